Source: an optimization exercise on an open RTL-to-GDS flow (aim: a short achievable clock period and few clock cycles). Production flows keep margins and buffers that such runs may drop. In this exercise RTL edits were held to simulation tests only and were not proved equivalent to the original. Runs are listed by start time; runs that overlapped did not see each other's results, and the first one shown may already differ from the original design. Some runs may be left out. An edit can pass the tests and still lose a function that they never use. Power and IR drop assume default switching activity.

==> design/flow/design.v <==
module ALU(
    input [31:0] A,
    input [31:0] B,
    input [1:0] ALUOp,
    output [31:0] res
);
assign res = (ALUOp == 2'b00) ? (A + B) :
             (ALUOp == 2'b01) ? (A - B) :
             (ALUOp == 2'b10) ? (A | B) :
             32'b000000;
endmodule
module CMP(
    input [31:0] inputA,
    input [31:0] inputB,
    input [5:0] op,
    output signal,
    output zero
);
assign zero = (inputA == inputB) ? 1'b1 : 1'b0;
assign signal = 1'b0;
endmodule
module DEreg(
    input clk,
    input reset,
    input DE_en,
    input DE_clr,
    input [31:0] D_instr,
    input [31:0] D_PCplus8,
    input [31:0] D_PC,
    input [31:0] D_RD1,
    input [31:0] D_RD2,
    input [4:0] D_A3,
    input [31:0] D_ext32,
    output reg [31:0] E_instr,
    output reg [31:0] E_PCplus8,
    output reg [31:0] E_PC,
    output reg [31:0] E_RD1,
    output reg [31:0] E_RD2,
    output reg [4:0] E_A3,
    output reg [31:0] E_ext32
);
always @(posedge clk) begin
    if(reset | DE_clr) begin
        E_instr <= 32'h00000000;
        E_PCplus8 <= 32'h00000000;
        E_PC <= 32'h00000000;
        E_RD1 <= 32'h00000000;
        E_RD2 <= 32'h00000000;
        E_A3 <= 5'b00000;
        E_ext32 <= 32'h00000000;
    end
    else if(DE_en) begin
        E_instr <= D_instr;
        E_PCplus8 <= D_PCplus8;
        E_PC <= D_PC;
        E_RD1 <= D_RD1;
        E_RD2 <= D_RD2;
        E_A3 <= D_A3;
        E_ext32 <= D_ext32;
    end
end
endmodule
module EMreg(
    input clk,
    input reset,
    input EM_en,
    input EM_clr,
    input [31:0] E_instr,
    input [31:0] E_PCplus8,
    input [31:0] E_PC,
    input [31:0] E_ALUres,
    input [31:0] E_RD2,
    input [4:0] E_A3,
    output reg [31:0] M_instr,
    output reg [31:0] M_PCplus8,
    output reg [31:0] M_PC,
    output reg [31:0] M_ALUres,
    output reg [31:0] M_RD2,
    output reg [4:0] M_A3
);
always @(posedge clk) begin
    if (reset | EM_clr) begin
        M_instr <= 32'h00000000;
        M_PCplus8 <= 32'h00000000;
        M_PC <= 32'h00000000;
        M_ALUres <= 32'h00000000;
        M_A3 <= 5'b00000;
    end
    else if(EM_en) begin
        M_instr <= E_instr;
        M_PCplus8 <= E_PCplus8;
        M_PC <= E_PC;
        M_ALUres <=E_ALUres;
        M_RD2 <= E_RD2;
        M_A3 <= E_A3;
    end
end
endmodule
module EXT(
    input [15:0] imm,
    input [1:0] Exstyle,
    output [31:0] B
);
reg [31:0] resultB;
assign B = (Exstyle == 2'b00) ? {{16{imm[15]}},imm} :
           (Exstyle == 2'b01) ? {16'b0,imm} :
           (Exstyle == 2'b10) ? {imm,16'b0} :
           32'b000000;
endmodule
module FDreg(
    input clk,
    input reset,
    input FD_en,
    input FD_clr,
    input [31:0] F_instr,
    input [31:0] F_PCplus8,
    input [31:0] F_PC,
    output reg [31:0] D_instr,
    output reg [31:0] D_PCplus8,
    output reg [31:0] D_PC
);
always @(posedge clk) begin
    if(reset | FD_clr) begin
        D_instr <= 32'h00000000;
        D_PCplus8 <= 32'h00000000;
        D_PC <= 32'h00000000;
    end
    else begin
        if(FD_en) begin
            D_instr <= F_instr;
            D_PCplus8 <= F_PCplus8;
            D_PC <=F_PC;
        end
    end
end
endmodule
module GRF(
    input clk,
    input reset,
    input WE,
    input [4:0] A1,
    input [4:0] A2,
    input [4:0] A3,
    input [31:0] WD,
    input [31:0] WPC,
    output [31:0] RD1,
    output [31:0] RD2
);
integer i;
reg [31:0] grf_regs [0:31];
reg [31:0] resultRD1;
reg [31:0] resultRD2;
always @(posedge clk) begin
    if(reset == 1'b1) begin
        for(i = 0;i < 32;i = i + 1) begin
            grf_regs[i] <= 32'h00000000;
        end
    end
    else begin
        if(WE == 1'b1) begin
            if(A3 != 5'b0) begin
                grf_regs[A3] <= WD;
            end
        end
    end
end
assign RD1 = grf_regs[A1];
assign RD2 = grf_regs[A2];
endmodule
module MWreg(
    input clk,
    input reset,
    input MW_en,
    input MW_clr,
    input [31:0] M_instr,
    input [31:0] M_PCplus8,
    input [31:0] M_PC,
    input [4:0] M_A3,
    input [31:0] M_ALUres,
    input [31:0] M_data,
    output reg [31:0] W_instr,
    output reg [31:0] W_PCplus8,
    output reg [31:0] W_PC,
    output reg [4:0] W_A3,
    output reg [31:0] W_ALUres,
    output reg [31:0] W_data 
);
always @(posedge clk) begin
    if(reset | MW_clr) begin
        W_instr <= 32'h00000000;
        W_PCplus8 <= 32'h00000000;
        W_PC <= 32'h00000000;
        W_A3 <= 5'b00000;
        W_ALUres <= 32'h00000000;
        W_data <= 32'h00000000;
    end
    else if (MW_en) begin
        W_instr <= M_instr;
        W_PCplus8 <= M_PCplus8;
        W_PC <= M_PC;
        W_A3 <= M_A3;
        W_ALUres <= M_ALUres;;
        W_data <= M_data;
    end
end
endmodule
module NPC(
    input [31:0] F_PC,
    input [25:0] imm26,
    input [31:0] GRF,
    input [15:0] imm16,
    input zero,
    input [2:0] NPCsle,
    input signal,
    output [31:0] NPC
);
wire [31:0] NPC_PCplus4;
wire [31:0] extimm26;
wire [31:0] extimm16;
wire [31:0] signimm16;
assign signimm16 = {{{14{imm16[15]}},imm16,2'b0}};
assign NPC_PCplus4 = F_PC + 4;
assign extimm26 = {F_PC[31:28],imm26,2'b0};
assign extimm16 = signimm16 + F_PC;
assign NPC = (NPCsle == 3'b000) ? NPC_PCplus4 :
             (NPCsle == 3'b001) ? extimm26 :
             (NPCsle == 3'b010) ? GRF :
             (NPCsle == 3'b011 && zero) ? extimm16 :
             NPC_PCplus4;
endmodule
module PC(
    input clk,
    input reset,
    input [31:0] npc,
    input PC_en,
    output [31:0] pc
);
reg [31:0] regPC;
always @(posedge clk) begin
    if (reset == 1'b1) begin
        regPC <= 32'h00003000;
    end
    else if(PC_en) begin
        regPC <= npc;
    end
end
assign pc = regPC;
endmodule
module control(
    input [5:0] fuc,
    input [5:0] op,
    output [2:0]NPCsle,
    output RegWrite,
    output [1:0] ALUOp,
    output Extsle,
    output [1:0] exstyle,
    output [1:0]RegDst,
    output [1:0]MemData,
    output MemWrite,
    output [3:0] t_rs,
    output [3:0] t_rt,
    output [3:0] t
);
assign add = (op == 6'b000000 && fuc == 6'b100000) ? 1'b1 : 1'b0;
assign sub = (op == 6'b000000 && fuc == 6'b100010) ? 1'b1 : 1'b0;
assign ori = (op == 6'b001101) ? 1'b1 : 1'b0;
assign lui = (op == 6'b001111) ? 1'b1 : 1'b0;
assign lw = (op == 6'b100011) ? 1'b1 : 1'b0;
assign sw = (op == 6'b101011) ? 1'b1 : 1'b0;
assign beq = (op == 6'b000100) ? 1'b1 : 1'b0;
assign j = (op == 6'b000010) ? 1'b1 : 1'b0;
assign jr = (op == 6'b000000 && fuc == 6'b001000) ? 1'b1 : 1'b0;
assign jal = (op == 6'b000011) ? 1'b1 : 1'b0;
assign nop = (op == 6'b000000 && fuc == 6'b000000) ? 1'b1 : 1'b0;
assign RegWrite = (add | sub | ori | lui | lw | jal) ? 1'b1 : 1'b0;
assign ALUOp = (sub) ? 2'b01 :
               (ori) ? 2'b10 : 2'b00;
assign RegDst = (add | sub) ? 2'b01 :
                (jal) ? 2'b10 : 2'b0;
assign NPCsle = (j | jal) ? 3'b001 :
                (jr) ? 3'b010 :
                (beq) ? 3'b011 : 3'b000;
assign Extsle = (ori | lui | lw | sw) ? 1'b1 : 1'b0;
assign exstyle = (ori) ? 2'b01 :
                 (lui) ? 2'b10 : 2'b00;
assign MemData = (lw) ? 2'b01 :
                 (jal) ? 2'b10 :
                 2'b00;
assign MemWrite = (sw) ? 1'b1 : 1'b0;
assign t_rs = (add) ? 4'd1 :
              (sub) ? 4'd1 :
              (ori) ? 4'd1 :
              (lui) ? 4'd15 :
              (lw) ? 4'd1 :
              (sw) ? 4'd1 :
              (beq) ? 4'd0 :
              (j) ? 4'd15 :
              (jal) ? 4'd0 :
              (jr) ? 4'd0 : 4'd15;
assign t_rt = (add) ? 4'd1 :
              (sub) ? 4'd1 :
              (ori) ? 4'd15 :
              (lui) ? 4'd15 :
              (lw) ? 4'd15 :
              (sw) ? 4'd2 :
              (beq) ? 4'd0 :
              (j) ? 4'd15 :
              (jal) ? 4'd15 :
              (jr) ? 4'd15 : 4'd15;
assign t = (add) ? 4'd2 :
           (sub) ? 4'd2 :
           (ori) ? 4'd2 :
           (lui) ? 4'd2 :
           (lw) ? 4'd3 :
           (sw) ? 4'd15 :
           (beq) ? 4'd15 :
           (j) ? 4'd15 :
           (jr) ? 4'd15 :
           (jal) ? 4'd0 : 4'd15;
endmodule
module mips(
    input clk,
    input reset,
    input [31:0] i_inst_rdata,
    input [31:0] m_data_rdata,
    output [31:0] i_inst_addr,
    output [31:0] m_data_addr,
    output [31:0] m_data_wdata,
    output m_data_we,
    output [31:0] m_inst_addr,
    output w_grf_we,
    output [4:0] w_grf_addr,
    output [31:0] w_grf_wdata,
    output [31:0] w_inst_addr
);
wire [31:0] F_PC;
wire [31:0] F_NPC;
wire [31:0] F_PCplus8;
wire [31:0] F_instr;
wire [2:0] D_NPCsle;
wire [1:0] D_exstyle;
wire [1:0] D_RegDst;
wire [3:0] D_t_rs;
wire [3:0] D_t_rt;
wire [3:0] D_t;
wire [31:0] D_instr;
wire [5:0] D_op;
wire [5:0] D_fuc;
wire [15:0] D_imm16;
wire [25:0] D_imm26;
wire [4:0] D_rs;
wire [4:0] D_rt;
wire [4:0] D_rd;
wire [4:0] D_shamt;
wire [4:0] D_grf_a1;
wire [4:0] D_grf_a2;
wire [31:0] D_grf_rd1;
wire [31:0] D_grf_rd2;
wire [4:0] D_grf_a3;
wire [31:0] D_ext32;
wire D_zero;
wire D_signal;
wire [31:0] D_PCplus8;
wire [31:0] D_PC;
wire [3:0] E_t_rs;
wire [3:0] E_t_rt;
wire [3:0] E_t;
wire [1:0] E_ALUOp;
wire E_Extsle;
wire [31:0] E_instr;
wire [5:0] E_op;
wire [5:0] E_fuc;
wire [15:0] E_imm16;
wire [25:0] E_imm26;
wire [4:0] E_rs;
wire [4:0] E_rt;
wire [4:0] E_rd;
wire [4:0] E_shamt;
wire [31:0] E_alu_a;
wire [31:0] E_alu_b;
wire [31:0] E_alu_res;
wire [31:0] E_PCplus8;
wire [31:0] E_PC;
wire [31:0] E_RD1;
wire [31:0] E_RD2;
wire [4:0] E_A3;
wire [31:0] E_ext32;
wire M_MemWrite;
wire [3:0] M_t_rs;
wire [3:0] M_t_rt;
wire [3:0] M_t;
wire [31:0] M_instr;
wire [5:0] M_op;
wire [5:0] M_fuc;
wire [15:0] M_imm16;
wire [25:0] M_imm26;
wire [4:0] M_rs;
wire [4:0] M_rt;
wire [4:0] M_rd;
wire [4:0] M_shamt;
wire [31:0] M_dm_addr;
wire [31:0] M_dm_data;
wire [31:0] M_dm_wd;
wire [31:0] M_PCplus8;
wire [31:0] M_PC;
wire [31:0] M_ALUres;
wire [31:0] M_RD2;
wire [4:0] M_A3;
wire W_RegWrite;
wire [1:0] W_MemData;
wire [1:0] W_RegDst;
wire [3:0] W_t_rs;
wire [3:0] W_t_rt;
wire [3:0] W_t;
wire [31:0] W_instr;
wire [5:0] W_op;
wire [5:0] W_fuc;
wire [15:0] W_imm16;
wire [25:0] W_imm26;
wire [4:0] W_rs;
wire [4:0] W_rt;
wire [4:0] W_rd;
wire [4:0] W_shamt;
wire [4:0] W_A3;
wire [31:0] W_grf_wd; 
wire [31:0] W_PCplus8;
wire [31:0] W_PC;
wire [31:0] W_ALUres;
wire [31:0] W_data; 
wire [31:0] D_fixedRD1;
wire [31:0] D_fixedRD2;
wire [31:0] E_fixedRD1;
wire [31:0] E_fixedRD2;
wire [31:0] M_fixedRD2;
wire [3:0] D_t_rsuse;
wire [3:0] D_t_rtuse;
wire [3:0] D_t_new;
wire [3:0] E_t_rsuse;
wire [3:0] E_t_rtuse;
wire [3:0] E_t_new;
wire [3:0] M_t_rsuse;
wire [3:0] M_t_rtuse;
wire [3:0] M_t_new;
wire [3:0] W_t_rsuse;
wire [3:0] W_t_rtuse;
wire [3:0] W_t_new;
wire E_isPCplus8;
wire M_isPCplus8;
wire D_RD1_from_E_PCplus8;
wire D_RD2_from_E_PCplus8;
wire D_RD1_from_M_PCplus8;
wire D_RD2_from_M_PCplus8;
wire E_RD1_from_M_PCplus8;
wire E_RD2_from_M_PCplus8;
wire D_RD1_from_M;
wire D_RD2_from_M;
wire E_RD1_from_M;
wire E_RD2_from_M;
wire D_RD1_from_W;
wire D_RD2_from_W;
wire E_RD1_from_W;
wire E_RD2_from_W;
wire M_RD2_from_W;
wire PC_en;
wire FD_en;
wire DE_en;
wire EM_en;
wire MW_en;
wire FD_clr;
wire DE_clr;
wire EM_clr;
wire MW_clr;
wire D_stall;
PC PC(.clk(clk),.reset(reset),.PC_en(PC_en),.npc(F_NPC),.pc(F_PC));
NPC NPC(.F_PC(F_PC),.imm26(D_imm26),.GRF(D_fixedRD1),.imm16(D_imm16),
        .zero(D_zero),.NPCsle(D_NPCsle),.NPC(F_NPC),.signal(D_signal));
assign i_inst_addr = F_PC;
assign F_instr = i_inst_rdata;
FDreg FDreg(.clk(clk),.reset(reset),.FD_en(FD_en),.FD_clr(FD_clr),
            .F_instr(F_instr),.F_PCplus8(F_PCplus8),.F_PC(F_PC),
            .D_instr(D_instr),.D_PCplus8(D_PCplus8),.D_PC(D_PC));
control D_control(.op(D_op),.fuc(D_fuc),.exstyle(D_exstyle),.NPCsle(D_NPCsle),
                .RegDst(D_RegDst),.t_rs(D_t_rs),.t_rt(D_t_rt),.t(D_t));
GRF GRF(.clk(clk),.reset(reset),.WE(W_RegWrite),.A1(D_grf_a1),.A2(D_grf_a2),
        .A3(W_A3),.WD(W_grf_wd),.RD1(D_grf_rd1),.RD2(D_grf_rd2),.WPC(W_PC));
EXT EXT(.imm(D_imm16),.Exstyle(D_exstyle),.B(D_ext32));
CMP CMP(.inputA(D_fixedRD1),.inputB(D_fixedRD2),
        .zero(D_zero),.op(D_op),.signal(D_signal));
DEreg DEreg(.clk(clk),.reset(reset),.DE_en(DE_en),.DE_clr(DE_clr),.D_instr(D_instr),
            .D_PCplus8(D_PCplus8),.D_PC(D_PC),.D_RD1(D_fixedRD1),.D_RD2(D_fixedRD2),
            .D_A3(D_grf_a3),.D_ext32(D_ext32),.E_instr(E_instr),.E_PCplus8(E_PCplus8),
            .E_PC(E_PC),.E_RD1(E_RD1),.E_RD2(E_RD2),.E_A3(E_A3),.E_ext32(E_ext32));
control E_control(.op(E_op),.fuc(E_fuc),.ALUOp(E_ALUOp),.t_rs(E_t_rs),.t_rt(E_t_rt),.t(E_t),.Extsle(E_Extsle));
ALU ALU(.A(E_alu_a),.B(E_alu_b),.ALUOp(E_ALUOp),.res(E_alu_res));
EMreg EMreg(.clk(clk),.reset(reset),.EM_en(EM_en),.EM_clr(EM_clr),.E_instr(E_instr),.E_PCplus8(E_PCplus8),.E_PC(E_PC),
            .E_ALUres(E_alu_res),.E_RD2(E_fixedRD2),.E_A3(E_A3),.M_instr(M_instr),.M_PCplus8(M_PCplus8),
            .M_ALUres(M_ALUres),.M_PC(M_PC),.M_RD2(M_RD2),.M_A3(M_A3));
control M_control(.op(M_op),.fuc(M_fuc),.MemWrite(M_MemWrite),.t_rs(M_t_rs),.t_rt(M_t_rt),.t(M_t));
assign m_data_addr = M_dm_addr;
assign m_data_wdata = M_dm_wd;
assign m_data_we = M_MemWrite;
assign m_inst_addr = M_PC;
assign M_dm_data = m_data_rdata;
MWreg MWreg(.clk(clk),.reset(reset),.MW_en(MW_en),.MW_clr(MW_clr),.M_instr(M_instr),.M_PCplus8(M_PCplus8),.M_PC(M_PC),
            .M_A3(M_A3),.M_ALUres(M_ALUres),.M_data(M_dm_data),.W_instr(W_instr),.W_PCplus8(W_PCplus8),.W_PC(W_PC),
            .W_A3(W_A3),.W_ALUres(W_ALUres),.W_data(W_data));
control W_control(.op(W_op),.fuc(W_fuc),.MemData(W_MemData),.RegWrite(W_RegWrite),.t_rs(W_t_rs),
                  .t_rt(W_t_rt),.t(W_t));
assign F_PCplus8 = F_PC + 32'h00000008;
assign D_op = D_instr[31:26];
assign D_fuc = D_instr[5:0];
assign D_rs = D_instr[25:21];
assign D_rt = D_instr[20:16];
assign D_rd = D_instr[15:11];
assign D_shamt = D_instr[10:6];
assign D_imm16 = D_instr[15:0];
assign D_imm26 = D_instr[25:0];
assign D_grf_a1 = D_rs;
assign D_grf_a2 = D_rt;
assign D_grf_a3 = (D_RegDst == 2'b01) ? D_rd :
                  (D_RegDst == 2'b10) ? 5'b11111 : D_rt;
assign E_op = E_instr[31:26];
assign E_fuc = E_instr[5:0];
assign E_rs = E_instr[25:21];
assign E_rt = E_instr[20:16];
assign E_rd = E_instr[15:11];
assign E_shamt = E_instr[10:6];
assign E_imm16 = E_instr[15:0];
assign E_imm26 = E_instr[25:0];
assign E_alu_a = E_fixedRD1;
assign E_alu_b = (E_Extsle) ? E_ext32 : E_fixedRD2;
assign M_op = M_instr[31:26];
assign M_fuc = M_instr[5:0];
assign M_rs = M_instr[25:21];
assign M_rt = M_instr[20:16];
assign M_rd = M_instr[15:11];
assign M_shamt = M_instr[10:6];
assign M_imm16 = M_instr[15:0];
assign M_imm26 = M_instr[25:0];
assign M_dm_addr = M_ALUres;
assign M_dm_wd = M_fixedRD2;
assign W_op = W_instr[31:26];
assign W_fuc = W_instr[5:0];
assign W_rs = W_instr[25:21];
assign W_rt = W_instr[20:16];
assign W_rd = W_instr[15:11];
assign W_shamt = W_instr[10:6];
assign W_imm16 = W_instr[15:0];
assign W_imm26 = W_instr[25:0];
assign W_grf_wd = (W_MemData == 2'b01) ? W_data :
                  (W_MemData == 2'b10) ? W_PCplus8 : W_ALUres;
assign D_fixedRD1 = (D_RD1_from_E_PCplus8) ? E_PCplus8 :
                    (D_RD1_from_M_PCplus8) ? M_PCplus8 :
                    (D_RD1_from_M) ? M_ALUres :
                    (D_RD1_from_W) ? W_grf_wd : D_grf_rd1;
assign D_fixedRD2 = (D_RD2_from_E_PCplus8) ? E_PCplus8 :
                    (D_RD2_from_M_PCplus8) ? M_PCplus8 :
                    (D_RD2_from_M) ? M_ALUres :
                    (D_RD2_from_W) ? W_grf_wd : D_grf_rd2;
assign E_fixedRD1 = (E_RD1_from_M_PCplus8) ? M_PCplus8 :
                    (E_RD1_from_M) ? M_ALUres :
                    (E_RD1_from_W) ? W_grf_wd : E_RD1;
assign E_fixedRD2 = (E_RD2_from_M_PCplus8) ? M_PCplus8 :
                    (E_RD2_from_M) ? M_ALUres :
                    (E_RD2_from_W) ? W_grf_wd : E_RD2;
assign M_fixedRD2 = (M_RD2_from_W) ? W_grf_wd : M_RD2;                 
assign D_t_rsuse = D_t_rs;
assign D_t_rtuse = D_t_rt;
assign D_t_new =D_t;
assign E_t_rsuse = (E_t_rs == 4'd15) ? 4'd15 :
                   (E_t_rs >= 4'd1) ? (E_t_rs - 4'd1) :
                   4'd0;
assign E_t_rtuse = (E_t_rt == 4'd15) ? 4'd15 :
                   (E_t_rt >= 4'd1) ? (E_t_rt - 4'd1) :
                   4'd0;
assign E_t_new = (E_t == 4'd15) ? 4'd15 :
                 (E_t >= 4'd1) ? (E_t - 4'd1) :
                 4'd0;
assign M_t_rsuse = (M_t_rs == 4'd15) ? 4'd15 :
                   (M_t_rs >= 4'd2) ? (M_t_rs - 4'd2) :
                   4'd0;
assign M_t_rtuse = (M_t_rt == 4'd15) ? 4'd15 :
                   (M_t_rt >= 4'd2) ? (M_t_rt - 4'd2) :
                   4'd0;
assign M_t_new = (M_t == 4'd15) ? 4'd15 :
                 (M_t >= 4'd2) ? (M_t - 4'd2) :
                 4'd0;
assign W_t_rsuse = (W_t_rs == 4'd15) ? 4'd15 :
                   (W_t_rs >= 4'd3) ? (W_t_rs - 4'd3) :
                   4'd0;
assign W_t_rtuse = (W_t_rt == 4'd15) ? 4'd15 :
                   (W_t_rt >= 4'd3) ? (W_t_rt - 4'd3) :
                   4'd0;
assign W_t_new = (W_t == 4'd15) ? 4'd15 :
                 (W_t >= 4'd3) ? (W_t - 4'd3) :
                 4'd0;                 
assign E_isPCplus8 = (E_op == 6'b000011) ? 1'b1 : 1'b0;
assign M_isPCplus8 = (M_op == 6'b000011) ? 1'b1 : 1'b0;
assign D_RD1_from_E_PCplus8 = (E_isPCplus8 && E_A3 != 5'b00000 
                              && D_rs == E_A3 && D_t_rsuse != 4'd15 && E_t_new != 4'd15 
                              && D_t_rsuse >= E_t_new) ? 1'b1 : 1'b0;
assign D_RD2_from_E_PCplus8 = (E_isPCplus8 && E_A3 != 5'b00000 
                              && D_rt == E_A3 && D_t_rtuse != 4'd15 && E_t_new != 4'd15 
                              && D_t_rtuse >= E_t_new) ? 1'b1 : 1'b0;
assign D_RD1_from_M_PCplus8 = (M_isPCplus8 && M_A3 != 5'b00000 
                              && D_rs == M_A3 && D_t_rsuse != 4'd15 && M_t_new != 4'd15 
                              && D_t_rsuse >= M_t_new) ? 1'b1 : 1'b0;
assign D_RD2_from_M_PCplus8 = (M_isPCplus8 && M_A3 != 5'b00000 
                              && D_rt == M_A3 && D_t_rtuse != 4'd15 && M_t_new != 4'd15 
                              && D_t_rtuse >= M_t_new) ? 1'b1 : 1'b0;
assign E_RD1_from_M_PCplus8 = (M_isPCplus8 && M_A3 != 5'b00000 
                              && E_rs == M_A3 && E_t_rsuse != 4'd15 && M_t_new != 4'd15 
                              && E_t_rsuse >= M_t_new) ? 1'b1 : 1'b0;
assign E_RD2_from_M_PCplus8 = (M_isPCplus8 && M_A3 != 5'b00000 
                              && E_rt == M_A3 && E_t_rtuse != 4'd15 && M_t_new != 4'd15 
                              && E_t_rtuse >= M_t_new) ? 1'b1 : 1'b0;
assign D_RD1_from_M = (~M_isPCplus8 && M_A3 != 5'b00000 
                      && D_rs == M_A3 && D_t_rsuse != 4'd15 && M_t_new != 4'd15 
                      && D_t_rsuse >= M_t_new) ? 1'b1 : 1'b0;
assign D_RD2_from_M = (~M_isPCplus8 && M_A3 != 5'b00000 
                      && D_rt == M_A3 && D_t_rtuse != 4'd15 && M_t_new != 4'd15 
                      && D_t_rtuse >= M_t_new) ? 1'b1 : 1'b0;
assign E_RD1_from_M = (~M_isPCplus8 && M_A3 != 5'b00000 
                      && E_rs == M_A3 && E_t_rsuse != 4'd15 && M_t_new != 4'd15 
                      && E_t_rsuse >= M_t_new) ? 1'b1 : 1'b0;
assign E_RD2_from_M = (~M_isPCplus8 && M_A3 != 5'b00000 
                      && E_rt == M_A3 && E_t_rtuse != 4'd15 && M_t_new != 4'd15 
                      && E_t_rtuse >= M_t_new) ? 1'b1 : 1'b0;
assign D_RD1_from_W = (W_A3 != 5'b00000 && D_rs == W_A3 && D_t_rsuse != 4'd15 && W_t_new != 4'd15 && D_t_rsuse >= W_t_new) ? 1'b1 : 1'b0;
assign D_RD2_from_W = (W_A3 != 5'b00000 && D_rt == W_A3 && D_t_rtuse != 4'd15 && W_t_new != 4'd15 && D_t_rtuse >= W_t_new) ? 1'b1 : 1'b0;
assign E_RD1_from_W = (W_A3 != 5'b00000 && E_rs == W_A3 && E_t_rsuse != 4'd15 && W_t_new != 4'd15 && E_t_rsuse >= W_t_new) ? 1'b1 : 1'b0;
assign E_RD2_from_W = (W_A3 != 5'b00000 && E_rt == W_A3 && E_t_rtuse != 4'd15 && W_t_new != 4'd15 && E_t_rtuse >= W_t_new) ? 1'b1 : 1'b0;
assign M_RD2_from_W = (W_A3 != 5'b00000 && M_rt == W_A3 && M_t_rtuse != 4'd15 && W_t_new != 4'd15 && M_t_rtuse >= W_t_new) ? 1'b1 : 1'b0;
assign PC_en = (D_stall) ? 1'b0 : 1'b1;
assign FD_en = (D_stall) ? 1'b0 : 1'b1;
assign DE_en = 1'b1;
assign EM_en = 1'b1;
assign MW_en = 1'b1;
assign FD_clr = 1'b0;
assign DE_clr = (D_stall) ? 1'b1 : 1'b0;
assign EM_clr = 1'b0;
assign MW_clr = 1'b0;
assign D_stall = (E_A3 != 5'b00000 && D_rs == E_A3 && D_t_rsuse != 4'd15 && E_t_new != 4'd15 && D_t_rsuse < E_t_new) ? 1'b1 :
                 (E_A3 != 5'b00000 && D_rt == E_A3 && D_t_rtuse != 4'd15 && E_t_new != 4'd15 && D_t_rtuse < E_t_new) ? 1'b1 :
                 (M_A3 != 5'b00000 && D_rs == M_A3 && D_t_rsuse != 4'd15 && M_t_new != 4'd15 && D_t_rsuse < M_t_new) ? 1'b1 :
                 (M_A3 != 5'b00000 && D_rt == M_A3 && D_t_rtuse != 4'd15 && M_t_new != 4'd15 && D_t_rtuse < M_t_new) ? 1'b1 :
                 (W_A3 != 5'b00000 && D_rs == W_A3 && D_t_rsuse != 4'd15 && W_t_new != 4'd15 && D_t_rsuse < W_t_new) ? 1'b1 :
                 (W_A3 != 5'b00000 && D_rt == W_A3 && D_t_rtuse != 4'd15 && W_t_new != 4'd15 && D_t_rtuse < W_t_new) ? 1'b1 : 1'b0;
assign w_grf_we = W_RegWrite;
assign w_grf_addr = W_A3;
assign w_grf_wdata = W_grf_wd;
assign w_inst_addr = W_PC;
endmodule
==> design/flow/run.sh <==
#!/bin/bash
# synth_recipe.tcl (not shown) runs the flow's synth.tcl, then flattens the netlist and writes it again
# the make line also repeats each setting of config.mk as NAME=value (left out here)
make -C /OpenROAD-flow-scripts/flow DESIGN_CONFIG=/design/flow/config.mk WORK_HOME=/design/flow/orfs CLKGATE_MAP_FILE= SYNTH_SCRIPT=/design/flow/synth_recipe.tcl finish
==> design/flow/config.mk <==
export PLATFORM = sky130hd
export DESIGN_NAME = mips
export DESIGN_NICKNAME = mips
export VERILOG_FILES = /design/flow/design.v
export SDC_FILE = /design/flow/constraint.sdc
export NUM_CORES = 4
export LEC_CHECK = 0
export CAP_MARGIN = 20
export CORE_MARGIN = 2
export CORE_UTILIZATION = 40
export SLEW_MARGIN = 20
==> design/flow/constraint.sdc <==
create_clock -name core_clock -period 7.5 [get_ports {clk}]
set_input_delay 1.5000 -clock core_clock [delete_from_list [all_inputs] [get_ports {clk}]]
set_output_delay 1.5000 -clock core_clock [all_outputs]
set_load 0.01 [all_outputs]
==> results of run 1 <==
metal layers:
metal / GRT usage, % / up-vias / wire, um / part of all wire, %
met1: 45.05 / 35220 / 142200 / 37
met5: 0.06588 / - / 296 / 0.076
met3: 12.53 / 1310 / 56440 / 15
met4: 20.13 / 24 / 26780 / 6.9
met2: 50.16 / 5689 / 163100 / 42
li1: - / 28630 / - / -
area by class of cell:
cell class                      instances  share of cell area [%]
Multi-Input combinational cell       5293                   39.90
Inverter                              185                  0.7062
Clock buffer                          216                   4.809
Timing Repair Buffer                  693                   6.269
Antenna cell                           22                 0.05549
Tap cell                             2821                   3.558
Clock inverter                        108                   1.124
Sequential cell                      1630                   43.58
report_power, final:
group | leakage, nW | total, mW | switching (mW) | internal [mW]
Combinational | 18.5 | 3.81 | 2.41 | 1.39
Clock | 2.85 | 9.02 | 3.98 | 5.04
Sequential | 15.6 | 10.3 | 0.421 | 9.92
kinds of logic after synthesis:
logic type      Yosys count  synth area share [%]
buf+inv                 869                 4.192
mux                     865                 16.87
other cells               1              0.004381
simple gates           2798                 14.53
xor+xnor                168                 1.719
compound gates         1241                 9.434
fa+ha+maj               189                 2.786
flops                  1630                 50.47
cell usage after synthesis (all sizes together), types with 11 or more instances:
cell type | n | share of area, %
inv | 183 | 0.80
mux2 | 28 | 0.37
o21bai | 21 | 0.18
xnor2 | 96 | 0.98
o21a | 18 | 0.16
dfxtp | 574 | 13
a211o | 13 | 0.13
nor2b | 254 | 1.9
xor2 | 72 | 0.74
or3 | 19 | 0.14
o221ai | 14 | 0.14
and2 | 21 | 0.15
nand2b | 47 | 0.34
a32oi | 14 | 0.14
o31ai | 11 | 0.096
nor2 | 1387 | 6.1
nand4 | 38 | 0.28
a31oi | 35 | 0.26
mux2i | 378 | 4.4
a21oi | 298 | 1.7
a22oi | 86 | 0.75
nand2 | 607 | 2.7
o21ai | 283 | 1.7
a221oi | 28 | 0.29
mux4 | 459 | 12
clkbuf | 489 | 2.1
buf | 195 | 1.2
or4 | 15 | 0.14
a31o | 21 | 0.21
a2111oi | 11 | 0.12
a21o | 87 | 0.76
and3 | 130 | 0.95
or2 | 21 | 0.15
o211ai | 32 | 0.28
a211oi | 98 | 0.87
o22ai | 72 | 0.53
edfxtp | 1056 | 37
nand3 | 78 | 0.46
ha | 185 | 2.7
nor4 | 28 | 0.23
nor3 | 110 | 0.66
final timing paths:
check	endpoint	slack (ns)	depth (start not counted)
min	EMreg.M_PC[16]	0.44	1
max	PC.regPC[21]	0.22	24
min reg2reg	EMreg.M_PC[16]	0.44	1
max reg2reg	PC.regPC[21]	0.22	24
repair_timing:
action | in CTS | in global routing
pin swaps | 0 | 6
hold buffers | 0 | 0
endpoints found under the setup margin | 2 | 27
buffers inserted | 0 | 5
gates resized for setup | 4 | 47
hold endpoints to repair | 0 | 0
per-stage QoR:
stage	setup WS (ns)	power, mW	cell area, sq um	TNS (ns)
floorplan	0.07410	12.33	85710	0
global placement	-0.09903	14.10	92970	-0.3474
detailed placement	-0.1316	14.12	92990	-0.2534
CTS	0.08247	22.96	98880	0
global route	-0.01017	23.64	99160	-0.01796
finish	0.2195	23.18	99210	0
==> impl_results.md, run 1 <==
- CTS buffer count: between 150 and 200
- Vias/cell: approximately 6.5
- # DRC: 0
- Syn-to-layout area delta: 15.91%
- Crit path from: MWreg.W_instr[29]
- Register bank with the most flops: GRF.grf_regs
- Synth cell types: 97
- First-pass GRT wire length: ~530000 um
- Die W: 466.6 um
- Routed length per instance: between 30 and 40 um
- Final period util: 97.07%
- Max_slew headroom: between 8 and 9%
- CP max stage delay: around 0.76 ns
- Layout cells sized above 1: between 10% and 20%
- Final setup viols: 0
- WS Path Type: reg2reg
- Worst slack on hold paths: 0.4362 ns
- Post-layout min period: roughly 7.3 ns
- Number of enable flip-flop cells after synthesis: about 1100
- Hold Fails Final Rpt: 0
- Crit path max fanout: 12
- Vias in the first global route: approximately 67000
- Hold Crit Start: DEreg.E_PC[16]
- Multi-input logic area: 0.03959 sq mm
- Root buf cell: clkbuf_16
- Seq. cell area: around 0.043 sq mm
- Leakage: approximately 37 nW
- Placed Instances: about 11000
- Max Slew Vio Count: 0
- Yosys reg bits: 1630
- Vias: just over 70000
- Layout Utilization: a little under half
- Post-synthesis sequential area ratio: about half
- Max-cap viol count: 0
- Status: finished clean
- GRT overflow: 0
- Clock Path Buffers: 3
- Synth warnings: 17
- Final wirelength: approximately 390000 um
- Core area: between 0.2 and 0.25 sq mm
- CP top delay family: simple AND/OR/NAND/NOR gates
- CP startpoint kind: flip-flop
- Crit end category: flip-flop
- Average size of a mapped cell: approximately 11 sq um
- Final non-filler cell total: between 10000 and 15000
- Async set or reset register ratio after synthesis: 0%
- Routed Antenna Nets: 0
- Starting density of the core: approximately 40%
- I/O Pins: about 270
- Post-DP HPWL: between 200000 and 300000 um
- Hold Path Class: reg2reg
- Die Ht: 466.6 um
- Cell area after synthesis: approximately 0.086 sq mm
- H-tree lvl count: 4
- Drt initial violations: approximately 12000
- Routability Congestion: ~1.0
- Most frequent cells in the layout: 1382 x nor2_1, 1056 x edfxtp_1, 563 x dfxtp_1
- Post-Syn Instances: a little under 8000
- Max frequency: around 140 MHz
- Critical path cell sequence: or3b_2 -> a211oi_2 -> nor2_1 -> ha_1 -> maj3_1 -> inv_1 -> buf_4 -> ha_1 -> a211o_1 -> a21oi_1 -> buf_4 -> or3_1 -> and3_1 -> a211oi_1 -> a211oi_1 -> xnor2_1 -> nand2_1 -> or4_1 -> or4_2 -> buf_12 -> buf_12 -> mux2i_1 -> o211ai_1 -> a31o_1
- Skew-Pair Late Insertion Delay: around 0.89 ns
- Final net count: between 8000 and 9000
- CTS tree: built
- Crit path buf inv count: 5
- Max FFs per register: between 1000 and 1500
- Ys flop type: edfxtp_1
- Die Area: 0.2177 sq mm
- Crit path DAT: 8.03 ns
- Power Dens Cells: between 200 and 250 mW/mm^2
- Row count: roughly 170
- Num Clock Sinks: around 1600
- Total GRT Usage: around a third
- Worst flop-to-flop path startpoint: MWreg.W_instr[29]
- Initial antenna violation count: 33
- Fin Clk Skew: approximately 0.046 ns
- Fillcell total: 19330
- TritonRoute pass-1 iters: 8
- WP data required: between 8 and 9 ns
- Clk slew on worst S/H paths: about 0.060 ns
- Crit-path slowest cell: or4_2
- Worst Tran Pin Value: ~1.4 ns
- Port Buffers: approximately 260
- Pin count of the biggest net entering global routing: roughly 150
- Peak supply drop: around 280 uV
- Commonest non-fill, non-tap cell in the layout: nor2_1
Testbench counts, summed over its fixed seeds: cycles 59,257.
==> run 2, diff against run 1 <==
==> design/flow/design.v (replaced) <==
module mips(
    input clk,
    input reset,
    input [31:0] i_inst_rdata,
    input [31:0] m_data_rdata,
    output [31:0] i_inst_addr,
    output [31:0] m_data_addr,
    output [31:0] m_data_wdata,
    output m_data_we,
    output [31:0] m_inst_addr,
    output w_grf_we,
    output [4:0] w_grf_addr,
    output [31:0] w_grf_wdata,
    output [31:0] w_inst_addr
);
reg [31:0] pc;
reg [31:0] d_ir;
reg [31:0] d_pc;
reg [31:0] d_pcp4;
reg [31:0] d_pcp8;
reg [31:0] e_a;
reg [31:0] e_b;
reg [31:0] e_sd;
reg        e_bypa;
reg        e_bypb;
reg        e_bypsd;
reg        e_sub;
reg        e_or;
reg        e_beq;       
reg        e_load;
reg        e_store;
reg        e_we;
reg [4:0]  e_dest;
reg [31:0] e_pc;
reg [31:0] e_target;
reg [31:0] m_res;
reg [31:0] m_sd;
reg        m_load;
reg        m_store;
reg        m_we;
reg [4:0]  m_dest;
reg [31:0] m_pc;
reg [31:0] w_value;
reg        w_we;
reg [4:0]  w_dest;
reg [31:0] w_pc;
reg [31:0] grf_regs [1:31];
wire [31:0] m_value = m_load ? m_data_rdata : m_res;
wire [5:0] d_op = d_ir[31:26];
wire [5:0] d_fn = d_ir[5:0];
wire [4:0] d_rs = d_ir[25:21];
wire [4:0] d_rt = d_ir[20:16];
wire [4:0] d_rd = d_ir[15:11];
wire [15:0] d_imm = d_ir[15:0];
wire d_rtype = (d_op == 6'h00);
wire d_add = d_rtype && (d_fn == 6'h20);
wire d_sub = d_rtype && (d_fn == 6'h22);
wire d_jr  = d_rtype && (d_fn == 6'h08);
wire d_ori = (d_op == 6'h0d);
wire d_lui = (d_op == 6'h0f);
wire d_lw  = (d_op == 6'h23);
wire d_sw  = (d_op == 6'h2b);
wire d_beq = (d_op == 6'h04);
wire d_j   = (d_op == 6'h02);
wire d_jal = (d_op == 6'h03);
wire d_we = d_add | d_sub | d_ori | d_lui | d_lw | d_jal;
wire [4:0] d_dest = (d_add | d_sub) ? d_rd :
                    (d_ori | d_lui | d_lw) ? d_rt :
                    d_jal ? 5'd31 : 5'd0;
wire d_rs_nz = (d_rs != 5'd0);
wire d_rt_nz = (d_rt != 5'd0);
wire rs_e = d_rs_nz && (d_rs == e_dest);
wire rs_m = d_rs_nz && (d_rs == m_dest);
wire rs_w = d_rs_nz && (d_rs == w_dest);
wire rt_e = d_rt_nz && (d_rt == e_dest);
wire rt_m = d_rt_nz && (d_rt == m_dest);
wire rt_w = d_rt_nz && (d_rt == w_dest);
wire [31:0] rf_rs = d_rs_nz ? grf_regs[d_rs] : 32'd0;
wire [31:0] rf_rt = d_rt_nz ? grf_regs[d_rt] : 32'd0;
wire [31:0] rs_val = rs_m ? m_value : rs_w ? w_value : rf_rs;
wire [31:0] rt_val = rt_m ? m_value : rt_w ? w_value : rf_rt;
wire [31:0] d_sext = {{16{d_imm[15]}}, d_imm};
wire [31:0] d_btarget = d_pcp4 + {d_sext[29:0], 2'b00};
wire [31:0] d_jtarget = {d_pcp4[31:28], d_ir[25:0], 2'b00};
wire d_beq_always = d_beq && (d_rs == d_rt);
wire stall = d_jr && rs_e;
wire d_redirect = d_j | d_jal | d_jr | d_beq_always;
wire [31:0] d_target = d_jr ? rs_val : d_beq_always ? d_btarget : d_jtarget;
wire [31:0] ea = e_bypa ? m_value : e_a;
wire [31:0] eb = e_bypb ? m_value : e_b;
wire [31:0] esd = e_bypsd ? m_value : e_sd;
wire [31:0] e_sum = ea + (eb ^ {32{e_sub}}) + {31'd0, e_sub};
wire [31:0] e_res = e_or ? (ea | eb) : e_sum;
wire e_redirect = e_beq && (ea == eb);
wire [31:0] pc_p4 = pc + 32'd4;
wire [31:0] pc_p8 = pc + 32'd8;
assign i_inst_addr = pc;
always @(posedge clk) begin
    if (reset) begin
        pc <= 32'h00003000;
        d_ir <= 32'd0;
    end else begin
        if (e_redirect)
            pc <= e_target;
        else if (!stall)
            pc <= d_redirect ? d_target : pc_p4;
        if (!stall) begin
            d_ir <= e_redirect ? 32'd0 : i_inst_rdata;
            d_pc <= pc;
            d_pcp4 <= pc_p4;
            d_pcp8 <= pc_p8;
        end
    end
end
always @(posedge clk) begin
    if (reset || stall) begin
        e_bypa <= 1'b0;
        e_bypb <= 1'b0;
        e_bypsd <= 1'b0;
        e_sub <= 1'b0;
        e_or <= 1'b0;
        e_beq <= 1'b0;
        e_load <= 1'b0;
        e_store <= 1'b0;
        e_we <= 1'b0;
        e_dest <= 5'd0;
    end else begin
        e_bypa <= rs_e && !(d_lui | d_jal);
        e_bypb <= rt_e && (d_add | d_sub | d_beq);
        e_bypsd <= rt_e && d_sw;
        e_sub <= d_sub;
        e_or <= d_ori | d_lui;
        e_beq <= d_beq && !d_beq_always;
        e_load <= d_lw;
        e_store <= d_sw;
        e_we <= d_we;
        e_dest <= d_dest;
    end
    e_a <= d_jal ? d_pcp8 : d_lui ? 32'd0 : rs_val;
    e_b <= (d_add | d_sub | d_beq) ? rt_val :
           d_ori ? {16'd0, d_imm} :
           d_lui ? {d_imm, 16'd0} :
           d_jal ? 32'd0 : d_sext;
    e_sd <= rt_val;
    e_pc <= d_pc;
    e_target <= d_btarget;
end
always @(posedge clk) begin
    if (reset) begin
        m_load <= 1'b0;
        m_store <= 1'b0;
        m_we <= 1'b0;
        m_dest <= 5'd0;
    end else begin
        m_load <= e_load;
        m_store <= e_store;
        m_we <= e_we;
        m_dest <= e_dest;
    end
    m_res <= e_res;
    m_sd <= esd;
    m_pc <= e_pc;
end
always @(posedge clk) begin
    if (reset) begin
        w_we <= 1'b0;
        w_dest <= 5'd0;
    end else begin
        w_we <= m_we;
        w_dest <= m_dest;
    end
    w_value <= m_value;
    w_pc <= m_pc;
end
integer i;
always @(posedge clk) begin
    if (reset) begin
        for (i = 1; i < 32; i = i + 1)
            grf_regs[i] <= 32'd0;
    end else if (w_dest != 5'd0) begin
        grf_regs[w_dest] <= w_value;
    end
end
assign m_data_addr = m_res;
assign m_data_wdata = m_sd;
assign m_data_we = m_store;
assign m_inst_addr = m_pc;
assign w_grf_we = w_we;
assign w_grf_addr = w_dest;
assign w_grf_wdata = w_value;
assign w_inst_addr = w_pc;
endmodule
--- a/design/flow/config.mk
+++ b/design/flow/config.mk
@@ -6,6 +6,9 @@
 export NUM_CORES = 4
 export LEC_CHECK = 0
+export ABC_CLOCK_PERIOD_IN_PS = 2800
 export CAP_MARGIN = 20
 export CORE_MARGIN = 2
 export CORE_UTILIZATION = 40
+export GPL_TIMING_DRIVEN = 1
+export SETUP_SLACK_MARGIN = 4.6
 export SLEW_MARGIN = 20
==> impl_results.md, run 2 <==
- Final wirelength: about 320000 um
- List of most frequent post-synthesis cells: 1115 x edfxtp_1, 1011 x and2_1, 639 x mux4_2, 420 x dfxtp_1, 360 x clkbuf_1
- # DRC: 0
- Post-layout min period: between 4 and 5 ns
- Clock Path Buffers: 3
- Cell area after synthesis: roughly 0.077 sq mm
- Ys flop type: edfxtp_1
- Most frequent cells in the layout: 1115 x edfxtp_1, 1010 x and2_1, 639 x mux4_2
- Yosys reg bits: 1535
- Routed length per instance: around 35 um
- Hold-fix buffers, CTS: 0
- Post-DP HPWL: between 150000 and 200000 um
- Final WS setup: 3.448 ns
- Syn-to-layout area delta: 31.37%
- Drt initial violations: about 7600
- Hold Path Class: reg2reg
- First-pass GRT wire length: 432600 um
- Yosys top cell by area: edfxtp_1
- Starting density of the core: ~40%
- Max Slew Vio Count: 0
- Worst Tran Pin Value: ~1.2 ns
- Async set or reset register ratio after synthesis: 0%
- Final net count: approximately 6500
- CP max stage delay: ~0.41 ns
- Peak supply drop: ~270 uV
- Max-cap viol count: 0
- Final setup viols: 0
- Max FFs per register: approximately 1000
- Power Dens Cells: 274.9 mW/mm^2
- Commonest non-fill, non-tap cell in the layout: edfxtp_1
- Register bank with the most flops: grf_regs
- Total GRT Usage: 31.53%
- Root buf cell: clkbuf_16
- Number of enable flip-flop cells after synthesis: 1115
- WP data required: 8.18 ns
- Top-area cell type share of the netlist area: a little over two fifths
- Leakage: ~38 nW
- Worst slack on hold paths: roughly 0.33 ns
- Final period util: a little over half
- Routability Congestion: 0.9510
- Crit end category: flip-flop
- Max frequency: roughly 250 MHz
- I/O Pins: around 270
- Layout cells sized above 1: between 40% and 50%
- Post-Syn Instances: about 5500
- Crit path max fanout: 3
- Vias: 55980
- GRT overflow: 0
- Placed cell area: just over 0.08 sq mm
- Row count: 160
- Skew-Pair Late Insertion Delay: around 0.84 ns
- Die W: about 440 um
- Initial antenna violation count: 27
- Post-layout instance area: roughly 0.10 sq mm
- Crit-path slowest cell: a2111oi_4
- Largest cells by area after synthesis: edfxtp_1 44%, mux4_2 19%, dfxtp_1 11%, and2_1 8.2%, clkbuf_1 1.8%
- Die Ht: roughly 440 um
- Average size of a mapped cell: approximately 14 sq um
- Most numerous cell in the Yosys netlist: edfxtp_1
- Die Area: between 0.15 and 0.2 sq mm
- CP startpoint kind: input port
- Vias in the first global route: between 50000 and 60000
- Crit path buf inv count: 3
- Pin count of the biggest net entering global routing: a little under 70
- CTS tree: built
- Status: finished clean
- WS Path Type: in2reg
- TritonRoute pass-1 iters: 6
- Post-synthesis sequential area ratio: about 55%
- Max_slew headroom: between 10% and 20%
- Port Buffers: 264
- Unrepaired setup endpoints after global routing: yes
- Crit path DAT: 4.73 ns
- Synth warnings: 1
- Clk slew on worst S/H paths: 0.06 ns
- Routed Antenna Nets: 0
- Layout Utilization: between 50% and 60%
- Hold Fails Final Rpt: 0
- Critical path cell sequence: buf_6 -> mux2i_4 -> nor2_2 -> a21oi_2 -> xnor2_2 -> inv_2 -> fa_2 -> nand2b_4 -> a2111oi_4 -> o22ai_2 -> a221oi_2 -> o211ai_1 -> buf_4 -> o21ai_4 -> a31oi_4 -> o21bai_1 -> xnor2_1 -> mux2i_1
- Setup_tns: 0 ns
- Core area: roughly 0.19 sq mm
- Synth cell types: 81
- CTS buffer count: 167
- Fin Clk Skew: approximately 0.040 ns
- Vias/cell: between 6 and 7
- H-tree lvl count: 4
- Num Clock Sinks: 1535
- Place WS: between 1.5 and 2 ns
- CP top delay family: compound AO/OA/AOI/OAI gates
==> run 2: cell types whose count changed after synthesis, sizes merged, moves of 124 or more <==
cell    previous run  this run
mux2i            378        55
nor2            1387       295
nor2b            254        45
nand2            607       131
o21ai            283       159
and2              21      1011
dfxtp            574       420
mux4             459       639
clkbuf           489       360
==> run 2: cells by family after synthesis <==
logic type	Yosys count	share of synthesized area, %
fa+ha+maj	94	1.547
buf+inv	590	3.197
other cells	1	0.004881
flops	1535	54.52
xor+xnor	174	1.993
compound gates	681	5.775
mux	756	20.38
simple gates	1715	12.58
==> run 2: path summary, 6_finish.rpt <==
check | startpoint | to | slack, ns | depth (start not counted)
worst min register to register | e_pc[6] | m_pc[6] | 0.33 | 0
worst min-delay path | e_pc[6] | m_pc[6] | 0.33 | 0
worst max-delay path | m_data_rdata[1] | m_res[24] | 3.45 | 18
worst max register to register | m_load | m_res[24] | 3.56 | 18
==> run 2: per-stage QoR <==
stage          std cells  power (mW)
2_1_floorplan       5577       13.34
3_3_place_gp        7991       15.95
3_5_place_dp        7991       15.99
4_1_cts             8895       27.21
5_1_grt             8998       28.39
6_report            9005       27.75
==> run 2: area by class of cell <==
type	count	area (sq um)
Antenna cell	8	20.02
Clock buffer	212	4524
Clock inverter	86	849.6
Fill cell	15310	89660
Inverter	89	354.1
Multi-Input combinational cell	3479	36220
Sequential cell	1535	42280
Tap cell	2511	3142
Timing Repair Buffer	1085	13540
==> run 2: where the power goes <==
group | total [mW] | switching, mW | internal [mW]
Combinational | 8.98 | 5.05 | 3.92
Sequential | 10.4 | 0.527 | 9.92
Clock | 8.33 | 3.59 | 4.74
Total | 27.7 | 9.17 | 18.6
==> run 2: timing repair <==
| item | 4_1_cts | 5_1_grt |
|---|---|---|
| pin swaps | 158 | 81 |
| buffers inserted | 507 | 95 |
| gates cloned | 99 | 7 |
| resized for setup | 1853 | 168 |
| setup endpoints to repair | 1531 | 923 |
==> run 2: layer usage <==
layer	track usage (%)	vias up	wire length (um)
met2	47.60	3892	139800
met1	39.92	28560	113100
met4	17.82	14	21370
met3	10.32	944	40700
li1	-	22570	-
met5	0.1954	-	123
Testbench counts for the RTL of run 2, summed over its fixed seeds: cycles 56,752.
==> run 3, diff against run 2 <==
--- a/design/flow/design.v
+++ b/design/flow/design.v
@@ -1,2 +1,56 @@
+module ALU(
+    input [31:0] a,
+    input [31:0] b,
+    input cin,
+    input or_mode,
+    output [31:0] s
+);
+wire [31:0] ab = a & b;
+wire [31:0] g0 = ab & {32{~or_mode}};
+wire [31:0] p0 = (a | b) & ~g0;
+wire [31:0] g1, p1, g2, p2, g3, p3, g4, p4, g5, p5;
+wire [31:0] gi = {g0[31:1], g0[0] | (p0[0] & cin)};
+genvar k;
+generate
+for (k = 0; k < 32; k = k + 1) begin : lvl
+    if (k >= 1) begin : l1
+        assign g1[k] = gi[k] | (p0[k] & gi[k-1]);
+        assign p1[k] = p0[k] & p0[k-1];
+    end else begin : l1z
+        assign g1[k] = gi[k];
+        assign p1[k] = p0[k];
+    end
+    if (k >= 2) begin : l2
+        assign g2[k] = g1[k] | (p1[k] & g1[k-2]);
+        assign p2[k] = p1[k] & p1[k-2];
+    end else begin : l2z
+        assign g2[k] = g1[k];
+        assign p2[k] = p1[k];
+    end
+    if (k >= 4) begin : l3
+        assign g3[k] = g2[k] | (p2[k] & g2[k-4]);
+        assign p3[k] = p2[k] & p2[k-4];
+    end else begin : l3z
+        assign g3[k] = g2[k];
+        assign p3[k] = p2[k];
+    end
+    if (k >= 8) begin : l4
+        assign g4[k] = g3[k] | (p3[k] & g3[k-8]);
+        assign p4[k] = p3[k] & p3[k-8];
+    end else begin : l4z
+        assign g4[k] = g3[k];
+        assign p4[k] = p3[k];
+    end
+    if (k >= 16) begin : l5
+        assign g5[k] = g4[k] | (p4[k] & g4[k-16]);
+        assign p5[k] = p4[k] & p4[k-16];
+    end else begin : l5z
+        assign g5[k] = g4[k];
+        assign p5[k] = p4[k];
+    end
+end
+endgenerate
+assign s = p0 ^ {g5[30:0], cin & ~or_mode};
+endmodule
 module mips(
     input clk,
@@ -22,7 +76,7 @@
 reg [31:0] e_b;
 reg [31:0] e_sd;
-reg        e_bypa;
-reg        e_bypb;
-reg        e_bypsd;
+reg        e_a_ld, e_a_alu, e_a_reg;
+reg        e_b_ldp, e_b_ldn, e_b_alup, e_b_alun, e_b_reg;
+reg        e_sd_ld, e_sd_alu, e_sd_reg;
 reg        e_sub;
 reg        e_or;
@@ -85,12 +139,20 @@
 wire d_beq_always = d_beq && (d_rs == d_rt);
 wire stall = d_jr && rs_e;
+wire byp_a = rs_e && !(d_lui | d_jal);
+wire byp_b = rt_e && (d_add | d_sub | d_beq);
+wire byp_sd = rt_e && d_sw;
 wire d_redirect = d_j | d_jal | d_jr | d_beq_always;
 wire [31:0] d_target = d_jr ? rs_val : d_beq_always ? d_btarget : d_jtarget;
-wire [31:0] ea = e_bypa ? m_value : e_a;
-wire [31:0] eb = e_bypb ? m_value : e_b;
-wire [31:0] esd = e_bypsd ? m_value : e_sd;
-wire [31:0] e_sum = ea + (eb ^ {32{e_sub}}) + {31'd0, e_sub};
-wire [31:0] e_res = e_or ? (ea | eb) : e_sum;
-wire e_redirect = e_beq && (ea == eb);
+wire [31:0] ea = ({32{e_a_ld}} & m_data_rdata) | ({32{e_a_alu}} & m_res) |
+                 ({32{e_a_reg}} & e_a);
+wire [31:0] eb = ({32{e_b_ldp}} & m_data_rdata) | ({32{e_b_ldn}} & ~m_data_rdata) |
+                 ({32{e_b_alup}} & m_res) | ({32{e_b_alun}} & ~m_res) |
+                 ({32{e_b_reg}} & e_b);
+wire [31:0] esd = ({32{e_sd_ld}} & m_data_rdata) | ({32{e_sd_alu}} & m_res) |
+                  ({32{e_sd_reg}} & e_sd);
+wire [31:0] e_res;
+ALU ALU(.a(ea), .b(eb), .cin(e_sub), .or_mode(e_or), .s(e_res));
+wire e_eq = &(~(ea | eb) | (ea & eb));
+wire e_redirect = e_beq && e_eq;
 wire [31:0] pc_p4 = pc + 32'd4;
 wire [31:0] pc_p8 = pc + 32'd8;
@@ -115,7 +177,15 @@
 always @(posedge clk) begin
     if (reset || stall) begin
-        e_bypa <= 1'b0;
-        e_bypb <= 1'b0;
-        e_bypsd <= 1'b0;
+        e_a_ld <= 1'b0;
+        e_a_alu <= 1'b0;
+        e_a_reg <= 1'b0;
+        e_b_ldp <= 1'b0;
+        e_b_ldn <= 1'b0;
+        e_b_alup <= 1'b0;
+        e_b_alun <= 1'b0;
+        e_b_reg <= 1'b0;
+        e_sd_ld <= 1'b0;
+        e_sd_alu <= 1'b0;
+        e_sd_reg <= 1'b0;
         e_sub <= 1'b0;
         e_or <= 1'b0;
@@ -126,7 +196,15 @@
         e_dest <= 5'd0;
     end else begin
-        e_bypa <= rs_e && !(d_lui | d_jal);
-        e_bypb <= rt_e && (d_add | d_sub | d_beq);
-        e_bypsd <= rt_e && d_sw;
+        e_a_ld <= byp_a && e_load;
+        e_a_alu <= byp_a && !e_load;
+        e_a_reg <= !byp_a;
+        e_b_ldp <= byp_b && e_load && !d_sub;
+        e_b_ldn <= byp_b && e_load && d_sub;
+        e_b_alup <= byp_b && !e_load && !d_sub;
+        e_b_alun <= byp_b && !e_load && d_sub;
+        e_b_reg <= !byp_b;
+        e_sd_ld <= byp_sd && e_load;
+        e_sd_alu <= byp_sd && !e_load;
+        e_sd_reg <= !byp_sd;
         e_sub <= d_sub;
         e_or <= d_ori | d_lui;
@@ -138,5 +216,6 @@
     end
     e_a <= d_jal ? d_pcp8 : d_lui ? 32'd0 : rs_val;
-    e_b <= (d_add | d_sub | d_beq) ? rt_val :
+    e_b <= (d_add | d_beq) ? rt_val :
+           d_sub ? ~rt_val :
            d_ori ? {16'd0, d_imm} :
            d_lui ? {d_imm, 16'd0} :
==> impl_results.md, run 3 <==
- Die W: 447.6 um
- Clk slew on worst S/H paths: 0.07 ns
- Vias/cell: 6.291
- Crit end category: flip-flop
- Average size of a mapped cell: between 10 and 15 sq um
- CTS tree: built
- Max_slew headroom: 16.91%
- Top-area cell type share of the netlist area: approximately 43%
- Final setup viols: 0
- Starting density of the core: 40.32%
- Clock Path Buffers: 3
- Root buf cell: clkbuf_16
- Layout cells sized above 1: 38.52%
- Power Dens Cells: around 240 mW/mm^2
- I/O Pins: around 270
- WS Path Type: in2reg
- Setup_tns: 0 ns
- Unrepaired setup endpoints after global routing: yes
- Synth cell types: just under 100
- Commonest non-fill, non-tap cell in the layout: edfxtp_1
- Skew-Pair Late Insertion Delay: between 0.8 and 0.9 ns
- WP data required: 8.25 ns
- GRT overflow: 0
- Status: finished clean
- First-pass GRT wire length: roughly 460000 um
- Crit path max fanout: 5
- Hold Path Class: reg2reg
- Die Area: ~0.2 sq mm
- Total GRT Usage: approximately a third
- Synth warnings: 1
- Most frequent cells in the layout: 1115 x edfxtp_1, 1002 x and2_1, 573 x mux4_2
- Final period util: a little over 50%
- Routed Antenna Nets: 0
- TritonRoute pass-1 iters: 12
- Final non-filler cell total: 9538
- List of most frequent post-synthesis cells: 1115 x edfxtp_1, 1006 x and2_1, 573 x mux4_2, 428 x dfxtp_1, 385 x clkbuf_1
- Async set or reset register ratio after synthesis: 0%
- Port Buffers: 264
- Post-Syn Instances: about 6000
- Max frequency: 263.2 MHz
- Drt initial violations: between 9000 and 10000
- Max FFs per register: around 1000
- Syn-to-layout area delta: 30.25%
- Initial antenna violation count: 27
- Worst slack on hold paths: between 0.3 and 0.4 ns
- Pin count of the biggest net entering global routing: 78
- Vias in the first global route: slightly below 60000
- Largest cells by area after synthesis: edfxtp_1 43%, mux4_2 16%, dfxtp_1 11%, and2_1 8.0%, mux2i_1 1.9%
- Place WS: around 1.9 ns
- Most numerous cell in the Yosys netlist: edfxtp_1
- Final WS setup: ~3.7 ns
- Max-cap viol count: 0
- Num Clock Sinks: between 1500 and 2000
- Die Ht: between 400 and 500 um
- Routability Congestion: 0.9889
- Ys flop type: edfxtp_1
- Post-DP HPWL: around 190000 um
- # DRC: 0
- Yosys top cell by area: edfxtp_1
- Final net count: slightly below 7000
- Cell area after synthesis: 0.07871 sq mm
- Crit path DAT: between 4 and 5 ns
- Layout Utilization: ~53%
- CTS buffer count: 170
- Fin Clk Skew: 0.05232 ns
- Placed Instances: about 8500
- Yosys reg bits: roughly 1500
- Routed length per instance: roughly 35 um
- Peak supply drop: between 200 and 300 uV
- Post-synthesis sequential area ratio: between 50% and 60%
- Worst Tran Pin Value: 1.242 ns
- Number of enable flip-flop cells after synthesis: 1115
- Row count: around 160
- Register bank with the most flops: grf_regs
- Final wirelength: 337600 um
- CP startpoint kind: input port
- Core area: 0.1952 sq mm
- H-tree lvl count: 4
- Hold Fails Final Rpt: 0
- Vias: 60010
- Post-layout min period: 3.799 ns
- Leakage: 38.63 nW
- Max Slew Vio Count: 0
==> run 3: power breakdown <==
group | internal [mW] | total [mW] | switching (mW)
Sequential | 9.71 | 10.1 | 0.401
Clock | 5.08 | 8.84 | 3.76
Combinational | 2.39 | 5.48 | 3.09
==> run 3: logic make-up (layout without fill, tap and decap cells) <==
group                      Yosys count  in the layout  share of synthesized area, %
and+or+nand+nor                   1883           1888                         13.49
DFF                               1543           1543                         53.43
AOI/OAI and AO/OA                  804            806                         7.233
muxes                              780            780                         19.11
buffers and inverters              711           1628                         3.717
xor gates and xnor gates           132            132                         1.469
adders and majority gates           97             97                         1.552
other                                1             40                      0.004764
==> run 3: repair_timing <==
action / CTS / global route
setup buffers: 457 / 137
gates resized for setup: 1896 / 310
gates cloned: 76 / 15
endpoints found under the hold margin: 0 / 0
hold buffers: 0 / 0
pin swaps: 195 / 174
setup endpoints to repair: 1572 / 951
==> run 3: final timing paths <==
| check | start | endpoint | slack (ns) | depth (start not counted) |
|---|---|---|---|---|
| setup / recovery | m_data_rdata[3] | d_ir[0] | 3.70 | 15 |
| hold / removal | e_pc[20] | m_pc[20] | 0.32 | 0 |
| setup reg to reg | d_ir[27] | pc[13] | 3.86 | 8 |
| hold reg to reg | e_pc[20] | m_pc[20] | 0.32 | 0 |
==> run 3: metal layers <==
metal	wire length, um	vias to the layer above	part of all wire (%)	global-route usage (%)
li1	-	24110	-	-
met5	92	-	0.027	0
met2	152500	4379	45	50.84
met3	45670	978	14	10.90
met1	117500	30520	35	40.82
met4	21820	16	6.5	18.13
==> run 3: critical path: stages <==
cell             delay (ns)
clkdlybuf4s15_2        0.22
a222oi_1               0.42
inv_1                  0.14
ha_4                   0.25
nor4_4                 0.30
nand4_1                0.15
buf_6                  0.16
buf_6                  0.11
nor4_4                 0.30
clkbuf_16              0.23
nor2_4                 0.07
buf_4                  0.22
buf_4                  0.16
buf_16                 0.13
and3_1                 0.18
==> run 3: final cells by class <==
type	instances	area, sq um
fill	16040	92680
inverter	171	676.9
multi-input combinational	3735	37470
tap	2624	3283
timing repair buffer	1141	12760
clock buffer	232	4843
timing repair inverter	1	7.507
sequential	1543	42500
clock inverter	83	957.2
antenna	8	20.02
==> run 3: metrics by stage <==
step | total power, mW | instance area [sq um]
after floorplan | 11.98 | 79700
after global placement | 13.70 | 85050
after detailed placement | 13.73 | 85070
after CTS | 24.03 | 99820
after global routing | 24.92 | 102500
final | 24.42 | 102500
Testbench counts for the RTL of run 3, summed over its fixed seeds: cycles 56,752.
==> run 4, diff against run 3 <==
--- a/design/flow/design.v
+++ b/design/flow/design.v
@@ -70,7 +70,13 @@
 reg [31:0] pc;
 reg [31:0] d_ir;
+reg        d_kill;      
 reg [31:0] d_pc;
 reg [31:0] d_pcp4;
 reg [31:0] d_pcp8;
+reg [31:0] d_btarget;   
+reg [31:0] d_rsv;       
+reg [31:0] d_rtv;
+reg        d_rs_e, d_rs_m, d_rs_w, d_rs_x;    
+reg        d_rt_e, d_rt_m, d_rt_w, d_rt_x;    
 reg [31:0] e_a;
 reg [31:0] e_b;
@@ -81,5 +87,7 @@
 reg        e_sub;
 reg        e_or;
-reg        e_beq;       
+reg        e_beq_ld, e_beq_alu, e_beq_reg;   
+reg [31:0] e_cmp;
+reg        e_eq_pre;
 reg        e_load;
 reg        e_store;
@@ -99,4 +107,5 @@
 reg [4:0]  w_dest;
 reg [31:0] w_pc;
+reg [31:0] x_value;     
 reg [31:0] grf_regs [1:31];
 wire [31:0] m_value = m_load ? m_data_rdata : m_res;
@@ -107,35 +116,34 @@
 wire [4:0] d_rd = d_ir[15:11];
 wire [15:0] d_imm = d_ir[15:0];
-wire d_rtype = (d_op == 6'h00);
+wire d_ok = !d_kill;
+wire d_rtype = d_ok && (d_op == 6'h00);
 wire d_add = d_rtype && (d_fn == 6'h20);
 wire d_sub = d_rtype && (d_fn == 6'h22);
 wire d_jr  = d_rtype && (d_fn == 6'h08);
-wire d_ori = (d_op == 6'h0d);
-wire d_lui = (d_op == 6'h0f);
-wire d_lw  = (d_op == 6'h23);
-wire d_sw  = (d_op == 6'h2b);
-wire d_beq = (d_op == 6'h04);
-wire d_j   = (d_op == 6'h02);
-wire d_jal = (d_op == 6'h03);
+wire d_ori = d_ok && (d_op == 6'h0d);
+wire d_lui = d_ok && (d_op == 6'h0f);
+wire d_lw  = d_ok && (d_op == 6'h23);
+wire d_sw  = d_ok && (d_op == 6'h2b);
+wire d_beq = d_ok && (d_op == 6'h04);
+wire d_j   = d_ok && (d_op == 6'h02);
+wire d_jal = d_ok && (d_op == 6'h03);
 wire d_we = d_add | d_sub | d_ori | d_lui | d_lw | d_jal;
 wire [4:0] d_dest = (d_add | d_sub) ? d_rd :
                     (d_ori | d_lui | d_lw) ? d_rt :
                     d_jal ? 5'd31 : 5'd0;
-wire d_rs_nz = (d_rs != 5'd0);
-wire d_rt_nz = (d_rt != 5'd0);
-wire rs_e = d_rs_nz && (d_rs == e_dest);
-wire rs_m = d_rs_nz && (d_rs == m_dest);
-wire rs_w = d_rs_nz && (d_rs == w_dest);
-wire rt_e = d_rt_nz && (d_rt == e_dest);
-wire rt_m = d_rt_nz && (d_rt == m_dest);
-wire rt_w = d_rt_nz && (d_rt == w_dest);
-wire [31:0] rf_rs = d_rs_nz ? grf_regs[d_rs] : 32'd0;
-wire [31:0] rf_rt = d_rt_nz ? grf_regs[d_rt] : 32'd0;
-wire [31:0] rs_val = rs_m ? m_value : rs_w ? w_value : rf_rs;
-wire [31:0] rt_val = rt_m ? m_value : rt_w ? w_value : rf_rt;
+wire rs_e = d_rs_e;
+wire rs_m = d_rs_m;
+wire rs_w = d_rs_w;
+wire rt_e = d_rt_e;
+wire rt_m = d_rt_m;
+wire rt_w = d_rt_w;
+wire rs_x = d_rs_x;
+wire rt_x = d_rt_x;
+wire [31:0] rs_val = rs_m ? m_value : rs_w ? w_value : rs_x ? x_value : d_rsv;
+wire [31:0] rt_val = rt_m ? m_value : rt_w ? w_value : rt_x ? x_value : d_rtv;
 wire [31:0] d_sext = {{16{d_imm[15]}}, d_imm};
-wire [31:0] d_btarget = d_pcp4 + {d_sext[29:0], 2'b00};
 wire [31:0] d_jtarget = {d_pcp4[31:28], d_ir[25:0], 2'b00};
 wire d_beq_always = d_beq && (d_rs == d_rt);
+wire d_beq_cond = d_beq && (d_rs != d_rt);
 wire stall = d_jr && rs_e;
 wire byp_a = rs_e && !(d_lui | d_jal);
@@ -153,13 +161,31 @@
 wire [31:0] e_res;
 ALU ALU(.a(ea), .b(eb), .cin(e_sub), .or_mode(e_or), .s(e_res));
-wire e_eq = &(~(ea | eb) | (ea & eb));
-wire e_redirect = e_beq && e_eq;
+wire e_eq_ld = (m_data_rdata == e_cmp);
+wire e_eq_alu = (m_res == e_cmp);
+wire e_redirect = (e_beq_ld && e_eq_ld) || (e_beq_alu && e_eq_alu) ||
+                  (e_beq_reg && e_eq_pre);
 wire [31:0] pc_p4 = pc + 32'd4;
 wire [31:0] pc_p8 = pc + 32'd8;
+wire [31:0] f_btarget = pc_p4 + {{14{i_inst_rdata[15]}}, i_inst_rdata[15:0], 2'b00};
 assign i_inst_addr = pc;
+wire [4:0] f_rs = i_inst_rdata[25:21];
+wire [4:0] f_rt = i_inst_rdata[20:16];
+wire f_rs_nz = (f_rs != 5'd0);
+wire f_rt_nz = (f_rt != 5'd0);
+wire [31:0] f_rsv = f_rs_nz ? grf_regs[f_rs] : 32'd0;
+wire [31:0] f_rtv = f_rt_nz ? grf_regs[f_rt] : 32'd0;
 always @(posedge clk) begin
     if (reset) begin
         pc <= 32'h00003000;
         d_ir <= 32'd0;
+        d_kill <= 1'b0;
+        d_rs_e <= 1'b0;
+        d_rs_m <= 1'b0;
+        d_rs_w <= 1'b0;
+        d_rs_x <= 1'b0;
+        d_rt_e <= 1'b0;
+        d_rt_m <= 1'b0;
+        d_rt_w <= 1'b0;
+        d_rt_x <= 1'b0;
     end else begin
         if (e_redirect)
@@ -168,8 +194,31 @@
             pc <= d_redirect ? d_target : pc_p4;
         if (!stall) begin
-            d_ir <= e_redirect ? 32'd0 : i_inst_rdata;
+            d_ir <= i_inst_rdata;
+            d_kill <= e_redirect;
             d_pc <= pc;
             d_pcp4 <= pc_p4;
             d_pcp8 <= pc_p8;
+            d_btarget <= f_btarget;
+            d_rsv <= f_rsv;
+            d_rtv <= f_rtv;
+            d_rs_e <= f_rs_nz && (f_rs == d_dest);
+            d_rs_m <= f_rs_nz && (f_rs == e_dest);
+            d_rs_w <= f_rs_nz && (f_rs == m_dest);
+            d_rs_x <= f_rs_nz && (f_rs == w_dest);
+            d_rt_e <= f_rt_nz && (f_rt == d_dest);
+            d_rt_m <= f_rt_nz && (f_rt == e_dest);
+            d_rt_w <= f_rt_nz && (f_rt == m_dest);
+            d_rt_x <= f_rt_nz && (f_rt == w_dest);
+        end else begin
+            d_rsv <= rs_val;
+            d_rtv <= rt_val;
+            d_rs_e <= 1'b0;
+            d_rs_m <= d_rs_e;
+            d_rs_w <= d_rs_m;
+            d_rs_x <= d_rs_w;
+            d_rt_e <= 1'b0;
+            d_rt_m <= d_rt_e;
+            d_rt_w <= d_rt_m;
+            d_rt_x <= d_rt_w;
         end
     end
@@ -190,5 +239,7 @@
         e_sub <= 1'b0;
         e_or <= 1'b0;
-        e_beq <= 1'b0;
+        e_beq_ld <= 1'b0;
+        e_beq_alu <= 1'b0;
+        e_beq_reg <= 1'b0;
         e_load <= 1'b0;
         e_store <= 1'b0;
@@ -209,5 +260,7 @@
         e_sub <= d_sub;
         e_or <= d_ori | d_lui;
-        e_beq <= d_beq && !d_beq_always;
+        e_beq_ld <= d_beq_cond && (rs_e || rt_e) && e_load;
+        e_beq_alu <= d_beq_cond && (rs_e || rt_e) && !e_load;
+        e_beq_reg <= d_beq_cond && !(rs_e || rt_e);
         e_load <= d_lw;
         e_store <= d_sw;
@@ -222,4 +275,6 @@
            d_jal ? 32'd0 : d_sext;
     e_sd <= rt_val;
+    e_cmp <= rs_e ? rt_val : rs_val;
+    e_eq_pre <= (rs_val == rt_val);
     e_pc <= d_pc;
     e_target <= d_btarget;
@@ -250,4 +305,5 @@
     end
     w_value <= m_value;
+    x_value <= w_value;
     w_pc <= m_pc;
 end
--- a/design/flow/config.mk
+++ b/design/flow/config.mk
@@ -9,6 +9,7 @@
 export CAP_MARGIN = 20
 export CORE_MARGIN = 2
-export CORE_UTILIZATION = 40
+export CORE_UTILIZATION = 55
 export GPL_TIMING_DRIVEN = 1
+export PLACE_DENSITY = 0.65
 export SETUP_SLACK_MARGIN = 4.6
 export SLEW_MARGIN = 20
==> impl_results.md, run 4 <==
- Final wirelength: about 350000 um
- Layout Utilization: between 60% and 70%
- Die W: approximately 390 um
- Initial antenna violation count: 33
- Fin Clk Skew: 0.03612 ns
- CTS tree: built
- Num Clock Sinks: around 1700
- Yosys reg bits: 1677
- Starting density of the core: between 50% and 60%
- WS Path Type: in2reg
- Max-cap viol count: 0
- Crit-path slowest cell: a311o_1
- First-pass GRT wire length: about 470000 um
- Crit path max fanout: 4
- Crit end category: flip-flop
- TritonRoute pass-1 iters: 9
- Synth Area in Adders: 0.6278%
- Post-Syn Instances: between 6000 and 7000
- Max FFs per register: 1024
- Worst Tran Pin Value: between 1 and 1.5 ns
- Core area: approximately 0.15 sq mm
- Async set or reset register ratio after synthesis: 0%
- Power Dens Cells: ~230 mW/mm^2
- I/O Pins: 265
- Final non-filler cell total: about 9100
- Final net count: 7004
- # DRC: 0
- Routed Antenna Nets: 0
- XOR/XNOR Fraction of Synth Area: roughly 2.6%
- Die Area: 0.1539 sq mm
- Max Slew Vio Count: 0
- Drt initial violations: 10360
- Clock Path Buffers: 3
- Final setup viols: 0
- Register bank with the most flops: grf_regs
- Post-synthesis compound-gate area fraction: 6.906%
- Largest cells by area after synthesis: edfxtp_1 43%, mux4_2 15%, dfxtp_1 12%, and2_1 7.6%, mux2i_1 2.9%
- Hold-fix buffers, CTS: 0
- Peak supply drop: between 200 and 300 uV
- Seq. cell area: 0.04581 sq mm
- Number of enable flip-flop cells after synthesis: ~1200
- Fillcell total: ~10000
- Post-synthesis simple-gate area fraction: 12.87%
- Clk slew on worst S/H paths: about 0.060 ns
- Row count: about 140
- Final period util: around half
- WP data required: between 8 and 9 ns
- Hold Fails Final Rpt: 0
- Power Total: about 24 mW
- H-tree lvl count: 4
- Skew-Pair Late Insertion Delay: approximately 0.85 ns
- CP startpoint kind: input port
- Pin count of the biggest net entering global routing: 76
- Routability Congestion: between 1 and 1.5
- Max frequency: about 280 MHz
- Average size of a mapped cell: around 13 sq um
- Total GRT Usage: roughly 45%
- Crit path DAT: between 4 and 5 ns
- CTS buffer count: 176
- Post-DP HPWL: about 180000 um
- Combinational family with the most area after synthesis: multiplexers
- Vias: 62810
- Most numerous cell in the Yosys netlist: edfxtp_1
- Ys flop type: edfxtp_1
- Synth warnings: 1
- List of most frequent post-synthesis cells: 1183 x edfxtp_1, 1006 x and2_1, 568 x mux4_2, 494 x dfxtp_1, 415 x clkbuf_1
- Die Ht: around 390 um
- GRT overflow: 0
- Port Buffers: 264
- Hold Path Class: reg2reg
- Unrepaired setup endpoints after global routing: yes
- Cell area after synthesis: between 0.08 and 0.09 sq mm
- Mux cell area share after synthesis: 19.16%
- Multi-input logic area: 0.03821 sq mm
- Vias in the first global route: between 60000 and 70000
- Leakage: a little under 40 nW
- Commonest non-fill, non-tap cell in the layout: edfxtp_1
- Root buf cell: clkbuf_16
- Routed length per instance: around 38 um
- Placed Instances: about 8300
- Layout cells sized above 1: about 32%
- Synth cell types: between 80 and 90
- Syn-to-layout area delta: 24.65%
- Top-area cell type share of the netlist area: 42.85%
- Vias/cell: approximately 6.9
- Critical path cell sequence: buf_12 -> buf_4 -> buf_6 -> mux2i_4 -> a311o_1 -> nand2_2 -> ha_4 -> a21oi_2 -> nand2_2 -> o221ai_4 -> o211ai_1 -> a2bb2oi_2 -> o221ai_2 -> buf_4 -> a21o_1 -> a21oi_2 -> o31ai_2 -> xor2_1
- Most frequent cells in the layout: 1183 x edfxtp_1, 1003 x and2_1, 568 x mux4_2
- Max_slew headroom: 16.88%
- Post-synthesis sequential area ratio: roughly 55%
- Post-layout min period: roughly 3.6 ns
- Setup_tns: 0 ns
- Yosys top cell by area: edfxtp_1
- CP max stage delay: ~0.33 ns
- Status: finished clean
-- run 4: final cells by class --
cell class,count,area share [%]
Multi-Input combinational cell,4025,36.97
Clock buffer,237,4.867
Timing Repair Buffer,933,10.44
Sequential cell,1677,44.33
Clock inverter,78,0.5521
Inverter,91,0.3596
Timing Repair inverter,1,0.007264
Antenna cell,13,0.03148
Tap cell,2016,2.441
-- run 4: critical path: cells and delay by family --
family                   cells  cell delay (ns)
multiplexers                 1             0.18
adder cells (fa/ha/maj)      1             0.16
AO/OA/AOI/OAI                9             1.62
buffers and inverters        4             0.50
AND/OR/NAND/NOR              2             0.20
XOR/XNOR                     1             0.16
-- run 4: logic make-up (layout without fill, tap and decap cells) --
logic type	after synthesis	count (layout)
mux	869	869
buf+inv	645	1340
other cells	1	45
fa+ha+maj	43	43
simple gates	1963	1965
xor+xnor	250	250
flops	1677	1677
compound gates	866	866
-- run 4: metal layers --
layer	vias up	track usage, %	share of wire (%)
met5	-	0	0.027
met4	12	32.60	9.1
met3	1266	16.47	15
met2	5414	65.74	43
met1	31220	54.77	33
li1	24900	-	-
-- run 4: worst paths after layout --
| kind | startpoint | to | slack [ns] | cells after the start |
|---|---|---|---|---|
| hold reg to reg | e_pc[22] | m_pc[22] | 0.32 | 0 |
| setup reg to reg | pc[7] | d_btarget[30] | 3.92 | 16 |
| setup / recovery | m_data_rdata[0] | m_res[20] | 3.90 | 18 |
| hold / removal | e_pc[22] | m_pc[22] | 0.32 | 0 |
-- run 4: power by group --
part           total [mW]  internal (mW)  leakage, nW  switching, mW
clock                8.68           4.92         2.75           3.76
combinational        4.61           1.85         19.8           2.75
sequential           10.9           10.5         16.3          0.396
total                24.2           17.3         38.9           6.91
-- run 4: what timing repair did --
action / 4_1_cts / 5_1_grt
pin swaps: 128 / 118
buffers inserted: 314 / 81
cloned: 70 / 12
resized for setup: 1454 / 290
endpoints found under the setup margin: 2064 / 469
-- run 4: per-stage QoR --
step,hold slack (ns),worst slack [ns],instance area [sq um]
floorplan,0.3096,3.512,84850
finish,0.3220,3.898,103300
CTS,0.3236,3.800,101500
global placement,0.3108,2.287,88590
global route,0.3300,3.744,103300
detailed placement,0.3121,2.357,88600
Testbench counts for the RTL of run 4, summed over its fixed seeds: cycles 56,752.
==> run 5, diff against run 4 <==
--- a/design/flow/design.v
+++ b/design/flow/design.v
@@ -74,5 +74,4 @@
 reg [31:0] d_pcp4;
 reg [31:0] d_pcp8;
-reg [31:0] d_btarget;   
 reg [31:0] d_rsv;       
 reg [31:0] d_rtv;
@@ -80,14 +79,10 @@
 reg        d_rt_e, d_rt_m, d_rt_w, d_rt_x;    
 reg [31:0] e_a;
-reg [31:0] e_b;
+reg [31:0] e_b;         
 reg [31:0] e_sd;
-reg        e_a_ld, e_a_alu, e_a_reg;
-reg        e_b_ldp, e_b_ldn, e_b_alup, e_b_alun, e_b_reg;
-reg        e_sd_ld, e_sd_alu, e_sd_reg;
+reg        e_sd_ld;     
 reg        e_sub;
 reg        e_or;
-reg        e_beq_ld, e_beq_alu, e_beq_reg;   
-reg [31:0] e_cmp;
-reg        e_eq_pre;
+reg        e_beq;       
 reg        e_load;
 reg        e_store;
@@ -110,4 +105,8 @@
 reg [31:0] grf_regs [1:31];
 wire [31:0] m_value = m_load ? m_data_rdata : m_res;
+wire [31:0] e_res;
+ALU ALU(.a(e_a), .b(e_b), .cin(e_sub), .or_mode(e_or), .s(e_res));
+wire e_redirect = e_beq && (e_a == e_b);
+wire [31:0] esd = e_sd_ld ? m_data_rdata : e_sd;
 wire [5:0] d_op = d_ir[31:26];
 wire [5:0] d_fn = d_ir[5:0];
@@ -132,40 +131,29 @@
                     (d_ori | d_lui | d_lw) ? d_rt :
                     d_jal ? 5'd31 : 5'd0;
-wire rs_e = d_rs_e;
-wire rs_m = d_rs_m;
-wire rs_w = d_rs_w;
-wire rt_e = d_rt_e;
-wire rt_m = d_rt_m;
-wire rt_w = d_rt_w;
-wire rs_x = d_rs_x;
-wire rt_x = d_rt_x;
-wire [31:0] rs_val = rs_m ? m_value : rs_w ? w_value : rs_x ? x_value : d_rsv;
-wire [31:0] rt_val = rt_m ? m_value : rt_w ? w_value : rt_x ? x_value : d_rtv;
-wire [31:0] d_sext = {{16{d_imm[15]}}, d_imm};
-wire [31:0] d_jtarget = {d_pcp4[31:28], d_ir[25:0], 2'b00};
+wire [31:0] rs_val = d_rs_m ? m_value : d_rs_w ? w_value : d_rs_x ? x_value : d_rsv;
+wire [31:0] rt_val = d_rt_m ? m_value : d_rt_w ? w_value : d_rt_x ? x_value : d_rtv;
+wire d_use_rs = d_add | d_sub | d_ori | d_lw | d_sw | d_beq;    
+wire d_use_rt = d_add | d_sub | d_beq;                          
 wire d_beq_always = d_beq && (d_rs == d_rt);
 wire d_beq_cond = d_beq && (d_rs != d_rt);
-wire stall = d_jr && rs_e;
-wire byp_a = rs_e && !(d_lui | d_jal);
-wire byp_b = rt_e && (d_add | d_sub | d_beq);
-wire byp_sd = rt_e && d_sw;
+wire stall = (d_jr && d_rs_e) ||
+             (e_load && ((d_rs_e && d_use_rs) || (d_rt_e && d_use_rt)));
+wire [31:0] d_sext = {{16{d_imm[15]}}, d_imm};
+wire [31:0] d_btarget = d_pcp4 + {d_sext[29:0], 2'b00};
+wire [31:0] d_jtarget = {d_pcp4[31:28], d_ir[25:0], 2'b00};
 wire d_redirect = d_j | d_jal | d_jr | d_beq_always;
 wire [31:0] d_target = d_jr ? rs_val : d_beq_always ? d_btarget : d_jtarget;
-wire [31:0] ea = ({32{e_a_ld}} & m_data_rdata) | ({32{e_a_alu}} & m_res) |
-                 ({32{e_a_reg}} & e_a);
-wire [31:0] eb = ({32{e_b_ldp}} & m_data_rdata) | ({32{e_b_ldn}} & ~m_data_rdata) |
-                 ({32{e_b_alup}} & m_res) | ({32{e_b_alun}} & ~m_res) |
-                 ({32{e_b_reg}} & e_b);
-wire [31:0] esd = ({32{e_sd_ld}} & m_data_rdata) | ({32{e_sd_alu}} & m_res) |
-                  ({32{e_sd_reg}} & e_sd);
-wire [31:0] e_res;
-ALU ALU(.a(ea), .b(eb), .cin(e_sub), .or_mode(e_or), .s(e_res));
-wire e_eq_ld = (m_data_rdata == e_cmp);
-wire e_eq_alu = (m_res == e_cmp);
-wire e_redirect = (e_beq_ld && e_eq_ld) || (e_beq_alu && e_eq_alu) ||
-                  (e_beq_reg && e_eq_pre);
+wire [31:0] a_early = d_jal ? d_pcp8 : d_lui ? 32'd0 : rs_val;
+wire [31:0] b_early = d_add | d_beq ? rt_val :
+                      d_sub ? ~rt_val :
+                      d_ori ? {16'd0, d_imm} :
+                      d_lui ? {d_imm, 16'd0} :
+                      d_jal ? 32'd0 : d_sext;
+wire a_from_e = d_rs_e && !(d_lui | d_jal);
+wire b_from_e = d_rt_e && (d_add | d_sub | d_beq);
+wire sd_from_e = d_rt_e;
+wire [31:0] e_res_b = d_sub ? ~e_res : e_res;
 wire [31:0] pc_p4 = pc + 32'd4;
 wire [31:0] pc_p8 = pc + 32'd8;
-wire [31:0] f_btarget = pc_p4 + {{14{i_inst_rdata[15]}}, i_inst_rdata[15:0], 2'b00};
 assign i_inst_addr = pc;
 wire [4:0] f_rs = i_inst_rdata[25:21];
@@ -199,5 +187,4 @@
             d_pcp4 <= pc_p4;
             d_pcp8 <= pc_p8;
-            d_btarget <= f_btarget;
             d_rsv <= f_rsv;
             d_rtv <= f_rtv;
@@ -226,20 +213,8 @@
 always @(posedge clk) begin
     if (reset || stall) begin
-        e_a_ld <= 1'b0;
-        e_a_alu <= 1'b0;
-        e_a_reg <= 1'b0;
-        e_b_ldp <= 1'b0;
-        e_b_ldn <= 1'b0;
-        e_b_alup <= 1'b0;
-        e_b_alun <= 1'b0;
-        e_b_reg <= 1'b0;
         e_sd_ld <= 1'b0;
-        e_sd_alu <= 1'b0;
-        e_sd_reg <= 1'b0;
         e_sub <= 1'b0;
         e_or <= 1'b0;
-        e_beq_ld <= 1'b0;
-        e_beq_alu <= 1'b0;
-        e_beq_reg <= 1'b0;
+        e_beq <= 1'b0;
         e_load <= 1'b0;
         e_store <= 1'b0;
@@ -247,20 +222,8 @@
         e_dest <= 5'd0;
     end else begin
-        e_a_ld <= byp_a && e_load;
-        e_a_alu <= byp_a && !e_load;
-        e_a_reg <= !byp_a;
-        e_b_ldp <= byp_b && e_load && !d_sub;
-        e_b_ldn <= byp_b && e_load && d_sub;
-        e_b_alup <= byp_b && !e_load && !d_sub;
-        e_b_alun <= byp_b && !e_load && d_sub;
-        e_b_reg <= !byp_b;
-        e_sd_ld <= byp_sd && e_load;
-        e_sd_alu <= byp_sd && !e_load;
-        e_sd_reg <= !byp_sd;
+        e_sd_ld <= sd_from_e && e_load;
         e_sub <= d_sub;
         e_or <= d_ori | d_lui;
-        e_beq_ld <= d_beq_cond && (rs_e || rt_e) && e_load;
-        e_beq_alu <= d_beq_cond && (rs_e || rt_e) && !e_load;
-        e_beq_reg <= d_beq_cond && !(rs_e || rt_e);
+        e_beq <= d_beq_cond;
         e_load <= d_lw;
         e_store <= d_sw;
@@ -268,13 +231,7 @@
         e_dest <= d_dest;
     end
-    e_a <= d_jal ? d_pcp8 : d_lui ? 32'd0 : rs_val;
-    e_b <= (d_add | d_beq) ? rt_val :
-           d_sub ? ~rt_val :
-           d_ori ? {16'd0, d_imm} :
-           d_lui ? {d_imm, 16'd0} :
-           d_jal ? 32'd0 : d_sext;
-    e_sd <= rt_val;
-    e_cmp <= rs_e ? rt_val : rs_val;
-    e_eq_pre <= (rs_val == rt_val);
+    e_a <= a_from_e ? e_res : a_early;
+    e_b <= b_from_e ? e_res_b : b_early;
+    e_sd <= sd_from_e ? e_res : rt_val;
     e_pc <= d_pc;
     e_target <= d_btarget;
@@ -305,6 +262,6 @@
     end
     w_value <= m_value;
-    x_value <= w_value;
     w_pc <= m_pc;
+    x_value <= w_value;
 end
 integer i;
--- a/design/flow/config.mk
+++ b/design/flow/config.mk
@@ -9,7 +9,6 @@
 export CAP_MARGIN = 20
 export CORE_MARGIN = 2
-export CORE_UTILIZATION = 55
+export CORE_UTILIZATION = 40
 export GPL_TIMING_DRIVEN = 1
-export PLACE_DENSITY = 0.65
 export SETUP_SLACK_MARGIN = 4.6
 export SLEW_MARGIN = 20
==> impl_results.md, run 5 <==
- Status: finished clean
- TritonRoute pass-1 iters: 8
- Pin count of the biggest net entering global routing: 73
- CP startpoint kind: flip-flop
- Die Ht: between 400 and 500 um
- Max_slew headroom: 24.71%
- Routed length per instance: approximately 36 um
- Most numerous cell in the Yosys netlist: edfxtp_1
- Layout cells sized above 1: 32.10%
- Crit path max fanout: 5
- Top Layer Used: met5
- Largest cells by area after synthesis: edfxtp_1 43%, mux4_2 16%, dfxtp_1 11%, and2_1 7.7%, mux2i_1 2.7%
- Place WS: 2.676 ns
- Clk slew on worst S/H paths: approximately 0.070 ns
- Top-area cell type share of the netlist area: around 43%
- WS Path Type: reg2reg
- # DRC: 0
- First-pass GRT wire length: roughly 470000 um
- Final setup viols: 0
- Root buf cell: clkbuf_16
- Met2 wire length: roughly 150000 um
- Worst flop-to-flop path startpoint: e_a[0]
- Die Area: approximately 0.21 sq mm
- Most frequent cells in the layout: 1179 x edfxtp_1, 1004 x and2_1, 572 x mux4_2
- I/O Pins: roughly 270
- Max-cap viol count: 0
- Synth warnings: 1
- WP data required: 8.19 ns
- Peak supply drop: 239.3 uV
- Combinational family with the most area after synthesis: multiplexers
- R2R cell count: 14
- List of most frequent post-synthesis cells: 1179 x edfxtp_1, 1006 x and2_1, 572 x mux4_2, 449 x dfxtp_1, 407 x clkbuf_1
- Hold Fails Final Rpt: 0
- Met1 WL: 122700 um
- Final period util: a little over two fifths
- Ys flop type: edfxtp_1
- Hold Crit Start: e_pc[13]
- Fillcell total: approximately 17000
- Post-synthesis simple-gate area fraction: between 10 and 15%
- Post-synthesis sequential area ratio: a little over half
- Final wirelength: ~350000 um
- Post-DP HPWL: 191200 um
- Vias in the first global route: between 50000 and 60000
- Register bank with the most flops: grf_regs
- Hold Path Class: reg2reg
- Syn-to-layout area delta: 24.28%
- Power Dens Cells: 253.9 mW/mm^2
- Worst Tran Pin Value: around 1.1 ns
- Layout Utilization: between 40 and 50%
- Routed Antenna Nets: 0
- GRT overflow: 0
- Number of enable flip-flop cells after synthesis: between 1000 and 1500
- Starting density of the core: 40.16%
- Yosys top cell by area: edfxtp_1
- Synth Area in Adders: under 10%
- Row count: roughly 170
- Async set or reset register ratio after synthesis: 0%
- Final WS setup: about 4.3 ns
- Hold-fix buffers, CTS: 0
- Mux cell area share after synthesis: around a fifth
- Leakage: around 38 nW
- Max frequency: 308.4 MHz
- Crit end category: flip-flop
- Final net count: between 6000 and 7000
- Fin Clk Skew: between 0.02 and 0.03 ns
- Initial antenna violation count: 40
- Yosys reg bits: between 1500 and 2000
- CTS buffer count: ~180
- Routability Congestion: 0.9677
- CTS tree: built
- Max FFs per register: slightly above 1000
- Max Slew Vio Count: 0
- Reg2Reg Setup Slack: approximately 4.3 ns
- Vias/cell: between 6 and 7
- Total GRT Usage: approximately a third
- Hold Path Depth: 0
- Skew-Pair Late Insertion Delay: between 0.8 and 0.9 ns
- Post-synthesis compound-gate area fraction: 7.333%
- Post-layout min period: approximately 3.2 ns
- Crit path DAT: just under 4 ns
- Die W: roughly 460 um
- Vias: slightly above 60000
- Commonest non-fill, non-tap cell in the layout: edfxtp_1
- Post-Syn Instances: roughly 6300
- XOR/XNOR Fraction of Synth Area: under 10%
- Cell area after synthesis: 0.08208 sq mm
- Crit Reg-Reg Endpoint: e_b[30]
- Synth cell types: 99
- Hold Path End: m_pc[13]
- H-tree lvl count: 4
- WL met3: around 54000 um
- Unrepaired setup endpoints after global routing: yes
- Setup_tns: 0 ns
- Num Clock Sinks: between 1500 and 2000
- Drt initial violations: 10040
- Clock Path Buffers: 3
- Average size of a mapped cell: approximately 13 sq um
- Port Buffers: between 200 and 300
- Core area: between 0.2 and 0.25 sq mm
==> run 5: critical path: stages (launching register included) <==
cell and delay (ns):
dfxtp_4 0.36, ha_4 0.16, nor2b_4 0.12, or2_4 0.24
ha_4 0.17, or2_4 0.23, a221oi_4 0.33, o41ai_4 0.14
a31oi_4 0.25, buf_12 0.14, a21o_4 0.18, o21ai_4 0.08
o32a_1 0.43, xnor2_1 0.17, o21ai_1 0.08
==> run 5: stage by stage <==
| step | hold slack [ns] | instance area [sq um] | instances | power [mW] |
|---|---|---|---|---|
| after floorplan | 0.3096 | 83520 | 6293 | 13.02 |
| after detailed placement | 0.3121 | 88340 | 8863 | 14.96 |
| after global routing | 0.3146 | 102000 | 9615 | 26.41 |
| after global placement | 0.3100 | 88170 | 8858 | 14.90 |
| after CTS | 0.3027 | 99420 | 9477 | 25.40 |
| final | 0.3113 | 102000 | 9622 | 25.89 |
==> run 5: area by class of cell <==
type / count / area (sq um) / area share [%]
diodes: 11 / 27.53 / 0.02699
clock buffers: 233 / 4888 / 4.792
clock inverters: 100 / 1016 / 0.9960
inverters: 119 / 483.0 / 0.4735
multi-input cells: 4002 / 37670 / 36.93
flip-flops and latches: 1628 / 44750 / 43.87
well taps: 2688 / 3363 / 3.297
repair buffers: 840 / 9798 / 9.606
repair inverters: 1 / 7.507 / 0.007360
==> run 5: timing repair <==
item / in CTS / in global routing
gates resized for setup: 1475 / 216
endpoints found under the setup margin: 1548 / 501
hold endpoints to repair: 0 / 0
pin swaps: 106 / 82
setup buffers: 211 / 105
gates cloned: 70 / 29
==> run 5: cells by family (layout without fill, tap and decap cells) <==
group / count (synthesis) / count (layout)
AND/OR/NAND/NOR: 1840 / 1848
flip-flops: 1628 / 1628
XOR/XNOR: 175 / 175
AO/OA/AOI/OAI: 956 / 961
buffers and inverters: 676 / 1293
adder cells (fa/ha/maj): 97 / 97
other: 1 / 43
multiplexers: 889 / 889
==> run 5: how the worst max path moves through the flow <==
stage	start	to
5_1_grt	e_a[0]	e_b[30]
4_1_cts	e_a[0]	e_sd[28]
3_5_place_dp	i_inst_rdata[24]	d_rsv[8]
6_report	e_a[0]	e_b[30]
3_3_place_gp	i_inst_rdata[24]	d_rs_w
2_1_floorplan	d_ir[31]	e_sd_ld
==> run 5: metal layers <==
metal	track usage [%]	vias to the layer above
met4	15.63	18
met3	12.70	892
met1	40.77	30890
met2	46.91	4887
met5	0	-
li1	-	24520
==> run 5: report_power, final <==
group | internal, mW | total (mW) | switching, mW
combinational | 2.45 | 6.12 | 3.66
clock | 5.09 | 9.01 | 3.92
sequential | 10.3 | 10.8 | 0.428
Testbench counts for the RTL of run 5, summed over its fixed seeds: cycles 57,432.
==> run 6, diff against run 5 <==
--- a/design/flow/design.v
+++ b/design/flow/design.v
@@ -4,5 +4,6 @@
     input cin,
     input or_mode,
-    output [31:0] s
+    output [31:0] s,
+    output eq            
 );
 wire [31:0] ab = a & b;
@@ -51,4 +52,5 @@
 end
 endgenerate
+assign eq = ~|p0;
 assign s = p0 ^ {g5[30:0], cin & ~or_mode};
 endmodule
@@ -106,6 +108,7 @@
 wire [31:0] m_value = m_load ? m_data_rdata : m_res;
 wire [31:0] e_res;
-ALU ALU(.a(e_a), .b(e_b), .cin(e_sub), .or_mode(e_or), .s(e_res));
-wire e_redirect = e_beq && (e_a == e_b);
+wire e_eq;
+ALU ALU(.a(e_a), .b(e_b), .cin(e_sub), .or_mode(e_or), .s(e_res), .eq(e_eq));
+wire e_redirect = e_beq && e_eq;
 wire [31:0] esd = e_sd_ld ? m_data_rdata : e_sd;
 wire [5:0] d_op = d_ir[31:26];
==> impl_results.md, run 6 <==
- Hold Crit Start: e_pc[6]
- Leakage: around 37 nW
- Worst Tran Pin Value: 1.375 ns
- Power Dens Cells: ~250 mW/mm^2
- Layout cells sized above 1: roughly 32%
- Crit-path slowest cell: dfxtp_4
- CP startpoint kind: flip-flop
- Syn-to-layout area delta: 23.54%
- Final non-filler cell total: about 9500
- Unrepaired setup endpoints after global routing: yes
- Post-Syn Instances: ~6200
- Top-area cell type share of the netlist area: 43.23%
- # DRC: 0
- Final wirelength: approximately 340000 um
- Final period util: 44.03%
- Max Slew Vio Count: 0
- Largest cells by area after synthesis: edfxtp_1 43%, mux4_2 18%, dfxtp_1 11%, and2_1 7.7%, clkbuf_1 2.1%
- Peak supply drop: 276.5 uV
- Crit Reg-Reg Endpoint: e_sd[12]
- Cell area after synthesis: between 0.08 and 0.09 sq mm
- Async set or reset register ratio after synthesis: 0%
- Crit end category: flip-flop
- Number of enable flip-flop cells after synthesis: between 1000 and 1500
- GRT overflow: 0
- Ys flop type: edfxtp_1
- Yosys top cell by area: edfxtp_1
- CTS buffer count: about 180
- Post-DP HPWL: about 190000 um
- Drt initial violations: approximately 9000
- Die W: 456.5 um
- Layout Utilization: 49.60%
- Die Area: around 0.21 sq mm
- First-pass GRT wire length: between 400000 and 500000 um
- Cell mode on critical path: nor2_2
- Register bank with the most flops: grf_regs
- Pin count of the biggest net entering global routing: between 60 and 70
- Initial antenna violation count: 28
- Routed Antenna Nets: 0
- Die Ht: between 400 and 500 um
- Synth warnings: 1
- I/O Pins: between 200 and 300
- Vias: 60360
- Fin Clk Skew: between 0.03 and 0.04 ns
- Routed length per instance: around 36 um
- TritonRoute pass-1 iters: 6
- Average size of a mapped cell: ~13 sq um
- Crit path DAT: slightly above 4 ns
- Critical path cell sequence: buf_4 -> and3b_2 -> nor2_2 -> ha_4 -> o211a_4 -> o2111ai_4 -> o221ai_2 -> a22o_1 -> a222oi_1 -> nor2_2 -> or3_4 -> and2_4 -> mux2_4
- Total GRT Usage: between 30% and 40%
- Row count: 166
- Final net count: 6757
- Reg2Reg Setup Slack: around 4.2 ns
- Routability Congestion: 0.9657
- Synth cell types: 97
- Worst flop-to-flop path startpoint: e_or
- Vias/cell: 6.345
- Max FFs per register: between 1000 and 1500
- Core area: around 0.20 sq mm
- Vias in the first global route: approximately 58000
- Most frequent cells in the layout: 1179 x edfxtp_1, 1006 x and2_1, 640 x mux4_2
- CP max stage delay: 0.39 ns
- Clock Path Buffers: 3
- Post-layout min period: between 3 and 4 ns
- Power Total: roughly 26 mW
- Hold Path End: m_pc[6]
- WP data required: just over 8 ns
- Num Clock Sinks: between 1500 and 2000
- WS Path Type: reg2reg
- Placed Instances: a little under 9000
- Starting density of the core: approximately 40%
- Skew-Pair Late Insertion Delay: roughly 0.86 ns
- List of most frequent post-synthesis cells: 1179 x edfxtp_1, 1007 x and2_1, 640 x mux4_2, 461 x clkbuf_1, 449 x dfxtp_1
- Max frequency: between 300 and 400 MHz
- Hold Path Depth: 0
- Port Buffers: ~260
- Max-cap viol count: 0
- Most numerous cell in the Yosys netlist: edfxtp_1
- R2R cell count: 13
- Root buf cell: clkbuf_16
- Hold Fails Final Rpt: 0
- Commonest non-fill, non-tap cell in the layout: edfxtp_1
- Clk slew on worst S/H paths: roughly 0.060 ns
- H-tree lvl count: 4
- Status: finished clean
- Max_slew headroom: under 10%
- Final setup viols: 0
- Post-synthesis sequential area ratio: between 50% and 60%
- Setup_tns: 0 ns
- Crit path max fanout: 5
- Yosys reg bits: ~1600
- CTS tree: built
- Hold Path Class: reg2reg
## run 6: changes by cell type in the layout (fill, tap and decap cells not counted), moves of 28 or more
cell     previous run  this run
nand2_1           233       302
o22ai_1            81        12
mux4_2            572       640
mux2i_1           182       116
buf_4             371       311
ha_1               73        17
a21oi_1           293       245
nor2_1            290       332
inv_1             100        63
dfxtp_1           320       348
## run 6: what timing repair did
item | in CTS | in global routing
gates cloned | 69 | 27
resized for setup | 1350 | 256
hold buffers | 0 | 0
setup endpoints to repair | 2091 | 747
pin swaps | 45 | 91
buffers inserted | 171 | 74
## run 6: kinds of logic (layout without fill, tap and decap cells)
group / Yosys count / after routing / share of synthesized area (%)
xor gates and xnor gates: 190 / 190 / 2.082
adders and majority gates: 42 / 42 / 0.6234
and+or+nand+nor: 1958 / 1959 / 12.77
AOI/OAI and AO/OA: 911 / 911 / 7.091
DFF: 1628 / 1628 / 54.21
muxes: 838 / 838 / 20.14
buffers and inverters: 653 / 1204 / 3.074
other: 1 / 53 / 0.004579
## run 6: worst max-delay path by stage
stage                        to  start  cells past startpoint  slack, ns
5_1_grt                e_sd[12]   e_or                     13       4.09
3_5_place_dp   grf_regs[28][13]  reset                      5       2.82
2_1_floorplan           e_sd_ld  reset                      6       3.85
4_1_cts                e_sd[12]   e_or                     13       4.15
3_3_place_gp   grf_regs[28][13]  reset                      5       2.83
6_report               e_sd[12]   e_or                     13       4.20
## run 6: area by class of cell
cell class / count / area [sq um]
fillers: 17350 / 102800
well taps: 2688 / 3363
multi-input cells: 3972 / 37390
diodes: 21 / 52.55
repair buffers: 809 / 9728
inverters: 70 / 279.0
clock buffers: 249 / 5020
clock inverters: 76 / 638.1
flip-flops and latches: 1628 / 44690
## run 6: critical path: cells and delay by family (launching register included)
family	cells	cell delay, ns
mux	1	0.24
simple gates	5	0.96
compound gates	5	1.26
buf+inv	1	0.15
flops	1	0.39
fa+ha+maj	1	0.16
## run 6: stage by stage
step           hold slack [ns]  worst slack (ns)  cell area [sq um]
6_report                0.3248             4.197             101200
5_1_grt                 0.3307             4.093             101100
4_1_cts                 0.3252             4.151              98820
3_5_place_dp            0.3121             2.825              88230
3_3_place_gp            0.3103             2.834              88180
2_1_floorplan           0.3096             3.845              83270
## run 6: report_power, final
| group | switching, mW | total [mW] | internal [mW] |
|---|---|---|---|
| clock network | 3.81 | 8.70 | 4.88 |
| registers | 0.466 | 10.9 | 10.4 |
| logic | 3.66 | 6.20 | 2.53 |
## run 6: per-layer routing
layer	share of wire (%)	track usage (%)
met1	34	38.09
met2	44	47.12
met3	13	10.28
met4	8.5	22.15
met5	0.019	0
Testbench counts for the RTL of run 6, summed over its fixed seeds: cycles 57,432.
==> run 7, diff against run 6 <==
--- a/design/flow/design.v
+++ b/design/flow/design.v
@@ -5,4 +5,5 @@
     input or_mode,
     output [31:0] s,
+    output [31:0] s_n,   
     output eq            
 );
@@ -54,4 +55,5 @@
 assign eq = ~|p0;
 assign s = p0 ^ {g5[30:0], cin & ~or_mode};
+assign s_n = p0 ^ ~{g5[30:0], cin & ~or_mode};
 endmodule
 module mips(
@@ -70,7 +72,9 @@
     output [31:0] w_inst_addr
 );
-reg [31:0] pc;
+reg [31:0] pc;          
+reg [31:0] pc4;         
 reg [31:0] d_ir;
 reg        d_kill;      
+reg        d_hazard;    
 reg [31:0] d_pc;
 reg [31:0] d_pcp4;
@@ -84,4 +88,5 @@
 reg [31:0] e_sd;
 reg        e_sd_ld;     
+reg        e_sd_alu;    
 reg        e_sub;
 reg        e_or;
@@ -93,4 +98,5 @@
 reg [31:0] e_pc;
 reg [31:0] e_target;
+reg [31:0] e_target4;   
 reg [31:0] m_res;
 reg [31:0] m_sd;
@@ -108,8 +114,9 @@
 wire [31:0] m_value = m_load ? m_data_rdata : m_res;
 wire [31:0] e_res;
+wire [31:0] e_res_n;
 wire e_eq;
-ALU ALU(.a(e_a), .b(e_b), .cin(e_sub), .or_mode(e_or), .s(e_res), .eq(e_eq));
+ALU ALU(.a(e_a), .b(e_b), .cin(e_sub), .or_mode(e_or), .s(e_res), .s_n(e_res_n), .eq(e_eq));
 wire e_redirect = e_beq && e_eq;
-wire [31:0] esd = e_sd_ld ? m_data_rdata : e_sd;
+wire [31:0] esd = e_sd_ld ? m_data_rdata : e_sd_alu ? m_res : e_sd;
 wire [5:0] d_op = d_ir[31:26];
 wire [5:0] d_fn = d_ir[5:0];
@@ -140,11 +147,15 @@
 wire d_beq_always = d_beq && (d_rs == d_rt);
 wire d_beq_cond = d_beq && (d_rs != d_rt);
-wire stall = (d_jr && d_rs_e) ||
-             (e_load && ((d_rs_e && d_use_rs) || (d_rt_e && d_use_rt)));
+wire stall = d_hazard && !d_kill;
 wire [31:0] d_sext = {{16{d_imm[15]}}, d_imm};
-wire [31:0] d_btarget = d_pcp4 + {d_sext[29:0], 2'b00};
 wire [31:0] d_jtarget = {d_pcp4[31:28], d_ir[25:0], 2'b00};
+wire [31:0] d_btarget = d_pcp4 + {d_sext[29:0], 2'b00};
+wire [31:0] d_btarget4 = d_pcp8 + {d_sext[29:0], 2'b00};
 wire d_redirect = d_j | d_jal | d_jr | d_beq_always;
-wire [31:0] d_target = d_jr ? rs_val : d_beq_always ? d_btarget : d_jtarget;
+wire [31:0] d_target = d_jr ? rs_val : d_beq ? d_btarget : d_jtarget;
+wire [31:0] d_target4 = d_jr ? rs_val + 32'd4 :
+                        d_beq ? d_btarget4 : d_jtarget + 32'd4;
+wire [31:0] pc_early = stall ? pc : d_redirect ? d_target : pc4;
+wire [31:0] pc4_early = stall ? pc4 : d_redirect ? d_target4 : pc8;
 wire [31:0] a_early = d_jal ? d_pcp8 : d_lui ? 32'd0 : rs_val;
 wire [31:0] b_early = d_add | d_beq ? rt_val :
@@ -156,7 +167,6 @@
 wire b_from_e = d_rt_e && (d_add | d_sub | d_beq);
 wire sd_from_e = d_rt_e;
-wire [31:0] e_res_b = d_sub ? ~e_res : e_res;
-wire [31:0] pc_p4 = pc + 32'd4;
-wire [31:0] pc_p8 = pc + 32'd8;
+wire [31:0] e_res_b = d_sub ? e_res_n : e_res;
+wire [31:0] pc8 = pc4 + 32'd4;
 assign i_inst_addr = pc;
 wire [4:0] f_rs = i_inst_rdata[25:21];
@@ -164,4 +174,15 @@
 wire f_rs_nz = (f_rs != 5'd0);
 wire f_rt_nz = (f_rt != 5'd0);
+wire [5:0] f_op = i_inst_rdata[31:26];
+wire [5:0] f_fn = i_inst_rdata[5:0];
+wire f_rtype = (f_op == 6'h00);
+wire f_jr = f_rtype && (f_fn == 6'h08);
+wire f_use_rs = (f_rtype && (f_fn == 6'h20 || f_fn == 6'h22)) ||
+                f_op == 6'h0d || f_op == 6'h23 || f_op == 6'h2b || f_op == 6'h04;
+wire f_use_rt = (f_rtype && (f_fn == 6'h20 || f_fn == 6'h22)) || f_op == 6'h04;
+wire f_rs_d = f_rs_nz && (f_rs == d_dest);
+wire f_rt_d = f_rt_nz && (f_rt == d_dest);
+wire f_hazard = (f_jr && f_rs_d) ||
+                (d_lw && ((f_rs_d && f_use_rs) || (f_rt_d && f_use_rt)));
 wire [31:0] f_rsv = f_rs_nz ? grf_regs[f_rs] : 32'd0;
 wire [31:0] f_rtv = f_rt_nz ? grf_regs[f_rt] : 32'd0;
@@ -169,6 +190,8 @@
     if (reset) begin
         pc <= 32'h00003000;
+        pc4 <= 32'h00003004;
         d_ir <= 32'd0;
         d_kill <= 1'b0;
+        d_hazard <= 1'b0;
         d_rs_e <= 1'b0;
         d_rs_m <= 1'b0;
@@ -180,21 +203,25 @@
         d_rt_x <= 1'b0;
     end else begin
-        if (e_redirect)
+        if (e_redirect) begin
             pc <= e_target;
-        else if (!stall)
-            pc <= d_redirect ? d_target : pc_p4;
+            pc4 <= e_target4;
+        end else begin
+            pc <= pc_early;
+            pc4 <= pc4_early;
+        end
         if (!stall) begin
             d_ir <= i_inst_rdata;
             d_kill <= e_redirect;
+            d_hazard <= f_hazard;
             d_pc <= pc;
-            d_pcp4 <= pc_p4;
-            d_pcp8 <= pc_p8;
+            d_pcp4 <= pc4;
+            d_pcp8 <= pc8;
             d_rsv <= f_rsv;
             d_rtv <= f_rtv;
-            d_rs_e <= f_rs_nz && (f_rs == d_dest);
+            d_rs_e <= f_rs_d;
             d_rs_m <= f_rs_nz && (f_rs == e_dest);
             d_rs_w <= f_rs_nz && (f_rs == m_dest);
             d_rs_x <= f_rs_nz && (f_rs == w_dest);
-            d_rt_e <= f_rt_nz && (f_rt == d_dest);
+            d_rt_e <= f_rt_d;
             d_rt_m <= f_rt_nz && (f_rt == e_dest);
             d_rt_w <= f_rt_nz && (f_rt == m_dest);
@@ -203,4 +230,5 @@
             d_rsv <= rs_val;
             d_rtv <= rt_val;
+            d_hazard <= 1'b0;
             d_rs_e <= 1'b0;
             d_rs_m <= d_rs_e;
@@ -217,4 +245,5 @@
     if (reset || stall) begin
         e_sd_ld <= 1'b0;
+        e_sd_alu <= 1'b0;
         e_sub <= 1'b0;
         e_or <= 1'b0;
@@ -226,4 +255,5 @@
     end else begin
         e_sd_ld <= sd_from_e && e_load;
+        e_sd_alu <= sd_from_e && !e_load;
         e_sub <= d_sub;
         e_or <= d_ori | d_lui;
@@ -236,7 +266,8 @@
     e_a <= a_from_e ? e_res : a_early;
     e_b <= b_from_e ? e_res_b : b_early;
-    e_sd <= sd_from_e ? e_res : rt_val;
+    e_sd <= rt_val;
     e_pc <= d_pc;
     e_target <= d_btarget;
+    e_target4 <= d_btarget4;
 end
 always @(posedge clk) begin
==> impl_results.md, run 7 <==
- Final wirelength: between 300000 and 400000 um
- Ys flop type: edfxtp_1
- Crit end category: flip-flop
- Final net count: 7994
- Synth warnings: 1
- Post-synthesis sequential area ratio: a little over half
- Register bank with the most flops: grf_regs
- Final period util: a little over two fifths
- Vias in the first global route: roughly 67000
- Fin Clk Skew: a little under 0.07 ns
- Placed cell area: about 0.095 sq mm
- GRT overflow: 0
- H-tree lvl count: 4
- Placed Instances: approximately 10000
- Clock Path Buffers: 3
- Synth cell types: 89
- Place WS: 2.620 ns
- CP startpoint kind: flip-flop
- Setup_tns: 0 ns
- Clk slew on worst S/H paths: about 0.060 ns
- Hold Path Class: reg2reg
- Row count: about 170
- Post-DP HPWL: 220200 um
- Most numerous cell in the Yosys netlist: edfxtp_1
- Largest cells by area after synthesis: edfxtp_1 40%, mux4_2 13%, dfxtp_1 12%, and2_1 7.3%, mux2i_1 3.1%
- Seq pwr share: about two fifths
- Post-Syn Instances: around 7300
- Num Clock Sinks: 1697
- Yosys top cell by area: edfxtp_1
- First-pass GRT wire length: about 530000 um
- Max_slew headroom: between 10% and 20%
- Hold-fix buffers, CTS: 0
- Sw power: 9.028 mW
- Drt initial violations: roughly 11000
- Async set or reset register ratio after synthesis: 0%
- Die Area: 0.2235 sq mm
- Initial antenna violation count: 46
- Crit path max fanout: 5
- Layout cells sized above 1: roughly a third
- List of most frequent post-synthesis cells: 1182 x edfxtp_1, 1021 x and2_1, 515 x dfxtp_1, 512 x clkbuf_1, 508 x mux4_2
- Cell internal pwr: 19.04 mW
- TritonRoute pass-1 iters: 6
- Power Dens Cells: 250.3 mW/mm^2
- Clock share of power: 34.2%
- Port Buffers: roughly 260
- I/O Pins: approximately 270
- Worst Tran Pin Value: around 1.2 ns
- Syn-to-layout area delta: 27.54%
- Post-layout instance area: around 0.11 sq mm
- Top-area cell type share of the netlist area: between 40% and 50%
- CTS buffer count: between 150 and 200
- Max-cap viol count: 0
- Average size of a mapped cell: between 10 and 15 sq um
- Final setup viols: 0
- Post-layout min period: 3.229 ns
- Starting density of the core: 40.13%
- Vias: around 71000
- Hold Fails Final Rpt: 0
- Routed length per instance: 35.84 um
- Pin count of the biggest net entering global routing: approximately 120
- Root buf cell: clkbuf_16
- Core area: ~0.22 sq mm
- Most frequent cells in the layout: 1182 x edfxtp_1, 1018 x and2_1, 508 x mux4_2
- CTS tree: built
- Fillcell total: 18540
- Switching Share: around a third
- Die Ht: between 400 and 500 um
- WP data required: about 8.2 ns
- Routability Congestion: 0.9875
- Commonest non-fill, non-tap cell in the layout: edfxtp_1
- # DRC: 0
- Skew-Pair Late Insertion Delay: about 0.88 ns
- Number of enable flip-flop cells after synthesis: ~1200
- Gate power share: 25.2%
- Total GRT Usage: 33.78%
- Final WS setup: 4.271 ns
- Unrepaired setup endpoints after global routing: yes
- Status: finished clean
- Leakage: about 42 nW
- Vias/cell: ~6.5
- Routed Antenna Nets: 0
- Crit path DAT: about 4.0 ns
- WS Path Type: reg2reg
- Max FFs per register: around 1000
- Cell area after synthesis: 0.08791 sq mm
- Final non-filler cell total: between 10000 and 15000
- Max Slew Vio Count: 0
- Max frequency: approximately 310 MHz
- Die W: 472.8 um
- Peak supply drop: 188.3 uV
- Yosys reg bits: between 1500 and 2000
[run 7: cell count changes after synthesis, sizes merged, moves of 52 or more]
| cell | previous run | this run |
|---|---|---|
| mux2i | 122 | 275 |
| mux4 | 640 | 508 |
| nand2 | 318 | 448 |
| a21oi | 276 | 386 |
| nand3 | 52 | 126 |
| o22ai | 21 | 95 |
| o21ai | 251 | 323 |
| dfxtp | 449 | 515 |
| nor2 | 377 | 323 |
| o211ai | 30 | 82 |
[run 7: path summary, 6_finish.rpt]
check / startpoint / to / slack (ns) / cells after the start
setup reg to reg: d_ir[4] / pc[15] / 4.27 / 11
hold reg to reg: e_pc[30] / m_pc[30] / 0.32 / 0
setup / recovery: d_ir[4] / pc[15] / 4.27 / 11
hold / removal: e_pc[30] / m_pc[30] / 0.32 / 0
[run 7: stage by stage]
step	utilization, %	total power [mW]	hold WS (ns)
2_1_floorplan	-	13.85	0.3096
3_3_place_gp	43.18	16.10	0.3127
3_5_place_dp	43.24	16.17	0.3121
4_1_cts	49.81	27.49	0.3259
5_1_grt	51.17	28.63	0.3291
6_report	51.18	28.07	0.3225
[run 7: logic make-up (layout without fill, tap and decap cells)]
| kind of cell | after synthesis | count (layout) | synth area share (%) |
|---|---|---|---|
| AND/OR/NAND/NOR | 2269 | 2273 | 13.83 |
| flip-flops | 1697 | 1697 | 52.10 |
| AO/OA/AOI/OAI | 1392 | 1393 | 10.10 |
| multiplexers | 884 | 884 | 17.44 |
| buffers and inverters | 703 | 1428 | 3.094 |
| XOR/XNOR | 238 | 238 | 2.402 |
| adder cells (fa/ha/maj) | 72 | 72 | 1.025 |
| other | 1 | 39 | 0.004266 |
[run 7: metal layers]
layer / wire length (um) / part of all wire [%] / GRT usage (%) / vias up
li1: - / - / - / 28480
met1: 138400 / 35 / 42.41 / 35500
met2: 169400 / 43 / 50.59 / 5302
met3: 53830 / 14 / 11.63 / 1369
met4: 28600 / 7.3 / 19.60 / 32
met5: 231 / 0.059 / 0 / -
[run 7: cell type report]
type	instances	area (sq um)	share of cell area, %
sequential	1697	46200	41.20
multi-input combinational	4892	43720	39.00
timing repair buffer	1022	12030	10.73
clock buffer	242	5126	4.572
tap	2871	3592	3.204
clock inverter	106	1160	1.034
inverter	57	270.3	0.2410
antenna	7	17.52	0.01562
timing repair inverter	1	8.758	0.007811
[run 7: power groups by stage]
stage	Combinational, mW	Clock, mW	Sequential (mW)
final	7.08	9.59	11.4
after global routing	7.19	9.97	11.5
after CTS	6.51	9.61	11.4
after detailed placement	4.70	0	11.5
after global placement	4.66	0	11.4
after floorplan	2.48	0	11.4
[run 7: what timing repair did]
action,CTS,global route
pin swaps,182,165
resized for setup,1897,336
endpoints found under the setup margin,1263,246
cloned,77,15
setup buffers,298,143
[run 7: worst max-delay path, cell delays in order (launching register included)]
cell and delay [ns]:
dfxtp_2 0.32, buf_12 0.13, or4_4 0.53, or3_4 0.36
or3_4 0.49, buf_12 0.17, buf_16 0.13, buf_12 0.14
buf_8 0.14, o211ai_1 0.32, a31oi_1 0.08, a311o_1 0.28
Testbench counts for the RTL of run 7, summed over its fixed seeds: cycles 57,432.
==> run 8, diff against run 7 <==
--- a/design/flow/design.v
+++ b/design/flow/design.v
@@ -72,6 +72,5 @@
     output [31:0] w_inst_addr
 );
-reg [31:0] pc;          
-reg [31:0] pc4;         
+reg [31:0] pc;
 reg [31:0] d_ir;
 reg        d_kill;      
@@ -98,5 +97,4 @@
 reg [31:0] e_pc;
 reg [31:0] e_target;
-reg [31:0] e_target4;   
 reg [31:0] m_res;
 reg [31:0] m_sd;
@@ -151,11 +149,7 @@
 wire [31:0] d_jtarget = {d_pcp4[31:28], d_ir[25:0], 2'b00};
 wire [31:0] d_btarget = d_pcp4 + {d_sext[29:0], 2'b00};
-wire [31:0] d_btarget4 = d_pcp8 + {d_sext[29:0], 2'b00};
 wire d_redirect = d_j | d_jal | d_jr | d_beq_always;
 wire [31:0] d_target = d_jr ? rs_val : d_beq ? d_btarget : d_jtarget;
-wire [31:0] d_target4 = d_jr ? rs_val + 32'd4 :
-                        d_beq ? d_btarget4 : d_jtarget + 32'd4;
-wire [31:0] pc_early = stall ? pc : d_redirect ? d_target : pc4;
-wire [31:0] pc4_early = stall ? pc4 : d_redirect ? d_target4 : pc8;
+wire [31:0] pc_early = stall ? pc : d_redirect ? d_target : pc_p4;
 wire [31:0] a_early = d_jal ? d_pcp8 : d_lui ? 32'd0 : rs_val;
 wire [31:0] b_early = d_add | d_beq ? rt_val :
@@ -168,5 +162,6 @@
 wire sd_from_e = d_rt_e;
 wire [31:0] e_res_b = d_sub ? e_res_n : e_res;
-wire [31:0] pc8 = pc4 + 32'd4;
+wire [31:0] pc_p4 = pc + 32'd4;
+wire [31:0] pc_p8 = pc + 32'd8;
 assign i_inst_addr = pc;
 wire [4:0] f_rs = i_inst_rdata[25:21];
@@ -190,5 +185,4 @@
     if (reset) begin
         pc <= 32'h00003000;
-        pc4 <= 32'h00003004;
         d_ir <= 32'd0;
         d_kill <= 1'b0;
@@ -203,11 +197,5 @@
         d_rt_x <= 1'b0;
     end else begin
-        if (e_redirect) begin
-            pc <= e_target;
-            pc4 <= e_target4;
-        end else begin
-            pc <= pc_early;
-            pc4 <= pc4_early;
-        end
+        pc <= e_redirect ? e_target : pc_early;
         if (!stall) begin
             d_ir <= i_inst_rdata;
@@ -215,6 +203,6 @@
             d_hazard <= f_hazard;
             d_pc <= pc;
-            d_pcp4 <= pc4;
-            d_pcp8 <= pc8;
+            d_pcp4 <= pc_p4;
+            d_pcp8 <= pc_p8;
             d_rsv <= f_rsv;
             d_rtv <= f_rtv;
@@ -269,5 +257,4 @@
     e_pc <= d_pc;
     e_target <= d_btarget;
-    e_target4 <= d_btarget4;
 end
 always @(posedge clk) begin
==> impl_results.md, run 8 <==
- Row count: between 150 and 200
- Vias in the first global route: between 50000 and 60000
- XOR/XNOR Fraction of Synth Area: under 10%
- CP max stage delay: about 0.37 ns
- Synth Area in Adders: less than 1%
- Max Slew Vio Count: 0
- Port Buffers: between 200 and 300
- Crit-path slowest cell: dfxtp_4
- Yosys reg bits: roughly 1600
- Initial antenna violation count: 53
- Post-layout instance area: 0.1018 sq mm
- Fin Clk Skew: ~0.084 ns
- Post-layout min period: between 3 and 4 ns
- Most numerous cell in the Yosys netlist: edfxtp_1
- First-pass GRT wire length: 490800 um
- Post-synthesis sequential area ratio: 54.07%
- CTS buffer count: 180
- Crit path DAT: between 3 and 4 ns
- Clock Path Buffers: 3
- Post-Syn Instances: about 6600
- Syn-to-layout area delta: 23.83%
- Max_slew headroom: between 10% and 20%
- Skew-Pair Late Insertion Delay: around 0.89 ns
- Final non-filler cell total: around 9900
- # DRC: 0
- Routability Congestion: roughly 0.98
- List of most frequent post-synthesis cells: 1179 x edfxtp_1, 1015 x and2_1, 466 x clkbuf_1, 460 x mux4_2, 451 x dfxtp_1
- Clk slew on worst S/H paths: about 0.060 ns
- Final wirelength: ~370000 um
- Crit path from: e_or
- Yosys top cell by area: edfxtp_1
- Combinational family with the most area after synthesis: multiplexers
- Final period util: a little over two fifths
- Die W: 457.2 um
- Routed length per instance: around 37 um
- WS Path Type: reg2reg
- Status: finished clean
- Cell area after synthesis: roughly 0.08 sq mm
- WP data required: 8.27 ns
- Leakage: around 38 nW
- Power Total: between 20 and 30 mW
- Most frequent cells in the layout: 1179 x edfxtp_1, 1013 x and2_1, 460 x mux4_2
- Routed Antenna Nets: 0
- Num Clock Sinks: roughly 1600
- CP startpoint kind: flip-flop
- Power Dens Cells: 258.0 mW/mm^2
- Hold Fails Final Rpt: 0
- Hold Crit Start: e_pc[30]
- Cell mode on critical path: buf_4
- Hold Path Class: reg2reg
- Layout cells sized above 1: between 20% and 30%
- Fillcell total: roughly 18000
- Starting density of the core: between 40% and 50%
- Synth warnings: 1
- Post-DP HPWL: approximately 210000 um
- Mux cell area share after synthesis: 17.83%
- Drt initial violations: 10520
- Final net count: between 7000 and 8000
- Core area: about 0.2 sq mm
- Die Ht: approximately 460 um
- TritonRoute pass-1 iters: 8
- Final setup viols: 0
- Average size of a mapped cell: between 10 and 15 sq um
- CTS tree: built
- Placed Instances: 9161
- Top-area cell type share of the netlist area: between 40% and 50%
- Vias: roughly 64000
- Vias/cell: 6.466
- Setup_tns: 0 ns
- Post-synthesis compound-gate area fraction: between 9 and 10%
- Register bank with the most flops: grf_regs
- Root buf cell: clkbuf_16
- Number of enable flip-flop cells after synthesis: ~1200
- Worst flop-to-flop path startpoint: e_or
- Crit end category: flip-flop
- Max frequency: ~320 MHz
- Async set or reset register ratio after synthesis: 0%
- Critical path cell sequence: buf_4 -> bufbuf_16 -> nand3b_1 -> o31ai_1 -> a41oi_2 -> o211ai_1 -> buf_4 -> and3_4 -> o211a_4 -> or3_4 -> and2_4 -> o221ai_2
- Unrepaired setup endpoints after global routing: yes
- Crit path max fanout: 12
- I/O Pins: between 200 and 300
- Worst Tran Pin Value: around 1.3 ns
- Placed cell area: between 0.08 and 0.09 sq mm
- Post-synthesis simple-gate area fraction: 13.47%
- Peak supply drop: 331.6 uV
- GRT overflow: 0
- Max FFs per register: slightly above 1000
- Commonest non-fill, non-tap cell in the layout: edfxtp_1
- Max-cap viol count: 0
- Pin count of the biggest net entering global routing: 87
- Synth cell types: 88
- Largest cells by area after synthesis: edfxtp_1 43%, mux4_2 13%, dfxtp_1 11%, and2_1 7.7%, mux2i_1 3.9%
- Die Area: 0.2091 sq mm
- H-tree lvl count: 4
- Ys flop type: edfxtp_1
- Total GRT Usage: between 30% and 40%
==> run 8: cell types whose count changed in the layout (fill, tap and decap cells not counted), sizes merged, moves of 32 or more <==
cell	change
nand2	-53
dfxtp	-64
buf	-204
mux2i	+47
nor2	-45
o21ai	-61
a21oi	-72
mux4	-48
xnor2	-59
ha	-32
nand3	-63
==> run 8: worst paths after layout <==
path,cells past startpoint,to,slack (ns)
max,12,e_b[30],4.37
min,0,m_pc[30],0.33
max reg2reg,12,e_b[30],4.37
min reg2reg,0,m_pc[30],0.33
==> run 8: final cells by class <==
type,instances,area [sq um],share of cell area [%]
flip-flops and latches,1630,44770,44.00
multi-input cells,4338,38100,37.44
repair buffers,821,9338,9.177
clock buffers,235,4994,4.908
well taps,2688,3363,3.305
clock inverters,101,944.7,0.9284
inverters,45,188.9,0.1857
diodes,14,35.03,0.03443
repair inverters,3,22.52,0.02213
==> run 8: through the flow <==
step	util (%)	setup slack, ns	hold slack, ns
after detailed placement	43.28	2.543	0.3121
after global routing	49.77	4.302	0.3297
after CTS	48.64	4.356	0.3250
after global placement	43.25	2.611	0.3098
after floorplan	-	3.715	0.3096
final	49.79	4.366	0.3252
==> run 8: kinds of logic after synthesis <==
kind of cell / count (synthesis)
buf+inv: 648
simple gates: 2050
xor+xnor: 175
compound gates: 1164
flops: 1630
other cells: 1
mux: 877
fa+ha+maj: 35
==> run 8: critical path, delay by kind of cell (launching register included) <==
family                 cells  cell delay, ns
buffers and inverters      3            0.71
AOI/OAI and AO/OA          5            1.06
DFF                        1            0.37
and+or+nand+nor            4            0.87
==> run 8: metal layers <==
metal | routed length, um | track usage [%] | vias up
li1 | - | - | 25650
met1 | 127600 | 42.74 | 31690
met2 | 154100 | 49.24 | 5320
met3 | 57080 | 13.01 | 1174
met4 | 27300 | 19.43 | 20
met5 | 199 | 0 | -
==> run 8: report_power, final <==
group          internal [mW]  total (mW)  leakage, nW  switching, mW
Clock                   5.10        9.06         2.93           3.96
Sequential              10.4        10.9         15.9          0.540
Combinational           2.42        6.25         19.1           3.83
Total                   17.9        26.3         38.0           8.33
==> run 8: repair_timing <==
| action | CTS | global route |
|---|---|---|
| pin swaps | 56 | 88 |
| setup endpoints to repair | 1796 | 464 |
| cloned | 66 | 15 |
| hold buffers | 0 | 0 |
| buffers inserted | 174 | 109 |
| gates resized for setup | 1505 | 224 |
Testbench counts for the RTL of run 8, summed over its fixed seeds: cycles 57,432.
==> run 9, diff against run 8 <==
--- a/design/flow/design.v
+++ b/design/flow/design.v
@@ -76,4 +76,7 @@
 reg        d_kill;      
 reg        d_hazard;    
+reg        d_c_add, d_c_sub, d_c_jr, d_c_ori, d_c_lui, d_c_lw, d_c_sw;
+reg        d_c_beq, d_c_beqa, d_c_j, d_c_jal;
+reg [4:0]  d_c_dest;
 reg [31:0] d_pc;
 reg [31:0] d_pcp4;
@@ -124,25 +127,22 @@
 wire [15:0] d_imm = d_ir[15:0];
 wire d_ok = !d_kill;
-wire d_rtype = d_ok && (d_op == 6'h00);
-wire d_add = d_rtype && (d_fn == 6'h20);
-wire d_sub = d_rtype && (d_fn == 6'h22);
-wire d_jr  = d_rtype && (d_fn == 6'h08);
-wire d_ori = d_ok && (d_op == 6'h0d);
-wire d_lui = d_ok && (d_op == 6'h0f);
-wire d_lw  = d_ok && (d_op == 6'h23);
-wire d_sw  = d_ok && (d_op == 6'h2b);
-wire d_beq = d_ok && (d_op == 6'h04);
-wire d_j   = d_ok && (d_op == 6'h02);
-wire d_jal = d_ok && (d_op == 6'h03);
+wire d_add = d_ok && d_c_add;
+wire d_sub = d_ok && d_c_sub;
+wire d_jr  = d_ok && d_c_jr;
+wire d_ori = d_ok && d_c_ori;
+wire d_lui = d_ok && d_c_lui;
+wire d_lw  = d_ok && d_c_lw;
+wire d_sw  = d_ok && d_c_sw;
+wire d_beq = d_ok && d_c_beq;
+wire d_j   = d_ok && d_c_j;
+wire d_jal = d_ok && d_c_jal;
 wire d_we = d_add | d_sub | d_ori | d_lui | d_lw | d_jal;
-wire [4:0] d_dest = (d_add | d_sub) ? d_rd :
-                    (d_ori | d_lui | d_lw) ? d_rt :
-                    d_jal ? 5'd31 : 5'd0;
+wire [4:0] d_dest = d_ok ? d_c_dest : 5'd0;
 wire [31:0] rs_val = d_rs_m ? m_value : d_rs_w ? w_value : d_rs_x ? x_value : d_rsv;
 wire [31:0] rt_val = d_rt_m ? m_value : d_rt_w ? w_value : d_rt_x ? x_value : d_rtv;
 wire d_use_rs = d_add | d_sub | d_ori | d_lw | d_sw | d_beq;    
 wire d_use_rt = d_add | d_sub | d_beq;                          
-wire d_beq_always = d_beq && (d_rs == d_rt);
-wire d_beq_cond = d_beq && (d_rs != d_rt);
+wire d_beq_always = d_beq && d_c_beqa;
+wire d_beq_cond = d_beq && !d_c_beqa;
 wire stall = d_hazard && !d_kill;
 wire [31:0] d_sext = {{16{d_imm[15]}}, d_imm};
@@ -172,5 +172,17 @@
 wire [5:0] f_fn = i_inst_rdata[5:0];
 wire f_rtype = (f_op == 6'h00);
+wire f_add = f_rtype && (f_fn == 6'h20);
+wire f_sub = f_rtype && (f_fn == 6'h22);
 wire f_jr = f_rtype && (f_fn == 6'h08);
+wire f_ori = (f_op == 6'h0d);
+wire f_lui = (f_op == 6'h0f);
+wire f_lw  = (f_op == 6'h23);
+wire f_sw  = (f_op == 6'h2b);
+wire f_beq = (f_op == 6'h04);
+wire f_j   = (f_op == 6'h02);
+wire f_jal = (f_op == 6'h03);
+wire [4:0] f_dest = (f_add | f_sub) ? i_inst_rdata[15:11] :
+                    (f_ori | f_lui | f_lw) ? f_rt :
+                    f_jal ? 5'd31 : 5'd0;
 wire f_use_rs = (f_rtype && (f_fn == 6'h20 || f_fn == 6'h22)) ||
                 f_op == 6'h0d || f_op == 6'h23 || f_op == 6'h2b || f_op == 6'h04;
@@ -188,4 +200,16 @@
         d_kill <= 1'b0;
         d_hazard <= 1'b0;
+        d_c_add <= 1'b0;
+        d_c_sub <= 1'b0;
+        d_c_jr <= 1'b0;
+        d_c_ori <= 1'b0;
+        d_c_lui <= 1'b0;
+        d_c_lw <= 1'b0;
+        d_c_sw <= 1'b0;
+        d_c_beq <= 1'b0;
+        d_c_beqa <= 1'b0;
+        d_c_j <= 1'b0;
+        d_c_jal <= 1'b0;
+        d_c_dest <= 5'd0;
         d_rs_e <= 1'b0;
         d_rs_m <= 1'b0;
@@ -202,4 +226,16 @@
             d_kill <= e_redirect;
             d_hazard <= f_hazard;
+            d_c_add <= f_add;
+            d_c_sub <= f_sub;
+            d_c_jr <= f_jr;
+            d_c_ori <= f_ori;
+            d_c_lui <= f_lui;
+            d_c_lw <= f_lw;
+            d_c_sw <= f_sw;
+            d_c_beq <= f_beq;
+            d_c_beqa <= (f_rs == f_rt);
+            d_c_j <= f_j;
+            d_c_jal <= f_jal;
+            d_c_dest <= f_dest;
             d_pc <= pc;
             d_pcp4 <= pc_p4;
==> impl_results.md, run 9 <==
- Status: finished clean
- Number of enable flip-flop cells after synthesis: between 1000 and 1500
- Layout Utilization: approximately half
- Num Clock Sinks: approximately 1600
- Syn-to-layout area delta: 23.05%
- Crit path max fanout: 5
- Die W: 460.0 um
- Power Total: between 20 and 30 mW
- Drt initial violations: approximately 10000
- CTS tree: built
- Top-area cell type share of the netlist area: a little over two fifths
- Row count: approximately 170
- Total GRT Usage: between 30% and 40%
- Final non-filler cell total: about 10000
- Setup_tns: 0 ns
- Most numerous cell in the Yosys netlist: edfxtp_1
- H-tree lvl count: 4
- Place WS: about 2.7 ns
- GRT overflow: 0
- Vias: 64120
- Skew-Pair Late Insertion Delay: around 0.86 ns
- Critical path cell sequence: buf_6 -> and3b_1 -> nor2_2 -> ha_4 -> nand2b_4 -> o311a_1 -> o211a_1 -> o21ai_4 -> buf_4 -> buf_6 -> a311oi_4 -> a211oi_4 -> buf_6 -> o21ba_2 -> nor3_2 -> buf_4 -> and3_1 -> a31oi_1
- Cell area after synthesis: ~0.083 sq mm
- WS Path Type: reg2reg
- Final setup viols: 0
- Core area: a little over 0.2 sq mm
- Clk slew on worst S/H paths: ~0.060 ns
- Post-Syn Instances: roughly 6700
- Max Slew Vio Count: 0
- Routed length per instance: 35.14 um
- Crit path buf inv count: 5
- Crit path capture: e_b[14]
- CP top delay family: compound AO/OA/AOI/OAI gates
- Die Area: between 0.2 and 0.25 sq mm
- Fillcell total: about 18000
- Hold Path Class: reg2reg
- Max frequency: 295.7 MHz
- Vias/cell: ~6.4
- Clock Path Buffers: 3
- Unrepaired setup endpoints after global routing: yes
- Vias in the first global route: 60780
- Max-cap viol count: 0
- Post-synthesis sequential area ratio: a little over half
- Cell mode on critical path: buf_6
- TritonRoute pass-1 iters: 8
- Fin Clk Skew: roughly 0.037 ns
- List of most frequent post-synthesis cells: 1179 x edfxtp_1, 1008 x and2_1, 478 x mux4_2, 473 x clkbuf_1, 461 x dfxtp_1
- Starting density of the core: between 40% and 50%
- Crit-path slowest cell: dfxtp_4
- Most frequent cells in the layout: 1179 x edfxtp_1, 1006 x and2_1, 478 x mux4_2
- Worst Tran Pin Value: around 1.3 ns
- Synth warnings: 1
- Commonest non-fill, non-tap cell in the layout: edfxtp_1
- Crit Reg-Reg Endpoint: e_b[14]
- Post-DP HPWL: ~200000 um
- Average size of a mapped cell: 12.41 sq um
- Final WS setup: ~4.1 ns
- Reg2Reg Setup Slack: 4.12 ns
- Post-layout min period: about 3.4 ns
- Async set or reset register ratio after synthesis: 0%
- Die Ht: around 460 um
- CP startpoint kind: flip-flop
- Port Buffers: around 260
- Hold Fails Final Rpt: 0
- Largest cells by area after synthesis: edfxtp_1 43%, mux4_2 13%, dfxtp_1 11%, and2_1 7.6%, mux2i_1 3.8%
- Pin count of the biggest net entering global routing: around 130
- Yosys top cell by area: edfxtp_1
- Final wirelength: about 350000 um
- Ys flop type: edfxtp_1
- # DRC: 0
- CTS buffer count: around 180
- Root buf cell: clkbuf_16
- Yosys reg bits: 1640
- Final period util: 45.09%
- Peak supply drop: approximately 210 uV
- Final net count: between 7000 and 8000
- Crit path DAT: between 4 and 5 ns
- Critical path depth: 18
- Leakage: ~38 nW
- Max FFs per register: about 1000
- Hold-fix buffers, CTS: 0
- Worst flop-to-flop path startpoint: e_or
- Crit end category: flip-flop
- Register bank with the most flops: grf_regs
- Routed Antenna Nets: 0
- First-pass GRT wire length: roughly 480000 um
- Power Dens Cells: around 250 mW/mm^2
- Hold Path Depth: 0
- I/O Pins: about 270
- Crit path from: e_or
- WP data required: 8.21 ns
- Synth cell types: about 100
- Initial antenna violation count: 33
- R2R cell count: 18
- CP max stage delay: roughly 0.40 ns
- Layout cells sized above 1: 29.81%
- Routability Congestion: between 0.9 and 1
- Placed Instances: 9270
- Max_slew headroom: between 10% and 20%
## run 9: metal layers
metal,vias up,GRT usage (%),share of wire [%]
met4,24,18.72,7.0
li1,26000,-,-
met3,1044,9.936,14
met5,-,0,0.046
met2,4890,47.50,43
met1,32160,41.95,36
## run 9: worst min path at each step
stage              from       end
6_report        e_pc[5]   m_pc[5]
5_1_grt        e_pc[17]  m_pc[17]
4_1_cts         e_pc[5]   m_pc[5]
3_5_place_dp   e_pc[20]  m_pc[20]
3_3_place_gp    e_pc[6]   m_pc[6]
2_1_floorplan  e_pc[10]  m_pc[10]
## run 9: repair_timing
item | in CTS | in global routing
gates resized for setup | 1504 | 216
setup buffers | 228 | 90
endpoints found under the hold margin | 0 | 0
gates cloned | 52 | 10
setup endpoints to repair | 2053 | 591
pin swaps | 77 | 105
## run 9: logic make-up (layout without fill, tap and decap cells)
family / after synthesis / count (layout) / share of synthesized area [%]
compound gates: 1167 / 1167 / 9.098
xor+xnor: 162 / 162 / 1.724
fa+ha+maj: 44 / 44 / 0.6379
buf+inv: 685 / 1232 / 3.265
flops: 1640 / 1640 / 53.67
mux: 888 / 888 / 18.02
other cells: 1 / 51 / 0.004509
simple gates: 2115 / 2117 / 13.58
## run 9: worst register-to-register path: stages, from the launching register on
cell      delay, ns
dfxtp_4        0.40
buf_6          0.12
and3b_1        0.19
nor2_2         0.16
ha_4           0.18
nand2b_4       0.12
o311a_1        0.18
o211a_1        0.22
o21ai_4        0.12
buf_4          0.18
buf_6          0.12
a311oi_4       0.25
a211oi_4       0.05
buf_6          0.16
o21ba_2        0.22
nor3_2         0.20
buf_4          0.19
and3_1         0.16
a31oi_1        0.04
## run 9: final cells by class
cell class | instances | area [sq um] | area share, %
Timing Repair inverter | 1 | 11.26 | 0.01100
Clock buffer | 254 | 5180 | 5.062
Tap cell | 2704 | 3383 | 3.306
Timing Repair Buffer | 845 | 9258 | 9.046
Sequential cell | 1640 | 45010 | 43.99
Multi-Input combinational cell | 4410 | 38440 | 37.56
Clock inverter | 81 | 748.2 | 0.7312
Inverter | 51 | 252.7 | 0.2470
Antenna cell | 19 | 47.55 | 0.04646
## run 9: per-stage QoR
stage / cell area (sq um) / hold WS [ns]
detailed placement: 89200 / 0.3121
floorplan: 84690 / 0.3096
finish: 102300 / 0.3197
global route: 102300 / 0.3279
global placement: 89180 / 0.3105
CTS: 100300 / 0.3223
## run 9: power breakdown
| group | internal, mW | switching [mW] | total [mW] |
|---|---|---|---|
| Combinational | 2.36 | 3.57 | 5.94 |
| Sequential | 10.4 | 0.460 | 10.8 |
| Clock | 5.22 | 3.84 | 9.07 |
Testbench counts for the RTL of run 9, summed over its fixed seeds: cycles 57,432.
==> run 10, diff against run 9 <==
--- a/design/flow/design.v
+++ b/design/flow/design.v
@@ -3,5 +3,5 @@
     input [31:0] b,
     input cin,
-    input or_mode,
+    input [31:0] kill,
     output [31:0] s,
     output [31:0] s_n,   
@@ -9,5 +9,5 @@
 );
 wire [31:0] ab = a & b;
-wire [31:0] g0 = ab & {32{~or_mode}};
+wire [31:0] g0 = ab & ~kill;
 wire [31:0] p0 = (a | b) & ~g0;
 wire [31:0] g1, p1, g2, p2, g3, p3, g4, p4, g5, p5;
@@ -54,6 +54,6 @@
 endgenerate
 assign eq = ~|p0;
-assign s = p0 ^ {g5[30:0], cin & ~or_mode};
-assign s_n = p0 ^ ~{g5[30:0], cin & ~or_mode};
+assign s = p0 ^ {g5[30:0], cin};
+assign s_n = p0 ^ ~{g5[30:0], cin};
 endmodule
 module mips(
@@ -92,5 +92,5 @@
 reg        e_sd_alu;    
 reg        e_sub;
-reg        e_or;
+reg [15:0] e_kill;      
 reg        e_beq;       
 reg        e_load;
@@ -117,5 +117,5 @@
 wire [31:0] e_res_n;
 wire e_eq;
-ALU ALU(.a(e_a), .b(e_b), .cin(e_sub), .or_mode(e_or), .s(e_res), .s_n(e_res_n), .eq(e_eq));
+ALU ALU(.a(e_a), .b(e_b), .cin(e_sub), .kill({16'd0, e_kill}), .s(e_res), .s_n(e_res_n), .eq(e_eq));
 wire e_redirect = e_beq && e_eq;
 wire [31:0] esd = e_sd_ld ? m_data_rdata : e_sd_alu ? m_res : e_sd;
@@ -271,5 +271,5 @@
         e_sd_alu <= 1'b0;
         e_sub <= 1'b0;
-        e_or <= 1'b0;
+        e_kill <= 16'd0;
         e_beq <= 1'b0;
         e_load <= 1'b0;
@@ -281,5 +281,5 @@
         e_sd_alu <= sd_from_e && !e_load;
         e_sub <= d_sub;
-        e_or <= d_ori | d_lui;
+        e_kill <= d_ori ? d_imm : 16'd0;
         e_beq <= d_beq_cond;
         e_load <= d_lw;
==> impl_results.md, run 10 <==
- Register bank with the most flops: grf_regs
- Die W: roughly 460 um
- CP max stage delay: a little under 0.4 ns
- CP startpoint kind: flip-flop
- Drt initial violations: slightly below 10000
- Max Slew Vio Count: 0
- TritonRoute pass-1 iters: 6
- Crit Reg-Reg Endpoint: pc[30]
- Hold Path Class: reg2reg
- Hold Crit Start: e_pc[6]
- Vias in the first global route: ~59000
- Cell area after synthesis: about 0.082 sq mm
- Number of enable flip-flop cells after synthesis: 1179
- Setup_tns: 0 ns
- Reg2Reg Setup Slack: around 4.2 ns
- Starting density of the core: about two fifths
- Crit end category: flip-flop
- Place WS: 2.577 ns
- Peak supply drop: approximately 240 uV
- Max frequency: ~300 MHz
- WS Path Type: reg2reg
- Vias: slightly above 60000
- Crit path DAT: approximately 4.0 ns
- Cell internal pwr: 17.87 mW
- Syn-to-layout area delta: 23.58%
- Post-layout min period: 3.295 ns
- Max-cap viol count: 0
- # DRC: 0
- Hold-fix buffers, CTS: 0
- Switching Share: around 31%
- Initial antenna violation count: 47
- H-tree lvl count: 4
- Port Buffers: roughly 260
- Fillcell total: approximately 18000
- Clock share of power: between 30% and 40%
- Max_slew headroom: between 10% and 20%
- Final WS setup: 4.205 ns
- Yosys top cell by area: edfxtp_1
- List of most frequent post-synthesis cells: 1179 x edfxtp_1, 994 x and2_1, 476 x dfxtp_1, 472 x mux4_2, 468 x clkbuf_1
- Crit-path slowest cell: or3b_1
- Routability Congestion: between 0.9 and 1
- Hold Fails Final Rpt: 0
- Gate power share: between 20% and 30%
- Placed cell area: 0.08817 sq mm
- Clock Path Buffers: 3
- Unrepaired setup endpoints after global routing: yes
- Skew-Pair Late Insertion Delay: ~0.87 ns
- Vias/cell: between 6 and 7
- Critical path cell sequence: ha_4 -> inv_2 -> fa_2 -> nor2b_2 -> o21ai_2 -> a21boi_2 -> o211ai_1 -> buf_4 -> a211oi_4 -> o21ai_4 -> a21oi_4 -> o2111a_1 -> nor3_1 -> or3b_1 -> a211oi_2
- Average size of a mapped cell: about 13 sq um
- Synth cell types: between 90 and 100
- Most frequent cells in the layout: 1179 x edfxtp_1, 994 x and2_1, 472 x mux4_2
- Final wirelength: about 340000 um
- Routed length per instance: 35.26 um
- Fin Clk Skew: around 0.060 ns
- Die Area: between 0.2 and 0.25 sq mm
- Post-DP HPWL: between 150000 and 200000 um
- Post-Syn Instances: roughly 6500
- Async set or reset register ratio after synthesis: 0%
- Seq pwr share: between 40% and 50%
- First-pass GRT wire length: 471100 um
- Clk slew on worst S/H paths: ~0.06 ns
- Largest cells by area after synthesis: edfxtp_1 43%, mux4_2 13%, dfxtp_1 12%, and2_1 7.6%, mux2i_1 3.9%
- Pin count of the biggest net entering global routing: roughly 100
- Worst flop-to-flop path startpoint: d_ir[0]
- Sw power: 7.996 mW
- Synth warnings: 1
- Layout cells sized above 1: a little under 30%
- Most numerous cell in the Yosys netlist: edfxtp_1
- Row count: 166
- CTS buffer count: approximately 180
- Final period util: between 40% and 50%
- I/O Pins: roughly 270
- Num Clock Sinks: between 1500 and 2000
- Yosys reg bits: around 1700
- Max FFs per register: between 1000 and 1500
- Final net count: between 7000 and 8000
- GRT overflow: 0
- Top-area cell type share of the netlist area: 43.20%
- Ys flop type: edfxtp_1
- Status: finished clean
- CTS tree: built
- Worst slack on hold paths: around 0.33 ns
- Post-synthesis sequential area ratio: 54.83%
- Hold Path Depth: 0
- Hold Path End: m_pc[6]
- Crit path max fanout: 3
- Die Ht: between 400 and 500 um
- Total GRT Usage: ~32%
- Root buf cell: clkbuf_16
- Commonest non-fill, non-tap cell in the layout: edfxtp_1
- Final setup viols: 0
- Power Dens Cells: ~260 mW/mm^2
- Routed Antenna Nets: 0
- Worst Tran Pin Value: around 1.2 ns
- Leakage: around 38 nW
- WP data required: about 8.2 ns
- Post-layout instance area: around 0.10 sq mm
- Core area: 0.2042 sq mm
- R2R cell count: 15
[run 10: cell types whose count changed in the layout (fill, tap and decap cells not counted), moves of 14 or more]
cell / change
nand2_1: -62
buf_4: -36
dfxtp_1: +31
xor2_1: -29
o211ai_1: -28
or2_2: -27
nor2_1: +26
a21oi_1: -24
buf_6: +24
a22oi_1: -20
ha_1: +14
xnor2_2: +14
[run 10: timing repair]
action,4_1_cts,5_1_grt
resized for setup,1488,193
setup endpoints to repair,1372,576
pin swaps,127,119
setup buffers,223,77
gates cloned,55,10
[run 10: area by class of cell]
type	count	area (sq um)	share of cell area, %
Antenna cell	11	27.53	0.02718
Clock buffer	246	4969	4.906
Clock inverter	90	917.1	0.9056
Inverter	43	198.9	0.1964
Multi-Input combinational cell	4210	37210	36.74
Sequential cell	1655	45260	44.69
Tap cell	2688	3363	3.321
Timing Repair Buffer	832	9318	9.201
Timing Repair inverter	1	8.758	0.008648
[run 10: logic make-up (layout without fill, tap and decap cells)]
group                      count (synthesis)  after routing  share of synthesized area [%]
DFF                                     1655           1655                          54.83
and+or+nand+nor                         2032           2040                          13.29
xor gates and xnor gates                 150            150                          1.649
buffers and inverters                    641           1212                          3.031
AOI/OAI and AO/OA                       1055           1055                          8.291
adders and majority gates                 49             49                         0.7573
muxes                                    884            884                          18.15
other                                      1             43                       0.004576
[run 10: worst max-delay path by stage]
stage	from	to
6_report	d_ir[0]	pc[30]
3_5_place_dp	i_inst_rdata[16]	d_rtv[18]
3_3_place_gp	i_inst_rdata[22]	d_rsv[22]
4_1_cts	w_dest[0]	w_grf_addr[0]
5_1_grt	e_a[0]	e_a[28]
2_1_floorplan	i_inst_rdata[21]	d_rsv[10]
[run 10: metal layers]
metal  vias to the layer above  part of all wire [%]  wire (um)  GRT usage [%]
li1                      25120                     -          -              -
met1                     31300                    36     124500          41.12
met2                      4668                    43     146700          47.01
met3                       922                    15      52270          12.60
met4                        30                   6.1      21040          16.13
met5                         -                 0.073        252              0
[run 10: power by group through the flow]
stage | clock, mW | sequential (mW) | combinational (mW)
2_1_floorplan | 0 | 11.0 | 2.00
3_3_place_gp | 0 | 11.0 | 3.92
3_5_place_dp | 0 | 11.1 | 3.95
4_1_cts | 9.01 | 10.9 | 5.45
5_1_grt | 9.35 | 11.0 | 6.02
6_report | 8.99 | 10.9 | 5.95
[run 10: stage by stage]
step,power (mW),util (%),instances
3_5_place_dp,15.00,43.18,9064
4_1_cts,25.36,48.76,9678
3_3_place_gp,14.96,43.15,9062
6_report,25.87,49.60,9776
2_1_floorplan,13.00,-,6498
5_1_grt,26.36,49.59,9768
[run 10: critical path, delay by kind of cell, from the launching register on]
kind | cells | cell delay [ns]
AND/OR/NAND/NOR | 3 | 0.58
buffers and inverters | 2 | 0.23
adder cells (fa/ha/maj) | 2 | 0.50
AO/OA/AOI/OAI | 8 | 1.47
flip-flops | 1 | 0.38
Testbench counts for the RTL of run 10, summed over its fixed seeds: cycles 57,432.
==> run 11, diff against run 10 <==
--- a/design/flow/design.v
+++ b/design/flow/design.v
@@ -76,7 +76,4 @@
 reg        d_kill;      
 reg        d_hazard;    
-reg        d_c_add, d_c_sub, d_c_jr, d_c_ori, d_c_lui, d_c_lw, d_c_sw;
-reg        d_c_beq, d_c_beqa, d_c_j, d_c_jal;
-reg [4:0]  d_c_dest;
 reg [31:0] d_pc;
 reg [31:0] d_pcp4;
@@ -127,22 +124,25 @@
 wire [15:0] d_imm = d_ir[15:0];
 wire d_ok = !d_kill;
-wire d_add = d_ok && d_c_add;
-wire d_sub = d_ok && d_c_sub;
-wire d_jr  = d_ok && d_c_jr;
-wire d_ori = d_ok && d_c_ori;
-wire d_lui = d_ok && d_c_lui;
-wire d_lw  = d_ok && d_c_lw;
-wire d_sw  = d_ok && d_c_sw;
-wire d_beq = d_ok && d_c_beq;
-wire d_j   = d_ok && d_c_j;
-wire d_jal = d_ok && d_c_jal;
+wire d_rtype = d_ok && (d_op == 6'h00);
+wire d_add = d_rtype && (d_fn == 6'h20);
+wire d_sub = d_rtype && (d_fn == 6'h22);
+wire d_jr  = d_rtype && (d_fn == 6'h08);
+wire d_ori = d_ok && (d_op == 6'h0d);
+wire d_lui = d_ok && (d_op == 6'h0f);
+wire d_lw  = d_ok && (d_op == 6'h23);
+wire d_sw  = d_ok && (d_op == 6'h2b);
+wire d_beq = d_ok && (d_op == 6'h04);
+wire d_j   = d_ok && (d_op == 6'h02);
+wire d_jal = d_ok && (d_op == 6'h03);
 wire d_we = d_add | d_sub | d_ori | d_lui | d_lw | d_jal;
-wire [4:0] d_dest = d_ok ? d_c_dest : 5'd0;
+wire [4:0] d_dest = (d_add | d_sub) ? d_rd :
+                    (d_ori | d_lui | d_lw) ? d_rt :
+                    d_jal ? 5'd31 : 5'd0;
 wire [31:0] rs_val = d_rs_m ? m_value : d_rs_w ? w_value : d_rs_x ? x_value : d_rsv;
 wire [31:0] rt_val = d_rt_m ? m_value : d_rt_w ? w_value : d_rt_x ? x_value : d_rtv;
 wire d_use_rs = d_add | d_sub | d_ori | d_lw | d_sw | d_beq;    
 wire d_use_rt = d_add | d_sub | d_beq;                          
-wire d_beq_always = d_beq && d_c_beqa;
-wire d_beq_cond = d_beq && !d_c_beqa;
+wire d_beq_always = d_beq && (d_rs == d_rt);
+wire d_beq_cond = d_beq && (d_rs != d_rt);
 wire stall = d_hazard && !d_kill;
 wire [31:0] d_sext = {{16{d_imm[15]}}, d_imm};
@@ -172,17 +172,5 @@
 wire [5:0] f_fn = i_inst_rdata[5:0];
 wire f_rtype = (f_op == 6'h00);
-wire f_add = f_rtype && (f_fn == 6'h20);
-wire f_sub = f_rtype && (f_fn == 6'h22);
 wire f_jr = f_rtype && (f_fn == 6'h08);
-wire f_ori = (f_op == 6'h0d);
-wire f_lui = (f_op == 6'h0f);
-wire f_lw  = (f_op == 6'h23);
-wire f_sw  = (f_op == 6'h2b);
-wire f_beq = (f_op == 6'h04);
-wire f_j   = (f_op == 6'h02);
-wire f_jal = (f_op == 6'h03);
-wire [4:0] f_dest = (f_add | f_sub) ? i_inst_rdata[15:11] :
-                    (f_ori | f_lui | f_lw) ? f_rt :
-                    f_jal ? 5'd31 : 5'd0;
 wire f_use_rs = (f_rtype && (f_fn == 6'h20 || f_fn == 6'h22)) ||
                 f_op == 6'h0d || f_op == 6'h23 || f_op == 6'h2b || f_op == 6'h04;
@@ -200,16 +188,4 @@
         d_kill <= 1'b0;
         d_hazard <= 1'b0;
-        d_c_add <= 1'b0;
-        d_c_sub <= 1'b0;
-        d_c_jr <= 1'b0;
-        d_c_ori <= 1'b0;
-        d_c_lui <= 1'b0;
-        d_c_lw <= 1'b0;
-        d_c_sw <= 1'b0;
-        d_c_beq <= 1'b0;
-        d_c_beqa <= 1'b0;
-        d_c_j <= 1'b0;
-        d_c_jal <= 1'b0;
-        d_c_dest <= 5'd0;
         d_rs_e <= 1'b0;
         d_rs_m <= 1'b0;
@@ -226,16 +202,4 @@
             d_kill <= e_redirect;
             d_hazard <= f_hazard;
-            d_c_add <= f_add;
-            d_c_sub <= f_sub;
-            d_c_jr <= f_jr;
-            d_c_ori <= f_ori;
-            d_c_lui <= f_lui;
-            d_c_lw <= f_lw;
-            d_c_sw <= f_sw;
-            d_c_beq <= f_beq;
-            d_c_beqa <= (f_rs == f_rt);
-            d_c_j <= f_j;
-            d_c_jal <= f_jal;
-            d_c_dest <= f_dest;
             d_pc <= pc;
             d_pcp4 <= pc_p4;
==> impl_results.md, run 11 <==
- Starting density of the core: 40.23%
- Die W: about 450 um
- Routed length per instance: about 35 um
- Status: finished clean
- Commonest non-fill, non-tap cell in the layout: edfxtp_1
- Max-cap viol count: 0
- CTS buffer count: between 150 and 200
- Crit path DAT: 4.11 ns
- Final period util: 45.54%
- Post-synthesis compound-gate area fraction: between 7 and 8%
- Power Total: 26.02 mW
- Ys flop type: edfxtp_1
- Num Clock Sinks: roughly 1600
- Leakage: between 30 and 40 nW
- I/O Pins: approximately 270
- Clk slew on worst S/H paths: about 0.060 ns
- H-tree lvl count: 4
- Final setup viols: 0
- Drt initial violations: 9459
- Largest cells by area after synthesis: edfxtp_1 44%, mux4_2 13%, dfxtp_1 11%, and2_1 7.8%, mux2i_1 3.9%
- # DRC: 0
- Peak supply drop: between 200 and 250 uV
- Die Ht: approximately 450 um
- Hold Path Class: reg2reg
- Post-synthesis simple-gate area fraction: approximately an eighth
- Clock Path Buffers: 3
- Synth cell types: 108
- XOR/XNOR Fraction of Synth Area: between 1.5 and 2%
- Top-area cell type share of the netlist area: ~44%
- Hold Fails Final Rpt: 0
- Fin Clk Skew: around 0.063 ns
- Crit end category: flip-flop
- Cell internal pwr: roughly 18 mW
- Crit path max fanout: 17
- Die Area: 0.2069 sq mm
- Initial antenna violation count: 30
- TritonRoute pass-1 iters: 6
- Number of enable flip-flop cells after synthesis: 1179
- Post-Syn Instances: 6317
- Post-synthesis sequential area ratio: 55.02%
- Cell area after synthesis: between 0.08 and 0.09 sq mm
- Row count: between 150 and 200
- Skew-Pair Late Insertion Delay: 0.86 ns
- Port Buffers: around 260
- Sw power: between 7 and 8 mW
- Routed Antenna Nets: 0
- Yosys reg bits: between 1500 and 2000
- Vias in the first global route: about 58000
- Switching Share: between 30 and 40%
- Core area: between 0.2 and 0.25 sq mm
- Fillcell total: 17270
- Pin count of the biggest net entering global routing: approximately 100
- Synth Area in Adders: 0.7633%
- Final net count: 6872
- Vias/cell: between 6 and 7
- Syn-to-layout area delta: 22.70%
- Power Dens Cells: 260.9 mW/mm^2
- Max frequency: ~290 MHz
- Seq pwr share: between 40 and 50%
- Post-DP HPWL: ~190000 um
- CP startpoint kind: flip-flop
- Setup_tns: 0 ns
- Max_slew headroom: roughly 16%
- Worst Tran Pin Value: 1.246 ns
- Layout cells sized above 1: between 20 and 30%
- Most frequent cells in the layout: 1179 x edfxtp_1, 1015 x and2_1, 480 x mux4_2
- First-pass GRT wire length: 453300 um
- Async set or reset register ratio after synthesis: 0%
- Clock share of power: a little over a third
- Gate power share: between 20% and 30%
- Mux cell area share after synthesis: between 10% and 20%
- Average size of a mapped cell: roughly 13 sq um
- Synth warnings: 1
- Max Slew Vio Count: 0
- Post-layout min period: roughly 3.4 ns
- WS Path Type: reg2reg
- Vias: approximately 61000
- WP data required: a little over 8 ns
- Register bank with the most flops: grf_regs
- Max FFs per register: between 1000 and 1500
- Routability Congestion: around 0.96
- Total GRT Usage: between 30 and 40%
- CTS tree: built
- Final wirelength: 332100 um
- Unrepaired setup endpoints after global routing: yes
- Hold-fix buffers, CTS: 0
- GRT overflow: 0
- List of most frequent post-synthesis cells: 1179 x edfxtp_1, 1015 x and2_1, 480 x mux4_2, 466 x dfxtp_1, 435 x clkbuf_1
- Yosys top cell by area: edfxtp_1
- Root buf cell: clkbuf_16
- Combinational family with the most area after synthesis: multiplexers
- Most numerous cell in the Yosys netlist: edfxtp_1
-- run 11: cell types whose count changed after synthesis, sizes merged, moves of 15 or more --
cell    delta
a211oi    -15
o21ai     -15
o211ai    +15
nor2b     -17
and2      +24
nor3      -22
a221o     -17
nor2      -62
xor2      +21
clkbuf    -31
-- run 11: layer usage --
metal / track usage [%] / vias to the layer above / wire length, um
met5: 0 / - / 82
met4: 18.13 / 14 / 22760
met3: 9.203 / 927 / 43500
met2: 46.93 / 4470 / 146100
met1: 40.28 / 30650 / 119700
li1: - / 24550 / -
-- run 11: cells by family (layout without fill, tap and decap cells) --
family                     after synthesis  in the layout
adders and majority gates               49             49
AOI/OAI and AO/OA                     1002           1002
and+or+nand+nor                       1944           1947
buffers and inverters                  620           1176
xor gates and xnor gates               176            176
muxes                                  880            880
DFF                                   1645           1645
other                                    1             39
-- run 11: worst paths after layout --
| path | start | to | slack (ns) | cells past startpoint |
|---|---|---|---|---|
| hold reg to reg | e_pc[26] | m_pc[26] | 0.32 | 0 |
| setup / recovery | d_rt_x | e_b[26] | 4.08 | 8 |
| setup reg to reg | d_rt_x | e_b[26] | 4.08 | 8 |
| hold / removal | e_pc[26] | m_pc[26] | 0.32 | 0 |
-- run 11: power groups by stage --
stage               sequential (mW)  combinational, mW  clock [mW]
CTS                            10.9               5.57        9.14
detailed placement             11.1               4.19           0
global route                   11.0               6.11        9.48
floorplan                      11.1               2.15           0
global placement               11.1               4.16           0
finish                         11.0               5.98        9.09
-- run 11: cell type report --
class	instances	area (sq um)	area share [%]
tap	2672	3343	3.351
clock buffer	238	4980	4.992
timing repair buffer	802	8498	8.519
clock inverter	93	994.7	0.9971
multi-input combinational	4086	36640	36.73
antenna	7	17.52	0.01756
inverter	40	170.2	0.1706
timing repair inverter	3	21.27	0.02132
sequential	1645	45090	45.20
-- run 11: critical path, stage by stage, from the launching register on --
cell	delay, ns
dfxtp_4	0.61
buf_4	0.49
mux2i_1	0.14
nor2_1	0.12
a21oi_1	0.05
o21ai_0	0.97
nor2_1	0.10
a2111oi_0	0.63
a21oi_2	0.13
-- run 11: metrics by stage --
step                      hold WS, ns  setup slack (ns)  std cells  area (sq um)  util (%)
after detailed placement       0.3121             2.614       8921         87530     43.31
after floorplan                0.3096             3.964       6348         82640         -
after global placement         0.3101             2.545       8918         87480     43.28
after global routing           0.3288             4.035       9582         99750     49.35
final                          0.3237             4.085       9586         99760     49.36
after CTS                      0.3262             4.130       9477         97840     48.41
-- run 11: what timing repair did --
item	4_1_cts	5_1_grt
resized for setup	1432	190
cloned	52	9
endpoints found under the setup margin	1386	346
setup buffers	173	92
pin swaps	77	91
Testbench counts for the RTL of run 11, summed over its fixed seeds: cycles 57,432.

[port drivers added, routing unchanged]
The flow's constraints put no driver on any port. The routed layouts listed below were extracted and timed again, unchanged, in two steps. Step 1 assumes that a clkbuf_16 drives the clock port and a buf_2 every other input. Step 2 moves the port delays by t, midway between the first and last clock arrival at a register: inputs arrive t later, outputs are due t later. That takes back most of the time a late clock gives input paths. a / b / c = no drivers / after step 1 / after step 2; a / b = the first two.
run	shift t [ns]	setup slack, ns	worst setup path at the end	worst register clock-pin slew, ns
run 1	0.955	0.219 / 0.169 / 0.219	register to register	0.08 / 0.08
run 2	0.907	3.448 / 3.495 / 2.589	input to register	0.07 / 0.07
run 3	0.947	3.701 / 3.766 / 2.819	input to register	0.07 / 0.07
run 4	0.911	3.898 / 3.925 / 3.020	input to register	0.07 / 0.07
run 5	0.924	4.258 / 4.258 / 3.421	input to register	0.07 / 0.07
run 6	0.927	4.197 / 4.171 / 3.244	input to register	0.07 / 0.07
run 7	0.933	4.271 / 4.268 / 3.335	input to register	0.07 / 0.07
run 8	0.940	4.366 / 4.320 / 3.381	input to register	0.07 / 0.07
run 9	0.942	4.118 / 4.118 / 3.446	input to register	0.07 / 0.07
run 10	0.934	4.205 / 4.205 / 3.352	input to register	0.07 / 0.07
run 11	0.911	4.085 / 4.085 / 3.319	input to register	0.07 / 0.07
After both steps every run listed still meets setup and hold. The setup slack of run 8, which loses most, moves by -0.046 ns with the drivers and by -0.985 ns with both steps.
